This is an optimization exercise on Yosys and OpenROAD, whose aim is small area, a short achievable clock period and few clock cycles, not a production implementation.
At most, simulation tests tie the RTL to the original design; equivalence was not proved.
The runs stand in the order in which they began. Some may have run side by side, so a run need not build on the results above it, and the first need not be the original design.
Not every run is shown, and edits may drop behaviour that the tests do not exercise.
For runs 12 to 15, 17 to 19, 27 and 30, only the layout was checked, not whether the RTL still works.
In runs 20 to 33, 36 and 37 the design's own scripts or RTL, not TritonCTS, make the clock network.
The flow treats the clock pin as an ideal source. Dropping or thinning the clock tree relies on that and would not hold on a real chip.
Power is estimated from default activity; no workload was simulated.

### run.sh
#!/bin/bash
# synth_recipe.tcl (not shown) runs the flow's synth.tcl, then flattens the netlist and writes it again
# the make line also repeats each setting of config.mk as NAME=value (left out here)
make -C /OpenROAD-flow-scripts/flow DESIGN_CONFIG=/design/flow/config.mk WORK_HOME=/design/flow/orfs CLKGATE_MAP_FILE= SYNTH_SCRIPT=/design/flow/synth_recipe.tcl finish
### config.mk
export PLATFORM = sky130hd
export DESIGN_NAME = crypto_accelerator_top
export DESIGN_NICKNAME = crypto_accelerator_top
export VERILOG_FILES = /design/flow/design.v
export SDC_FILE = /design/flow/constraint.sdc
export NUM_CORES = 4
export LEC_CHECK = 0
export CAP_MARGIN = 20
export CORE_MARGIN = 2
export CORE_UTILIZATION = 35
export SLEW_MARGIN = 20
### constraint.sdc
create_clock -name core_clock -period 6.0 [get_ports {clk}]
set_input_delay 1.2000 -clock core_clock [delete_from_list [all_inputs] [get_ports {clk}]]
set_output_delay 1.2000 -clock core_clock [all_outputs]
set_load 0.01 [all_outputs]
### design.v
module performance_counter #(
    parameter COUNTER_WIDTH = 16
) (
    input  logic                        clk,
    input  logic                        rst_n,
    input  logic                        block_completed,
    output logic [COUNTER_WIDTH-1:0]    blocks_processed,
    output logic [COUNTER_WIDTH-1:0]    cycles_elapsed
);
    always_ff @(posedge clk or negedge rst_n) begin
        if (!rst_n)
            blocks_processed <= '0;
        else if (block_completed)
            blocks_processed <= blocks_processed + 1'b1;
    end
    always_ff @(posedge clk or negedge rst_n) begin
        if (!rst_n)
            cycles_elapsed <= '0;
        else
            cycles_elapsed <= cycles_elapsed + 1'b1;
    end
endmodule
module encrypt_engine #(
    parameter BLOCK_WIDTH = 32
) (
    input  logic [BLOCK_WIDTH-1:0]  data_in,
    output logic [BLOCK_WIDTH-1:0]  data_out
);
    localparam logic [8*32-1:0] KEYS = {
        32'h55555555, 32'hAAAAAAAA, 32'h76543210, 32'hFEDCBA98,
        32'h9ABCDEF0, 32'h12345678, 32'hCAFEBABE, 32'hDEADBEEF
    };
    always_comb begin
        data_out = data_in;
        for (int r = 0; r < 8; r++) begin
            data_out = data_out ^ KEYS[r*32 +: 32];
            data_out = {data_out[BLOCK_WIDTH-2:0], data_out[BLOCK_WIDTH-1]};
        end
    end
endmodule
module crypto_accelerator_top #(
    parameter BLOCK_WIDTH = 32,
    parameter COUNTER_WIDTH = 16
) (
    input  logic                        clk,
    input  logic                        rst_n,
    input  logic [BLOCK_WIDTH-1:0]      data_in,
    input  logic                        data_in_valid,
    output logic                        data_in_ready,
    output logic [BLOCK_WIDTH-1:0]      data_out,
    output logic                        data_out_valid,
    input  logic                        data_out_ready,
    output logic [COUNTER_WIDTH-1:0]    blocks_processed,
    output logic [COUNTER_WIDTH-1:0]    cycles_elapsed
);
    logic [BLOCK_WIDTH-1:0] encrypted;
    encrypt_engine #(.BLOCK_WIDTH(BLOCK_WIDTH)) u_encrypt_engine (
        .data_in  (data_in),
        .data_out (encrypted)
    );
    assign data_in_ready = !data_out_valid || data_out_ready;
    always_ff @(posedge clk or negedge rst_n) begin
        if (!rst_n)
            data_out_valid <= 1'b0;
        else if (data_in_ready)
            data_out_valid <= data_in_valid;
    end
    always_ff @(posedge clk) begin
        if (data_in_ready)
            data_out <= encrypted;
    end
    performance_counter #(.COUNTER_WIDTH(COUNTER_WIDTH)) u_performance_counter (
        .clk              (clk),
        .rst_n            (rst_n),
        .block_completed  (data_out_valid & data_out_ready),
        .blocks_processed (blocks_processed),
        .cycles_elapsed   (cycles_elapsed)
    );
endmodule
==> results of run 1 <==
-- layout by cell type, fill, tap and decap left out, drive strengths merged, types with 2 or more instances in the layout --
master           n
dfrtp           33
clkdlybuf4s50  101
nand2           10
edfxtp          32
ha               2
inv             17
nor2             9
nand4           10
buf              2
xor2             8
nor3             4
clkbuf          12
clkinv           2
xnor2           21
and4             2
nand2b           3
nand3            9
-- cell usage after synthesis --
library cell	instances	share of area [%]
inv_1	17	2.6
nand2_1	10	1.5
nor3_2	3	1.2
xnor2_1	21	7.6
nand3_1	9	1.9
nand4_4	1	0.88
nand4_2	1	0.52
nor2_1	8	1.2
nor3_1	1	0.21
and4_1	2	0.72
dfrtp_1	33	34
and2_4	1	0.36
edfxtp_1	32	40
mux2_1	1	0.46
nand4_1	8	2.1
nor2_2	1	0.26
nand2b_1	3	0.77
ha_1	2	1.0
xor2_1	8	2.9
-- cell type report --
class	instances	area, um2	share of cell area (%)
repair buffers	103	1030	27.3
inverters	17	63.8	1.70
clock buffers	12	155	4.13
flip-flops and latches	65	1790	47.6
well taps	80	100	2.66
multi-input cells	80	573	15.3
clock inverters	4	51.3	1.37
-- worst max-delay path, delay by kind of cell --
| kind | cells | cell delay, ns |
|---|---|---|
| buffers and inverters | 3 | 1.50 |
| and+or+nand+nor | 1 | 0.11 |
-- worst paths after layout --
kind,cells after the start,endpoint,slack [ns],from
worst max-delay path,4,data_in_ready,1.97,data_out_ready
worst min-delay path,1,u_performance_counter.cycles_elapsed[15],0.47,u_performance_counter.cycles_elapsed[15]
max in group asynchronous,2,u_performance_counter.cycles_elapsed[10],4.43,rst_n
min in group asynchronous,2,u_performance_counter.blocks_processed[5],1.27,rst_n
worst min register to register,1,u_performance_counter.cycles_elapsed[15],0.47,u_performance_counter.cycles_elapsed[15]
worst max register to register,5,u_performance_counter.cycles_elapsed[12],4.54,u_performance_counter.cycles_elapsed[0]
-- per-layer routing --
layer  GRT usage, %  vias to the layer above  part of all wire [%]
li1               -                      778                     -
met1           20.5                      762                    50
met2           17.9                       79                    39
met3           4.36                        7                    10
met4           6.29                        0                   1.3
met5              0                        -                     0
-- metrics by stage --
step / power [mW] / setup slack [ns]
2_1_floorplan: 0.602 / 2.70
3_3_place_gp: 0.706 / 2.00
3_5_place_dp: 0.709 / 1.95
4_1_cts: 1.09 / 1.95
5_1_grt: 1.13 / 1.86
6_report: 1.08 / 1.97
-- cells by family (layout without fill, tap and decap cells) --
kind of cell               after synthesis  after routing  synth area share [%]
DFF                                     65             65                  73.7
buffers and inverters                   17            136                  2.63
adders and majority gates                2              2                  1.03
xor gates and xnor gates                29             29                  10.5
muxes                                    1              1                 0.465
and+or+nand+nor                         48             48                  11.7
-- where the power goes --
group          switching [mW]  internal, mW  leakage [nW]
clock                   0.164         0.215         0.103
sequential             0.0347         0.506         0.750
combinational          0.0583        0.0978         0.693
-- state kept, by name, indices dropped and copies added, names as in the netlist --
signal,cells
data_out_valid,1
u_performance_counter.cycles_elapsed,16
data_out,32
u_performance_counter.blocks_processed,16
==> notes.md, run 1 <==
status=no timing/DRC/antenna violations; Net Count, Synth=200; TNS Setup=0 ns; cell chain of the critical path=clkdlybuf4s50_1, nand2b_1, buf_4, clkdlybuf4s50_1; leakage=1.54 nW; Area Overhead vs Synth=55.0%; Clock transition at path regs=about 0.070 ns; antenna violations before repair=0; setup bufs post-CTS=0; Setup crit end kind=primary output; Via density=4.50; critical path required time=4.80 ns; worst relative slew slack=72.0%; DRT iter0 DRCs=68; GR Overflow Total=0; Initial Util=35.9%; DP Wirelength=~3600 um; final core occ=~56%; HP Class=reg -> reg; synthesized cell area=0.00242 mm2; first-pass GRT wire length=7840 um; final hold violations=0; final setup violation count=0; clk root buf=clkbuf_8; FMAX=0.248 GHz; via count=1626; Syn Area/Cell=15.0 um2; synthesized flop and latch total=65; Non-Filler Instances=361; worst skew pair latency=0.33 ns; Crit path arrival time=2.83 ns; largest net degree at the start of global routing=35; Synth Warn #=3; Cells after DPL=approximately 350; cells after synthesis=between 150 and 200; Clock Path Buffers=2; max_cap viols=0; DIE AREA=0.00761 mm2; kind of critical path=in -> out; WL/cell=roughly 14 um; routed wire length=5130 um; Post-Layout Inst Area=between 0.003 and 0.004 mm2; All-Layer GR Usage=13.7%; die width=87.2 um; Fill cells=570; CTS Buf Count=9; DRC=0; n_diodes=0; pwr/cell area=286 mW/mm2; proportion of layout cells with a drive suffix above 1=8.54%; Final #Nets=314; unique cell type count in the Yosys netlist=19; drt first pass iters=5; Die Height=~87 um; io pins=102; Critical-path top delay cell=clkdlybuf4s50_1; core area=0.00676 mm2; Post-DRT Antenna Nets=0; TritonCTS clock tree=built; port bufs=101; Slew Viols, Final=0; Slew @ Worst Pin=approximately 0.42 ns; # H-tree levels=3; Final Cycle Share=approximately two thirds; Placer Congestion=0.705; peak supply drop=0.131 mV; CTS Hold Bufs=0; RSZ-0062 raised after global routing=no; placement row count=30; final hold slack=0.472 ns; startpoint types=input pin; crit-path most repeated cell=clkdlybuf4s50_1; post-synthesis sequential area ratio=about 74%; vias in the first global route=~1600; Critical Path Fanout Max=34; final critical-path required period=4.03 ns; Post-DP Area=0.00355 mm2; worst clock skew=around 0.0069 ns; CTS resizes=0; CTS Sinks=65; max incr delay on CP=0.62 ns
Testbench counts, summed over its fixed seeds: cycles 11,070.
==> run 2: changes to the inputs <==
--- a/design.v
+++ b/design.v
@@ -56,2 +56,5 @@
     logic [BLOCK_WIDTH-1:0] encrypted;
+    logic [BLOCK_WIDTH-1:0] skid_data;
+    logic                   skid_valid;
+    logic                   out_load;
     encrypt_engine #(.BLOCK_WIDTH(BLOCK_WIDTH)) u_encrypt_engine (
@@ -60,12 +63,22 @@
     );
-    assign data_in_ready = !data_out_valid || data_out_ready;
+    assign data_in_ready = !skid_valid;
+    assign out_load = !data_out_valid || data_out_ready;
     always_ff @(posedge clk or negedge rst_n) begin
-        if (!rst_n)
+        if (!rst_n) begin
             data_out_valid <= 1'b0;
-        else if (data_in_ready)
-            data_out_valid <= data_in_valid;
+            skid_valid     <= 1'b0;
+        end else if (out_load) begin
+            data_out_valid <= skid_valid || data_in_valid;
+            skid_valid     <= 1'b0;
+        end else if (!skid_valid) begin
+            skid_valid     <= data_in_valid;
+        end
     end
     always_ff @(posedge clk) begin
-        if (data_in_ready)
-            data_out <= encrypted;
+        if (out_load)
+            data_out <= skid_valid ? skid_data : encrypted;
+    end
+    always_ff @(posedge clk) begin
+        if (!skid_valid)
+            skid_data <= encrypted;
     end
==> run 2 against run 1 <==
Against the previous run:
- synthesized cell count rose by 48%
- hold slack barely moved
- clock power rose by 26%
- critical path depth fell by 1
- count of clock-buffer cells in the layout fell by 1
- first-iteration DRC count fell by 50%
==> notes.md, run 2 <==
Hold Path Sink=skid_data[7]; final setup violation count=0 (unchanged); most frequent cells in the layout=101 x clkdlybuf4s50_1, 34 x dfrtp_1, 32 x edfxtp_1, 32 x dfxtp_1, 23 x nand2_1; CTS Hold Bufs=0 (unchanged); Post-Layout Inst Area=0.00480 mm2 (+28%); via count=2109 (+30%); synthesized flop and latch total=98 (+51%); Clk pwr share=31.1% (-4.1 points); TritonCTS clock tree=built; Post-DP Area=0.00457 mm2 (+29%); Crit path arrival time=1.66 ns (-1.17 ns); final hold slack=0.472 ns (+0.000416 ns); Cells after DPL=466 (+35%); unique cell type count in the Yosys netlist=24 (+5); # H-tree levels=3 (unchanged); Top Registers=data_out (32), skid_data (32); most instantiated cells after synthesis=34 x dfrtp_1, 32 x dfxtp_1, 32 x edfxtp_1, 23 x nand2_1, 20 x xnor2_1; peak supply drop=0.165 mV (+26%); antenna violations before repair=0 (unchanged); FF-to-FF End=u_performance_counter.blocks_processed[15]; cell taking the most area after synthesis=edfxtp_1; WL/cell=12.8 um (-10%); Gate power share=15.9% (+1.4 points); final hold violations=0 (unchanged); kind of critical path=reg -> out; placement row count=35 (+17%); Pint=1.17 mW (+43%); Reg2Reg Setup Slack=4.42 ns (-0.12 ns); commonest non-fill, non-tap cell in the layout=clkdlybuf4s50_1; cell chain of the critical path=buf_4, inv_1, clkdlybuf4s50_1; DRC=0 (unchanged); most frequent cell after synthesis=dfrtp_1; synthesized cell area=0.00340 mm2 (+40%); Final #Nets=386 (+23%); Critical path buffers and inverters=3 (unchanged); DRT iter0 DRCs=34 (-50%); Final Cycle Share=47.7% (-19 points); first-pass GRT wire length=9850 um (+26%); die width=103 um (+18%); Synth area leaders=edfxtp_1 28%, dfrtp_1 25%, dfxtp_1 19%; clk root buf=clkbuf_8; RSZ-0062 raised after global routing=no; Setup crit end kind=primary output; DIE AREA=0.0105 mm2 (+38%); io pins=102 (unchanged); HP Class=reg -> reg; Critical Path Fanout Max=48 (+41%); top_reg_cell synth=dfrtp_1; Slew Viols, Final=0 (unchanged); Synth Warn #=3 (unchanged); All-Layer GR Usage=12.3% (-1.4 points); core area=0.00933 mm2 (+38%); CTS resizes=0 (unchanged); Post-synth EDFFs=32 (unchanged); Post-DRT Antenna Nets=0 (unchanged); TNS Setup=0 ns (unchanged); CTS Sinks=98 (+51%); Critical-path top delay cell=clkdlybuf4s50_1; min-delay src=skid_data[7]; critical path required time=4.80 ns (about the same); Net Sw Power=0.360 mW (+40%); Reg2Reg Depth=4 (-1); cell family with most CP delay=buffers and inverters; Non-Filler Instances=482 (+34%); status=no timing/DRC/antenna violations; Area Overhead vs Synth=41.2%; proportion of layout cells with a drive suffix above 1=12.2% (+3.6 points); port bufs=101 (unchanged); DP Wirelength=4310 um (+21%); Die Height=103 um (+18%); Fill cells=848 (+49%); final critical-path required period=2.86 ns (-1.16 ns); n_diodes=0 (unchanged); Placer Congestion=0.745 (+5.7%); Via density=4.38 (-2.9%); ys async rst share=34.7% (-16 points); post-synthesis sequential area ratio=72.1% (-1.7 points); Multi-input gate area=895 um2 (+56%); setup bufs post-CTS=0 (unchanged); FF/Latch Area=0.00245 mm2 (+37%); max_cap viols=0 (unchanged); drt first pass iters=4 (-1); Clock Path Buffers=2 (unchanged); R2R Path Start=data_out_valid; hold depth=2 (+1); Slew @ Worst Pin=0.502 ns (+0.0810 ns); pwr/cell area=319 mW/mm2 (+11%); Syn Area/Cell=14.2 um2 (-4.8%); FMAX=0.349 GHz (+41%); Yosys top cell area share=28.2% (-11 points); max incr delay on CP=0.49 ns (-0.13 ns); worst relative slew slack=66.6% (-5.4 points); Net Count, Synth=277 (+39%); worst clock skew=0.0106 ns (+0.00366 ns); vias in the first global route=1963 (+27%); CTS Buf Count=9 (unchanged); worst skew pair latency=0.35 ns (+0.02 ns); Clock transition at path regs=0.09 ns (+0.02 ns); routed wire length=6160 um (+20%); sw frac=23.5% (-0.41 points); leakage=1.90 nW (+23%); largest net degree at the start of global routing=49 (+40%); cells after synthesis=239 (+48%); final core occ=51.5% (-4.1 points); Flop pwr share=53.0% (+2.7 points); startpoint types=flop; Initial Util=36.5% (+0.62 points); GR Overflow Total=0 (unchanged)
run 2: changes by cell type after synthesis, sizes merged, moves of 5 or more:
cell	before	now
nand2	10	23
dfxtp	0	32
inv	17	7
clkbuf	0	5
o21ai	0	14
mux2	1	19
run 2: tightest hold or removal path, delay by kind of cell, from the launching register on:
kind | cells | cell delay [ns]
DFF | 1 | 0.31
and+or+nand+nor | 1 | 0.04
AOI/OAI and AO/OA | 1 | 0.08
run 2: per-layer routing:
layer / global-route usage [%] / vias up / share of wire, %
met3: 3.59 / 11 / 5.1
li1: - / 1045 / -
met5: 0 / - / 0
met4: 5.23 / 0 / 1.6
met2: 19.8 / 55 / 50
met1: 15.7 / 998 / 43
run 2: cell families (layout without fill, tap and decap cells):
kind of cell | after synthesis | in the layout | share of synthesized area, %
compound gates | 14 | 14 | 2.06
fa+ha+maj | 2 | 2 | 0.735
mux | 19 | 19 | 6.29
simple gates | 64 | 64 | 9.74
buf+inv | 13 | 127 | 1.65
xor+xnor | 29 | 29 | 7.46
flops | 98 | 98 | 72.1
run 2: area by class of cell:
type | instances | share of cell area (%)
Sequential cell | 98 | 51.0
Timing Repair Buffer | 104 | 21.5
Multi-Input combinational cell | 128 | 18.6
Tap cell | 129 | 3.36
Clock buffer | 11 | 3.15
Clock inverter | 5 | 1.77
Inverter | 7 | 0.547
run 2: worst max-delay path by stage:
stage,start,endpoint,slack (ns),depth (start not counted)
2_1_floorplan,data_out_ready,data_out[0],3.66,1
3_3_place_gp,data_out_ready,u_performance_counter.blocks_processed[15],3.17,5
3_5_place_dp,data_out_ready,u_performance_counter.blocks_processed[15],3.13,5
4_1_cts,skid_valid,data_in_ready,3.09,3
5_1_grt,skid_valid,data_in_ready,2.99,3
6_report,skid_valid,data_in_ready,3.14,3
run 2: power by group through the flow:
stage	Sequential [mW]	Combinational [mW]	Clock, mW
final	0.813	0.243	0.477
after global routing	0.821	0.267	0.529
after CTS	0.813	0.249	0.496
after detailed placement	0.828	0.248	0
after global placement	0.827	0.243	0
after floorplan	0.846	0.0775	0
run 2: metrics by stage:
stage | setup slack, ns | power (mW)
after floorplan | 3.66 | 0.923
after global placement | 3.17 | 1.07
after detailed placement | 3.13 | 1.08
after CTS | 3.09 | 1.56
after global routing | 2.99 | 1.62
final | 3.14 | 1.53
Testbench counts for the RTL of run 2, summed over its fixed seeds: cycles 11,071.
==> run 3: changes to the inputs <==
--- a/design.v
+++ b/design.v
@@ -56,5 +56,2 @@
     logic [BLOCK_WIDTH-1:0] encrypted;
-    logic [BLOCK_WIDTH-1:0] skid_data;
-    logic                   skid_valid;
-    logic                   out_load;
     encrypt_engine #(.BLOCK_WIDTH(BLOCK_WIDTH)) u_encrypt_engine (
@@ -63,22 +60,12 @@
     );
-    assign data_in_ready = !skid_valid;
-    assign out_load = !data_out_valid || data_out_ready;
+    assign data_in_ready = !data_out_valid || data_out_ready;
     always_ff @(posedge clk or negedge rst_n) begin
-        if (!rst_n) begin
+        if (!rst_n)
             data_out_valid <= 1'b0;
-            skid_valid     <= 1'b0;
-        end else if (out_load) begin
-            data_out_valid <= skid_valid || data_in_valid;
-            skid_valid     <= 1'b0;
-        end else if (!skid_valid) begin
-            skid_valid     <= data_in_valid;
-        end
+        else if (data_in_ready)
+            data_out_valid <= data_in_valid;
     end
     always_ff @(posedge clk) begin
-        if (out_load)
-            data_out <= skid_valid ? skid_data : encrypted;
-    end
-    always_ff @(posedge clk) begin
-        if (!skid_valid)
-            skid_data <= encrypted;
+        if (data_in_ready)
+            data_out <= encrypted;
     end
--- a/config.mk
+++ b/config.mk
@@ -10,2 +10,3 @@
 export CORE_UTILIZATION = 35
+export SETUP_SLACK_MARGIN = 4
 export SLEW_MARGIN = 20
==> run 3 against run 2 <==
Against the previous run:
- synthesized cell count down 32%
- critical endpoint unchanged
- clock skew down 0.00086 ns
- highest routed layer unchanged
- sequential power down 36%
- synthesized area down 29%
- count of clock-buffer cells in the layout down 1
==> notes.md, run 3 <==
CTS Sinks=65 (-34%); number of flip-flops under the largest register name=32; most instantiated cells after synthesis=33 x dfrtp_1, 32 x edfxtp_1, 21 x xnor2_1, 17 x inv_1, 10 x nand2_1; n_diodes=0 (unchanged); io pins=102 (unchanged); DRT iter0 DRCs=52 (+53%); Top Registers=data_out (32), u_performance_counter.blocks_processed (16), u_performance_counter.cycles_elapsed (16); max_cap viols=0 (unchanged); setup ws final=3.23 ns (+0.0949 ns); HP Class=reg -> reg; unique cell type count in the Yosys netlist=19 (-21%); DRC=0 (unchanged); Initial Util=35.9% (-0.62 points); Reg with most FFs=data_out; RSZ-0062 raised after global routing=yes; port bufs=101 (unchanged); Post-DRT Antenna Nets=0 (unchanged); kind of critical path=in -> out; die width=87.2 um (-15%); TritonCTS clock tree=built; mux contribution to synthesized area=0.465% (-5.8 points); Cells after DPL=344 (-26%); most frequent cell after synthesis=dfrtp_1; Syn Area/Cell=15.0 um2 (+5.1%); Post-Layout Inst Area=0.00381 mm2 (-21%); cells after synthesis=162 (-32%); Final #Nets=356 (-7.8%); GR Overflow Total=0 (unchanged); pwr/cell area=282 mW/mm2 (-12%); Slew @ Worst Pin=0.428 ns (-0.0736 ns); FMAX=0.361 GHz (+3.4%); most frequent cells in the layout=56 x buf_2, 42 x buf_4, 34 x clkdlybuf4s50_1; antenna violations before repair=0 (unchanged); via count=1793 (-15%); ys async rst share=50.8% (+16 points); Final Cycle Share=46.2% (-1.6 points); first-pass GRT wire length=8780 um (-11%); cell taking the most area after synthesis=edfxtp_1; synthesized flop and latch total=65 (-34%); leakage=1.81 nW (-4.9%); # H-tree levels=3 (unchanged); worst clock skew=0.00972 ns (-0.000861 ns); vias in the first global route=1706 (-13%); final hold violations=0 (unchanged); max incr delay on CP=0.15 ns (-0.34 ns); DIE AREA=0.00761 mm2 (-28%); critical path required time=4.80 ns (about the same); Yosys top cell area share=39.6% (+11 points); Synth Area in Compound Gates=0% (-2.1 points); final setup violation count=0 (unchanged); WL/cell=14.5 um (+14%); Net Count, Synth=200 (-28%); peak supply drop=0.194 mV (+18%); largest family of logic cells by synthesized area=simple AND/OR/NAND/NOR gates; startpoint types=input pin; xor/xnor share of the synthesized area=10.5% (+3.0 points); post-synthesis sequential area ratio=73.7% (+1.7 points); final critical-path required period=2.77 ns (-0.0949 ns); commonest non-fill, non-tap cell in the layout=buf_2; cell chain of the critical path=buf_8, nand2b_4, buf_6; worst skew pair latency=0.33 ns (-0.02 ns); Critical Path Fanout Max=2 (-96%); All-Layer GR Usage=15.7% (+3.3 points); Area Overhead vs Synth=57.2%; synthesized cell area=0.00242 mm2 (-29%); Synth area leaders=edfxtp_1 40%, dfrtp_1 34%, xnor2_1 7.6%; largest net degree at the start of global routing=34 (-31%); pre-CTS WS=2.04 ns (-1.10 ns); Slew Viols, Final=0 (unchanged); top_reg_cell synth=dfrtp_1; Setup crit end kind=primary output; DP Wirelength=3730 um (-13%); placement row count=30 (-14%); CTS Buf Count=9 (unchanged); Die Height=87.2 um (-15%); Post-DP Area=0.00355 mm2 (-22%); Non-Filler Instances=403 (-16%); worst relative slew slack=71.5% (+4.9 points); Post-Synth Simple-Gate Area=11.7% (+1.9 points); Critical-path top delay cell=nand2b_4; final hold slack=0.544 ns (+0.0715 ns); drt first pass iters=4 (unchanged); Synth Warn #=3 (unchanged); TNS Setup=0 ns (unchanged); routed wire length=5860 um (-4.9%); Clock Path Buffers=2 (unchanged); status=no timing/DRC/antenna violations; Post-synth EDFFs=32 (unchanged); Clock transition at path regs=0.07 ns (-0.02 ns); clk root buf=clkbuf_8; Placer Congestion=0.738 (-0.95%); Via density=4.45 (+1.7%); Post-Synth Adder-Cell Area=1.03% (+0.30 points); Crit path arrival time=1.57 ns (-0.09 ns); proportion of layout cells with a drive suffix above 1=43.3% (+31 points); core area=0.00676 mm2 (-28%)
run 3: cell types whose count changed in the layout (fill, tap and decap cells not counted), moves of 6 or more:
cell             before  now
buf_2                 0   56
buf_4                 3   42
buf_6                 0   11
clkdlybuf4s50_1     101   34
dfrtp_1              34   27
dfrtp_2               0    6
dfxtp_1              32    0
inv_1                 7   17
mux2_2               19    0
nand2_1              23   10
o21ai_0              14    0
run 3: final cells by class:
type	instances	area, um2
Clock inverter	6	60.1
Sequential cell	65	1790
Timing Repair Buffer	144	1070
Fill cell	629	2950
Multi-Input combinational cell	81	589
Inverter	17	63.8
Tap cell	80	100
Clock buffer	10	128
run 3: layer usage:
metal	global-route usage (%)	routed length (um)	vias up	share of wire [%]
met5	0	0	-	0
met4	4.62	63	0	1.1
met3	6.16	577	7	9.9
met2	22.1	2440	92	42
met1	22.4	2780	829	47
li1	-	-	865	-
run 3: metrics by stage:
| step | total power, mW | utilization, % |
|---|---|---|
| final | 1.08 | 56.4 |
| after CTS | 1.08 | 55.4 |
| after global placement | 0.706 | 52.5 |
| after global routing | 1.13 | 56.4 |
| after detailed placement | 0.711 | 52.5 |
| after floorplan | 0.602 | - |
run 3: repair_timing:
action | CTS | global route
endpoints found under the hold margin | 0 | 0
setup buffers | 34 | 8
gates resized for setup | 288 | 1
cloned | 1 | 0
hold buffers | 0 | 0
setup endpoints to repair | 110 | 66
run 3: cells by family (layout without fill, tap and decap cells):
| kind of cell | count (synthesis) | in the layout |
|---|---|---|
| simple gates | 48 | 49 |
| fa+ha+maj | 2 | 2 |
| mux | 1 | 1 |
| buf+inv | 17 | 177 |
| xor+xnor | 29 | 29 |
| flops | 65 | 65 |
run 3: where the power goes:
part	internal, mW	total [mW]	switching, mW
Combinational	0.107	0.196	0.0891
Sequential	0.508	0.524	0.0162
Clock	0.190	0.355	0.166
run 3: worst max-delay path, delay by kind of cell:
| family | cells | cell delay (ns) |
|---|---|---|
| buf+inv | 2 | 0.21 |
| simple gates | 1 | 0.15 |
run 3: final timing paths:
check	startpoint	endpoint	slack, ns	cells past startpoint
max	data_out_ready	data_in_ready	3.23	3
min	u_performance_counter.cycles_elapsed[15]	u_performance_counter.cycles_elapsed[15]	0.54	2
max reg2reg	u_performance_counter.cycles_elapsed[1]	u_performance_counter.cycles_elapsed[12]	4.43	7
min reg2reg	u_performance_counter.cycles_elapsed[15]	u_performance_counter.cycles_elapsed[15]	0.54	2
max in group asynchronous	rst_n	u_performance_counter.cycles_elapsed[9]	4.39	2
min in group asynchronous	rst_n	u_performance_counter.blocks_processed[5]	1.26	2
Testbench counts for the RTL of run 3, summed over its fixed seeds: cycles 11,070.
==> run 4: changes to the inputs <==
--- a/design.v
+++ b/design.v
@@ -56,2 +56,5 @@
     logic [BLOCK_WIDTH-1:0] encrypted;
+    logic [BLOCK_WIDTH-1:0] skid_data;
+    logic                   skid_valid;
+    logic                   out_load;
     encrypt_engine #(.BLOCK_WIDTH(BLOCK_WIDTH)) u_encrypt_engine (
@@ -60,12 +63,22 @@
     );
-    assign data_in_ready = !data_out_valid || data_out_ready;
+    assign data_in_ready = !skid_valid;
+    assign out_load = !data_out_valid || data_out_ready;
     always_ff @(posedge clk or negedge rst_n) begin
-        if (!rst_n)
+        if (!rst_n) begin
             data_out_valid <= 1'b0;
-        else if (data_in_ready)
-            data_out_valid <= data_in_valid;
+            skid_valid     <= 1'b0;
+        end else if (out_load) begin
+            data_out_valid <= skid_valid || data_in_valid;
+            skid_valid     <= 1'b0;
+        end else if (!skid_valid) begin
+            skid_valid     <= data_in_valid;
+        end
     end
     always_ff @(posedge clk) begin
-        if (data_in_ready)
-            data_out <= encrypted;
+        if (out_load)
+            data_out <= skid_valid ? skid_data : encrypted;
+    end
+    always_ff @(posedge clk) begin
+        if (!skid_valid)
+            skid_data <= encrypted;
     end
==> run 4 against run 3 <==
Against the previous run:
- still clean on timing, DRC and antenna
- register-to-register slack got worse by 0.17 ns
- synthesized cell count increased by 48%
- power increased by 42%
- synthesized area increased by 40%
- utilization is 3.1 points lower
- wire length rose by 23%
- global-route usage shrank 1.8 points
- combinational power is 52% higher
- cell count up 32%
- largest power group unchanged
==> notes.md, run 4 <==
Syn Area/Cell=14.2 um2 (-4.8%); Post-DRT Antenna Nets=0 (unchanged); port bufs=101 (unchanged); DP Wirelength=4480 um (+20%); HP Class=reg -> reg; synthesized cell area=0.00340 mm2 (+40%); most instantiated cells after synthesis=34 x dfrtp_1, 32 x dfxtp_1, 32 x edfxtp_1, 23 x nand2_1, 20 x xnor2_1; Post-synth EDFFs=32 (unchanged); Setup crit end kind=primary output; GR Overflow Total=0 (unchanged); ys async rst share=34.7% (-16 points); xor/xnor share of the synthesized area=7.46% (-3.0 points); Synth Area in Compound Gates=2.06% (+2.1 points); Synth Warn #=3 (unchanged); Slew @ Worst Pin=0.499 ns (+0.0710 ns); kind of critical path=reg -> out; max incr delay on CP=0.50 ns (+0.35 ns); Area Overhead vs Synth=46.2%; most frequent cells in the layout=50 x buf_2, 47 x buf_4, 34 x clkdlybuf4s50_1; die width=103 um (+18%); largest family of logic cells by synthesized area=simple AND/OR/NAND/NOR gates; n_diodes=0 (unchanged); worst clock skew=0.00954 ns (-0.000185 ns); worst relative slew slack=66.7% (-4.7 points); CTS Buf Count=9 (unchanged); proportion of layout cells with a drive suffix above 1=42.4% (-0.95 points); unique cell type count in the Yosys netlist=24 (+5); Crit path arrival time=0.99 ns (-0.58 ns); Clock Path Buffers=2 (unchanged); io pins=102 (unchanged); routed wire length=7200 um (+23%); cells after synthesis=239 (+48%); Critical-path top delay cell=dfrtp_4; vias in the first global route=2364 (+39%); worst skew pair latency=0.35 ns (+0.02 ns); RSZ-0062 raised after global routing=yes; CTS Hold Bufs=0 (unchanged); Placer Congestion=0.773 (+4.7%); final setup violation count=0 (unchanged); FMAX=0.456 GHz (+26%); Net Count, Synth=277 (+39%); Die Height=103 um (+18%); Final #Nets=434 (+22%); pwr/cell area=307 mW/mm2 (+8.7%); status=no timing/DRC/antenna violations; Multi-input gate area=933 um2 (+58%); final core occ=53.3% (-3.1 points); commonest non-fill, non-tap cell in the layout=buf_2; Critical path buffers and inverters=2 (unchanged); Final Power=1.53 mW (+42%); WL/cell=13.6 um (-6.5%); CTS Sinks=98 (+51%); Post-Synth Adder-Cell Area=0.735% (-0.30 points); placement row count=35 (+17%); clk root buf=clkbuf_8; All-Layer GR Usage=13.9% (-1.8 points); mux contribution to synthesized area=6.29% (+5.8 points); TritonCTS clock tree=built; synthesized flop and latch total=98 (+51%); Critical Path Fanout Max=2 (unchanged); # H-tree levels=3 (unchanged); Clock transition at path regs=0.09 ns (+0.02 ns); Synth area leaders=edfxtp_1 28%, dfrtp_1 25%, dfxtp_1 19%; antenna violations before repair=0 (unchanged); Non-Filler Instances=530 (+32%); drt first pass iters=4 (unchanged); Final Cycle Share=36.5% (-9.6 points); core area=0.00933 mm2 (+38%); cell chain of the critical path=inv_2, buf_6; DRT iter0 DRCs=43 (-17%); DIE AREA=0.0105 mm2 (+38%); Top Registers=data_out (32), skid_data (32); largest net degree at the start of global routing=35 (+2.9%); peak supply drop=0.186 mV (-4.2%); via count=2319 (+29%); cell taking the most area after synthesis=edfxtp_1; max_cap viols=0 (unchanged); Slew Viols, Final=0 (unchanged); TNS Setup=0 ns (unchanged); FF/Latch Area=0.00246 mm2 (+37%); top_reg_cell synth=dfrtp_1; Via density=4.38 (-1.7%); leakage=2.21 nW (+22%); post-synthesis sequential area ratio=72.1% (-1.7 points); first-pass GRT wire length=11100 um (+27%); Fill cells=868 (+38%); Yosys top cell area share=28.2% (-11 points); critical path required time=4.80 ns (about the same); Post-Synth Simple-Gate Area=9.74% (-1.9 points); Post-Layout Inst Area=0.00497 mm2 (+31%); final hold violations=0 (unchanged); Cells after DPL=464 (+35%); startpoint types=flop; cell family with most CP delay=flip-flops; most frequent cell after synthesis=dfrtp_1; Post-DP Area=0.00457 mm2 (+29%); Initial Util=36.5% (+0.62 points); final critical-path required period=2.19 ns (-0.578 ns); DRC=0 (unchanged)
-- run 4: changes by cell type after synthesis, sizes merged, moves of 4 or more --
cell	before	now
nand3	9	13
inv	17	7
and3	0	4
mux2	1	19
nand4	10	6
clkbuf	0	5
dfxtp	0	32
nand2	10	23
o21ai	0	14
-- run 4: worst paths after layout --
check	start	end	slack [ns]	cells past startpoint
max	skid_valid	data_in_ready	3.81	2
min	skid_data[25]	skid_data[25]	0.47	2
max reg2reg	data_out_valid	u_performance_counter.blocks_processed[13]	4.26	7
min reg2reg	skid_data[25]	skid_data[25]	0.47	2
max in group asynchronous	rst_n	skid_valid	4.40	2
min in group asynchronous	rst_n	u_performance_counter.blocks_processed[12]	1.26	2
-- run 4: kinds of logic after synthesis --
logic type      after synthesis
xor+xnor                     29
compound gates               14
mux                          19
simple gates                 64
fa+ha+maj                     2
buf+inv                      13
flops                        98
-- run 4: per-layer routing --
layer,part of all wire [%],track usage [%]
met1,42,16.3
met5,0,0
met2,49,22.9
met3,9.4,6.85
met4,0.26,3.38
-- run 4: per-stage QoR --
stage	setup slack (ns)	hold WS, ns
2_1_floorplan	3.72	0.431
3_3_place_gp	3.16	0.443
4_1_cts	3.77	0.480
6_report	3.81	0.472
5_1_grt	3.75	0.495
3_5_place_dp	3.13	0.457
-- run 4: area by class of cell --
| type | instances | share of cell area, % |
|---|---|---|
| clock buffer | 10 | 2.77 |
| clock inverter | 6 | 1.31 |
| inverter | 7 | 0.528 |
| multi-input combinational | 128 | 18.8 |
| sequential | 98 | 49.5 |
| tap | 129 | 3.24 |
| timing repair buffer | 152 | 23.9 |
-- run 4: timing repair --
item / CTS / global route
setup endpoints to repair: 109 / 74
buffers inserted: 41 / 9
pin swaps: 5 / 4
gates resized for setup: 290 / 12
-- run 4: power breakdown --
group	leakage (nW)	internal (mW)	total, mW	switching [mW]
logic	1.09	0.163	0.298	0.135
registers	1.02	0.771	0.805	0.0334
clock network	0.103	0.205	0.424	0.219
total	2.21	1.14	1.53	0.388
-- run 4: tightest hold or removal path: cells and delay by family (launching register included) --
family | cells | cell delay [ns]
compound gates | 1 | 0.08
simple gates | 1 | 0.04
flops | 1 | 0.32
Testbench counts for the RTL of run 4, summed over its fixed seeds: cycles 11,071.
==> run 5: changes to the inputs <==
--- a/design.v
+++ b/design.v
@@ -56,5 +56,2 @@
     logic [BLOCK_WIDTH-1:0] encrypted;
-    logic [BLOCK_WIDTH-1:0] skid_data;
-    logic                   skid_valid;
-    logic                   out_load;
     encrypt_engine #(.BLOCK_WIDTH(BLOCK_WIDTH)) u_encrypt_engine (
@@ -63,22 +60,12 @@
     );
-    assign data_in_ready = !skid_valid;
-    assign out_load = !data_out_valid || data_out_ready;
+    assign data_in_ready = !data_out_valid || data_out_ready;
     always_ff @(posedge clk or negedge rst_n) begin
-        if (!rst_n) begin
+        if (!rst_n)
             data_out_valid <= 1'b0;
-            skid_valid     <= 1'b0;
-        end else if (out_load) begin
-            data_out_valid <= skid_valid || data_in_valid;
-            skid_valid     <= 1'b0;
-        end else if (!skid_valid) begin
-            skid_valid     <= data_in_valid;
-        end
+        else if (data_in_ready)
+            data_out_valid <= data_in_valid;
     end
     always_ff @(posedge clk) begin
-        if (out_load)
-            data_out <= skid_valid ? skid_data : encrypted;
-    end
-    always_ff @(posedge clk) begin
-        if (!skid_valid)
-            skid_data <= encrypted;
+        if (data_in_ready)
+            data_out <= encrypted;
     end
==> flow/run.sh (new file) <==
#!/bin/bash
# Own layout flow: the standard ORFS flow, with every input and output port
# buffered by a plain sky130_fd_sc_hd__buf_1 (which timing repair then sizes as
# needed) instead of the delay buffer buffer_ports picks by default.
# The make output goes to flow_make.log in the work folder; each ORFS step also
# keeps its own log under orfs/logs/.
set -euo pipefail
export BUFFER_PORTS_ARGS="-buffer_cell sky130_fd_sc_hd__buf_1"
bash standard.sh > flow_make.log 2>&1
==> standard.sh (new file) <==
#!/bin/bash
# synth_recipe.tcl (not shown) runs the flow's synth.tcl, then flattens the netlist and writes it again
# the make line also repeats each setting of config.mk as NAME=value (left out here)
make -C /OpenROAD-flow-scripts/flow DESIGN_CONFIG=/design/flow/config.mk WORK_HOME=/design/flow/orfs CLKGATE_MAP_FILE= SYNTH_SCRIPT=/design/flow/synth_recipe.tcl "${@:-finish}"
removed: run.sh
==> run 5 against run 4 <==
Against the previous run:
- still clean on timing, DRC and antenna
- fmax shrank 21%
- sequential power fell by 35%
- register-to-register slack better by 0.19 ns
- clock skew fell by 0.0056 ns
- via count down 24%
- non-clock buffer count is 7 lower
- utilization down 0.61 points
==> notes.md, run 5 <==
status=no timing/DRC/antenna violations; Final Power=1.05 mW (-31%); unique cell type count in the Yosys netlist=19 (-21%); worst relative slew slack=43.7% (-23 points); TNS Setup=0 ns (unchanged); Synth area leaders=edfxtp_1 40%, dfrtp_1 34%, xnor2_1 7.6%; cell taking the most area after synthesis=edfxtp_1; Clock Path Buffers=2 (unchanged); vias in the first global route=1643 (-30%); synthesized flop and latch total=65 (-34%); CTS Sinks=65 (-34%); most frequent cell after synthesis=dfrtp_1; most instantiated cells after synthesis=33 x dfrtp_1, 32 x edfxtp_1, 21 x xnor2_1, 17 x inv_1, 10 x nand2_1; via count=1772 (-24%); final setup violation count=0 (unchanged); CTS Hold Bufs=0 (unchanged); GR Overflow Total=0 (unchanged); Reg with most FFs=data_out; Non-Filler Instances=403 (-24%); Top Registers=data_out (32), u_performance_counter.blocks_processed (16), u_performance_counter.cycles_elapsed (16); Post-synth EDFFs=32 (unchanged); setup ws final=3.23 ns (-0.579 ns); commonest non-fill, non-tap cell in the layout=buf_4; Via density=4.40 (+0.49%); first-pass GRT wire length=8070 um (-28%); pre-CTS WS=2.85 ns (-0.278 ns); Slew Viols, Final=0 (unchanged); n_diodes=0 (unchanged); proportion of layout cells with a drive suffix above 1=41.8% (-0.60 points); die width=87.2 um (-15%); DIE AREA=0.00761 mm2 (-28%); Final Cycle Share=46.2% (+9.6 points); Crit path arrival time=1.57 ns (+0.58 ns); Post-DRT Antenna Nets=0 (unchanged); Syn Area/Cell=15.0 um2 (+5.1%); final hold violations=0 (unchanged); WL/cell=13.5 um (-0.62%); post-synthesis sequential area ratio=73.7% (+1.7 points); RSZ-0062 raised after global routing=yes; FMAX=0.361 GHz (-21%); Placer Congestion=0.711 (-8.0%); CTS Buf Count=9 (unchanged); synthesized cell area=0.00242 mm2 (-29%); clk root buf=clkbuf_8; Slew @ Worst Pin=0.845 ns (+0.346 ns); final core occ=52.7% (-0.61 points); All-Layer GR Usage=14.2% (+0.35 points); top_reg_cell synth=dfrtp_1; routed wire length=5440 um (-24%); placement row count=30 (-14%); DRT iter0 DRCs=29 (-33%); DP Wirelength=3360 um (-25%); number of flip-flops under the largest register name=32; most frequent cells in the layout=44 x buf_4, 43 x clkbuf_2, 41 x buf_1; Post-DP Area=0.00291 mm2 (-36%); max_cap viols=0 (unchanged); Setup crit end kind=primary output; kind of critical path=in -> out; critical path required time=4.80 ns (about the same); drt first pass iters=4 (unchanged); worst clock skew=0.00398 ns (-0.00556 ns); Area Overhead vs Synth=47.0%; Post-Layout Inst Area=0.00356 mm2 (-28%); Yosys top cell area share=39.6% (+11 points); Synth Warn #=3 (unchanged); Die Height=87.2 um (-15%); antenna violations before repair=0 (unchanged); DRC=0 (unchanged); Net Count, Synth=200 (-28%); core area=0.00676 mm2 (-28%); peak supply drop=0.144 mV (-22%); largest net degree at the start of global routing=34 (-2.9%); port bufs=101 (unchanged); Critical Path Fanout Max=2 (unchanged); # H-tree levels=3 (unchanged); Reg2Reg Setup Slack=4.45 ns (+0.19 ns); worst skew pair latency=0.32 ns (-0.03 ns); Cells after DPL=343 (-26%); Initial Util=35.9% (-0.62 points); startpoint types=input pin; pwr/cell area=295 mW/mm2 (-3.8%); ys async rst share=50.8% (+16 points); TritonCTS clock tree=built; Clock transition at path regs=0.07 ns (-0.02 ns); io pins=102 (unchanged); leakage=1.69 nW (-23%); HP Class=reg -> reg; final hold slack=0.494 ns (+0.0220 ns); Final #Nets=357 (-18%); cells after synthesis=162 (-32%); final critical-path required period=2.77 ns (+0.579 ns)
==> run 5: metal layers <==
| metal | part of all wire [%] | GRT usage [%] |
|---|---|---|
| met1 | 46 | 18.9 |
| met2 | 45 | 21.4 |
| met5 | 0 | 0 |
| met3 | 9.0 | 5.50 |
| met4 | 0.40 | 5.03 |
==> run 5: final timing paths <==
kind,startpoint,to,depth (start not counted)
setup / recovery,data_out_ready,data_in_ready,3
min in group asynchronous,rst_n,u_performance_counter.blocks_processed[6],1
setup reg to reg,u_performance_counter.cycles_elapsed[1],u_performance_counter.cycles_elapsed[12],7
hold / removal,u_performance_counter.blocks_processed[13],u_performance_counter.blocks_processed[13],1
hold reg to reg,u_performance_counter.blocks_processed[13],u_performance_counter.blocks_processed[13],1
max in group asynchronous,rst_n,u_performance_counter.cycles_elapsed[9],1
==> run 5: cell type report <==
class	instances	area, um2
fillers	618	3190
flip-flops and latches	65	1790
repair buffers	145	826
multi-input cells	81	594
clock buffers	9	124
well taps	80	100
inverters	17	63.8
clock inverters	6	60.1
==> run 5: critical path, stage by stage <==
cell and delay, ns:
buf_8 0.09, nand2b_4 0.15, buf_6 0.12
==> run 5: logic make-up after synthesis <==
logic type / count (synthesis) / synth area share [%]
adders and majority gates: 2 / 1.03
xor gates and xnor gates: 29 / 10.5
and+or+nand+nor: 48 / 11.7
muxes: 1 / 0.465
buffers and inverters: 17 / 2.63
DFF: 65 / 73.7
==> run 5: what timing repair did <==
action                     in CTS  in global routing
gates cloned                    1                  0
buffers inserted               32                 12
resized for setup              27                 49
setup endpoints to repair      66                 67
==> run 5: power by group <==
group	switching (mW)	internal, mW	total (mW)
logic	0.0918	0.0884	0.180
registers	0.0159	0.508	0.524
clock network	0.161	0.187	0.348
Testbench counts for the RTL of run 5, summed over its fixed seeds: cycles 11,070.
==> run 6: changes to the inputs <==
--- a/design.v
+++ b/design.v
@@ -56,2 +56,5 @@
     logic [BLOCK_WIDTH-1:0] encrypted;
+    logic [BLOCK_WIDTH-1:0] skid_data;
+    logic                   skid_valid;
+    logic                   out_load;
     encrypt_engine #(.BLOCK_WIDTH(BLOCK_WIDTH)) u_encrypt_engine (
@@ -60,12 +63,22 @@
     );
-    assign data_in_ready = !data_out_valid || data_out_ready;
+    assign data_in_ready = !skid_valid;
+    assign out_load = !data_out_valid || data_out_ready;
     always_ff @(posedge clk or negedge rst_n) begin
-        if (!rst_n)
+        if (!rst_n) begin
             data_out_valid <= 1'b0;
-        else if (data_in_ready)
-            data_out_valid <= data_in_valid;
+            skid_valid     <= 1'b0;
+        end else if (out_load) begin
+            data_out_valid <= skid_valid || data_in_valid;
+            skid_valid     <= 1'b0;
+        end else if (!skid_valid) begin
+            skid_valid     <= data_in_valid;
+        end
     end
     always_ff @(posedge clk) begin
-        if (data_in_ready)
-            data_out <= encrypted;
+        if (out_load)
+            data_out <= skid_valid ? skid_data : encrypted;
+    end
+    always_ff @(posedge clk) begin
+        if (!skid_valid)
+            skid_data <= encrypted;
     end
==> run 6 against run 5 <==
Against the previous run:
- still clean on timing, DRC and antenna
- flip-flop and latch count grew 33
- clock skew grew 0.0040 ns
- register-to-register slack got worse by 0.11 ns
- critical path depth fell by 2
- power up 39%
- count of clock-buffer cells in the layout rose by 1
- fmax grew 30%
- worst setup slack improved by 0.64 ns
- cell count is 30% higher
- highest routed layer unchanged
==> notes.md, run 6 <==
CTS Buf Count=9 (unchanged); Clock transition at path regs=0.09 ns (+0.02 ns); proportion of layout cells with a drive suffix above 1=39.6% (-2.2 points); Clock Path Buffers=2 (unchanged); startpoint types=flop; Placer Congestion=0.747 (+5.0%); Post-Layout Inst Area=0.00460 mm2 (+29%); Post-DP Area=0.00394 mm2 (+35%); clk root buf=clkbuf_8; Post-DRT Antenna Nets=0 (unchanged); Yosys top cell area share=28.2% (-11 points); cell family with most CP delay=flip-flops; critical path required time=4.80 ns (about the same); drt first pass iters=5 (+1); DP Wirelength=4270 um (+27%); max incr delay on CP=0.45 ns (+0.30 ns); max_cap viols=0 (unchanged); DRT iter0 DRCs=34 (+17%); Post-synth EDFFs=32 (unchanged); cells after synthesis=239 (+48%); Flop pwr share=54.9% (+5.1 points); DRC=0 (unchanged); crit path from=data_out_valid; peak supply drop=0.146 mV (+1.6%); Slew @ Worst Pin=0.824 ns (-0.0212 ns); synthesized flop and latch total=98 (+51%); All-Layer GR Usage=12.9% (-1.3 points); M3 GR Usage=6.85% (+1.3 points); cell taking the most area after synthesis=edfxtp_1; Initial Util=36.5% (+0.62 points); Area Overhead vs Synth=35.2%; routed wire length=6690 um (+23%); Syn Area/Cell=14.2 um2 (-4.8%); Critical Path Fanout Max=5 (+3); Final Cycle Share=35.4% (-11 points); pwr/cell area=318 mW/mm2 (+7.6%); GR Layer Usage met2=20.4% (-0.96 points); final hold violations=0 (unchanged); most frequent cells in the layout=46 x clkbuf_2, 44 x buf_4, 39 x buf_1; synthesized cell area=0.00340 mm2 (+40%); CTS Sinks=98 (+51%); TNS Setup=0 ns (unchanged); CP Capture Point=data_out_valid; ys async rst share=34.7% (-16 points); HP Class=reg -> reg; Synth Warn #=3 (unchanged); status=no timing/DRC/antenna violations; WL/cell=12.8 um (-5.2%); port bufs=101 (unchanged); DIE AREA=0.0105 mm2 (+38%); FF-to-FF End=u_performance_counter.blocks_processed[15]; Net Sw Power=0.393 mW (+47%); worst clock skew=0.00798 ns (+0.00400 ns); GR Overflow Total=0 (unchanged); core area=0.00933 mm2 (+38%); via count=2310 (+30%); first-pass GRT wire length=10400 um (+28%); most frequent cell after synthesis=dfrtp_1; most instantiated cells after synthesis=34 x dfrtp_1, 32 x dfxtp_1, 32 x edfxtp_1, 23 x nand2_1, 20 x xnor2_1; CP Depth=1 (-2); largest net degree at the start of global routing=48 (+41%); Final #Nets=427 (+20%); Setup crit end kind=primary output; RSZ-0062 raised after global routing=yes; kind of critical path=reg -> out; R2R Path Start=u_performance_counter.blocks_processed[4]; Gate power share=18.0% (+0.9 points); antenna violations before repair=0 (unchanged); Synth area leaders=edfxtp_1 28%, dfrtp_1 25%, dfxtp_1 19%; Critical path buffers and inverters=1 (-1); worst relative slew slack=45.1% (+1.4 points); leakage=2.03 nW (+20%); TritonCTS clock tree=built; # H-tree levels=3 (unchanged); busiest layer in global routing=met2; sw frac=26.9% (+1.4 points); met1 GRT Util=15.2% (-3.6 points); worst skew pair latency=0.35 ns (+0.03 ns); Die Height=103 um (+18%); Via density=4.42 (+0.45%); Reg2Reg Depth=6 (-1); final critical-path required period=2.13 ns (-0.643 ns); io pins=102 (unchanged); Clk pwr share=27.1% (-5.9 points); Pint=1.07 mW (+36%); cell chain of the critical path=buf_1; top_reg_cell synth=dfrtp_1; placement row count=35 (+17%); Slew Viols, Final=0 (unchanged); Top Registers=data_out (32), skid_data (32); final setup violation count=0 (unchanged); unique cell type count in the Yosys netlist=24 (+5); vias in the first global route=2268 (+38%); Crit path arrival time=0.93 ns (-0.64 ns); Critical-path top delay cell=dfrtp_2; post-synthesis sequential area ratio=72.1% (-1.7 points); FMAX=0.470 GHz (+30%); n_diodes=0 (unchanged); Reg2Reg Setup Slack=4.34 ns (-0.11 ns); commonest non-fill, non-tap cell in the layout=clkbuf_2; Net Count, Synth=277 (+39%); die width=103 um (+18%)
run 6: cell count changes in the layout (fill, tap and decap cells not counted), sizes merged, moves of 2 or more:
cell / previous run / this run
nor2: 9 / 11
nand4: 10 / 6
clkbuf: 52 / 56
nand2b: 4 / 0
nand2: 10 / 23
nand3: 9 / 13
dfxtp: 0 / 32
and3: 0 / 4
buf: 102 / 99
o21ai: 0 / 14
inv: 17 / 9
mux2: 1 / 19
run 6: what timing repair did:
item,4_1_cts,5_1_grt
hold buffers,0,0
gates resized for setup,21,61
cloned,0,0
endpoints found under the setup margin,72,72
setup buffers,30,13
pin swaps,0,3
run 6: power groups by stage:
stage               logic [mW]  clock network (mW)  registers [mW]
CTS                      0.236               0.415           0.801
global placement         0.169                   0           0.830
finish                   0.264               0.396           0.802
global route             0.291               0.444           0.810
detailed placement       0.173                   0           0.832
floorplan               0.0797                   0           0.848
run 6: layer usage:
layer | vias up | routed length (um)
met5 | - | 0
met4 | 0 | 25
met3 | 2 | 600
met2 | 71 | 3210
met1 | 1112 | 2860
li1 | 1125 | -
run 6: cells by family (layout without fill, tap and decap cells):
| family | count (synthesis) | after routing | synth area share [%] |
|---|---|---|---|
| AOI/OAI and AO/OA | 14 | 14 | 2.06 |
| xor gates and xnor gates | 29 | 29 | 7.46 |
| adders and majority gates | 2 | 2 | 0.735 |
| buffers and inverters | 13 | 168 | 1.65 |
| DFF | 98 | 98 | 72.1 |
| muxes | 19 | 19 | 6.29 |
| and+or+nand+nor | 64 | 64 | 9.74 |
run 6: how the worst min path moves through the flow:
stage               slack [ns]  cells after the start          start            end
detailed placement        0.46                      2  skid_data[15]  skid_data[15]
floorplan                 0.43                      2  skid_data[11]  skid_data[11]
global placement          0.44                      2   skid_data[8]   skid_data[8]
global route              0.50                      2   skid_data[5]   skid_data[5]
CTS                       0.48                      2  skid_data[15]  skid_data[15]
finish                    0.47                      2  skid_data[16]  skid_data[16]
run 6: stage by stage:
step | util, % | power [mW] | cells | setup WS, ns | hold slack, ns
after floorplan | - | 0.927 | 239 | 3.72 | 0.431
after global placement | 42.2 | 0.999 | 464 | 3.52 | 0.442
after detailed placement | 42.2 | 1.01 | 464 | 3.51 | 0.455
after CTS | 47.0 | 1.45 | 510 | 3.83 | 0.478
after global routing | 49.3 | 1.55 | 523 | 3.81 | 0.499
final | 49.3 | 1.46 | 523 | 3.87 | 0.471
run 6: area by class of cell:
class	instances	area, um2
fill	872	4730
clock buffer	10	138
sequential	98	2460
inverter	7	26.3
multi-input combinational	128	917
timing repair buffer	145	850
clock inverter	6	50.0
tap	129	161
Testbench counts for the RTL of run 6, summed over its fixed seeds: cycles 11,071.
==> run 7: changes to the inputs <==
--- a/design.v
+++ b/design.v
@@ -57,3 +57,5 @@
     logic [BLOCK_WIDTH-1:0] skid_data;
-    logic                   skid_valid;
+    logic                   skid_valid;    
+    logic                   in_ready;      
+    logic                   out_empty;     
     logic                   out_load;
@@ -63,4 +65,4 @@
     );
-    assign data_in_ready = !skid_valid;
-    assign out_load = !data_out_valid || data_out_ready;
+    assign data_in_ready = in_ready;
+    assign out_load = out_empty || data_out_ready;
     always_ff @(posedge clk or negedge rst_n) begin
@@ -68,8 +70,13 @@
             data_out_valid <= 1'b0;
+            out_empty      <= 1'b1;
             skid_valid     <= 1'b0;
+            in_ready       <= 1'b1;
         end else if (out_load) begin
             data_out_valid <= skid_valid || data_in_valid;
+            out_empty      <= !(skid_valid || data_in_valid);
             skid_valid     <= 1'b0;
+            in_ready       <= 1'b1;
         end else if (!skid_valid) begin
             skid_valid     <= data_in_valid;
+            in_ready       <= !data_in_valid;
         end
@@ -87,3 +94,3 @@
         .rst_n            (rst_n),
-        .block_completed  (data_out_valid & data_out_ready),
+        .block_completed  (!out_empty && data_out_ready),
         .blocks_processed (blocks_processed),
==> run 7 against run 6 <==
Against the previous run:
- still clean on timing, DRC and antenna
- register-to-register slack about the same
- sequential share of layout area up 0.75 points
- power down 1.9%
- clock power up 1%
- hold slack better by 0.0058 ns
- wire length down 2.5%
- sequential power up 1%
- utilization down 1.5 points
- global-route usage down 0.80 points
- clock skew up 0.0049 ns
- first-iteration DRC count up 85%
- count of clock-buffer cells in the layout up 2
==> notes.md, run 7 <==
Area Overhead vs Synth=34.1%; worst clock skew=0.0129 ns (+0.00488 ns); cell family with most CP delay=flip-flops; Initial Util=35.6% (-0.84 points); proportion of layout cells with a drive suffix above 1=39.1% (-0.51 points); drt first pass iters=4 (-1); TNS Setup=0 ns (unchanged); post-synthesis sequential area ratio=72.6% (+0.50 points); cells after synthesis=236 (-1.3%); Post-DP Area=0.00399 mm2 (+1.3%); final core occ=47.8% (-1.5 points); Net Count, Synth=274 (-1.1%); setup ws final=3.81 ns (-0.0588 ns); Post-Layout Inst Area=0.00463 mm2 (+0.63%); Slew @ Worst Pin=0.890 ns (+0.0664 ns); Final Power=1.43 mW (-1.9%); worst relative slew slack=40.7% (-4.4 points); TritonCTS clock tree=built; Setup crit end kind=primary output; die width=103 um (+0.68%); ys async rst share=36.0% (+1.3 points); peak supply drop=0.154 mV (+5.4%); first-pass GRT wire length=9840 um (-5.0%); Critical Path Fanout Max=2 (-3); kind of critical path=reg -> out; Critical-path top delay cell=dfstp_2; CTS Buf Count=9 (unchanged); Cells after DPL=465 (+0.22%); largest net degree at the start of global routing=49 (+2.1%); synthesized flop and latch total=100 (+2.0%); Syn Area/Cell=14.6 um2 (+2.7%); Crit path arrival time=0.99 ns (+0.06 ns); Synth area leaders=edfxtp_1 28%, dfrtp_1 25%, dfxtp_1 19%; DRT iter0 DRCs=63 (+85%); Post-DRT Antenna Nets=0 (unchanged); FMAX=0.458 GHz (-2.7%); cell chain of the critical path=buf_6; DP Wirelength=4070 um (-4.5%); Synth Warn #=3 (unchanged); status=no timing/DRC/antenna violations; Die Height=103 um (+0.68%); Placer Congestion=0.718 (-3.8%); unique cell type count in the Yosys netlist=27 (+13%); All-Layer GR Usage=12.1% (-0.80 points); Slew Viols, Final=0 (unchanged); core area=0.00968 mm2 (+3.8%); DIE AREA=0.0107 mm2 (+1.4%); # H-tree levels=3 (unchanged); leakage=2.14 nW (+5.4%); final setup violation count=0 (unchanged); Clock Path Buffers=2 (unchanged); DRC=0 (unchanged); Non-Filler Instances=527 (+0.76%); Clock transition at path regs=0.09 ns (about the same); pwr/cell area=310 mW/mm2 (-2.5%); cell taking the most area after synthesis=edfxtp_1; clk root buf=clkbuf_8; n_diodes=0 (unchanged); GR Overflow Total=0 (unchanged); WL/cell=12.4 um (-3.3%); CTS Sinks=100 (+2.0%); HP Class=reg -> reg; most frequent cell after synthesis=dfrtp_1; placement row count=36 (+2.9%); Yosys top cell area share=27.8% (-0.40 points); vias in the first global route=2109 (-7.0%); synthesized cell area=0.00345 mm2 (+1.4%); Final #Nets=427 (unchanged); Top Registers=data_out (32), skid_data (32); Critical path buffers and inverters=1 (unchanged); RSZ-0062 raised after global routing=yes; most instantiated cells after synthesis=34 x dfrtp_1, 32 x dfxtp_1, 32 x edfxtp_1, 22 x nand2_1, 19 x mux2_2; final hold slack=0.477 ns (+0.00582 ns); top_reg_cell synth=dfrtp_1; io pins=102 (unchanged); commonest non-fill, non-tap cell in the layout=clkbuf_2; max incr delay on CP=0.55 ns (+0.10 ns); most frequent cells in the layout=54 x clkbuf_2, 46 x buf_4, 38 x buf_1; routed wire length=6530 um (-2.5%); port bufs=101 (unchanged); antenna violations before repair=0 (unchanged); Final Cycle Share=36.4% (+0.98 points); Post-synth EDFFs=32 (unchanged); final critical-path required period=2.19 ns (+0.0588 ns); final hold violations=0 (unchanged); pre-CTS WS=3.66 ns (+0.152 ns); via count=2257 (-2.3%); startpoint types=flop; max_cap viols=0 (unchanged); critical path required time=4.80 ns (about the same); Via density=4.28 (-3.0%); worst skew pair latency=0.35 ns (about the same)
-- run 7: cell count changes in the layout (fill, tap and decap cells not counted), moves of 4 or more --
cell,previous run,this run
inv_1,6,2
buf_6,10,5
xor2_1,9,14
clkbuf_2,46,54
xnor2_1,20,15
and3_1,3,12
nand4_1,5,0
-- run 7: final timing paths --
check	slack [ns]	endpoint	start	cells past startpoint
max	3.81	data_in_ready	in_ready	1
min	0.48	skid_data[30]	skid_data[30]	2
max reg2reg	4.35	data_out[1]	skid_valid	1
min reg2reg	0.48	skid_data[30]	skid_data[30]	2
max in group asynchronous	4.44	skid_valid	rst_n	1
min in group asynchronous	0.95	u_performance_counter.blocks_processed[15]	rst_n	1
-- run 7: report_power, final --
part | switching, mW | internal (mW)
clock | 0.222 | 0.179
combinational | 0.112 | 0.110
sequential | 0.0341 | 0.778
total | 0.368 | 1.07
-- run 7: repair_timing --
action,CTS,global route
endpoints found under the hold margin,0,0
setup buffers,31,15
setup endpoints to repair,66,68
pin swaps,0,1
hold buffers,0,0
gates resized for setup,11,62
-- run 7: area by class of cell --
type | count | area, um2
clock buffers | 12 | 156
fillers | 902 | 5050
repair buffers | 147 | 835
clock inverters | 4 | 28.8
well taps | 133 | 166
multi-input cells | 129 | 927
flip-flops and latches | 100 | 2510
inverters | 2 | 7.51
-- run 7: kinds of logic after synthesis --
family / synth area share, %
buffers and inverters: 0.834
DFF: 72.6
adders and majority gates: 0.725
and+or+nand+nor: 10.3
muxes: 6.20
AOI/OAI and AO/OA: 2.03
xor gates and xnor gates: 7.36
-- run 7: routing by layer --
layer,global-route usage (%),vias to the layer above,wire [um]
met3,3.49,8,373
met4,5.77,0,97
met2,19.0,65,3170
met5,0,-,0
met1,15.4,1062,2880
li1,-,1122,-
Testbench counts for the RTL of run 7, summed over its fixed seeds: cycles 11,071.
==> run 8: changes to the inputs <==
--- a/config.mk
+++ b/config.mk
@@ -9,3 +9,3 @@
 export CORE_MARGIN = 2
-export CORE_UTILIZATION = 35
+export CORE_UTILIZATION = 60
 export SETUP_SLACK_MARGIN = 4
==> run 8 against run 7 <==
Against the previous run:
- still clean
- die area down 40%
- fmax is 0.46% lower
- first-iteration DRC count is 86% higher
- register-to-register slack better by 0.04 ns
- synthesized cell count unchanged
- count of clock-buffer cells in the layout down 1
- combinational power up 2%
- clock skew is 0.0027 ns lower
- worst setup slack lost 0.010 ns
- sequential share of layout area is 1.1 points higher
- critical path depth did not move
- synthesized area did not move
- critical endpoint unchanged
- largest cell class unchanged
- largest power group unchanged
==> notes.md, run 8 <==
placement row count=27 (-25%); core area=0.00554 mm2 (-43%); Via density=4.95 (+16%); via count=2293 (+1.6%); TritonCTS clock tree=built; unique cell type count in the Yosys netlist=27 (unchanged); Synth area leaders=edfxtp_1 28%, dfrtp_1 25%, dfxtp_1 19%; worst skew pair latency=0.35 ns (about the same); crit path from=in_ready; DRC=0 (unchanged); Area Overhead vs Synth=31.5%; All-Layer GR Usage=21.2% (+9.1 points); final hold violations=0 (unchanged); final setup violation count=0 (unchanged); worst relative slew slack=41.5% (+0.81 points); final critical-path required period=2.20 ns (+0.0102 ns); Fill cells=342 (-62%); Syn Area/Cell=14.6 um2 (unchanged); final core occ=81.9% (+34 points); vias in the first global route=2146 (+1.8%); kind of critical path=reg -> out; Yosys top cell area share=27.8% (unchanged); Final Cycle Share=36.6% (+0.17 points); Initial Util=62.3% (+27 points); top_reg_cell synth=dfrtp_1; routed wire length=6810 um (+4.3%); GR Overflow Total=0 (unchanged); DP Wirelength=4030 um (-1.0%); Net Count, Synth=274 (unchanged); HP Class=reg -> reg; Critical Path Fanout Max=2 (unchanged); pwr/cell area=320 mW/mm2 (+3.3%); worst clock skew=0.0101 ns (-0.00273 ns); largest net degree at the start of global routing=49 (unchanged); port bufs=101 (unchanged); pre-CTS WS=3.66 ns (+0.00405 ns); TNS Setup=0 ns (unchanged); # H-tree levels=3 (unchanged); cell chain of the critical path=buf_6; Clock Path Buffers=2 (unchanged); Critical path buffers and inverters=1 (unchanged); max incr delay on CP=0.55 ns (about the same); Reg2Reg Setup Slack=4.39 ns (+0.04 ns); Clock transition at path regs=0.08 ns (about the same); DRT iter0 DRCs=117 (+86%); leakage=2.10 nW (-1.5%); FF-to-FF End=u_performance_counter.cycles_elapsed[8]; critical path required time=4.80 ns (about the same); ys async rst share=36.0% (unchanged); Critical-path top delay cell=dfstp_2; CTS Buf Count=9 (unchanged); max_cap viols=0 (unchanged); post-synthesis sequential area ratio=72.6% (unchanged); commonest non-fill, non-tap cell in the layout=buf_1; Crit path arrival time=1.00 ns (about the same); Post-DP Area=0.00392 mm2 (-1.8%); first-pass GRT wire length=10100 um (+2.4%); Placer Congestion=0.714 (-0.58%); CP Capture Point=data_in_ready; DIE AREA=0.00638 mm2 (-40%); antenna violations before repair=0 (unchanged); WL/cell=14.7 um (+19%); CTS Hold Bufs=0 (unchanged); Setup crit end kind=primary output; R2R Path Start=u_performance_counter.cycles_elapsed[3]; FMAX=0.456 GHz (-0.46%); Reg2Reg Depth=6 (+5); peak supply drop=0.212 mV (+37%); drt first pass iters=4 (unchanged); final hold slack=0.471 ns (-0.00612 ns); setup ws final=3.80 ns (-0.0102 ns); Post-DRT Antenna Nets=0 (unchanged); cells after synthesis=236 (unchanged); most frequent cells in the layout=46 x buf_1, 44 x buf_4, 37 x clkbuf_2; synthesized cell area=0.00345 mm2 (unchanged); Slew Viols, Final=0 (unchanged); n_diodes=0 (unchanged); cell taking the most area after synthesis=edfxtp_1; Final #Nets=424 (-0.70%); Post-Layout Inst Area=0.00454 mm2 (-2.0%); most frequent cell after synthesis=dfrtp_1; Final Power=1.45 mW (+1.2%); status=no timing/DRC/antenna violations; Post-synth EDFFs=32 (unchanged); proportion of layout cells with a drive suffix above 1=36.6% (-2.5 points); synthesized flop and latch total=100 (unchanged); clk root buf=clkbuf_8; startpoint types=flop; Cells after DPL=405 (-13%); Top Registers=data_out (32), skid_data (32); CTS Sinks=100 (unchanged); die width=79.9 um (-23%); Die Height=79.9 um (-23%); most instantiated cells after synthesis=34 x dfrtp_1, 32 x dfxtp_1, 32 x edfxtp_1, 22 x nand2_1, 19 x mux2_2; Non-Filler Instances=463 (-12%); Synth Warn #=3 (unchanged); io pins=102 (unchanged); cell family with most CP delay=flip-flops; Slew @ Worst Pin=0.878 ns (-0.0121 ns); CP Depth=1 (unchanged); RSZ-0062 raised after global routing=yes
run 8: logic make-up (layout without fill, tap and decap cells):
family | count (synthesis) | in the layout | synth area share [%]
compound gates | 14 | 14 | 2.03
simple gates | 65 | 65 | 10.3
flops | 100 | 100 | 72.6
xor+xnor | 29 | 29 | 7.36
mux | 19 | 19 | 6.20
fa+ha+maj | 2 | 2 | 0.725
buf+inv | 7 | 162 | 0.834
run 8: report_power, final:
group | switching (mW) | internal [mW] | total, mW
sequential | 0.0264 | 0.779 | 0.805
combinational | 0.120 | 0.105 | 0.225
clock | 0.216 | 0.206 | 0.422
run 8: how the worst min path moves through the flow:
stage / slack [ns] / cells after the start / endpoint / start
final: 0.47 / 2 / skid_data[24] / skid_data[24]
after global routing: 0.50 / 1 / skid_data[20] / skid_data[20]
after CTS: 0.48 / 2 / skid_data[24] / skid_data[24]
after detailed placement: 0.45 / 2 / skid_data[28] / skid_data[28]
after global placement: 0.44 / 2 / skid_data[14] / skid_data[14]
after floorplan: 0.43 / 2 / skid_data[11] / skid_data[11]
run 8: area by class of cell:
cell class / count / area (um2) / share of cell area, %
Sequential cell: 100 / 2510 / 55.3
Inverter: 2 / 7.51 / 0.165
Clock inverter: 5 / 60.1 / 1.32
Multi-Input combinational cell: 129 / 927 / 20.4
Timing Repair Buffer: 144 / 805 / 17.7
Clock buffer: 11 / 141 / 3.11
Tap cell: 72 / 90.1 / 1.98
run 8: per-layer routing:
layer | up-vias | wire length (um) | track usage (%) | share of wire, %
met5 | - | 0 | 0 | 0
met3 | 11 | 448 | 6.90 | 6.6
met2 | 75 | 3390 | 34.9 | 50
li1 | 1116 | - | - | -
met1 | 1091 | 2840 | 26.7 | 42
met4 | 0 | 126 | 7.12 | 1.9
run 8: repair_timing:
action	4_1_cts	5_1_grt
pin swaps	0	4
setup buffers	31	11
endpoints found under the setup margin	66	71
gates resized for setup	20	46
==> run 9: changes to the inputs <==
--- a/config.mk
+++ b/config.mk
@@ -9,4 +9,3 @@
 export CORE_MARGIN = 2
-export CORE_UTILIZATION = 60
-export SETUP_SLACK_MARGIN = 4
+export CORE_UTILIZATION = 35
 export SLEW_MARGIN = 20
==> run 9 against run 8 <==
Against the previous run:
- die area grew 67%
- hold slack gained 0.00077 ns
- count of clock-buffer cells in the layout is the same
- synthesized area is the same
- worst setup slack lost 0.053 ns
- global-route usage shrank 9.8 points
- via count shrank 8.6%
- wire length shrank 11%
- synthesized cell count is the same
- sequential share of layout area grew 4.8 points
- critical path type unchanged
- largest power group unchanged
==> notes.md, run 9 <==
status=no timing/DRC/antenna violations; final critical-path required period=2.25 ns (+0.0525 ns); Critical-path top delay cell=dfstp_2; Critical path buffers and inverters=1 (unchanged); worst skew pair latency=0.35 ns (about the same); DIE AREA=0.0107 mm2 (+67%); most instantiated cells after synthesis=34 x dfrtp_1, 32 x dfxtp_1, 32 x edfxtp_1, 22 x nand2_1, 19 x mux2_2; Synth area leaders=edfxtp_1 28%, dfrtp_1 25%, dfxtp_1 19%; Net Count, Synth=274 (unchanged); GR Overflow Total=0 (unchanged); Placer Congestion=0.784 (+9.8%); pwr/cell area=332 mW/mm2 (+3.7%); most frequent cells in the layout=100 x buf_1, 33 x dfrtp_1, 32 x edfxtp_1, 32 x dfxtp_1, 22 x nand2_1; leakage=1.69 nW (-20%); Slew @ Worst Pin=0.875 ns (-0.00271 ns); CTS Hold Bufs=0 (unchanged); unique cell type count in the Yosys netlist=27 (unchanged); vias in the first global route=1925 (-10%); Reg2Reg Setup Slack=4.34 ns (-0.05 ns); HP Class=reg -> reg; cell taking the most area after synthesis=edfxtp_1; port bufs=101 (unchanged); Top Registers=data_out (32), skid_data (32); die width=103 um (+29%); CTS Sinks=100 (unchanged); io pins=102 (unchanged); startpoint types=flop; Yosys top cell area share=27.8% (unchanged); via count=2096 (-8.6%); max incr delay on CP=0.54 ns (about the same); Slew Viols, Final=0 (unchanged); RSZ-0062 raised after global routing=no; Initial Util=35.6% (-27 points); Syn Area/Cell=14.6 um2 (unchanged); proportion of layout cells with a drive suffix above 1=12.1% (-25 points); Post-DRT Antenna Nets=0 (unchanged); Final Cycle Share=37.5% (+0.88 points); peak supply drop=0.142 mV (-33%); synthesized flop and latch total=100 (unchanged); cell family with most CP delay=flip-flops; pre-CTS WS=3.48 ns (-0.187 ns); DP Wirelength=4180 um (+3.7%); # H-tree levels=3 (unchanged); CTS resizes=0 (-100%); Die Height=103 um (+29%); DRC=0 (unchanged); n_diodes=0 (unchanged); WL/cell=12.6 um (-14%); Final Power=1.38 mW (-4.7%); Post-synth EDFFs=32 (unchanged); Area Overhead vs Synth=20.8%; placement row count=36 (+33%); commonest non-fill, non-tap cell in the layout=buf_1; TritonCTS clock tree=built; FMAX=0.445 GHz (-2.3%); top_reg_cell synth=dfrtp_1; final hold violations=0 (unchanged); core area=0.00968 mm2 (+75%); TNS Setup=0 ns (unchanged); drt first pass iters=4 (unchanged); first-pass GRT wire length=9170 um (-9.0%); post-synthesis sequential area ratio=72.6% (unchanged); ys async rst share=36.0% (unchanged); kind of critical path=reg -> out; Via density=4.36 (-12%); DRT iter0 DRCs=59 (-50%); All-Layer GR Usage=11.4% (-9.8 points); Final #Nets=381 (-10%); setup ws final=3.75 ns (-0.0525 ns); Critical Path Fanout Max=2 (unchanged); final setup violation count=0 (unchanged); cells after synthesis=236 (unchanged); CTS Buf Count=9 (unchanged); max_cap viols=0 (unchanged); antenna violations before repair=0 (unchanged); largest net degree at the start of global routing=49 (unchanged); Clock Path Buffers=2 (unchanged); routed wire length=6080 um (-11%); clk root buf=clkbuf_8; worst relative slew slack=41.6% (+0.18 points); Clock transition at path regs=0.09 ns (about the same); most frequent cell after synthesis=dfrtp_1; setup bufs post-CTS=0 (-100%); cell chain of the critical path=buf_1; Crit path arrival time=1.05 ns (+0.05 ns); worst clock skew=0.0106 ns (+0.000494 ns); Setup crit end kind=primary output; Synth Warn #=3 (unchanged); synthesized cell area=0.00345 mm2 (unchanged); critical path required time=4.80 ns (about the same)
run 9: cell types whose count changed in the layout (fill, tap and decap cells not counted), sizes merged:
| cell | before | now |
|---|---|---|
| buf | 107 | 100 |
| clkbuf | 48 | 12 |
run 9: worst paths after layout:
check | startpoint | end | cells after the start
hold / removal | skid_data[14] | skid_data[14] | 2
min in group asynchronous | rst_n | u_performance_counter.blocks_processed[15] | 1
setup / recovery | in_ready | data_in_ready | 1
hold reg to reg | skid_data[14] | skid_data[14] | 2
setup reg to reg | out_empty | data_out_valid | 3
max in group asynchronous | rst_n | skid_valid | 1
run 9: cell families (layout without fill, tap and decap cells):
group	after synthesis	in the layout	share of synthesized area, %
DFF	100	100	72.6
and+or+nand+nor	65	65	10.3
xor gates and xnor gates	29	29	7.36
muxes	19	19	6.20
AOI/OAI and AO/OA	14	14	2.03
buffers and inverters	7	119	0.834
adders and majority gates	2	2	0.725
run 9: power breakdown:
part,leakage (nW),switching (mW),internal (mW),total [mW]
registers,1.06,0.0519,0.777,0.829
clock network,0.0939,0.221,0.195,0.415
logic,0.543,0.0811,0.0589,0.140
run 9: per-layer routing:
metal	part of all wire [%]	track usage (%)	wire length, um	vias to the layer above
li1	-	-	-	1023
met1	46	14.5	2770	999
met4	0.81	5.16	49	0
met3	6.9	4.91	420	4
met2	47	16.9	2830	70
met5	0	0	0	-
run 9: cell type report:
type,instances,area [um2]
flip-flops and latches,100,2510
repair buffers,101,380
inverters,2,7.51
clock buffers,11,131
well taps,133,166
fillers,939,5510
multi-input cells,129,918
clock inverters,5,60.1
run 9: metrics by stage:
step           area [um2]  hold slack (ns)  util (%)  instances
6_report             4170            0.472      43.1        481
5_1_grt              4170            0.492      43.1        481
4_1_cts              4170            0.474      43.1        481
3_5_place_dp         3980            0.457      41.1        465
3_3_place_gp         3980            0.441      41.1        465
2_1_floorplan        3450            0.431         -        236
==> run 10: changes to the inputs <==
==> flow/run.sh (replaced) <==
#!/bin/bash
# Own layout flow: the standard ORFS flow (standard.sh) with
#  - every input and output port buffered by a plain sky130_fd_sc_hd__buf_1
#    (timing repair sizes it as needed) instead of the delay buffer
#    buffer_ports picks by default;
set -euo pipefail
export BUFFER_PORTS_ARGS="-buffer_cell sky130_fd_sc_hd__buf_1"
export SETUP_MOVE_SEQUENCE="sizeup,swap"
export SKIP_GATE_CLONING=1
bash standard.sh > flow_make.log 2>&1
--- a/config.mk
+++ b/config.mk
@@ -10,2 +10,3 @@
 export CORE_UTILIZATION = 35
+export SETUP_SLACK_MARGIN = 4
 export SLEW_MARGIN = 20
==> run 10 against run 9 <==
Against the previous run:
- hold slack gained 0.0034 ns
- still clean on timing, DRC and antenna
- flip-flop and latch count did not move
- largest power group unchanged
- largest cell class unchanged
- critical path type unchanged
- non-clock buffer count did not move
- die area did not move
- critical endpoint unchanged
- clock skew is 0.00082 ns higher
==> notes.md, run 10 <==
HP Class=reg -> reg; peak supply drop=0.132 mV (-6.9%); max_cap viols=0 (unchanged); Initial Util=35.6% (unchanged); Critical path buffers and inverters=1 (unchanged); drt first pass iters=4 (unchanged); cell taking the most area after synthesis=edfxtp_1; via count=2057 (-1.9%); ys async rst share=36.0% (unchanged); worst clock skew=0.0114 ns (+0.000819 ns); cell chain of the critical path=buf_6; GR Overflow Total=0 (unchanged); largest net degree at the start of global routing=49 (unchanged); RSZ-0062 raised after global routing=yes; most instantiated cells after synthesis=34 x dfrtp_1, 32 x dfxtp_1, 32 x edfxtp_1, 22 x nand2_1, 19 x mux2_2; cells after synthesis=236 (unchanged); Synth area leaders=edfxtp_1 28%, dfrtp_1 25%, dfxtp_1 19%; Net Count, Synth=274 (unchanged); CTS Hold Bufs=0 (unchanged); Via density=4.28 (-1.9%); Crit path arrival time=0.99 ns (-0.06 ns); WL/cell=12.3 um (-2.5%); Clk pwr share=28.6% (-1.4 points); Reg2Reg Depth=1 (-2); most frequent cell after synthesis=dfrtp_1; synthesized cell area=0.00345 mm2 (unchanged); most frequent cells in the layout=43 x clkbuf_2, 36 x buf_1, 32 x edfxtp_1, 32 x dfxtp_1, 27 x dfrtp_1; final critical-path required period=2.19 ns (-0.0563 ns); die width=103 um (unchanged); proportion of layout cells with a drive suffix above 1=32.5% (+20 points); core area=0.00968 mm2 (unchanged); setup bufs post-CTS=0 (unchanged); TNS Setup=0 ns (unchanged); antenna violations before repair=0 (unchanged); Syn Area/Cell=14.6 um2 (unchanged); Gate power share=11.8% (+1.7 points); CTS Sinks=100 (unchanged); crit path from=in_ready; final hold violations=0 (unchanged); status=no timing/DRC/antenna violations; sw frac=25.5% (-0.037 points); io pins=102 (unchanged); worst skew pair latency=0.35 ns (about the same); Die Height=103 um (unchanged); Flop pwr share=59.5% (-0.4 points); worst relative slew slack=42.3% (+0.68 points); routed wire length=5930 um (-2.5%); setup ws final=3.81 ns (+0.0563 ns); vias in the first global route=1965 (+2.1%); commonest non-fill, non-tap cell in the layout=clkbuf_2; Final #Nets=381 (unchanged); Post-DRT Antenna Nets=0 (unchanged); GR Layer Usage met2=17.2% (+0.30 points); CP Depth=1 (unchanged); pre-CTS WS=3.66 ns (+0.183 ns); critical path required time=4.80 ns (about the same); FMAX=0.456 GHz (+2.6%); first-pass GRT wire length=9340 um (+1.9%); Fill cells=914 (-2.7%); CTS Buf Count=9 (unchanged); unique cell type count in the Yosys netlist=27 (unchanged); startpoint types=flop; final core occ=44.6% (+1.5 points); hold depth=2 (unchanged); final setup violation count=0 (unchanged); Slew Viols, Final=0 (unchanged); Yosys top cell area share=27.8% (unchanged); Clock transition at path regs=0.09 ns (about the same); pwr/cell area=324 mW/mm2 (-2.3%); Placer Congestion=0.718 (-8.4%); Synth Warn #=3 (unchanged); port bufs=101 (unchanged); Pint=1.04 mW (+1.2%); Area Overhead vs Synth=25.0%; clk root buf=clkbuf_8; leakage=1.91 nW (+13%); cell family with most CP delay=flip-flops; Slew @ Worst Pin=0.865 ns (-0.0103 ns); Final Cycle Share=36.5% (-0.94 points); DRT iter0 DRCs=51 (-14%); busiest layer in global routing=met2; M3 GR Usage=3.49% (-1.4 points); final hold slack=0.475 ns (+0.00336 ns); R2R Path Start=skid_valid; placement row count=36 (unchanged); Final Power=1.40 mW (+1.2%); post-synthesis sequential area ratio=72.6% (unchanged); DP Wirelength=4070 um (-2.5%); min-delay src=skid_data[30]; TritonCTS clock tree=built; kind of critical path=reg -> out; DIE AREA=0.0107 mm2 (unchanged); DRC=0 (unchanged); top_reg_cell synth=dfrtp_1; Critical-path top delay cell=dfstp_2; Critical Path Fanout Max=2 (unchanged); n_diodes=0 (unchanged); Net Sw Power=0.357 mW (+1.0%); synthesized flop and latch total=100 (unchanged); Clock Path Buffers=2 (unchanged); Top Registers=data_out (32), skid_data (32); met1 GRT Util=15.1% (+0.53 points); Setup crit end kind=primary output; All-Layer GR Usage=11.5% (+0.051 points); # H-tree levels=3 (unchanged); Post-synth EDFFs=32 (unchanged); max incr delay on CP=0.55 ns (about the same)
-- run 10: cell types whose count changed in the layout (fill, tap and decap cells not counted), moves of 6 or more --
cell | before | now
clkbuf_2 | 1 | 43
buf_2 | 0 | 13
buf_6 | 0 | 9
dfrtp_2 | 1 | 7
buf_1 | 100 | 36
dfrtp_1 | 33 | 27
-- run 10: kinds of logic (layout without fill, tap and decap cells) --
logic type | count (synthesis) | count (layout) | synth area share (%)
flip-flops | 100 | 100 | 72.6
buffers and inverters | 7 | 119 | 0.834
adder cells (fa/ha/maj) | 2 | 2 | 0.725
XOR/XNOR | 29 | 29 | 7.36
AND/OR/NAND/NOR | 65 | 65 | 10.3
multiplexers | 19 | 19 | 6.20
AO/OA/AOI/OAI | 14 | 14 | 2.03
-- run 10: area by class of cell --
cell class                      instances  area, um2  area share [%]
Clock inverter                          4       28.8           0.667
Multi-Input combinational cell        129        927            21.5
Tap cell                              133        166            3.86
Sequential cell                       100       2510            58.2
Inverter                                2       7.51           0.174
Clock buffer                           12        156            3.62
Timing Repair Buffer                  101        517            12.0
-- run 10: final timing paths --
path                                                              endpoint  slack [ns]
worst max-delay path                                         data_in_ready        3.81
worst min-delay path                                         skid_data[30]        0.48
max in group asynchronous        u_performance_counter.blocks_processed[4]        4.45
min in group asynchronous       u_performance_counter.blocks_processed[15]        0.95
worst min register to register                               skid_data[30]        0.48
worst max register to register                                 data_out[1]        4.38
-- run 10: power groups by stage --
stage	Combinational (mW)	Sequential (mW)	Clock, mW
3_5_place_dp	0.144	0.844	0
4_1_cts	0.153	0.832	0.419
6_report	0.166	0.834	0.401
3_3_place_gp	0.140	0.843	0
2_1_floorplan	0.0691	0.853	0
5_1_grt	0.189	0.846	0.448
-- run 10: per-layer routing --
metal  vias up  wire [um]
met5         -          0
met1       958       2720
met2        62       2780
li1       1029          -
met4         0        100
met3         8        329
-- run 10: repair_timing --
item,CTS,global route
resized for setup,26,55
endpoints found under the setup margin,66,68
pin swaps,0,1
-- run 10: through the flow --
stage,std cells,area [um2]
after floorplan,236,3460
after global placement,465,3990
after detailed placement,465,3990
after CTS,481,4220
after global routing,481,4320
final,481,4320
==> run 11: changes to the inputs <==
--- a/config.mk
+++ b/config.mk
@@ -10,2 +10,4 @@
 export CORE_UTILIZATION = 35
+export CTS_CLUSTER_DIAMETER = 100
+export CTS_CLUSTER_SIZE = 50
 export SETUP_SLACK_MARGIN = 4
==> run 11 against run 10 <==
Against the previous run:
- critical path type unchanged
- combinational power about the same
- non-clock buffer count stayed put
- via count unchanged
- fmax stayed put
- largest cell class unchanged
- count of clock-buffer cells in the layout unchanged
- hold slack unchanged
- utilization is the same
- synthesized cell count unchanged
- synthesized area is the same
- cell area stayed put
- largest power group unchanged
- critical path depth did not move
==> notes.md, run 11 <==
FMAX=0.456 GHz (unchanged); CTS Buf Count=9 (unchanged); routed wire length=5930 um (unchanged); Crit path arrival time=0.99 ns (about the same); worst skew pair latency=0.35 ns (about the same); CP Depth=1 (unchanged); All-Layer GR Usage=11.5% (unchanged); Synth area leaders=edfxtp_1 28%, dfrtp_1 25%, dfxtp_1 19%; Setup crit end kind=primary output; final hold violations=0 (unchanged); Gate power share=11.8% (about the same); # H-tree levels=3 (unchanged); setup bufs post-CTS=0 (unchanged); CTS Sinks=100 (unchanged); Slew Viols, Final=0 (unchanged); Flop pwr share=59.5% (about the same); most frequent cell after synthesis=dfrtp_1; critical path required time=4.80 ns (about the same); post-synthesis sequential area ratio=72.6% (unchanged); Reg2Reg Depth=1 (unchanged); Critical-path top delay cell=dfstp_2; placement row count=36 (unchanged); Clk pwr share=28.6% (about the same); worst relative slew slack=42.3% (unchanged); worst clock skew=0.0114 ns (unchanged); Clock transition at path regs=0.09 ns (about the same); DRC=0 (unchanged); DRT iter0 DRCs=51 (unchanged); Area Overhead vs Synth=25.0% (unchanged); Pint=1.04 mW (unchanged); leakage=1.91 nW (unchanged); unique cell type count in the Yosys netlist=27 (unchanged); Die Height=103 um (unchanged); peak supply drop=0.132 mV (unchanged); Placer Congestion=0.718 (unchanged); Final Power=1.40 mW (unchanged); HP Class=reg -> reg; cell family with most CP delay=flip-flops; top_reg_cell synth=dfrtp_1; Synth Warn #=3 (unchanged); startpoint types=flop; Reg2Reg Setup Slack=4.38 ns (about the same); first-pass GRT wire length=9340 um (unchanged); Clock Path Buffers=2 (unchanged); largest net degree at the start of global routing=49 (unchanged); RSZ-0062 raised after global routing=yes; vias in the first global route=1965 (unchanged); max_cap viols=0 (unchanged); synthesized flop and latch total=100 (unchanged); Yosys top cell area share=27.8% (unchanged); GR Overflow Total=0 (unchanged); antenna violations before repair=0 (unchanged); max incr delay on CP=0.55 ns (about the same); synthesized cell area=0.00345 mm2 (unchanged); clk root buf=clkbuf_8; Final Cycle Share=36.5% (unchanged); port bufs=101 (unchanged); TNS Setup=0 ns (unchanged); TritonCTS clock tree=built; Cells after DPL=465 (unchanged); drt first pass iters=4 (unchanged); most instantiated cells after synthesis=34 x dfrtp_1, 32 x dfxtp_1, 32 x edfxtp_1, 22 x nand2_1, 19 x mux2_2; Non-Filler Instances=481 (unchanged); commonest non-fill, non-tap cell in the layout=clkbuf_2; Initial Util=35.6% (unchanged); CTS Hold Bufs=0 (unchanged); kind of critical path=reg -> out; Syn Area/Cell=14.6 um2 (unchanged); Critical Path Fanout Max=2 (unchanged); die width=103 um (unchanged); sw frac=25.5% (unchanged); cells after synthesis=236 (unchanged); DP Wirelength=4070 um (unchanged); Post-DRT Antenna Nets=0 (unchanged); Net Count, Synth=274 (unchanged); n_diodes=0 (unchanged); most frequent cells in the layout=43 x clkbuf_2, 36 x buf_1, 32 x edfxtp_1, 32 x dfxtp_1, 27 x dfrtp_1; Multi-input gate area=927 um2 (unchanged); status=no timing/DRC/antenna violations; io pins=102 (unchanged); Fill cells=914 (unchanged); final setup violation count=0 (unchanged); core area=0.00968 mm2 (unchanged); Post-synth EDFFs=32 (unchanged); ys async rst share=36.0% (unchanged); final core occ=44.6% (unchanged); hold depth=2 (unchanged); Net Sw Power=0.357 mW (unchanged); DIE AREA=0.0107 mm2 (unchanged); Final #Nets=381 (unchanged); Critical path buffers and inverters=1 (unchanged); final critical-path required period=2.19 ns (unchanged); cell taking the most area after synthesis=edfxtp_1; FF/Latch Area=0.00251 mm2 (unchanged); Top Registers=data_out (32), skid_data (32); via count=2057 (unchanged); pwr/cell area=324 mW/mm2 (unchanged); WL/cell=12.3 um (unchanged); proportion of layout cells with a drive suffix above 1=32.5% (unchanged); Slew @ Worst Pin=0.865 ns (unchanged); final hold slack=0.475 ns (unchanged); cell chain of the critical path=buf_6; Via density=4.28 (unchanged)
-- run 11: what timing repair did --
action                                  CTS  global route
resized for setup                        26            55
pin swaps                                 0             1
endpoints found under the setup margin   66            68
-- run 11: power by group through the flow --
stage               sequential (mW)  clock, mW  combinational, mW
global route                  0.846      0.448              0.189
finish                        0.834      0.401              0.166
CTS                           0.832      0.419              0.153
floorplan                     0.853          0             0.0691
global placement              0.843          0              0.140
detailed placement            0.844          0              0.144
-- run 11: metal layers --
metal,up-vias,wire [um],GRT usage (%)
met5,-,0,0
met4,0,100,5.77
met3,8,329,3.49
met2,62,2780,17.2
met1,958,2720,15.1
li1,1029,-,-
-- run 11: per-stage QoR --
stage	worst slack, ns	cell area (um2)
global placement	3.72	3990
CTS	3.78	4220
finish	3.81	4320
global route	3.76	4320
floorplan	3.99	3460
detailed placement	3.66	3990
-- run 11: cell families after synthesis --
family	after synthesis	synth area share [%]
and+or+nand+nor	65	10.3
adders and majority gates	2	0.725
AOI/OAI and AO/OA	14	2.03
xor gates and xnor gates	29	7.36
muxes	19	6.20
buffers and inverters	7	0.834
DFF	100	72.6
-- run 11: area by class of cell --
cell class	count	area share [%]
clock inverters	4	0.667
flip-flops and latches	100	58.2
repair buffers	101	12.0
inverters	2	0.174
multi-input cells	129	21.5
clock buffers	12	3.62
well taps	133	3.86
-- run 11: final timing paths --
path | from | end
max | in_ready | data_in_ready
max reg2reg | skid_valid | data_out[1]
min | skid_data[30] | skid_data[30]
min in group asynchronous | rst_n | u_performance_counter.blocks_processed[15]
max in group asynchronous | rst_n | u_performance_counter.blocks_processed[4]
min reg2reg | skid_data[30] | skid_data[30]
==> run 12: changes to the inputs <==
--- a/design.v
+++ b/design.v
@@ -67,3 +67,3 @@
     assign out_load = out_empty || data_out_ready;
-    always_ff @(posedge clk or negedge rst_n) begin
+    always_ff @(posedge clk) begin
         if (!rst_n) begin
--- a/config.mk
+++ b/config.mk
@@ -10,4 +10,2 @@
 export CORE_UTILIZATION = 35
-export CTS_CLUSTER_DIAMETER = 100
-export CTS_CLUSTER_SIZE = 50
 export SETUP_SLACK_MARGIN = 4
==> run 12 against run 11 <==
Against the previous run:
- flip-flop and latch count did not move
- synthesized cell count rose by 3.0%
- die area rose by 0.52%
- register-to-register slack got worse by 0.08 ns
- global-route usage rose by 0.95 points
- cell count rose by 1.5%
- clock power rose by 8.5%
- critical endpoint is now data_out[18]
- cell area rose by 1.7%
- synthesized area rose by 0.54%
- power fell by 3.7%
- critical path depth rose by 2
- clock skew fell by 0.0016 ns
==> notes.md, run 12 <==
post-synthesis sequential area ratio=71.5% (-1.0 points); Slew Viols, Final=0 (unchanged); Syn Area/Cell=14.3 um2 (-2.4%); clk root buf=clkbuf_8; largest net degree at the start of global routing=50 (+2.0%); Final #Nets=388 (+1.8%); max_cap viols=0 (unchanged); DIE AREA=0.0107 mm2 (+0.52%); status=no timing/DRC/antenna violations; drt first pass iters=4 (unchanged); DP Wirelength=4240 um (+4.1%); DRC=0 (unchanged); Post-DRT Antenna Nets=0 (unchanged); final hold violations=0 (unchanged); Via density=4.39 (+2.6%); Slew @ Worst Pin=0.947 ns (+0.0819 ns); via count=2142 (+4.1%); synthesized cell area=0.00347 mm2 (+0.54%); Synth Warn #=3 (unchanged); startpoint types=input pin; Critical Path Fanout Max=33 (+31); core area=0.00968 mm2 (unchanged); leakage=1.86 nW (-2.6%); Synth area leaders=edfxtp_1 28%, dfrtp_1 23%, dfxtp_1 21%; cell chain of the critical path=buf_8, nor2_4, clkinvlp_4; CTS Sinks=100 (unchanged); io pins=102 (unchanged); hold depth=2 (unchanged); TNS Setup=0 ns (unchanged); unique cell type count in the Yosys netlist=32 (+19%); # H-tree levels=3 (unchanged); peak supply drop=0.136 mV (+3.4%); cells after synthesis=243 (+3.0%); TritonCTS clock tree=built; port bufs=101 (unchanged); CTS Buf Count=9 (unchanged); n_diodes=0 (unchanged); first-pass GRT wire length=10500 um (+12%); synthesized flop and latch total=100 (unchanged); Top Registers=data_out (32), skid_data (32); FMAX=0.442 GHz (-3.2%); Area Overhead vs Synth=26.5%; setup bufs post-CTS=0 (unchanged); RSZ-0062 raised after global routing=yes; Clock transition at path regs=0.08 ns (about the same); Critical-path top delay cell=clkinvlp_4; Reg2Reg Depth=2 (+1); antenna violations before repair=0 (unchanged); DRT iter0 DRCs=69 (+35%); ys async rst share=32.0% (-4.0 points); Crit path arrival time=2.11 ns (+1.12 ns); GR Overflow Total=0 (unchanged); worst skew pair latency=0.35 ns (about the same); final setup violation count=0 (unchanged); proportion of layout cells with a drive suffix above 1=32.1% (-0.36 points); max incr delay on CP=0.66 ns (+0.11 ns); most instantiated cells after synthesis=36 x dfxtp_1, 32 x dfrtp_1, 32 x edfxtp_1, 26 x nand2_1; Clock Path Buffers=2 (unchanged); Final Cycle Share=37.7% (+1.2 points); Fill cells=924 (+1.1%); Setup crit end kind=flop; top_reg_cell synth=dfxtp_1; worst clock skew=0.00985 ns (-0.00159 ns); Placer Congestion=0.738 (+2.8%); vias in the first global route=2076 (+5.6%); CP Depth=3 (+2); CTS Hold Bufs=0 (unchanged); Yosys top cell area share=27.7% (-0.15 points); final critical-path required period=2.26 ns (+0.0716 ns); cell taking the most area after synthesis=edfxtp_1; WL/cell=13.0 um (+5.5%); commonest non-fill, non-tap cell in the layout=buf_1; worst relative slew slack=36.9% (-5.5 points); cell family with most CP delay=buffers and inverters; Final Power=1.35 mW (-3.7%); pwr/cell area=307 mW/mm2 (-5.4%); Post-synth EDFFs=32 (unchanged); Net Count, Synth=281 (+2.6%); Die Height=104 um (+0.26%); routed wire length=6350 um (+7.1%); most frequent cell after synthesis=dfxtp_1; Critical path buffers and inverters=2 (+1); Initial Util=35.8% (+0.19 points); die width=104 um (+0.26%); kind of critical path=in -> reg; most frequent cells in the layout=38 x buf_1, 33 x dfxtp_1, 32 x edfxtp_1, 32 x clkbuf_2, 26 x nand2_1; final core occ=45.3% (+0.78 points); critical path required time=5.84 ns (+1.04 ns); All-Layer GR Usage=12.4% (+0.95 points); placement row count=36 (unchanged); HP Class=reg -> reg
## run 12: cell types whose count changed in the layout (fill, tap and decap cells not counted), moves of 3 or more
| cell | before | now |
|---|---|---|
| clkbuf_2 | 43 | 32 |
| and3_1 | 12 | 2 |
| xnor2_1 | 15 | 19 |
| nand2_1 | 22 | 26 |
| nand4_1 | 0 | 3 |
| dfxtp_2 | 0 | 3 |
| buf_2 | 13 | 17 |
| buf_6 | 9 | 13 |
| xor2_1 | 14 | 10 |
## run 12: path summary, 6_finish.rpt
check	from	to	slack, ns
setup reg to reg	out_empty	data_out[18]	4.30
max in group asynchronous	rst_n	u_performance_counter.blocks_processed[0]	4.57
setup / recovery	data_out_ready	data_out[18]	3.74
hold / removal	skid_data[14]	skid_data[14]	0.47
hold reg to reg	skid_data[14]	skid_data[14]	0.47
min in group asynchronous	rst_n	u_performance_counter.cycles_elapsed[15]	0.90
## run 12: logic make-up after synthesis
family / synth area share [%]
muxes: 6.45
adders and majority gates: 0.721
DFF: 71.5
xor gates and xnor gates: 7.32
AOI/OAI and AO/OA: 2.52
and+or+nand+nor: 10.5
buffers and inverters: 0.937
## run 12: layer usage
layer  track usage, %  vias up  wire (um)
met5                0        -          0
met4             4.63        0         93
met3             5.10        9        414
met2             19.3       56       3030
met1             15.6     1023       2810
li1                 -     1054          -
## run 12: cell type report
class	count	area [um2]	share of cell area [%]
Sequential cell	100	2490	56.8
Multi-Input combinational cell	135	963	21.9
Timing Repair Buffer	101	549	12.5
Tap cell	133	166	3.79
Clock buffer	13	160	3.65
Clock inverter	3	42.5	0.969
Inverter	3	15.0	0.342
## run 12: timing repair
item | 4_1_cts | 5_1_grt
gates resized for setup | 40 | 52
cloned | 0 | 0
pin swaps | 1 | 1
setup endpoints to repair | 99 | 100
## run 12: stage by stage
stage	instance area [um2]	hold WS [ns]	cells	setup slack, ns
2_1_floorplan	3480	0.431	243	3.83
3_3_place_gp	4010	0.442	472	3.36
3_5_place_dp	4010	0.456	472	3.29
4_1_cts	4290	0.477	488	3.70
5_1_grt	4390	0.497	488	3.64
6_report	4390	0.469	488	3.74
## run 12: power by group
part           internal (mW)  total [mW]  switching (mW)
Combinational         0.0674       0.127          0.0601
Sequential             0.753       0.786          0.0326
Clock                  0.220       0.435           0.215
Total                   1.04        1.35           0.308
## run 12: worst reg2reg max path: stages, from the launching register on
cell and delay [ns]:
dfxtp_1 0.36, nor2_4 0.17, clkinvlp_4 0.66
==> run 13: changes to the inputs <==
--- a/design.v
+++ b/design.v
@@ -9,3 +9,3 @@
 );
-    always_ff @(posedge clk or negedge rst_n) begin
+    always_ff @(posedge clk) begin
         if (!rst_n)
@@ -15,3 +15,3 @@
     end
-    always_ff @(posedge clk or negedge rst_n) begin
+    always_ff @(posedge clk) begin
         if (!rst_n)
==> run 13 against run 12 <==
Against the previous run:
- still clean
- first-iteration DRC count increased by 51%
- die area up 0.24%
- cell area grew 5.2%
- combinational power fell by 41%
- synthesized cell count up 19%
- fmax rose by 1.8%
- wire length up 7.7%
- via count rose by 13%
- largest cell class unchanged
- highest routed layer unchanged
==> notes.md, run 13 <==
final setup violation count=0 (unchanged); cell taking the most area after synthesis=dfxtp_1; Fill cells=924 (unchanged); n_diodes=0 (unchanged); Crit path arrival time=2.50 ns (+0.39 ns); worst clock skew=0.00764 ns (-0.00221 ns); DP Wirelength=4540 um (+6.9%); cells after synthesis=290 (+19%); DRC=0 (unchanged); # H-tree levels=3 (unchanged); Initial Util=35.8% (-0.076 points); Slew @ Worst Pin=0.927 ns (-0.0201 ns); Critical Path Fanout Max=31 (-6.1%); worst relative slew slack=38.2% (+1.3 points); commonest non-fill, non-tap cell in the layout=buf_1; CTS Buf Count=9 (unchanged); FMAX=0.450 GHz (+1.8%); max_cap viols=0 (unchanged); Syn Area/Cell=12.0 um2 (-16%); worst skew pair latency=0.35 ns (about the same); Multi-input gate area=0.00112 mm2 (+16%); Yosys top cell area share=39.1% (+11 points); synthesized cell area=0.00348 mm2 (+0.25%); final critical-path required period=2.22 ns (-0.0407 ns); post-synthesis sequential area ratio=66.7% (-4.8 points); most frequent cell after synthesis=dfxtp_1; proportion of layout cells with a drive suffix above 1=35.4% (+3.2 points); Area Overhead vs Synth=32.8%; Synth Warn #=3 (unchanged); port bufs=101 (unchanged); top_reg_cell synth=dfxtp_1; Slew Viols, Final=0 (unchanged); startpoint types=input pin; Final Cycle Share=37.0% (-0.68 points); antenna violations before repair=0 (unchanged); synthesized flop and latch total=100 (unchanged); kind of critical path=in -> reg; All-Layer GR Usage=13.0% (+0.63 points); final hold violations=0 (unchanged); Net Count, Synth=328 (+17%); drt first pass iters=4 (unchanged); HP Class=reg -> reg; unique cell type count in the Yosys netlist=36 (+13%); Post-DRT Antenna Nets=0 (unchanged); Die Height=104 um (+0.12%); DRT iter0 DRCs=104 (+51%); Post-synth EDFFs=32 (unchanged); peak supply drop=0.131 mV (-4.0%); Clock transition at path regs=0.10 ns (+0.02 ns); Clock Path Buffers=2 (unchanged); Final #Nets=429 (+11%); Synth area leaders=dfxtp_1 39%, edfxtp_1 28%, mux2_2 5.8%; TNS Setup=0 ns (unchanged); clk root buf=clkbuf_8; GR Overflow Total=0 (unchanged); Via density=4.59 (+4.5%); pwr/cell area=265 mW/mm2 (-14%); Top Registers=data_out (32), skid_data (32); WL/cell=12.9 um (-0.64%); placement row count=36 (unchanged); core area=0.00973 mm2 (+0.47%); ys async rst share=0% (-32 points); FF/Latch Area=0.00242 mm2 (-2.9%); leakage=1.66 nW (-11%); RSZ-0062 raised after global routing=yes; first-pass GRT wire length=11400 um (+8.8%); Placer Congestion=0.750 (+1.5%); TritonCTS clock tree=built; vias in the first global route=2322 (+12%); status=no timing/DRC/antenna violations; Setup crit end kind=flop; via count=2427 (+13%); CTS Sinks=100 (unchanged); critical path required time=6.28 ns (+0.44 ns); most frequent cells in the layout=41 x buf_1, 34 x buf_6, 33 x dfxtp_1; io pins=102 (unchanged); final core occ=47.5% (+2.2 points); die width=104 um (+0.12%); most instantiated cells after synthesis=68 x dfxtp_1, 32 x edfxtp_1, 28 x nor2_1, 27 x nand2_1, 19 x o21ai_0; DIE AREA=0.0108 mm2 (+0.24%); routed wire length=6840 um (+7.7%); largest net degree at the start of global routing=50 (unchanged); setup bufs post-CTS=0 (unchanged)
==> run 13: cell count changes after synthesis, moves of 7 or more <==
cell	previous run	this run
nor2_1	9	28
xnor2_1	19	9
dfxtp_1	36	68
dfrtp_1	32	0
a21oi_1	0	7
==> run 13: final cells by class <==
type,count,area share [%]
clock buffer,10,2.98
clock inverter,6,1.22
inverter,6,0.650
multi-input combinational,173,24.1
sequential,100,52.4
tap,133,3.60
timing repair buffer,101,15.0
==> run 13: cell families after synthesis <==
logic type      count (synthesis)  synth area share [%]
fa+ha+maj                       2                 0.719
mux                            20                  6.40
compound gates                 34                  5.54
flops                         100                  66.7
xor+xnor                       18                  4.53
simple gates                   99                  14.2
buf+inv                        17                  1.87
==> run 13: power breakdown <==
group,switching [mW],leakage (nW),internal [mW],total (mW)
Sequential,0.0142,0.916,0.727,0.741
Combinational,0.0400,0.646,0.0346,0.0746
Clock,0.240,0.0965,0.170,0.411
==> run 13: worst max-delay path, stage by stage <==
cell	delay (ns)
buf_12	0.10
clkinvlp_4	0.45
or4_1	0.66
o21ai_1	0.09
==> run 13: what timing repair did <==
item | 4_1_cts | 5_1_grt
hold buffers | 0 | 0
pin swaps | 6 | 2
endpoints found under the hold margin | 0 | 0
endpoints found under the setup margin | 130 | 107
gates resized for setup | 132 | 35
==> run 13: stage by stage <==
stage / area, um2 / hold slack [ns] / total power, mW / setup WS (ns) / instances
6_report: 4620 / 0.455 / 1.23 / 3.78 / 529
5_1_grt: 4620 / 0.471 / 1.28 / 3.69 / 529
4_1_cts: 4560 / 0.457 / 1.24 / 3.77 / 529
3_5_place_dp: 4000 / 0.458 / 0.831 / 3.11 / 513
3_3_place_gp: 4000 / 0.444 / 0.829 / 3.14 / 513
2_1_floorplan: 3500 / 0.431 / 0.800 / 3.74 / 290
==> run 13: per-layer routing <==
layer	GRT usage [%]	vias to the layer above	routed length (um)
li1	-	1227	-
met1	16.5	1118	3170
met2	21.1	72	3120
met3	4.03	10	443
met4	4.63	0	101
met5	0	-	0
==> run 13: worst paths after layout <==
| check | from | end | slack (ns) | cells after the start |
|---|---|---|---|---|
| worst max-delay path | rst_n | u_performance_counter.blocks_processed[9] | 3.78 | 4 |
| worst min-delay path | u_performance_counter.cycles_elapsed[0] | u_performance_counter.cycles_elapsed[0] | 0.45 | 1 |
| worst max register to register | u_performance_counter.cycles_elapsed[2] | u_performance_counter.cycles_elapsed[15] | 4.32 | 4 |
| worst min register to register | u_performance_counter.cycles_elapsed[0] | u_performance_counter.cycles_elapsed[0] | 0.45 | 1 |
==> run 14: changes to the inputs <==
--- a/design.v
+++ b/design.v
@@ -9,3 +9,3 @@
 );
-    always_ff @(posedge clk) begin
+    always_ff @(posedge clk or negedge rst_n) begin
         if (!rst_n)
@@ -15,3 +15,3 @@
     end
-    always_ff @(posedge clk) begin
+    always_ff @(posedge clk or negedge rst_n) begin
         if (!rst_n)
==> flow/run.sh (replaced) <==
#!/bin/bash
# Own layout flow: the standard ORFS flow, with every input and output port
# buffered by a plain sky130_fd_sc_hd__buf_1 (which timing repair then sizes as
# needed) instead of the delay buffer buffer_ports picks by default.
# The make output goes to flow_make.log in the work folder; each ORFS step also
# keeps its own log under orfs/logs/.
set -euo pipefail
export BUFFER_PORTS_ARGS="-buffer_cell sky130_fd_sc_hd__buf_1"
bash standard.sh > flow_make.log 2>&1
--- a/config.mk
+++ b/config.mk
@@ -10,3 +10,4 @@
 export CORE_UTILIZATION = 35
-export SETUP_SLACK_MARGIN = 4
+export SETUP_SLACK_MARGIN = 4.2
 export SLEW_MARGIN = 20
+export TNS_END_PERCENT = 0
==> run 14 against run 13 <==
Against the previous run:
- still clean on timing, DRC and antenna
- fmax up 5.2%
- worst setup slack better by 0.11 ns
- sequential share of layout area up 3.6 points
- critical path type is now reg -> out
- highest routed layer unchanged
==> notes.md, run 14 <==
Syn Area/Cell=14.3 um2 (+19%); Yosys top cell area share=27.7% (-11 points); CP Capture Point=cycles_elapsed[12]; RSZ-0062 raised after global routing=yes; R2R Path Start=skid_valid; Initial Util=35.8% (+0.076 points); Flop pwr share=58.1% (-2.3 points); CTS Hold Bufs=0 (unchanged); max_cap viols=0 (unchanged); die width=104 um (-0.12%); DRC=0 (unchanged); Post-DRT Antenna Nets=0 (unchanged); TNS Setup=0 ns (unchanged); placement row count=36 (unchanged); CP Depth=1 (-3); peak supply drop=0.136 mV (+3.9%); Gate power share=10.1% (+4.0 points); final hold slack=0.475 ns (+0.0205 ns); Clock Path Buffers=2 (unchanged); Top Registers=data_out (32), skid_data (32); All-Layer GR Usage=13.2% (+0.14 points); antenna violations before repair=0 (unchanged); synthesized cell area=0.00347 mm2 (-0.25%); GR Overflow Total=0 (unchanged); Post-DP Area=0.00401 mm2 (+0.34%); Critical-path top delay cell=dfrtp_1; DRT iter0 DRCs=102 (-1.9%); Placer Congestion=0.740 (-1.3%); HP Class=reg -> reg; Slew Viols, Final=0 (unchanged); Reg2Reg Depth=1 (-3); Die Height=104 um (-0.12%); WL/cell=13.2 um (+1.9%); worst clock skew=0.0122 ns (+0.00455 ns); TritonCTS clock tree=built; FMAX=0.474 GHz (+5.2%); n_diodes=0 (unchanged); vias in the first global route=2205 (-5.0%); DIE AREA=0.0107 mm2 (-0.24%); Reg2Reg Setup Slack=4.34 ns (+0.02 ns); cell chain of the critical path=buf_2; final hold violations=0 (unchanged); final setup violation count=0 (unchanged); Critical Path Fanout Max=3 (-90%); sw frac=24.1% (+0.076 points); commonest non-fill, non-tap cell in the layout=buf_1; # H-tree levels=3 (unchanged); crit path from=u_performance_counter.cycles_elapsed[12]; Net Count, Synth=281 (-14%); FF-to-FF End=data_out[21]; cell taking the most area after synthesis=edfxtp_1; Pint=1.01 mW (+8.2%); Clk pwr share=31.8% (-1.7 points); Post-Layout Inst Area=0.00444 mm2 (-4.0%); Setup crit end kind=primary output; proportion of layout cells with a drive suffix above 1=21.6% (-14 points); most frequent cells in the layout=94 x buf_1, 35 x dfxtp_1, 32 x edfxtp_1; largest net degree at the start of global routing=50 (unchanged); core area=0.00968 mm2 (-0.46%); Crit path arrival time=0.91 ns (-1.59 ns); Final Cycle Share=35.2% (-1.8 points); critical path required time=4.80 ns (-1.48 ns); kind of critical path=reg -> out; DP Wirelength=4400 um (-2.9%); hold depth=2 (+1); port bufs=101 (unchanged); startpoint types=flop; final core occ=45.8% (-1.7 points); Synth Warn #=3 (unchanged); Via density=4.35 (-5.1%); status=no timing/DRC/antenna violations; worst relative slew slack=36.8% (-1.5 points); top_reg_cell synth=dfxtp_1; Net Sw Power=0.320 mW (+8.7%); Final #Nets=418 (-2.6%); CTS Buf Count=9 (unchanged); CTS Sinks=100 (unchanged); most frequent cell after synthesis=dfxtp_1; via count=2255 (-7.1%); Post-synth EDFFs=32 (unchanged); worst skew pair latency=0.36 ns (about the same); unique cell type count in the Yosys netlist=32 (-11%); setup ws final=3.89 ns (+0.111 ns); clk root buf=clkbuf_8; leakage=1.81 nW (+9.1%); synthesized flop and latch total=100 (unchanged); max incr delay on CP=0.41 ns (-0.25 ns); io pins=102 (unchanged); Clock transition at path regs=0.09 ns (about the same); pre-CTS WS=3.35 ns (+0.239 ns); cell family with most CP delay=flip-flops; final critical-path required period=2.11 ns (-0.111 ns); first-pass GRT wire length=11100 um (-2.7%); routed wire length=6820 um (-0.20%); drt first pass iters=4 (unchanged); most instantiated cells after synthesis=36 x dfxtp_1, 32 x dfrtp_1, 32 x edfxtp_1, 26 x nand2_1; Critical path buffers and inverters=1 (-1); Slew @ Worst Pin=0.949 ns (+0.0218 ns); cells after synthesis=243 (-16%); Synth area leaders=edfxtp_1 28%, dfrtp_1 23%, dfxtp_1 21%; ys async rst share=32.0% (+32 points); pwr/cell area=299 mW/mm2 (+13%); post-synthesis sequential area ratio=71.5% (+4.8 points); Area Overhead vs Synth=27.9%
-- run 14: stage by stage --
stage | instances | power, mW
after floorplan | 243 | 0.846
after global placement | 472 | 0.896
after detailed placement | 472 | 0.900
after CTS | 512 | 1.35
after global routing | 518 | 1.40
final | 518 | 1.33
-- run 14: cell type report --
type | count | area (um2)
fillers | 930 | 5250
clock inverters | 5 | 61.3
inverters | 3 | 15.0
repair buffers | 130 | 606
clock buffers | 11 | 131
repair inverters | 1 | 7.51
well taps | 133 | 166
flip-flops and latches | 100 | 2490
multi-input cells | 135 | 963
-- run 14: how the worst min path moves through the flow --
stage / from / end / slack, ns
after detailed placement: skid_data[30] / skid_data[30] / 0.45
after global placement: skid_data[28] / skid_data[28] / 0.44
after global routing: skid_data[13] / skid_data[13] / 0.50
after CTS: skid_data[30] / skid_data[30] / 0.48
final: skid_data[5] / skid_data[5] / 0.48
after floorplan: skid_data[11] / skid_data[11] / 0.43
-- run 14: per-layer routing --
layer / global-route usage, % / wire length [um] / up-vias
met2: 20.8 / 3300 / 56
met5: 0 / 0 / -
met3: 4.03 / 388 / 10
li1: - / - / 1116
met4: 6.76 / 140 / 0
met1: 16.4 / 2990 / 1073
-- run 14: what timing repair did --
action	in CTS	in global routing
gates cloned	1	0
setup buffers	23	6
setup endpoints to repair	107	112
gates resized for setup	9	1
-- run 14: kinds of logic after synthesis --
family                     synth area share (%)
DFF                                        71.5
adders and majority gates                 0.721
xor gates and xnor gates                   7.32
AOI/OAI and AO/OA                          2.52
buffers and inverters                     0.937
muxes                                      6.45
and+or+nand+nor                            10.5
-- run 14: power by group through the flow --
stage | registers (mW) | logic, mW | clock network [mW]
2_1_floorplan | 0.807 | 0.0390 | 0
3_3_place_gp | 0.794 | 0.102 | 0
3_5_place_dp | 0.797 | 0.104 | 0
4_1_cts | 0.773 | 0.131 | 0.442
5_1_grt | 0.777 | 0.151 | 0.470
6_report | 0.772 | 0.135 | 0.423
==> run 15: changes to the inputs <==
--- a/config.mk
+++ b/config.mk
@@ -10,3 +10,3 @@
 export CORE_UTILIZATION = 35
-export SETUP_SLACK_MARGIN = 4.2
+export SETUP_SLACK_MARGIN = 4
 export SLEW_MARGIN = 20
==> run 15 against run 14 <==
Against the previous run:
- count of clock-buffer cells in the layout is the same
- cell area grew 1.0%
- wire length rose by 2.5%
- via count grew 2.1%
- combinational power shrank 4%
- first-iteration DRC count is 8.8% higher
- non-clock buffer count grew 5
- largest cell class unchanged
==> notes.md, run 15 <==
status=no timing/DRC/antenna violations; CP Depth=1 (unchanged); most frequent cell after synthesis=dfxtp_1; crit path from=u_performance_counter.cycles_elapsed[6]; Post-synth EDFFs=32 (unchanged); antenna violations before repair=0 (unchanged); R2R Path Start=skid_valid; TNS Setup=0 ns (unchanged); placement row count=36 (unchanged); drt first pass iters=4 (unchanged); Reg2Reg Setup Slack=4.34 ns (about the same); critical path required time=4.80 ns (about the same); Synth area leaders=edfxtp_1 28%, dfrtp_1 23%, dfxtp_1 21%; commonest non-fill, non-tap cell in the layout=buf_1; Via density=4.40 (+1.1%); Clock transition at path regs=0.09 ns (about the same); leakage=1.83 nW (+1.3%); cell family with most CP delay=flip-flops; Non-Filler Instances=523 (+0.97%); unique cell type count in the Yosys netlist=32 (unchanged); Setup crit end kind=primary output; routed wire length=6990 um (+2.5%); peak supply drop=0.139 mV (+1.9%); Die Height=104 um (unchanged); top_reg_cell synth=dfxtp_1; RSZ-0062 raised after global routing=yes; Initial Util=35.8% (unchanged); final setup violation count=0 (unchanged); cell taking the most area after synthesis=edfxtp_1; largest net degree at the start of global routing=50 (unchanged); most frequent cells in the layout=92 x buf_1, 35 x dfxtp_1, 34 x buf_4; vias in the first global route=2074 (-5.9%); Clock Path Buffers=2 (unchanged); Reg2Reg Depth=1 (unchanged); clk root buf=clkbuf_8; Cells after DPL=472 (unchanged); core area=0.00968 mm2 (unchanged); port bufs=101 (unchanged); Post-DRT Antenna Nets=0 (unchanged); CTS Buf Count=9 (unchanged); Net Count, Synth=281 (unchanged); Slew Viols, Final=0 (unchanged); worst clock skew=0.0164 ns (+0.00420 ns); Slew @ Worst Pin=0.948 ns (-0.000837 ns); CP Capture Point=cycles_elapsed[6]; Yosys top cell area share=27.7% (unchanged); TritonCTS clock tree=built; synthesized cell area=0.00347 mm2 (unchanged); via count=2302 (+2.1%); max_cap viols=0 (unchanged); Placer Congestion=0.740 (unchanged); WL/cell=13.4 um (+1.5%); pwr/cell area=296 mW/mm2 (-1.3%); Critical Path Fanout Max=5 (+2); Syn Area/Cell=14.3 um2 (unchanged); CTS Hold Bufs=0 (unchanged); ys async rst share=32.0% (unchanged); synthesized flop and latch total=100 (unchanged); Final Cycle Share=35.9% (+0.74 points); Fill cells=933 (+0.32%); Synth Warn #=3 (unchanged); max incr delay on CP=0.44 ns (+0.03 ns); FF-to-FF End=data_out[19]; final critical-path required period=2.16 ns (+0.0447 ns); kind of critical path=reg -> out; final hold violations=0 (unchanged); n_diodes=0 (unchanged); Critical-path top delay cell=dfrtp_1; DRC=0 (unchanged); cells after synthesis=243 (unchanged); CTS Sinks=100 (unchanged); FMAX=0.464 GHz (-2.1%); HP Class=reg -> reg; Area Overhead vs Synth=29.2%; io pins=102 (unchanged); proportion of layout cells with a drive suffix above 1=24.1% (+2.5 points); All-Layer GR Usage=12.5% (-0.64 points); die width=104 um (unchanged); DIE AREA=0.0107 mm2 (unchanged); DRT iter0 DRCs=111 (+8.8%); cell chain of the critical path=clkbuf_2; first-pass GRT wire length=10500 um (-4.7%); Final #Nets=423 (+1.2%); startpoint types=flop; worst relative slew slack=36.8% (+0.056 points); # H-tree levels=3 (unchanged); worst skew pair latency=0.36 ns (about the same); DP Wirelength=4400 um (unchanged); GR Overflow Total=0 (unchanged); Top Registers=data_out (32), skid_data (32); Critical path buffers and inverters=1 (unchanged); post-synthesis sequential area ratio=71.5% (unchanged); most instantiated cells after synthesis=36 x dfxtp_1, 32 x dfrtp_1, 32 x edfxtp_1, 26 x nand2_1; Crit path arrival time=0.96 ns (+0.05 ns)
==> run 15: how the worst min path moves through the flow <==
stage | end | depth (start not counted) | from | slack [ns]
3_5_place_dp | skid_data[30] | 2 | skid_data[30] | 0.45
5_1_grt | skid_data[13] | 1 | skid_data[13] | 0.50
3_3_place_gp | skid_data[28] | 2 | skid_data[28] | 0.44
4_1_cts | skid_data[30] | 2 | skid_data[30] | 0.48
2_1_floorplan | skid_data[11] | 2 | skid_data[11] | 0.43
6_report | skid_data[5] | 2 | skid_data[5] | 0.48
==> run 15: tightest hold or removal path: cells and delay by family (launching register included) <==
kind	cells	cell delay [ns]
AO/OA/AOI/OAI	1	0.08
AND/OR/NAND/NOR	1	0.04
flip-flops	1	0.32
==> run 15: what timing repair did <==
action	4_1_cts	5_1_grt
hold endpoints to repair	0	0
resized for setup	0	16
setup endpoints to repair	99	100
gates cloned	0	1
setup buffers	0	34
==> run 15: cells by family (layout without fill, tap and decap cells) <==
logic type	count (synthesis)	count (layout)	synth area share [%]
xor gates and xnor gates	29	29	7.32
AOI/OAI and AO/OA	16	16	2.52
and+or+nand+nor	68	68	10.5
DFF	100	100	71.5
muxes	20	20	6.45
adders and majority gates	2	2	0.721
buffers and inverters	8	155	0.937
==> run 15: per-layer routing <==
layer	wire, um	part of all wire (%)	up-vias	track usage, %
met2	3370	48	59	19.1
met1	3080	44	1108	16.0
li1	-	-	1126	-
met4	130	1.9	0	6.37
met5	0	0	-	0
met3	409	5.9	9	4.09
==> run 15: stage by stage <==
step	util (%)	total power [mW]	cell area, um2	hold slack (ns)	worst slack (ns)
final	46.3	1.33	4480	0.476	3.84
after floorplan	-	0.846	3480	0.431	3.83
after CTS	43.4	1.33	4200	0.478	3.75
after global routing	46.3	1.40	4480	0.499	3.82
after detailed placement	41.4	0.900	4010	0.455	3.35
after global placement	41.4	0.896	4010	0.444	3.37
==> run 15: report_power, final <==
group	internal, mW	leakage [nW]	total (mW)	switching [mW]
registers	0.752	1.05	0.773	0.0207
clock network	0.196	0.0979	0.423	0.227
logic	0.0575	0.686	0.129	0.0718
total	1.01	1.83	1.33	0.320
==> run 15: final cells by class <==
type                            instances  area (um2)  area share, %
Timing Repair Buffer                  135         646           14.4
Tap cell                              133         166           3.71
Sequential cell                       100        2490           55.6
Multi-Input combinational cell        135         963           21.5
Timing Repair inverter                  1        7.51          0.167
Clock inverter                          5        61.3           1.37
Clock buffer                           11         131           2.93
Inverter                                3        15.0          0.335
==> run 16: changes to the inputs <==
--- a/design.v
+++ b/design.v
@@ -67,3 +67,3 @@
     assign out_load = out_empty || data_out_ready;
-    always_ff @(posedge clk) begin
+    always_ff @(posedge clk or negedge rst_n) begin
         if (!rst_n) begin
--- a/config.mk
+++ b/config.mk
@@ -10,3 +10,3 @@
 export CORE_UTILIZATION = 35
-export SETUP_SLACK_MARGIN = 4
+export SETUP_SLACK_MARGIN = 3.95
 export SLEW_MARGIN = 20
==> run 16 against run 15 <==
Against the previous run:
- critical endpoint is now data_in_ready
- hold slack improved by 0.00077 ns
- via count fell by 8.3%
- wire length fell by 12%
- highest routed layer unchanged
- count of clock-buffer cells in the layout fell by 1
- sequential power rose by 6.7%
==> notes.md, run 16 <==
final critical-path required period=2.20 ns (+0.0426 ns); routed wire length=6180 um (-12%); HP Class=reg -> reg; FF/Latch Area=0.00251 mm2 (+0.60%); Yosys top cell area share=27.8% (+0.15 points); most frequent cells in the layout=99 x buf_1, 32 x edfxtp_1, 32 x dfrtp_1, 32 x dfxtp_1, 22 x nand2_1; final hold violations=0 (unchanged); Net Count, Synth=274 (-2.5%); largest net degree at the start of global routing=37 (-26%); Clock transition at path regs=0.10 ns (about the same); proportion of layout cells with a drive suffix above 1=13.2% (-11 points); CTS Hold Bufs=0 (unchanged); Post-DP Area=0.00399 mm2 (-0.53%); Fill cells=940 (+0.75%); Via density=4.38 (-0.45%); via count=2112 (-8.3%); GR Overflow Total=0 (unchanged); Clk pwr share=29.2% (-2.7 points); leakage=1.70 nW (-7.1%); Reg2Reg Depth=2 (+1); Flop pwr share=60.2% (+1.9 points); GR Layer Usage met2=19.1% (-0.030 points); Slew Viols, Final=0 (unchanged); TritonCTS clock tree=built; Initial Util=35.6% (-0.19 points); Critical Path Fanout Max=2 (-3); Slew @ Worst Pin=0.890 ns (-0.0583 ns); final hold slack=0.476 ns (+0.000768 ns); Critical path buffers and inverters=1 (unchanged); Crit path arrival time=1.00 ns (+0.04 ns); most instantiated cells after synthesis=34 x dfrtp_1, 32 x dfxtp_1, 32 x edfxtp_1, 22 x nand2_1, 19 x mux2_2; top_reg_cell synth=dfrtp_1; cell taking the most area after synthesis=edfxtp_1; CTS Buf Count=9 (unchanged); Final #Nets=382 (-9.7%); Pint=0.998 mW (-0.72%); DIE AREA=0.0107 mm2 (-0.52%); DP Wirelength=4310 um (-2.0%); most frequent cell after synthesis=dfrtp_1; critical path required time=4.80 ns (about the same); Die Height=103 um (-0.26%); status=no timing/DRC/antenna violations; vias in the first global route=2056 (-0.87%); DRC=0 (unchanged); Post-synth EDFFs=32 (unchanged); Synth area leaders=edfxtp_1 28%, dfrtp_1 25%, dfxtp_1 19%; FMAX=0.455 GHz (-1.9%); Net Sw Power=0.373 mW (+17%); WL/cell=12.8 um (-4.1%); placement row count=36 (unchanged); cell chain of the critical path=buf_6; pre-CTS WS=3.65 ns (+0.295 ns); ys async rst share=36.0% (+4.0 points); Post-DRT Antenna Nets=0 (unchanged); cell family with most CP delay=flip-flops; RSZ-0062 raised after global routing=yes; synthesized flop and latch total=100 (unchanged); cells after synthesis=236 (-2.9%); Cells after DPL=466 (-1.3%); setup ws final=3.80 ns (-0.0426 ns); kind of critical path=reg -> out; commonest non-fill, non-tap cell in the layout=buf_1; TNS Setup=0 ns (unchanged); antenna violations before repair=0 (unchanged); port bufs=101 (unchanged); n_diodes=0 (unchanged); max_cap viols=0 (unchanged); drt first pass iters=3 (-1); clk root buf=clkbuf_8; io pins=102 (unchanged); CP Depth=1 (unchanged); core area=0.00968 mm2 (unchanged); first-pass GRT wire length=9740 um (-7.6%); All-Layer GR Usage=12.0% (-0.49 points); Final Cycle Share=36.6% (+0.71 points); met1 GRT Util=15.1% (-0.93 points); hold depth=1 (-1); worst relative slew slack=40.7% (+3.9 points); synthesized cell area=0.00345 mm2 (-0.54%); Clock Path Buffers=2 (unchanged); Top Registers=data_out (32), skid_data (32); Critical-path top delay cell=dfstp_2; CTS Sinks=100 (unchanged); Syn Area/Cell=14.6 um2 (+2.4%); startpoint types=flop; Area Overhead vs Synth=21.2%; Post-Layout Inst Area=0.00419 mm2 (-6.6%); Placer Congestion=0.728 (-1.6%); DRT iter0 DRCs=77 (-31%); # H-tree levels=3 (unchanged); pwr/cell area=328 mW/mm2 (+11%); setup bufs post-CTS=0 (unchanged); sw frac=27.2% (+3.1 points); peak supply drop=0.107 mV (-23%); busiest layer in global routing=met2; final core occ=43.2% (-3.1 points); Setup crit end kind=primary output; final setup violation count=0 (unchanged); unique cell type count in the Yosys netlist=27 (-16%); max incr delay on CP=0.55 ns (+0.11 ns); worst skew pair latency=0.35 ns (about the same); Synth Warn #=3 (unchanged); Final Power=1.37 mW (+3.4%); worst clock skew=0.0121 ns (-0.00431 ns); M3 GR Usage=3.16% (-0.93 points); Gate power share=10.7% (+0.9 points); Multi-input gate area=921 um2 (-4.4%); Non-Filler Instances=482 (-7.8%); post-synthesis sequential area ratio=72.6% (+1.0 points); die width=103 um (-0.26%)
run 16: cell types whose count changed after synthesis, moves of 3 or more:
cell,previous run,this run
nand4_1,3,0
dfxtp_1,36,32
nand2_1,26,22
and3_1,2,12
xnor2_1,19,15
xor2_1,10,14
run 16: layout make-up:
type,count,area share (%)
clock inverter,6,1.43
multi-input combinational,129,22.0
clock buffer,10,3.05
inverter,2,0.179
sequential,100,59.9
timing repair buffer,102,9.45
tap,133,3.98
run 16: final timing paths:
path / slack [ns] / start / endpoint
min: 0.48 / u_performance_counter.blocks_processed[15] / u_performance_counter.blocks_processed[15]
min reg2reg: 0.48 / u_performance_counter.blocks_processed[15] / u_performance_counter.blocks_processed[15]
min in group asynchronous: 0.95 / rst_n / u_performance_counter.cycles_elapsed[11]
max: 3.80 / in_ready / data_in_ready
max in group asynchronous: 4.43 / rst_n / u_performance_counter.blocks_processed[3]
max reg2reg: 4.18 / skid_valid / data_out[22]
run 16: power by group through the flow:
stage / sequential (mW) / clock, mW / combinational, mW
after floorplan: 0.853 / 0 / 0.0687
after global placement: 0.837 / 0 / 0.146
after detailed placement: 0.840 / 0 / 0.150
after CTS: 0.827 / 0.420 / 0.151
after global routing: 0.836 / 0.448 / 0.169
final: 0.825 / 0.400 / 0.146
run 16: what timing repair did:
item | in CTS | in global routing
resized for setup | 4 | 0
cloned | 0 | 0
hold endpoints to repair | 0 | 0
setup endpoints to repair | 66 | 67
run 16: layer usage:
| layer | wire length [um] | part of all wire (%) |
|---|---|---|
| met5 | 0 | 0 |
| met1 | 2690 | 44 |
| met2 | 3010 | 49 |
| met4 | 154 | 2.5 |
| met3 | 321 | 5.2 |
run 16: cells by family after synthesis:
family	after synthesis	share of synthesized area, %
xor gates and xnor gates	29	7.36
muxes	19	6.20
and+or+nand+nor	65	10.3
DFF	100	72.6
buffers and inverters	7	0.834
AOI/OAI and AO/OA	14	2.03
adders and majority gates	2	0.725
Testbench counts for the RTL of run 16, summed over its fixed seeds: cycles 11,071.
==> run 17: changes to the inputs <==
--- a/design.v
+++ b/design.v
@@ -67,3 +67,3 @@
     assign out_load = out_empty || data_out_ready;
-    always_ff @(posedge clk or negedge rst_n) begin
+    always_ff @(posedge clk) begin
         if (!rst_n) begin
--- a/config.mk
+++ b/config.mk
@@ -10,4 +10,2 @@
 export CORE_UTILIZATION = 35
-export SETUP_SLACK_MARGIN = 3.95
 export SLEW_MARGIN = 20
-export TNS_END_PERCENT = 0
==> run 17 against run 16 <==
Against the previous run:
- synthesized area is 0.54% higher
- flip-flop and latch count did not move
- largest cell class unchanged
- utilization increased by 0.18 points
- cell area up 0.42%
- critical endpoint is now blocks_processed[2]
- highest routed layer unchanged
==> notes.md, run 17 <==
CTS Buf Count=9 (unchanged); TritonCTS clock tree=built; synthesized flop and latch total=100 (unchanged); pwr/cell area=312 mW/mm2 (-4.7%); Syn Area/Cell=14.3 um2 (-2.4%); first-pass GRT wire length=10700 um (+9.5%); most frequent cells in the layout=100 x buf_1, 35 x dfxtp_1, 32 x edfxtp_1, 32 x dfrtp_1, 26 x nand2_1; Initial Util=35.8% (+0.19 points); Synth area leaders=edfxtp_1 28%, dfrtp_1 23%, dfxtp_1 21%; max incr delay on CP=0.46 ns (-0.09 ns); R2R Path Start=skid_valid; Final Cycle Share=36.8% (+0.18 points); Setup crit end kind=primary output; Post-synth EDFFs=32 (unchanged); top_reg_cell synth=dfxtp_1; final hold violations=0 (unchanged); cells after synthesis=243 (+3.0%); DRC=0 (unchanged); max_cap viols=0 (unchanged); vias in the first global route=2170 (+5.5%); Crit path arrival time=1.01 ns (about the same); crit path from=u_performance_counter.blocks_processed[2]; TNS Setup=0 ns (unchanged); Final #Nets=389 (+1.8%); routed wire length=6400 um (+3.6%); Area Overhead vs Synth=21.1%; synthesized cell area=0.00347 mm2 (+0.54%); All-Layer GR Usage=12.8% (+0.72 points); Flop pwr share=59.5% (-0.7 points); io pins=102 (unchanged); clk root buf=clkbuf_8; worst skew pair latency=0.36 ns (about the same); Placer Congestion=0.725 (-0.32%); worst clock skew=0.0112 ns (-0.000916 ns); Critical Path Fanout Max=5 (+3); core area=0.00968 mm2 (unchanged); die width=104 um (+0.26%); GR Overflow Total=0 (unchanged); final core occ=43.4% (+0.18 points); proportion of layout cells with a drive suffix above 1=12.1% (-1.1 points); min-delay src=skid_data[5]; cell taking the most area after synthesis=edfxtp_1; Yosys top cell area share=27.7% (-0.15 points); worst relative slew slack=39.0% (-1.7 points); antenna violations before repair=0 (unchanged); Net Sw Power=0.322 mW (-14%); Reg2Reg Depth=1 (-1); Net Count, Synth=281 (+2.6%); Via density=4.40 (+0.34%); Fill cells=949 (+0.96%); via count=2150 (+1.8%); final setup violation count=0 (unchanged); leakage=1.64 nW (-3.5%); n_diodes=0 (unchanged); RSZ-0062 raised after global routing=no; status=no timing/DRC/antenna violations; Slew Viols, Final=0 (unchanged); CTS Hold Bufs=0 (unchanged); CTS Sinks=100 (unchanged); Die Height=104 um (+0.26%); Clk pwr share=32.7% (+3.5 points); sw frac=24.5% (-2.7 points); FMAX=0.453 GHz (-0.50%); most instantiated cells after synthesis=36 x dfxtp_1, 32 x dfrtp_1, 32 x edfxtp_1, 26 x nand2_1; placement row count=36 (unchanged); port bufs=101 (unchanged); peak supply drop=0.177 mV (+66%); HP Class=reg -> reg; Top Registers=data_out (32), skid_data (32); Hold Path Sink=skid_data[5]; Critical path buffers and inverters=1 (unchanged); setup bufs post-CTS=0 (unchanged); cell family with most CP delay=flip-flops; DRT iter0 DRCs=66 (-14%); CTS resizes=0 (-4); # H-tree levels=3 (unchanged); commonest non-fill, non-tap cell in the layout=buf_1; startpoint types=flop; kind of critical path=reg -> out; DIE AREA=0.0107 mm2 (+0.52%); most frequent cell after synthesis=dfxtp_1; critical path required time=4.80 ns (about the same); hold depth=2 (+1); Critical-path top delay cell=dfrtp_1; Slew @ Worst Pin=0.915 ns (+0.0257 ns); ys async rst share=32.0% (-4.0 points); drt first pass iters=4 (+1); largest net degree at the start of global routing=50 (+35%); cell chain of the critical path=buf_1; Reg2Reg Setup Slack=4.36 ns (+0.18 ns); Synth Warn #=3 (unchanged); Pint=0.990 mW (-0.80%); final critical-path required period=2.21 ns (+0.0110 ns); Clock Path Buffers=2 (unchanged); DP Wirelength=4570 um (+5.9%); Gate power share=7.7% (-3.0 points); WL/cell=13.1 um (+2.1%); unique cell type count in the Yosys netlist=32 (+19%); Clock transition at path regs=0.10 ns (about the same); Post-DRT Antenna Nets=0 (unchanged); post-synthesis sequential area ratio=71.5% (-1.0 points); FF-to-FF End=data_out[22]
==> run 17: kinds of logic (layout without fill, tap and decap cells) <==
kind of cell,count (synthesis),in the layout,synth area share [%]
multiplexers,20,20,6.45
buffers and inverters,8,121,0.937
flip-flops,100,100,71.5
AND/OR/NAND/NOR,68,68,10.5
adder cells (fa/ha/maj),2,2,0.721
XOR/XNOR,29,29,7.32
AO/OA/AOI/OAI,16,16,2.52
==> run 17: metrics by stage <==
stage	hold WS, ns	cells	total power, mW	setup WS (ns)	area (um2)
floorplan	0.431	243	0.845	3.70	3470
global placement	0.441	473	0.898	3.46	4010
detailed placement	0.457	473	0.902	3.42	4010
CTS	0.482	489	1.34	3.76	4200
global route	0.493	489	1.38	3.68	4200
finish	0.475	489	1.31	3.79	4200
==> run 17: area by class of cell <==
type	instances	area (um2)	share of cell area [%]
Sequential cell	100	2480	59.1
Tap cell	133	166	3.96
Multi-Input combinational cell	135	956	22.7
Clock buffer	10	128	3.04
Inverter	3	11.3	0.268
Timing Repair Buffer	102	388	9.23
Clock inverter	6	70.1	1.67
==> run 17: worst max path at each step <==
| stage | slack, ns | cells past startpoint | to |
|---|---|---|---|
| 6_report | 3.79 | 1 | blocks_processed[2] |
| 5_1_grt | 3.68 | 4 | data_out[12] |
| 4_1_cts | 3.76 | 1 | blocks_processed[2] |
| 3_5_place_dp | 3.42 | 4 | data_out[27] |
| 3_3_place_gp | 3.46 | 4 | data_out[29] |
| 2_1_floorplan | 3.70 | 2 | data_out[0] |
==> run 17: power groups by stage <==
| stage | sequential (mW) | clock (mW) | combinational (mW) |
|---|---|---|---|
| 4_1_cts | 0.782 | 0.451 | 0.106 |
| 5_1_grt | 0.788 | 0.475 | 0.116 |
| 2_1_floorplan | 0.807 | 0 | 0.0385 |
| 3_5_place_dp | 0.797 | 0 | 0.106 |
| 3_3_place_gp | 0.795 | 0 | 0.102 |
| 6_report | 0.781 | 0.429 | 0.102 |
==> run 17: metal layers <==
metal  wire length, um  GRT usage (%)
met1              2770           15.4
met2              2970           19.4
met3               573           6.29
met4                87           5.50
met5                 0              0
==> run 18: changes to the inputs <==
--- a/design.v
+++ b/design.v
@@ -9,3 +9,3 @@
 );
-    always_ff @(posedge clk or negedge rst_n) begin
+    always_ff @(posedge clk) begin
         if (!rst_n)
@@ -15,3 +15,3 @@
     end
-    always_ff @(posedge clk or negedge rst_n) begin
+    always_ff @(posedge clk) begin
         if (!rst_n)
==> run 18 against run 17 <==
Against the previous run:
- still clean on timing, DRC and antenna
- clock power is 8.2% lower
- count of clock-buffer cells in the layout decreased by 1
- critical path depth grew 3
- sequential share of layout area decreased by 3.4 points
- combinational power is 37% lower
- first-iteration DRC count rose by 44%
- non-clock buffer count stayed put
- critical path type is now in -> reg
==> notes.md, run 18 <==
max_cap viols=0 (unchanged); CTS Hold Bufs=0 (unchanged); Placer Congestion=0.709 (-2.2%); R2R Path Start=u_performance_counter.blocks_processed[2]; mux contribution to synthesized area=6.40% (-0.052 points); DRC=0 (unchanged); Synth Warn #=3 (unchanged); CTS Buf Count=9 (unchanged); largest family of logic cells by synthesized area=simple AND/OR/NAND/NOR gates; cell chain of the critical path=buf_1, inv_1, or4_1, o21ai_0; Top Registers=data_out (32), skid_data (32); Slew Viols, Final=0 (unchanged); Critical Path Fanout Max=31 (+26); leakage=1.39 nW (-15%); vias in the first global route=2339 (+7.8%); drt first pass iters=4 (unchanged); placement row count=36 (unchanged); TNS Setup=0 ns (unchanged); CTS resizes=0 (unchanged); worst relative slew slack=36.6% (-2.4 points); Synth area leaders=dfxtp_1 39%, edfxtp_1 28%, mux2_2 5.8%; Crit path arrival time=2.75 ns (+1.74 ns); DIE AREA=0.0108 mm2 (+0.24%); critical path required time=6.29 ns (+1.49 ns); clk root buf=clkbuf_8; pwr/cell area=289 mW/mm2 (-7.3%); HP Class=reg -> reg; io pins=102 (unchanged); kind of critical path=in -> reg; routed wire length=6910 um (+8.0%); antenna violations before repair=0 (unchanged); Post-synth EDFFs=32 (unchanged); proportion of layout cells with a drive suffix above 1=9.85% (-2.2 points); worst clock skew=0.0101 ns (-0.00102 ns); peak supply drop=0.0906 mV (-49%); Cells after DPL=514 (+8.7%); ys async rst share=0% (-32 points); most instantiated cells after synthesis=68 x dfxtp_1, 32 x edfxtp_1, 28 x nor2_1, 27 x nand2_1, 19 x o21ai_0; unique cell type count in the Yosys netlist=36 (+13%); CTS Sinks=100 (unchanged); Net Count, Synth=328 (+17%); DRT iter0 DRCs=95 (+44%); GR Overflow Total=0 (unchanged); max incr delay on CP=0.64 ns (+0.18 ns); final hold violations=0 (unchanged); Critical-path top delay cell=or4_1; Fill cells=974 (+2.6%); core area=0.00973 mm2 (+0.47%); Final Cycle Share=41.1% (+4.2 points); Syn Area/Cell=12.0 um2 (-16%); Post-Synth Adder-Cell Area=0.719% (-0.0018 points); status=no timing/DRC/antenna violations; cell taking the most area after synthesis=dfxtp_1; n_diodes=0 (unchanged); Initial Util=35.8% (-0.076 points); Area Overhead vs Synth=19.9%; xor/xnor share of the synthesized area=4.53% (-2.8 points); Die Height=104 um (+0.12%); FMAX=0.406 GHz (-10%); Via density=4.68 (+6.5%); die width=104 um (+0.12%); min-delay src=skid_data[14]; final critical-path required period=2.46 ns (+0.254 ns); first-pass GRT wire length=11400 um (+7.0%); final hold slack=0.474 ns (-0.000699 ns); WL/cell=13.1 um (-0.20%); Final #Nets=430 (+11%); port bufs=101 (unchanged); Synth Area in Compound Gates=5.54% (+3.0 points); RSZ-0062 raised after global routing=no; # H-tree levels=3 (unchanged); Clock transition at path regs=0.09 ns (about the same); most frequent cells in the layout=101 x buf_1, 67 x dfxtp_1, 32 x edfxtp_1; final setup violation count=0 (unchanged); Slew @ Worst Pin=0.949 ns (+0.0342 ns); commonest non-fill, non-tap cell in the layout=buf_1; synthesized cell area=0.00348 mm2 (+0.25%); All-Layer GR Usage=13.2% (+0.47 points); Post-DRT Antenna Nets=0 (unchanged); synthesized flop and latch total=100 (unchanged); Post-Synth Simple-Gate Area=14.2% (+3.7 points); setup bufs post-CTS=0 (unchanged); DP Wirelength=4780 um (+4.6%); worst skew pair latency=0.36 ns (about the same); top_reg_cell synth=dfxtp_1; Setup crit end kind=flop; Non-Filler Instances=529 (+8.2%); TritonCTS clock tree=built; most frequent cell after synthesis=dfxtp_1; post-synthesis sequential area ratio=66.7% (-4.8 points); crit path from=rst_n; startpoint types=input pin; Clock Path Buffers=2 (unchanged); Final Power=1.21 mW (-8.0%); cells after synthesis=290 (+19%); via count=2477 (+15%); Yosys top cell area share=39.1% (+11 points); final core occ=42.9% (-0.51 points); largest net degree at the start of global routing=50 (unchanged)
run 18: routing by layer:
metal  vias up  GRT usage, %  share of wire, %
li1       1223             -                 -
met2        93          21.0                46
met1      1153          16.7                46
met3         8          5.22               6.6
met4         0          4.05               1.1
met5         -             0                 0
run 18: area by class of cell:
class                           count  area, um2  share of cell area, %
Clock buffer                        9        124                   2.97
Timing Repair Buffer              102        387                   9.27
Tap cell                          133        166                   3.99
Inverter                            6       22.5                  0.540
Clock inverter                      6       57.6                   1.38
Multi-Input combinational cell    173       1090                   26.2
Sequential cell                   100       2320                   55.7
run 18: cell families (layout without fill, tap and decap cells):
kind of cell	count (synthesis)	count (layout)
compound gates	34	34
xor+xnor	18	18
fa+ha+maj	2	2
buf+inv	17	123
flops	100	100
mux	20	20
simple gates	99	99
run 18: worst max-delay path, delay by kind of cell:
family | cells | cell delay (ns)
AO/OA/AOI/OAI | 1 | 0.08
buffers and inverters | 2 | 0.82
AND/OR/NAND/NOR | 1 | 0.64
run 18: per-stage QoR:
step	area, um2	worst slack (ns)
3_5_place_dp	3990	3.16
5_1_grt	4170	3.38
3_3_place_gp	3990	3.20
6_report	4170	3.54
4_1_cts	4170	3.53
2_1_floorplan	3480	3.59
run 18: worst paths after layout:
kind | slack (ns) | end | cells past startpoint
min | 0.47 | skid_data[14] | 2
min reg2reg | 0.47 | skid_data[14] | 2
max reg2reg | 4.16 | u_performance_counter.blocks_processed[15] | 4
max | 3.54 | u_performance_counter.blocks_processed[9] | 4
run 18: power breakdown:
group / switching, mW / leakage [nW] / internal, mW
Clock: 0.236 / 0.0937 / 0.158
Sequential: 0.0135 / 0.894 / 0.736
Combinational: 0.0396 / 0.403 / 0.0251
==> run 19: changes to the inputs <==
--- a/config.mk
+++ b/config.mk
@@ -10,2 +10,4 @@
 export CORE_UTILIZATION = 35
+export SETUP_SLACK_MARGIN = 4.2
 export SLEW_MARGIN = 20
+export TNS_END_PERCENT = 0
==> run 19 against run 18 <==
Against the previous run:
- flip-flop and latch count unchanged
- sequential share of layout area fell by 1.0 points
- register-to-register slack improved by 0.19 ns
- still clean on timing, DRC and antenna
- global-route usage increased by 0.41 points
- largest power group unchanged
- largest cell class unchanged
==> notes.md, run 19 <==
port bufs=101 (unchanged); FMAX=0.477 GHz (+17%); # H-tree levels=3 (unchanged); Net Count, Synth=328 (unchanged); hold depth=1 (-1); Syn Area/Cell=12.0 um2 (unchanged); Critical path buffers and inverters=1 (-1); most frequent cells in the layout=72 x buf_1, 43 x dfxtp_1, 32 x edfxtp_1; Final Power=1.24 mW (+2.5%); final critical-path required period=2.10 ns (-0.366 ns); leakage=1.55 nW (+12%); DIE AREA=0.0108 mm2 (unchanged); Synth Warn #=3 (unchanged); cell taking the most area after synthesis=dfxtp_1; top_reg_cell synth=dfxtp_1; drt first pass iters=4 (unchanged); FF-to-FF End=data_out[23]; via count=2482 (+0.20%); antenna violations before repair=0 (unchanged); placement row count=36 (unchanged); worst clock skew=0.0107 ns (+0.000520 ns); Initial Util=35.8% (unchanged); Hold Path Sink=u_performance_counter.cycles_elapsed[0]; cell chain of the critical path=buf_1; kind of critical path=reg -> out; most instantiated cells after synthesis=68 x dfxtp_1, 32 x edfxtp_1, 28 x nor2_1, 27 x nand2_1, 19 x o21ai_0; critical path required time=4.80 ns (-1.49 ns); TNS Setup=0 ns (unchanged); Post-synth EDFFs=32 (unchanged); n_diodes=0 (unchanged); Post-DP Area=0.00399 mm2 (about the same); synthesized flop and latch total=100 (unchanged); pwr/cell area=286 mW/mm2 (-1.2%); Via density=4.61 (-1.5%); Reg2Reg Setup Slack=4.35 ns (+0.19 ns); DRT iter0 DRCs=59 (-38%); peak supply drop=0.0899 mV (-0.68%); first-pass GRT wire length=11600 um (+2.1%); final setup violation count=0 (unchanged); die width=104 um (unchanged); TritonCTS clock tree=built; Clock transition at path regs=0.10 ns (about the same); Non-Filler Instances=538 (+1.7%); cells after synthesis=290 (unchanged); proportion of layout cells with a drive suffix above 1=25.4% (+16 points); All-Layer GR Usage=13.6% (+0.41 points); R2R Path Start=skid_valid; CTS Sinks=100 (unchanged); unique cell type count in the Yosys netlist=36 (unchanged); Crit path arrival time=0.90 ns (-1.85 ns); RSZ-0062 raised after global routing=yes; Final #Nets=438 (+1.9%); ys async rst share=0% (unchanged); Die Height=104 um (unchanged); core area=0.00973 mm2 (unchanged); Critical Path Fanout Max=3 (-90%); CTS Buf Count=9 (unchanged); routed wire length=7210 um (+4.3%); final hold slack=0.460 ns (-0.0142 ns); setup ws final=3.90 ns (+0.366 ns); max_cap viols=0 (unchanged); startpoint types=flop; Reg2Reg Depth=1 (-3); DRC=0 (unchanged); clk root buf=clkbuf_8; cell family with most CP delay=flip-flops; GR Overflow Total=0 (unchanged); pre-CTS WS=3.12 ns (-0.0328 ns); WL/cell=13.4 um (+2.6%); commonest non-fill, non-tap cell in the layout=buf_1; largest net degree at the start of global routing=50 (unchanged); max incr delay on CP=0.37 ns (-0.27 ns); io pins=102 (unchanged); Slew @ Worst Pin=0.932 ns (-0.0180 ns); Setup crit end kind=primary output; Area Overhead vs Synth=24.5%; CTS Hold Bufs=0 (unchanged); Critical-path top delay cell=dfxtp_1; vias in the first global route=2371 (+1.4%); min-delay src=u_performance_counter.cycles_elapsed[0]; Synth area leaders=dfxtp_1 39%, edfxtp_1 28%, mux2_2 5.8%; Fill cells=966 (-0.82%); HP Class=reg -> reg; final core occ=44.5% (+1.6 points); status=no timing/DRC/antenna violations; Yosys top cell area share=39.1% (unchanged); Clock Path Buffers=2 (unchanged); most frequent cell after synthesis=dfxtp_1; Top Registers=data_out (32), skid_data (32); synthesized cell area=0.00348 mm2 (unchanged); Slew Viols, Final=0 (unchanged); worst skew pair latency=0.36 ns (about the same); Post-Layout Inst Area=0.00433 mm2 (+3.8%); Final Cycle Share=35.0% (-6.1 points); Cells after DPL=513 (-0.19%); worst relative slew slack=37.9% (+1.3 points); DP Wirelength=4540 um (-5.1%); final hold violations=0 (unchanged); post-synthesis sequential area ratio=66.7% (unchanged); Post-DRT Antenna Nets=0 (unchanged); Placer Congestion=0.706 (-0.37%)
==> run 19: cells by family after synthesis <==
kind of cell / synth area share (%)
DFF: 66.7
AOI/OAI and AO/OA: 5.54
and+or+nand+nor: 14.2
xor gates and xnor gates: 4.53
muxes: 6.40
buffers and inverters: 1.87
adders and majority gates: 0.719
==> run 19: metal layers <==
layer | wire (um) | global-route usage [%] | vias up
met1 | 3530 | 18.2 | 1149
met3 | 356 | 2.96 | 12
met5 | 0 | 0 | -
li1 | - | - | 1241
met4 | 159 | 6.85 | 0
met2 | 3160 | 21.1 | 80
==> run 19: area by class of cell <==
class	instances	area (um2)	area share, %
timing repair inverter	2	15.0	0.347
multi-input combinational	173	1100	25.3
tap	133	166	3.84
clock inverter	6	61.3	1.41
clock buffer	10	128	2.95
sequential	100	2370	54.7
inverter	6	30.0	0.693
timing repair buffer	108	468	10.8
==> run 19: power breakdown <==
| group | internal [mW] | total [mW] | switching (mW) |
|---|---|---|---|
| clock | 0.193 | 0.421 | 0.227 |
| sequential | 0.733 | 0.747 | 0.0140 |
| combinational | 0.0283 | 0.0704 | 0.0421 |
==> run 19: how the worst max path moves through the flow <==
| stage | end | from | cells past startpoint |
|---|---|---|---|
| after CTS | data_out[13] | data_out[13] | 1 |
| after floorplan | u_performance_counter.blocks_processed[14] | data_out_ready | 5 |
| after global placement | u_performance_counter.blocks_processed[9] | rst_n | 4 |
| after detailed placement | u_performance_counter.blocks_processed[9] | rst_n | 4 |
| after global routing | data_out[8] | data_out[8] | 1 |
| final | blocks_processed[15] | u_performance_counter.blocks_processed[15] | 1 |
==> run 19: what timing repair did <==
item                                    CTS  global route
gates cloned                              2             0
gates resized for setup                  62             1
buffers inserted                          4             3
endpoints found under the setup margin  130           112
pin swaps                                 2             0
hold endpoints to repair                  0             0
==> run 20: changes to the inputs <==
--- a/design.v
+++ b/design.v
@@ -9,7 +9,7 @@
 );
+    logic [COUNTER_WIDTH-1:0] blocks_next;
+    assign blocks_next = rst_n ? blocks_processed + 1'b1 : '0;
     always_ff @(posedge clk) begin
-        if (!rst_n)
-            blocks_processed <= '0;
-        else if (block_completed)
-            blocks_processed <= blocks_processed + 1'b1;
+        if (block_completed || !rst_n)
+            blocks_processed <= blocks_next;
     end
==> flow/run.sh (replaced) <==
#!/bin/bash
# Own layout flow: the standard ORFS flow (standard.sh) with
#  - every input and output port buffered by a plain sky130_fd_sc_hd__buf_1
#    (timing repair sizes it as needed) instead of the delay buffer
#    buffer_ports picks by default;
#  - ORFS's cts step replaced by flow/cts.tcl: a balanced one-level clock
#    tree (the clock port drives 4 clkbuf_16, each driving a cluster of
#    flip-flops), then setup repair aiming at REPAIR_MARGIN ns of slack;
#  - the same setup margin for the repair after global routing.
# Each step's output goes to its own log in the work folder (flow_place.log,
# flow_cts.log, flow_finish.log); ORFS's steps also keep their logs under
# orfs/logs/.
set -euo pipefail
REPAIR_MARGIN=${REPAIR_MARGIN:-4.3}
export BUFFER_PORTS_ARGS="-buffer_cell sky130_fd_sc_hd__buf_1"
bash standard.sh place > flow_place.log 2>&1
RESULTS_DIR=orfs/results/$FLOW_PLATFORM/crypto_accelerator_top/base \
PLATFORM_DIR=$FLOW_HOME/platforms/$FLOW_PLATFORM \
CTS_CLOCK_PORT=clk CTS_NBUF=4 CTS_BUF_CELL=sky130_fd_sc_hd__clkbuf_16 \
CTS_REPAIR_MARGIN=$REPAIR_MARGIN \
  openroad -no_init -exit flow/cts.tcl > flow_cts.log 2>&1
export SETUP_SLACK_MARGIN=$REPAIR_MARGIN
bash standard.sh > flow_finish.log 2>&1
==> flow/cts.tcl (new file) <==
# Clock tree step, in place of ORFS's cts step: a one-level tree in which the
# clock port drives CTS_NBUF buffers (CTS_BUF_CELL), each driving the
# flip-flops of one cluster (k-means on the flip-flop positions). The tree is
# balanced: every flip-flop is one buffer from the port. Then setup repair
# aiming at CTS_REPAIR_MARGIN ns of slack, hold repair, and legalization.
# Reads 3_place.odb/.sdc and writes 4_1_cts.odb and 4_cts.sdc in RESULTS_DIR.
set P $::env(PLATFORM_DIR)
set R $::env(RESULTS_DIR)
read_liberty $P/lib/sky130_fd_sc_hd__tt_025C_1v80.lib
read_db $R/3_place.odb
read_sdc $R/3_place.sdc
source $P/setRC.tcl
set_dont_use [list sky130_fd_sc_hd__probe_p_8 sky130_fd_sc_hd__probec_p_8 sky130_fd_sc_hd__lpflow_*]

set block [ord::get_db_block]
set clknet [[$block findBTerm $::env(CTS_CLOCK_PORT)] getNet]
set sinks {}
foreach it [$clknet getITerms] {
  set inst [$it getInst]
  lappend sinks [list $it {*}[$inst getLocation]]
}
set n [llength $sinks]
set k $::env(CTS_NBUF)
puts "clock sinks: $n, clusters: $k"
# k-means, seeded with sinks sorted by angle around the centroid
set cx 0; set cy 0
foreach s $sinks { set cx [expr {$cx + [lindex $s 1]}]; set cy [expr {$cy + [lindex $s 2]}] }
set cx [expr {$cx / double($n)}]; set cy [expr {$cy / double($n)}]
set sorted [lsort -real -index 3 [lmap s $sinks { list {*}$s [expr {atan2([lindex $s 2]-$cy, [lindex $s 1]-$cx)}] }]]
set cent {}
for {set c 0} {$c < $k} {incr c} {
  set s [lindex $sorted [expr {int(($c + 0.5) * $n / $k)}]]
  lappend cent [list [lindex $s 1] [lindex $s 2]]
}
for {set iter 0} {$iter < 50} {incr iter} {
  set sumx [lrepeat $k 0.0]; set sumy [lrepeat $k 0.0]; set cnt [lrepeat $k 0]
  set assign {}
  foreach s $sorted {
    set best 0; set bd 1e30
    for {set c 0} {$c < $k} {incr c} {
      set d [expr {abs([lindex $s 1]-[lindex $cent $c 0]) + abs([lindex $s 2]-[lindex $cent $c 1])}]
      if {$d < $bd} { set bd $d; set best $c }
    }
    lappend assign $best
    lset sumx $best [expr {[lindex $sumx $best] + [lindex $s 1]}]
    lset sumy $best [expr {[lindex $sumy $best] + [lindex $s 2]}]
    lset cnt $best [expr {[lindex $cnt $best] + 1}]
  }
  for {set c 0} {$c < $k} {incr c} {
    if {[lindex $cnt $c] > 0} {
      lset cent $c [list [expr {[lindex $sumx $c] / [lindex $cnt $c]}] [expr {[lindex $sumy $c] / [lindex $cnt $c]}]]
    }
  }
}
puts "cluster sizes: $cnt"
set master [[ord::get_db] findMaster $::env(CTS_BUF_CELL)]
set bufs {}
for {set c 0} {$c < $k} {incr c} {
  set inst [odb::dbInst_create $block $master "clkbuf_leaf_$c"]
  set net [odb::dbNet_create $block "clknet_leaf_$c"]
  $net setSigType CLOCK
  [$inst findITerm A] connect $clknet
  [$inst findITerm X] connect $net
  $inst setLocation [expr {int([lindex $cent $c 0])}] [expr {int([lindex $cent $c 1])}]
  $inst setPlacementStatus PLACED
  lappend bufs $net
}
foreach s $sorted a $assign {
  set it [lindex $s 0]
  $it disconnect
  $it connect [lindex $bufs $a]
}
$clknet setSigType CLOCK
detailed_placement
set_propagated_clock [all_clocks]
estimate_parasitics -placement
report_clock_latency
report_worst_slack -max -digits 3
repair_timing -setup -setup_margin $::env(CTS_REPAIR_MARGIN) -repair_tns 100 -match_cell_footprint -verbose
repair_timing -hold -hold_margin 0 -match_cell_footprint -verbose
detailed_placement
check_placement -verbose
estimate_parasitics -placement
report_clock_latency
report_worst_slack -max -digits 3
report_checks -group_path_count 5 -format end
write_db $R/4_1_cts.odb
write_sdc -no_timestamp $R/4_cts.sdc
--- a/config.mk
+++ b/config.mk
@@ -9,5 +9,3 @@
 export CORE_MARGIN = 2
-export CORE_UTILIZATION = 35
-export SETUP_SLACK_MARGIN = 4.2
+export CORE_UTILIZATION = 55
 export SLEW_MARGIN = 20
-export TNS_END_PERCENT = 0
==> run 20 against run 19 <==
Against the previous run:
- hold slack better by 0.021 ns
- wire length increased by 20%
- register-to-register slack got worse by 0.24 ns
- sequential power up 4.7%
- via count is 8.3% higher
- clock skew is 0.020 ns higher
- utilization grew 38 points
- critical path type unchanged
- critical endpoint is now blocks_processed[12]
==> notes.md, run 20 <==
status=no timing/DRC/antenna violations; routed wire length=8670 um (+20%); Final Cycle Share=32.3% (-2.7 points); vias in the first global route=2561 (+8.0%); core area=0.00639 mm2 (-34%); n_diodes=0 (unchanged); DRC=0 (unchanged); RSZ-0062 raised after global routing=yes; top_reg_cell synth=dfxtp_1; synthesized cell area=0.00367 mm2 (+5.4%); max incr delay on CP=0.42 ns (+0.05 ns); worst clock skew=0.0311 ns (+0.0204 ns); FMAX=0.516 GHz (+8.4%); All-Layer GR Usage=20.2% (+6.5 points); Initial Util=57.4% (+22 points); Post-synth EDFFs=48 (+50%); drt first pass iters=4 (unchanged); cell taking the most area after synthesis=edfxtp_1; synthesized flop and latch total=100 (unchanged); Clock transition at path regs=0.11 ns (about the same); Placer Congestion=0.735 (+4.0%); Synth Warn #=3 (unchanged); unique cell type count in the Yosys netlist=32 (-11%); Slew Viols, Final=0 (unchanged); cells after synthesis=282 (-2.8%); Critical path buffers and inverters=1 (unchanged); final setup violation count=0 (unchanged); kind of critical path=reg -> out; final hold slack=0.481 ns (+0.0205 ns); Post-DP Area=0.00413 mm2 (+3.4%); placement row count=29 (-19%); cell family with most CP delay=flip-flops; most instantiated cells after synthesis=52 x dfxtp_1, 48 x edfxtp_1, 26 x and2_1, 22 x nand2_1, 18 x mux2_2; leakage=2.20 nW (+42%); Critical-path top delay cell=edfxtp_1; Setup crit end kind=primary output; first-pass GRT wire length=12100 um (+3.8%); Syn Area/Cell=13.0 um2 (+8.3%); antenna violations before repair=0 (unchanged); critical path required time=4.80 ns (about the same); GR Overflow Total=0 (unchanged); final hold violations=0 (unchanged); Final Power=1.23 mW (-0.40%); cell chain of the critical path=clkbuf_2; proportion of layout cells with a drive suffix above 1=44.7% (+19 points); pwr/cell area=234 mW/mm2 (-18%); Die Height=85.6 um (-17%); DRT iter0 DRCs=102 (+73%); most frequent cells in the layout=48 x edfxtp_1, 42 x buf_4, 41 x buf_1; max_cap viols=0 (unchanged); port bufs=101 (unchanged); io pins=102 (unchanged); Via density=5.19 (+12%); Top Registers=data_out (32), skid_data (32); post-synthesis sequential area ratio=67.7% (+0.97 points); via count=2687 (+8.3%); Final #Nets=481 (+9.8%); worst skew pair latency=0.17 ns (-0.19 ns); Critical Path Fanout Max=2 (-1); Crit path arrival time=0.74 ns (-0.16 ns); most frequent cell after synthesis=dfxtp_1; DP Wirelength=4400 um (-2.9%); Yosys top cell area share=39.3% (+0.19 points); Post-Layout Inst Area=0.00526 mm2 (+21%); WL/cell=16.7 um (+25%); ys async rst share=0% (unchanged); commonest non-fill, non-tap cell in the layout=edfxtp_1; Post-DRT Antenna Nets=0 (unchanged); die width=85.6 um (-17%); peak supply drop=0.252 mV (+180%); Slew @ Worst Pin=0.551 ns (-0.380 ns); Synth area leaders=edfxtp_1 39%, dfxtp_1 28%, mux2_2 5.5%; HP Class=reg -> reg; startpoint types=flop; TNS Setup=0 ns (unchanged); Net Count, Synth=320 (-2.4%); DIE AREA=0.00733 mm2 (-32%); Area Overhead vs Synth=43.5%; final critical-path required period=1.94 ns (-0.162 ns); worst relative slew slack=63.2% (+25 points); largest net degree at the start of global routing=50 (unchanged)
-- run 20: changes by cell type after synthesis, sizes merged, moves of 3 or more --
cell | previous run | this run
and2 | 2 | 26
xnor2 | 9 | 12
nand2 | 27 | 22
edfxtp | 32 | 48
a21oi | 7 | 0
o31ai | 4 | 1
xor2 | 9 | 12
or3 | 5 | 2
nor2 | 28 | 8
or4 | 4 | 0
dfxtp | 68 | 52
-- run 20: power by group --
group	switching [mW]	internal [mW]
registers	0.0191	0.763
clock network	0.157	0.122
logic	0.0802	0.0918
total	0.257	0.977
-- run 20: routing by layer --
layer  vias to the layer above  share of wire (%)  GRT usage, %
li1                       1310                  -             -
met1                      1302                 40          25.3
met2                        65                 54          37.9
met3                        10                5.7          4.04
met4                         0                1.0          1.30
met5                         -                  0             0
-- run 20: through the flow --
step                      std cells  setup slack, ns  utilization, %
after floorplan                 282             3.19               -
after detailed placement        453             3.48            64.6
final                           518             4.06            82.4
after global routing            518             4.03            82.4
after global placement          453             3.49            64.6
-- run 20: layout make-up --
class | count | area, um2
well taps | 77 | 96.3
flip-flops and latches | 100 | 2520
plain buffers | 4 | 100
multi-input cells | 165 | 1240
fillers | 357 | 1120
repair buffers | 165 | 1270
inverters | 7 | 33.8
-- run 20: logic make-up (layout without fill, tap and decap cells) --
kind of cell | Yosys count | count (layout) | synth area share [%]
and+or+nand+nor | 97 | 97 | 14.5
AOI/OAI and AO/OA | 21 | 21 | 3.21
xor gates and xnor gates | 24 | 24 | 5.73
DFF | 100 | 100 | 67.7
buffers and inverters | 17 | 176 | 1.77
muxes | 21 | 21 | 6.35
adders and majority gates | 2 | 2 | 0.682
-- run 20: worst paths after layout --
kind                                                                 start                                    endpoint  slack [ns]  cells after the start
worst max-delay path            u_performance_counter.blocks_processed[12]                        blocks_processed[12]        4.06                      1
worst min-delay path                                          skid_data[6]                                skid_data[6]        0.48                      1
worst max register to register   u_performance_counter.blocks_processed[1]  u_performance_counter.blocks_processed[14]        4.11                      5
worst min register to register                                skid_data[6]                                skid_data[6]        0.48                      1
Testbench counts for the RTL of run 20, summed over its fixed seeds: cycles 11,071.
==> run 21: changes to the inputs <==
--- a/config.mk
+++ b/config.mk
@@ -9,3 +9,3 @@
 export CORE_MARGIN = 2
-export CORE_UTILIZATION = 55
+export CORE_UTILIZATION = 35
 export SLEW_MARGIN = 20
==> run 21 against run 20 <==
Against the previous run:
- still clean on timing, DRC and antenna
- global-route usage decreased by 7.3 points
- power increased by 0.16%
- cell count increased by 10%
- flip-flop and latch count unchanged
- critical path type unchanged
- critical endpoint is now blocks_processed[0]
- largest power group unchanged
==> notes.md, run 21 <==
DRT iter0 DRCs=52 (-49%); Fill cells=902 (+150%); Critical-path top delay cell=edfxtp_1; Final Cycle Share=32.6% (+0.31 points); commonest non-fill, non-tap cell in the layout=edfxtp_1; Setup crit end kind=primary output; crit path from=u_performance_counter.blocks_processed[0]; io pins=102 (unchanged); most frequent cell after synthesis=dfxtp_1; pwr/cell area=234 mW/mm2 (-0.10%); Yosys top cell area share=39.3% (unchanged); cell family with most CP delay=flip-flops; DIE AREA=0.0113 mm2 (+54%); Reg2Reg Setup Slack=4.14 ns (+0.03 ns); unique cell type count in the Yosys netlist=32 (unchanged); ys async rst share=0% (unchanged); RSZ-0062 raised after global routing=yes; FMAX=0.512 GHz (-0.96%); Final Power=1.24 mW (+0.16%); first-pass GRT wire length=12100 um (-0.22%); status=no timing/DRC/antenna violations; Critical path buffers and inverters=1 (unchanged); Critical Path Fanout Max=4 (+2); HP Class=reg -> reg; most instantiated cells after synthesis=52 x dfxtp_1, 48 x edfxtp_1, 26 x and2_1, 22 x nand2_1, 18 x mux2_2; R2R Path Start=u_performance_counter.blocks_processed[9]; Post-synth EDFFs=48 (unchanged); kind of critical path=reg -> out; cell taking the most area after synthesis=edfxtp_1; WL/cell=13.4 um (-20%); Post-DRT Antenna Nets=0 (unchanged); Initial Util=35.8% (-22 points); GR Overflow Total=0 (unchanged); leakage=2.15 nW (-2.2%); Placer Congestion=0.726 (-1.2%); placement row count=37 (+28%); final setup violation count=0 (unchanged); Clock transition at path regs=0.09 ns (-0.02 ns); peak supply drop=0.148 mV (-41%); vias in the first global route=2427 (-5.2%); TNS Setup=0 ns (unchanged); largest net degree at the start of global routing=50 (unchanged); worst relative slew slack=63.7% (+0.46 points); Slew Viols, Final=0 (unchanged); Crit path arrival time=0.76 ns (+0.02 ns); Multi-input gate area=0.00123 mm2 (-0.81%); Top Registers=data_out (32), skid_data (32); Syn Area/Cell=13.0 um2 (unchanged); top_reg_cell synth=dfxtp_1; cells after synthesis=282 (unchanged); proportion of layout cells with a drive suffix above 1=42.3% (-2.4 points); setup ws final=4.04 ns (-0.0188 ns); min-delay src=skid_data[27]; die width=106 um (+24%); max incr delay on CP=0.44 ns (+0.02 ns); synthesized flop and latch total=100 (unchanged); final critical-path required period=1.96 ns (+0.0188 ns); Non-Filler Instances=571 (+10%); port bufs=101 (unchanged); All-Layer GR Usage=12.9% (-7.3 points); DP Wirelength=4590 um (+4.2%); pre-CTS WS=3.47 ns (-0.0105 ns); via count=2576 (-4.1%); Net Count, Synth=320 (unchanged); antenna violations before repair=0 (unchanged); synthesized cell area=0.00367 mm2 (unchanged); max_cap viols=0 (unchanged); core area=0.0102 mm2 (+60%); Synth Warn #=3 (unchanged); startpoint types=flop; routed wire length=7640 um (-12%); DRC=0 (unchanged); worst skew pair latency=0.16 ns (about the same); final core occ=51.6% (-31 points); critical path required time=4.80 ns (about the same); Cells after DPL=512 (+13%); cell chain of the critical path=buf_1; Synth area leaders=edfxtp_1 39%, dfxtp_1 28%, mux2_2 5.5%; Via density=4.51 (-13%); post-synthesis sequential area ratio=67.7% (unchanged); worst clock skew=0.0137 ns (-0.0174 ns); FF/Latch Area=0.00252 mm2 (about the same); final hold violations=0 (unchanged); n_diodes=0 (unchanged); Die Height=106 um (+24%); Area Overhead vs Synth=43.9%; Slew @ Worst Pin=0.545 ns (-0.00685 ns); Final #Nets=475 (-1.2%); drt first pass iters=4 (unchanged); most frequent cells in the layout=48 x edfxtp_1, 43 x buf_1, 42 x buf_4
run 21: metrics by stage:
step,hold WS [ns],area [um2]
final,0.476,5280
after global routing,0.491,5280
after detailed placement,0.454,4200
after global placement,0.441,4200
after floorplan,0.431,3670
run 21: kinds of logic after synthesis:
| group | synth area share (%) |
|---|---|
| adder cells (fa/ha/maj) | 0.682 |
| AND/OR/NAND/NOR | 14.5 |
| XOR/XNOR | 5.73 |
| AO/OA/AOI/OAI | 3.21 |
| buffers and inverters | 1.77 |
| flip-flops | 67.7 |
| multiplexers | 6.35 |
run 21: final timing paths:
kind,end,depth (start not counted)
max,blocks_processed[0],1
max reg2reg,u_performance_counter.blocks_processed[14],6
min,skid_data[27],1
min reg2reg,skid_data[27],1
run 21: power by group:
group / switching (mW) / internal (mW)
clock: 0.165 / 0.123
sequential: 0.0189 / 0.762
combinational: 0.0768 / 0.0903
total: 0.261 / 0.975
run 21: final cells by class:
class                   count  share of cell area, %
flip-flops and latches    100                   47.8
multi-input cells         165                   23.3
repair buffers            159                   23.1
well taps                 136                   3.23
plain buffers               4                   1.90
inverters                   7                  0.593
run 21: metal layers:
metal,routed length [um],vias up,GRT usage [%]
met5,0,-,0
met4,125,0,2.07
met3,433,9,2.39
met2,3620,61,21.2
met1,3460,1210,18.2
li1,-,1296,-
==> run 22: changes to the inputs <==
--- a/flow/run.sh
+++ b/flow/run.sh
@@ -13,3 +13,3 @@
 set -euo pipefail
-REPAIR_MARGIN=${REPAIR_MARGIN:-4.3}
+REPAIR_MARGIN=${REPAIR_MARGIN:-4.0}
 export BUFFER_PORTS_ARGS="-buffer_cell sky130_fd_sc_hd__buf_1"
==> run 22 against run 21 <==
Against the previous run:
- hold slack got worse by 0.0019 ns
- fmax is 0.19% lower
- via count fell by 8.2%
- worst setup slack worse by 0.0038 ns
- cell count shrank 7.2%
- clock skew rose by 0.0021 ns
- first-iteration DRC count rose by 35%
- cell area shrank 16%
- synthesized area stayed put
==> notes.md, run 22 <==
All-Layer GR Usage=11.2% (-1.8 points); Post-Synth Simple-Gate Area=14.5% (unchanged); Syn Area/Cell=13.0 um2 (unchanged); die width=106 um (unchanged); worst relative slew slack=37.7% (-26 points); drt first pass iters=4 (unchanged); DP Wirelength=4590 um (unchanged); most frequent cells in the layout=101 x buf_1, 48 x edfxtp_1, 47 x dfxtp_1; kind of critical path=reg -> out; Pint=0.935 mW (-4.1%); startpoint types=flop; busiest layer in global routing=met2; Post-synth EDFFs=48 (unchanged); Synth Warn #=3 (unchanged); Post-DRT Antenna Nets=0 (unchanged); post-synthesis sequential area ratio=67.7% (unchanged); Final #Nets=434 (-8.6%); Final Cycle Share=32.6% (+0.063 points); Clk pwr share=24.3% (+1.0 points); status=no timing/DRC/antenna violations; Critical Path Fanout Max=4 (unchanged); final critical-path required period=1.96 ns (+0.00379 ns); cells after synthesis=282 (unchanged); final hold slack=0.475 ns (-0.00190 ns); xor/xnor share of the synthesized area=5.73% (unchanged); pwr/cell area=267 mW/mm2 (+14%); met1 GRT Util=16.3% (-1.9 points); Top Registers=data_out (32), skid_data (32); Slew Viols, Final=0 (unchanged); Flop pwr share=66.4% (+3.2 points); core area=0.0102 mm2 (unchanged); setup ws final=4.04 ns (-0.00379 ns); largest family of logic cells by synthesized area=simple AND/OR/NAND/NOR gates; Via density=4.46 (-1.1%); DRC=0 (unchanged); Critical-path top delay cell=edfxtp_1; GR Overflow Total=0 (unchanged); min-delay src=u_performance_counter.cycles_elapsed[0]; final setup violation count=0 (unchanged); WL/cell=12.6 um (-5.7%); cell family with most CP delay=flip-flops; cell taking the most area after synthesis=edfxtp_1; leakage=1.62 nW (-25%); synthesized flop and latch total=100 (unchanged); Critical path buffers and inverters=1 (unchanged); proportion of layout cells with a drive suffix above 1=12.7% (-30 points); worst skew pair latency=0.17 ns (about the same); antenna violations before repair=0 (unchanged); Post-DP Area=0.00420 mm2 (unchanged); vias in the first global route=2138 (-12%); most instantiated cells after synthesis=52 x dfxtp_1, 48 x edfxtp_1, 26 x and2_1, 22 x nand2_1, 18 x mux2_2; Net Count, Synth=320 (unchanged); pre-CTS WS=3.47 ns (unchanged); FMAX=0.511 GHz (-0.19%); GR Layer Usage met2=17.4% (-3.7 points); Clock transition at path regs=0.09 ns (about the same); Reg2Reg Setup Slack=4.12 ns (-0.02 ns); Area Overhead vs Synth=20.9%; DIE AREA=0.0113 mm2 (unchanged); io pins=102 (unchanged); Yosys top cell area share=39.3% (unchanged); DRT iter0 DRCs=70 (+35%); first-pass GRT wire length=10600 um (-12%); Synth Area in Compound Gates=3.21% (unchanged); via count=2365 (-8.2%); max incr delay on CP=0.45 ns (about the same); Reg2Reg Depth=5 (-1); Synth area leaders=edfxtp_1 39%, dfxtp_1 28%, mux2_2 5.5%; mux contribution to synthesized area=6.35% (unchanged); Crit path arrival time=0.76 ns (about the same); final hold violations=0 (unchanged); FF-to-FF End=u_performance_counter.blocks_processed[14]; critical path required time=4.80 ns (about the same); TNS Setup=0 ns (unchanged); Die Height=106 um (unchanged); largest net degree at the start of global routing=50 (unchanged); most frequent cell after synthesis=dfxtp_1; Gate power share=9.3% (-4.2 points); R2R Path Start=u_performance_counter.blocks_processed[0]; Placer Congestion=0.726 (unchanged); Initial Util=35.8% (unchanged); cell chain of the critical path=buf_1; HP Class=reg -> reg; placement row count=37 (unchanged); routed wire length=6690 um (-12%); M3 GR Usage=2.51% (+0.12 points); Post-Layout Inst Area=0.00443 mm2 (-16%); Hold Path Sink=u_performance_counter.cycles_elapsed[0]; commonest non-fill, non-tap cell in the layout=buf_1; hold depth=1 (unchanged); Slew @ Worst Pin=0.934 ns (+0.389 ns); synthesized cell area=0.00367 mm2 (unchanged); max_cap viols=0 (unchanged); n_diodes=0 (unchanged); Setup crit end kind=primary output; Post-Synth Adder-Cell Area=0.683% (unchanged); worst clock skew=0.0158 ns (+0.00211 ns); port bufs=101 (unchanged); sw frac=20.9% (-0.21 points); top_reg_cell synth=dfxtp_1; peak supply drop=0.148 mV (about the same); RSZ-0062 raised after global routing=no; ys async rst share=0% (unchanged); Net Sw Power=0.247 mW (-5.3%); unique cell type count in the Yosys netlist=32 (unchanged)
run 22: kinds of logic (layout without fill, tap and decap cells):
| logic type | count (synthesis) | count (layout) |
|---|---|---|
| DFF | 100 | 100 |
| and+or+nand+nor | 97 | 97 |
| xor gates and xnor gates | 24 | 24 |
| AOI/OAI and AO/OA | 21 | 21 |
| muxes | 21 | 21 |
| buffers and inverters | 17 | 129 |
| adders and majority gates | 2 | 2 |
run 22: metrics by stage:
step | power [mW] | util, % | std cells
2_1_floorplan | 0.855 | - | 282
3_3_place_gp | 0.897 | 41.1 | 512
3_5_place_dp | 0.900 | 41.1 | 512
5_1_grt | 1.23 | 43.3 | 530
6_report | 1.18 | 43.3 | 530
run 22: per-layer routing:
layer	vias to the layer above	wire, um
li1	1215	-
met1	1088	3180
met2	56	2950
met3	6	451
met4	0	105
met5	-	0
run 22: cell type report:
| cell class | instances | area (um2) |
|---|---|---|
| multi-input combinational | 165 | 1120 |
| fill | 987 | 5800 |
| sequential | 100 | 2490 |
| timing repair buffer | 118 | 522 |
| buffer | 4 | 100 |
| inverter | 7 | 28.8 |
| tap | 136 | 170 |
run 22: power groups by stage:
| stage | Combinational (mW) | Clock, mW | Sequential [mW] |
|---|---|---|---|
| global placement | 0.0918 | 0 | 0.806 |
| global route | 0.123 | 0.316 | 0.791 |
| floorplan | 0.0393 | 0 | 0.816 |
| detailed placement | 0.0931 | 0 | 0.807 |
| finish | 0.110 | 0.287 | 0.785 |
run 22: how the worst max path moves through the flow:
stage / cells past startpoint / startpoint / slack, ns / endpoint
after global placement: 4 / data_out_ready / 3.50 / data_out[16]
final: 1 / u_performance_counter.blocks_processed[0] / 4.04 / blocks_processed[0]
after floorplan: 2 / data_out_ready / 3.19 / u_performance_counter.blocks_processed[0]
after detailed placement: 4 / data_out_ready / 3.47 / data_out[15]
after global routing: 4 / rst_n / 4.00 / u_performance_counter.blocks_processed[5]
==> run 23: changes to the inputs <==
--- a/flow/run.sh
+++ b/flow/run.sh
@@ -18,3 +18,3 @@
 PLATFORM_DIR=$FLOW_HOME/platforms/$FLOW_PLATFORM \
-CTS_CLOCK_PORT=clk CTS_NBUF=4 CTS_BUF_CELL=sky130_fd_sc_hd__clkbuf_16 \
+CTS_CLOCK_PORT=clk CTS_NBUF=3 CTS_BUF_CELL=sky130_fd_sc_hd__clkbuf_16 \
 CTS_REPAIR_MARGIN=$REPAIR_MARGIN \
==> run 23 against run 22 <==
Against the previous run:
- fmax is 2.0% lower
- highest routed layer unchanged
- still clean on timing, DRC and antenna
- die area stayed put
- global-route usage hardly changed
- synthesized area stayed put
- critical path type unchanged
- utilization is 0.13 points higher
- largest power group unchanged
- via count is 0.51% higher
- clock power is about 10% lower
- cell area is 0.31% higher
- sequential power hardly changed
- clock skew is 0.0035 ns lower
- wire length is 0.55% lower
- hold slack better by 0.0053 ns
==> notes.md, run 23 <==
status=no timing/DRC/antenna violations; drt first pass iters=4 (unchanged); Net Count, Synth=320 (unchanged); Clock transition at path regs=0.12 ns (+0.03 ns); most instantiated cells after synthesis=52 x dfxtp_1, 48 x edfxtp_1, 26 x and2_1, 22 x nand2_1, 18 x mux2_2; GR Overflow Total=0 (unchanged); Setup crit end kind=primary output; antenna violations before repair=0 (unchanged); Post-DRT Antenna Nets=0 (unchanged); Critical-path top delay cell=edfxtp_1; FMAX=0.500 GHz (-2.0%); worst clock skew=0.0123 ns (-0.00352 ns); n_diodes=0 (unchanged); HP Class=reg -> reg; Placer Congestion=0.726 (unchanged); routed wire length=6650 um (-0.55%); DRT iter0 DRCs=96 (+37%); Slew @ Worst Pin=0.920 ns (-0.0136 ns); unique cell type count in the Yosys netlist=32 (unchanged); Via density=4.46 (about the same); Synth Area in Compound Gates=3.21% (unchanged); final core occ=43.5% (+0.13 points); leakage=1.64 nW (+0.91%); most frequent cells in the layout=99 x buf_1, 48 x edfxtp_1, 44 x dfxtp_1; sw frac=21.3% (+0.42 points); final hold violations=0 (unchanged); DP Wirelength=4590 um (unchanged); Post-Synth Adder-Cell Area=0.683% (unchanged); synthesized flop and latch total=100 (unchanged); Slew Viols, Final=0 (unchanged); Gate power share=9.9% (+0.6 points); proportion of layout cells with a drive suffix above 1=15.1% (+2.4 points); Reg2Reg Depth=6 (+1); synthesized cell area=0.00367 mm2 (unchanged); cell taking the most area after synthesis=edfxtp_1; cell chain of the critical path=buf_1; die width=106 um (unchanged); worst relative slew slack=38.6% (+0.90 points); commonest non-fill, non-tap cell in the layout=buf_1; final hold slack=0.480 ns (+0.00534 ns); final critical-path required period=2.00 ns (+0.0406 ns); Synth Warn #=3 (unchanged); worst skew pair latency=0.18 ns (about the same); Cells after DPL=512 (unchanged); Critical Path Fanout Max=4 (unchanged); All-Layer GR Usage=11.2% (-0.013 points); TNS Setup=0 ns (unchanged); xor/xnor share of the synthesized area=5.73% (unchanged); Post-synth EDFFs=48 (unchanged); Critical path buffers and inverters=1 (unchanged); first-pass GRT wire length=10700 um (+0.58%); cells after synthesis=282 (unchanged); Die Height=106 um (unchanged); top_reg_cell synth=dfxtp_1; Flop pwr share=67.9% (+1.5 points); Yosys top cell area share=39.3% (unchanged); Crit path arrival time=0.80 ns (+0.04 ns); critical path required time=4.80 ns (about the same); mux contribution to synthesized area=6.35% (unchanged); pwr/cell area=260 mW/mm2 (-2.6%); cell family with most CP delay=flip-flops; max incr delay on CP=0.47 ns (+0.02 ns); Net Sw Power=0.246 mW (-0.32%); Syn Area/Cell=13.0 um2 (unchanged); WL/cell=12.5 um (-1.1%); io pins=102 (unchanged); Top Registers=data_out (32), skid_data (32); port bufs=101 (unchanged); Initial Util=35.8% (unchanged); Pint=0.909 mW (-2.8%); DRC=0 (unchanged); peak supply drop=0.146 mV (-1.6%); Clk pwr share=22.2% (-2.1 points); hold depth=1 (unchanged); startpoint types=flop; kind of critical path=reg -> out; Final Cycle Share=33.3% (+0.68 points); largest family of logic cells by synthesized area=simple AND/OR/NAND/NOR gates; placement row count=37 (unchanged); RSZ-0062 raised after global routing=yes; Post-Synth Simple-Gate Area=14.5% (unchanged); Final #Nets=437 (+0.69%); CP Depth=1 (unchanged); Non-Filler Instances=533 (+0.57%); vias in the first global route=2183 (+2.1%); via count=2377 (+0.51%); post-synthesis sequential area ratio=67.7% (unchanged); Area Overhead vs Synth=21.3%; most frequent cell after synthesis=dfxtp_1; largest net degree at the start of global routing=50 (unchanged); final setup violation count=0 (unchanged); ys async rst share=0% (unchanged); Synth area leaders=edfxtp_1 39%, dfxtp_1 28%, mux2_2 5.5%; DIE AREA=0.0113 mm2 (unchanged); max_cap viols=0 (unchanged); core area=0.0102 mm2 (unchanged)
[run 23: cell counts after synthesis]
No cell type changed its count.
[run 23: final timing paths]
path | from | end | slack (ns)
max | u_performance_counter.blocks_processed[1] | blocks_processed[1] | 4.00
max reg2reg | u_performance_counter.blocks_processed[1] | u_performance_counter.blocks_processed[14] | 4.06
min reg2reg | u_performance_counter.cycles_elapsed[0] | u_performance_counter.cycles_elapsed[0] | 0.48
min | u_performance_counter.cycles_elapsed[0] | u_performance_counter.cycles_elapsed[0] | 0.48
[run 23: final cells by class]
class / instances / area [um2]
Inverter: 7 / 28.8
Timing Repair Buffer: 122 / 551
Fill cell: 983 / 5780
Tap cell: 136 / 170
Buffer: 3 / 75.1
Sequential cell: 100 / 2490
Multi-Input combinational cell: 165 / 1130
[run 23: metal layers]
layer	wire, um	part of all wire (%)	GRT usage [%]
met1	3120	47	16.3
met2	3020	45	17.7
met3	467	7.0	2.64
met4	42	0.63	0.752
met5	0	0	0
[run 23: logic make-up (layout without fill, tap and decap cells)]
group,Yosys count,count (layout)
AOI/OAI and AO/OA,21,21
xor gates and xnor gates,24,24
adders and majority gates,2,2
buffers and inverters,17,132
DFF,100,100
muxes,21,21
and+or+nand+nor,97,97
[run 23: per-stage QoR]
stage | worst slack [ns] | area, um2 | total power, mW
2_1_floorplan | 3.19 | 3670 | 0.855
3_3_place_gp | 3.50 | 4200 | 0.897
3_5_place_dp | 3.47 | 4200 | 0.900
5_1_grt | 3.98 | 4450 | 1.20
6_report | 4.00 | 4450 | 1.15
[run 23: worst register-to-register path, delay by kind of cell (launching register included)]
family        cells  cell delay (ns)
xor+xnor          1             0.13
fa+ha+maj         1             0.19
buf+inv           1             0.14
flops             1             0.44
simple gates      3             0.83
[run 23: power groups by stage]
stage               logic (mW)  registers (mW)  clock network, mW
floorplan               0.0393           0.816                  0
global placement        0.0918           0.806                  0
detailed placement      0.0931           0.807                  0
global route             0.128           0.790              0.285
finish                   0.114           0.784              0.257
==> run 24: changes to the inputs <==
--- a/flow/run.sh
+++ b/flow/run.sh
@@ -18,3 +18,3 @@
 PLATFORM_DIR=$FLOW_HOME/platforms/$FLOW_PLATFORM \
-CTS_CLOCK_PORT=clk CTS_NBUF=3 CTS_BUF_CELL=sky130_fd_sc_hd__clkbuf_16 \
+CTS_CLOCK_PORT=clk CTS_NBUF=4 CTS_BUF_CELL=sky130_fd_sc_hd__clkbuf_16 \
 CTS_REPAIR_MARGIN=$REPAIR_MARGIN \
--- a/config.mk
+++ b/config.mk
@@ -9,3 +9,3 @@
 export CORE_MARGIN = 2
-export CORE_UTILIZATION = 35
+export CORE_UTILIZATION = 55
 export SLEW_MARGIN = 20
==> run 24 against run 23 <==
Against the previous run:
- first-iteration DRC count decreased by 10%
- sequential power about the same
- still clean on timing, DRC and antenna
- die area decreased by 35%
- utilization increased by 25 points
- combinational power decreased by 4%
- global-route usage increased by 5.9 points
- cell area decreased by 1.7%
==> notes.md, run 24 <==
first-pass GRT wire length=10400 um (-2.6%); Initial Util=57.4% (+22 points); Crit path arrival time=0.78 ns (-0.02 ns); Final #Nets=435 (-0.46%); critical path required time=4.80 ns (about the same); io pins=102 (unchanged); Placer Congestion=0.735 (+1.2%); Critical-path top delay cell=edfxtp_1; core area=0.00639 mm2 (-38%); port bufs=101 (unchanged); final core occ=68.4% (+25 points); All-Layer GR Usage=17.1% (+5.9 points); Syn Area/Cell=13.0 um2 (unchanged); routed wire length=6350 um (-4.5%); setup ws final=4.02 ns (+0.0227 ns); most instantiated cells after synthesis=52 x dfxtp_1, 48 x edfxtp_1, 26 x and2_1, 22 x nand2_1, 18 x mux2_2; Die Height=85.6 um (-19%); pwr/cell area=268 mW/mm2 (+3.4%); Synth area leaders=edfxtp_1 39%, dfxtp_1 28%, mux2_2 5.5%; Top Registers=data_out (32), skid_data (32); most frequent cells in the layout=101 x buf_1, 48 x edfxtp_1, 48 x dfxtp_1; max incr delay on CP=0.47 ns (about the same); Top Layer Used=met4; GR Overflow Total=0 (unchanged); HP Class=reg -> reg; status=no timing/DRC/antenna violations; cell family with most CP delay=flip-flops; Setup crit end kind=primary output; leakage=1.63 nW (-0.63%); Area Overhead vs Synth=19.2%; cells after synthesis=282 (unchanged); DIE AREA=0.00733 mm2 (-35%); Net Count, Synth=320 (unchanged); final hold violations=0 (unchanged); pre-CTS WS=3.48 ns (+0.0105 ns); DRT iter0 DRCs=86 (-10%); DP Wirelength=4400 um (-4.0%); largest net degree at the start of global routing=50 (unchanged); FF-to-FF End=u_performance_counter.blocks_processed[14]; n_diodes=0 (unchanged); CP Depth=1 (unchanged); commonest non-fill, non-tap cell in the layout=buf_1; post-synthesis sequential area ratio=67.7% (unchanged); R2R Path Start=u_performance_counter.blocks_processed[0]; met3 wire len=477 um (+2.1%); kind of critical path=reg -> out; unique cell type count in the Yosys netlist=32 (unchanged); startpoint types=flop; top_reg_cell synth=dfxtp_1; min-delay src=data_out_valid; TNS Setup=0 ns (unchanged); cell chain of the critical path=buf_1; Reg2Reg Setup Slack=4.11 ns (+0.05 ns); Via density=5.04 (+13%); peak supply drop=0.262 mV (+80%); worst skew pair latency=0.17 ns (about the same); Slew Viols, Final=0 (unchanged); Post-synth EDFFs=48 (unchanged); Reg2Reg Depth=5 (-1); hold depth=2 (+1); drt first pass iters=4 (unchanged); antenna violations before repair=0 (unchanged); FMAX=0.506 GHz (+1.2%); die width=85.6 um (-19%); Synth Warn #=3 (unchanged); final hold slack=0.472 ns (-0.00756 ns); cell taking the most area after synthesis=edfxtp_1; synthesized flop and latch total=100 (unchanged); Non-Filler Instances=472 (-11%); DRT met1 WL=2780 um (-11%); worst clock skew=0.0296 ns (+0.0173 ns); Cells after DPL=453 (-12%); Hold Path Sink=data_out_valid; Post-DRT Antenna Nets=0 (unchanged); final critical-path required period=1.98 ns (-0.0227 ns); Critical Path Fanout Max=5 (+1); Slew @ Worst Pin=0.909 ns (-0.0116 ns); via count=2378 (+0.042%); most frequent cell after synthesis=dfxtp_1; WL/cell=13.5 um (+7.8%); Clock transition at path regs=0.09 ns (-0.03 ns); final setup violation count=0 (unchanged); proportion of layout cells with a drive suffix above 1=12.7% (-2.5 points); Critical path buffers and inverters=1 (unchanged); WL met2=3050 um (+1.1%); RSZ-0062 raised after global routing=no; placement row count=29 (-22%); DRC=0 (unchanged); synthesized cell area=0.00367 mm2 (unchanged); Final Cycle Share=32.9% (-0.38 points); vias in the first global route=2253 (+3.2%); max_cap viols=0 (unchanged); worst relative slew slack=39.4% (+0.77 points); ys async rst share=0% (unchanged); Yosys top cell area share=39.3% (unchanged)
[run 24: cell type report]
type                    instances  area (um2)
flip-flops and latches        100        2490
fillers                       517        2020
multi-input cells             165        1130
repair buffers                119         529
plain buffers                   4         100
well taps                      77        96.3
inverters                       7        26.3
[run 24: worst max-delay path by stage]
stage,from,endpoint,slack [ns]
after global placement,data_out_ready,data_out[30],3.49
after floorplan,data_out_ready,u_performance_counter.blocks_processed[0],3.19
final,u_performance_counter.blocks_processed[7],blocks_processed[7],4.02
after global routing,u_performance_counter.blocks_processed[11],blocks_processed[11],4.00
after detailed placement,data_out_ready,data_out[30],3.48
[run 24: routing by layer]
| layer | up-vias | GRT usage, % |
|---|---|---|
| li1 | 1207 | - |
| met1 | 1107 | 22.8 |
| met2 | 60 | 29.8 |
| met3 | 4 | 4.23 |
| met4 | 0 | 1.01 |
| met5 | - | 0 |
[run 24: kinds of logic (layout without fill, tap and decap cells)]
logic type | count (synthesis) | after routing | synth area share (%)
xor+xnor | 24 | 24 | 5.73
fa+ha+maj | 2 | 2 | 0.682
flops | 100 | 100 | 67.7
simple gates | 97 | 97 | 14.5
mux | 21 | 21 | 6.35
compound gates | 21 | 21 | 3.21
buf+inv | 17 | 130 | 1.77
[run 24: power by group]
group / leakage [nW] / switching [mW] / internal [mW] / total, mW
sequential: 0.933 / 0.0220 / 0.764 / 0.786
clock: 0.0493 / 0.156 / 0.122 / 0.278
combinational: 0.643 / 0.0601 / 0.0490 / 0.109
total: 1.63 / 0.238 / 0.935 / 1.17
[run 24: through the flow]
| stage | instance area (um2) | power, mW |
|---|---|---|
| after floorplan | 3670 | 0.855 |
| after global placement | 4130 | 0.895 |
| after detailed placement | 4130 | 0.899 |
| after global routing | 4370 | 1.22 |
| final | 4370 | 1.17 |
==> run 25: changes to the inputs <==
--- a/flow/run.sh
+++ b/flow/run.sh
@@ -13,3 +13,3 @@
 set -euo pipefail
-REPAIR_MARGIN=${REPAIR_MARGIN:-4.0}
+REPAIR_MARGIN=${REPAIR_MARGIN:-4.1}
 export BUFFER_PORTS_ARGS="-buffer_cell sky130_fd_sc_hd__buf_1"
--- a/config.mk
+++ b/config.mk
@@ -9,3 +9,3 @@
 export CORE_MARGIN = 2
-export CORE_UTILIZATION = 55
+export CORE_UTILIZATION = 35
 export SLEW_MARGIN = 20
==> run 25 against run 24 <==
Against the previous run:
- utilization down 21 points
- combinational power up 32%
- global-route usage down 5.4 points
- via count up 4.4%
- synthesized cell count unchanged
- flip-flop and latch count unchanged
- cell area up 11%
- still clean
- die area up 54%
- critical endpoint is now blocks_processed[1]
- cell count up 17%
==> notes.md, run 25 <==
DP Wirelength=4590 um (+4.2%); ys async rst share=0% (unchanged); max incr delay on CP=0.45 ns (-0.02 ns); DIE AREA=0.0113 mm2 (+54%); DRT iter0 DRCs=63 (-27%); critical path required time=4.80 ns (about the same); status=no timing/DRC/antenna violations; worst clock skew=0.0121 ns (-0.0175 ns); commonest non-fill, non-tap cell in the layout=buf_1; via count=2483 (+4.4%); Non-Filler Instances=553 (+17%); Post-DRT Antenna Nets=0 (unchanged); synthesized flop and latch total=100 (unchanged); Reg2Reg Depth=5 (unchanged); hold depth=1 (-1); largest net degree at the start of global routing=50 (unchanged); leakage=1.97 nW (+21%); proportion of layout cells with a drive suffix above 1=32.4% (+20 points); HP Class=reg -> reg; Placer Congestion=0.726 (-1.2%); n_diodes=0 (unchanged); cells after synthesis=282 (unchanged); Final Power=1.21 mW (+3.3%); worst relative slew slack=38.5% (-0.92 points); antenna violations before repair=0 (unchanged); Crit path arrival time=0.76 ns (-0.02 ns); All-Layer GR Usage=11.7% (-5.4 points); Area Overhead vs Synth=32.3%; busiest layer in global routing=met2; Post-DP Area=0.00420 mm2 (+1.8%); Critical path buffers and inverters=1 (unchanged); DRC=0 (unchanged); synthesized cell area=0.00367 mm2 (unchanged); Via density=4.49 (-11%); top_reg_cell synth=dfxtp_1; M3 GR Usage=2.39% (-1.8 points); Slew @ Worst Pin=0.922 ns (+0.0138 ns); Cells after DPL=512 (+13%); GR Layer Usage met2=18.5% (-11 points); peak supply drop=0.148 mV (-43%); RSZ-0062 raised after global routing=yes; Setup crit end kind=primary output; most frequent cell after synthesis=dfxtp_1; Clock transition at path regs=0.09 ns (about the same); Net Count, Synth=320 (unchanged); Final #Nets=457 (+5.1%); Yosys top cell area share=39.3% (unchanged); routed wire length=7100 um (+12%); Syn Area/Cell=13.0 um2 (unchanged); post-synthesis sequential area ratio=67.7% (unchanged); Final Cycle Share=32.7% (-0.22 points); max_cap viols=0 (unchanged); placement row count=37 (+28%); Synth area leaders=edfxtp_1 39%, dfxtp_1 28%, mux2_2 5.5%; pwr/cell area=250 mW/mm2 (-6.9%); vias in the first global route=2245 (-0.36%); worst skew pair latency=0.16 ns (about the same); final setup violation count=0 (unchanged); cell taking the most area after synthesis=edfxtp_1; FMAX=0.509 GHz (+0.68%); cell chain of the critical path=buf_1; cell family with most CP delay=flip-flops; Initial Util=35.8% (-22 points); first-pass GRT wire length=11100 um (+6.3%); met1 GRT Util=16.8% (-6.0 points); Top Registers=data_out (32), skid_data (32); Slew Viols, Final=0 (unchanged); io pins=102 (unchanged); Post-Layout Inst Area=0.00485 mm2 (+11%); Critical-path top delay cell=edfxtp_1; Critical Path Fanout Max=4 (-1); most frequent cells in the layout=52 x buf_1, 48 x edfxtp_1, 36 x clkbuf_2; GR Overflow Total=0 (unchanged); most instantiated cells after synthesis=52 x dfxtp_1, 48 x edfxtp_1, 26 x and2_1, 22 x nand2_1, 18 x mux2_2; port bufs=101 (unchanged); drt first pass iters=4 (unchanged); TNS Setup=0 ns (unchanged); core area=0.0102 mm2 (+60%); final critical-path required period=1.96 ns (-0.0133 ns); final hold violations=0 (unchanged); WL/cell=12.8 um (-4.6%); Synth Warn #=3 (unchanged); unique cell type count in the Yosys netlist=32 (unchanged); startpoint types=flop; kind of critical path=reg -> out; Post-synth EDFFs=48 (unchanged); final hold slack=0.476 ns (+0.00410 ns); Die Height=106 um (+24%); die width=106 um (+24%); CP Depth=1 (unchanged)
## run 25: cell count changes in the layout (fill, tap and decap cells not counted), sizes merged
cell and change:
inv -1, clkinv +1, clkbuf +39, buf -17
## run 25: worst paths after layout
path / startpoint / to / slack [ns]
hold / removal: skid_data[27] / skid_data[27] / 0.48
setup reg to reg: u_performance_counter.blocks_processed[1] / u_performance_counter.blocks_processed[14] / 4.12
setup / recovery: u_performance_counter.blocks_processed[1] / blocks_processed[1] / 4.04
hold reg to reg: skid_data[27] / skid_data[27] / 0.48
## run 25: cells by family (layout without fill, tap and decap cells)
logic type / count (synthesis) / in the layout / synth area share, %
xor+xnor: 24 / 24 / 5.73
buf+inv: 17 / 152 / 1.77
mux: 21 / 21 / 6.35
flops: 100 / 100 / 67.7
fa+ha+maj: 2 / 2 / 0.682
simple gates: 97 / 97 / 14.5
compound gates: 21 / 21 / 3.21
## run 25: per-stage QoR
stage	util (%)	worst slack, ns
2_1_floorplan	-	3.19
3_3_place_gp	41.1	3.50
3_5_place_dp	41.1	3.47
5_1_grt	47.4	4.01
6_report	47.4	4.04
## run 25: layer usage
layer / share of wire, % / up-vias
li1: - / 1261
met1: 46 / 1159
met2: 46 / 56
met3: 6.0 / 7
met4: 1.5 / 0
met5: 0 / -
## run 25: area by class of cell
| type | count | area [um2] |
|---|---|---|
| sequential | 100 | 2520 |
| inverter | 7 | 31.3 |
| buffer | 4 | 100 |
| tap | 136 | 170 |
| fill | 951 | 5380 |
| multi-input combinational | 165 | 1130 |
| timing repair buffer | 141 | 900 |
## run 25: power breakdown
part	total, mW	switching, mW	internal (mW)	leakage (nW)
sequential	0.781	0.0190	0.762	0.941
clock	0.286	0.164	0.123	0.0493
combinational	0.144	0.0696	0.0745	0.976
total	1.21	0.252	0.959	1.97
==> run 26: changes to the inputs <==
--- a/flow/run.sh
+++ b/flow/run.sh
@@ -13,3 +13,3 @@
 set -euo pipefail
-REPAIR_MARGIN=${REPAIR_MARGIN:-4.1}
+REPAIR_MARGIN=${REPAIR_MARGIN:-4.0}
 export BUFFER_PORTS_ARGS="-buffer_cell sky130_fd_sc_hd__buf_1"
--- a/config.mk
+++ b/config.mk
@@ -7,2 +7,3 @@
 export LEC_CHECK = 0
+export ABC_AREA = 1
 export CAP_MARGIN = 20
==> run 26 against run 25 <==
Against the previous run:
- critical path type unchanged
- sequential power increased by 0.6%
- clock skew increased by 0.0073 ns
- critical endpoint is now blocks_processed[4]
- still clean on timing, DRC and antenna
- worst setup slack got worse by 0.021 ns
==> notes.md, run 26 <==
Clk pwr share=24.1% (+0.5 points); pwr/cell area=260 mW/mm2 (+4.3%); worst skew pair latency=0.17 ns (about the same); drt first pass iters=4 (unchanged); synthesized cell area=0.00378 mm2 (+3.2%); Net Sw Power=0.254 mW (+0.73%); cells after synthesis=406 (+44%); WL/cell=12.1 um (-5.7%); Critical-path top delay cell=edfxtp_1; Crit path arrival time=0.78 ns (+0.02 ns); cell chain of the critical path=buf_1; Syn Area/Cell=9.32 um2 (-28%); pre-CTS WS=3.77 ns (+0.296 ns); final hold slack=0.459 ns (-0.0172 ns); Slew @ Worst Pin=0.532 ns (-0.391 ns); post-synthesis sequential area ratio=65.6% (-2.1 points); Post-synth EDFFs=48 (unchanged); proportion of layout cells with a drive suffix above 1=6.38% (-26 points); Pint=0.929 mW (-3.2%); Setup crit end kind=primary output; Yosys top cell area share=38.1% (-1.2 points); final core occ=43.6% (-3.8 points); via count=2923 (+18%); DIE AREA=0.0117 mm2 (+3.1%); max incr delay on CP=0.47 ns (+0.02 ns); critical path required time=4.80 ns (about the same); Critical Path Fanout Max=4 (unchanged); Area Overhead vs Synth=20.1%; ys async rst share=0% (unchanged); core area=0.0104 mm2 (+1.8%); FMAX=0.504 GHz (-1.1%); startpoint types=flop; Net Count, Synth=444 (+39%); Critical path buffers and inverters=1 (unchanged); Clock transition at path regs=0.09 ns (about the same); routed wire length=7900 um (+11%); vias in the first global route=2737 (+22%); DP Wirelength=5550 um (+21%); Initial Util=36.3% (+0.48 points); die width=108 um (+1.5%); Final #Nets=557 (+22%); TNS Setup=0 ns (unchanged); Placer Congestion=0.861 (+19%); leakage=1.79 nW (-9.0%); most frequent cell after synthesis=nand2_1; Top Registers=data_out (32), skid_data (32); top_reg_cell synth=dfxtp_1; Cells after DPL=638 (+25%); max_cap viols=0 (unchanged); Final Cycle Share=33.1% (+0.35 points); cell taking the most area after synthesis=edfxtp_1; final setup violation count=0 (unchanged); status=no timing/DRC/antenna violations; placement row count=37 (unchanged); unique cell type count in the Yosys netlist=26 (-19%); Post-DRT Antenna Nets=0 (unchanged); All-Layer GR Usage=13.3% (+1.6 points); peak supply drop=0.268 mV (+81%); io pins=102 (unchanged); Via density=4.48 (-0.31%); HP Class=reg -> reg; final hold violations=0 (unchanged); Non-Filler Instances=653 (+18%); Gate power share=9.5% (-2.4 points); DRT iter0 DRCs=146 (+130%); kind of critical path=reg -> out; n_diodes=0 (unchanged); commonest non-fill, non-tap cell in the layout=nand2_1; worst clock skew=0.0194 ns (+0.00732 ns); setup ws final=4.02 ns (-0.0209 ns); Synth Warn #=3 (unchanged); first-pass GRT wire length=12900 um (+16%); cell family with most CP delay=flip-flops; Die Height=108 um (+1.5%); Synth area leaders=edfxtp_1 38%, dfxtp_1 28%, nand2_1 14%; sw frac=21.5% (+0.66 points); DRC=0 (unchanged); GR Overflow Total=0 (unchanged); most instantiated cells after synthesis=137 x nand2_1, 57 x nor2_1, 52 x dfxtp_1, 48 x edfxtp_1, 34 x inv_1; RSZ-0062 raised after global routing=yes; synthesized flop and latch total=100 (unchanged); final critical-path required period=1.98 ns (+0.0209 ns); worst relative slew slack=64.3% (+26 points); antenna violations before repair=0 (unchanged); port bufs=101 (unchanged); most frequent cells in the layout=137 x nand2_1, 101 x buf_1, 57 x nor2_1; Flop pwr share=66.5% (+2.0 points); largest net degree at the start of global routing=49 (-2.0%); Fill cells=1070 (+13%); Slew Viols, Final=0 (unchanged)
run 26: kinds of logic after synthesis:
group	after synthesis	synth area share (%)
adders and majority gates	2	0.661
AOI/OAI and AO/OA	40	5.56
xor gates and xnor gates	3	0.695
and+or+nand+nor	216	22.8
DFF	100	65.6
buffers and inverters	45	4.63
run 26: power by group through the flow:
| stage | registers, mW | logic, mW | clock network (mW) |
|---|---|---|---|
| detailed placement | 0.804 | 0.101 | 0 |
| global route | 0.792 | 0.128 | 0.317 |
| finish | 0.786 | 0.112 | 0.285 |
| floorplan | 0.815 | 0.0417 | 0 |
| global placement | 0.802 | 0.0991 | 0 |
run 26: per-stage QoR:
stage / total power [mW] / instance area (um2)
after global placement: 0.901 / 4320
after global routing: 1.24 / 4540
after floorplan: 0.857 / 3780
final: 1.18 / 4540
after detailed placement: 0.905 / 4320
run 26: metal layers:
layer  wire length (um)  GRT usage, %  up-vias
met5                  0             0        -
met4                 71          1.10        0
met3                701          3.74        4
met2               3610          22.9       74
met1               3520          17.5     1322
li1                   -             -     1523
run 26: path summary, 6_finish.rpt:
kind / cells after the start / start / slack (ns) / end
hold / removal: 2 / skid_data[19] / 0.46 / skid_data[19]
setup reg to reg: 9 / u_performance_counter.blocks_processed[0] / 4.44 / u_performance_counter.blocks_processed[14]
setup / recovery: 1 / u_performance_counter.blocks_processed[4] / 4.02 / blocks_processed[4]
hold reg to reg: 2 / skid_data[19] / 0.46 / skid_data[19]
run 26: final cells by class:
type | instances | area (um2) | area share (%)
Timing Repair Buffer | 116 | 519 | 11.4
Inverter | 36 | 139 | 3.06
Multi-Input combinational cell | 261 | 1120 | 24.8
Tap cell | 136 | 170 | 3.75
Buffer | 4 | 100 | 2.20
Sequential cell | 100 | 2490 | 54.8
run 26: worst reg2reg max path, stage by stage (launching register included):
cell	delay, ns
edfxtp_1	0.38
buf_4	0.15
ha_1	0.17
nand2_2	0.08
nor2_4	0.13
nand2_1	0.11
nor2_1	0.15
nand2_1	0.07
nand2_1	0.05
nor2_1	0.03
==> run 27: changes to the inputs <==
--- a/design.v
+++ b/design.v
@@ -15,3 +15,3 @@
     end
-    always_ff @(posedge clk) begin
+    always_ff @(posedge clk or negedge rst_n) begin
         if (!rst_n)
--- a/config.mk
+++ b/config.mk
@@ -7,3 +7,2 @@
 export LEC_CHECK = 0
-export ABC_AREA = 1
 export CAP_MARGIN = 20
==> run 27 against run 26 <==
Against the previous run:
- still clean
- wire length is 12% lower
- flip-flop and latch count stayed put
- global-route usage is 1.4 points lower
- combinational power is 4% lower
- register-to-register slack worse by 0.30 ns
- clock power is 1% lower
- synthesized cell count is 35% lower
- critical path depth stayed put
- hold slack better by 0.013 ns
- sequential power is 0.5% lower
- fmax is 0.14% higher
- die area is 4.1% lower
==> notes.md, run 27 <==
status=no timing/DRC/antenna violations; core area=0.0102 mm2 (-2.2%); max incr delay on CP=0.46 ns (about the same); routed wire length=6920 um (-12%); startpoint types=flop; Post-DRT Antenna Nets=0 (unchanged); cell chain of the critical path=clkbuf_2; ys async rst share=16.0% (+16 points); synthesized flop and latch total=100 (unchanged); WL/cell=13.4 um (+10%); cell taking the most area after synthesis=edfxtp_1; Fill cells=992 (-7.3%); Reg2Reg Setup Slack=4.14 ns (-0.30 ns); Slew @ Worst Pin=0.932 ns (+0.401 ns); CP Capture Point=blocks_processed[7]; most instantiated cells after synthesis=48 x edfxtp_1, 36 x dfxtp_1, 24 x nand2_1, 18 x mux2_2; post-synthesis sequential area ratio=70.7% (+5.1 points); Final Cycle Share=33.0% (-0.047 points); Setup crit end kind=primary output; Crit path arrival time=0.78 ns (about the same); crit path from=u_performance_counter.blocks_processed[7]; Net Count, Synth=301 (-32%); Yosys top cell area share=39.8% (+1.7 points); All-Layer GR Usage=11.9% (-1.4 points); proportion of layout cells with a drive suffix above 1=14.1% (+7.8 points); worst skew pair latency=0.16 ns (about the same); Top Registers=data_out (32), skid_data (32); Final #Nets=422 (-24%); cell family with most CP delay=flip-flops; critical path required time=4.80 ns (about the same); worst clock skew=0.0156 ns (-0.00382 ns); leakage=1.71 nW (-4.3%); final setup violation count=0 (unchanged); commonest non-fill, non-tap cell in the layout=buf_1; Critical Path Fanout Max=4 (unchanged); DRC=0 (unchanged); Via density=4.47 (-0.20%); Initial Util=35.6% (-0.75 points); HP Class=reg -> reg; pwr/cell area=264 mW/mm2 (+1.3%); Critical-path top delay cell=edfxtp_1; Area Overhead vs Synth=22.6%; largest net degree at the start of global routing=50 (+2.0%); n_diodes=0 (unchanged); GR Overflow Total=0 (unchanged); synthesized cell area=0.00362 mm2 (-4.2%); max_cap viols=0 (unchanged); most frequent cells in the layout=100 x buf_1, 48 x edfxtp_1, 35 x dfxtp_1; Syn Area/Cell=13.8 um2 (+48%); FMAX=0.505 GHz (+0.14%); DP Wirelength=4680 um (-16%); TNS Setup=0 ns (unchanged); FF-to-FF End=u_performance_counter.blocks_processed[14]; io pins=102 (unchanged); Clock transition at path regs=0.10 ns (about the same); unique cell type count in the Yosys netlist=30 (+15%); Post-synth EDFFs=48 (unchanged); first-pass GRT wire length=11200 um (-13%); Slew Viols, Final=0 (unchanged); vias in the first global route=2289 (-16%); die width=106 um (-2.1%); port bufs=101 (unchanged); most frequent cell after synthesis=edfxtp_1; peak supply drop=0.220 mV (-18%); Synth area leaders=edfxtp_1 40%, dfxtp_1 20%, dfrtp_1 11%; Reg2Reg Depth=6 (-3); Die Height=106 um (-2.1%); worst relative slew slack=37.8% (-26 points); CP Depth=1 (unchanged); RSZ-0062 raised after global routing=yes; via count=2314 (-21%); final hold violations=0 (unchanged); Synth Warn #=3 (unchanged); final critical-path required period=1.98 ns (-0.00282 ns); cells after synthesis=263 (-35%); top_reg_cell synth=edfxtp_1; DRT iter0 DRCs=130 (-11%); antenna violations before repair=0 (unchanged); Critical path buffers and inverters=1 (unchanged); Final Power=1.17 mW (-0.98%); Placer Congestion=0.734 (-15%); drt first pass iters=4 (unchanged); placement row count=37 (unchanged); kind of critical path=reg -> out; R2R Path Start=u_performance_counter.blocks_processed[0]; DIE AREA=0.0112 mm2 (-4.1%)
## run 27: cell types whose count changed in the layout (fill, tap and decap cells not counted), sizes merged, moves of 16 or more
cell | before | now
dfrtp | 0 | 16
dfxtp | 52 | 36
nand2 | 139 | 24
nor2 | 61 | 12
mux2 | 0 | 18
inv | 34 | 8
## run 27: power breakdown
part | total, mW | internal (mW) | switching, mW
Combinational | 0.108 | 0.0467 | 0.0613
Sequential | 0.782 | 0.764 | 0.0186
Clock | 0.281 | 0.122 | 0.159
Total | 1.17 | 0.933 | 0.239
## run 27: per-stage QoR
step                worst slack (ns)  cells  util, %  hold slack (ns)  cell area (um2)
floorplan                       3.19    263        -            0.431             3620
global placement                3.57    495     40.8            0.440             4160
detailed placement              3.52    495     40.8            0.453             4160
global route                    4.00    518     43.6            0.493             4440
finish                          4.02    518     43.6            0.473             4440
## run 27: worst min path at each step
stage                        startpoint       endpoint  cells past startpoint  slack (ns)
after global routing      skid_data[12]  skid_data[12]                      1        0.49
final                     skid_data[11]  skid_data[11]                      2        0.47
after detailed placement  skid_data[11]  skid_data[11]                      2        0.45
after global placement    skid_data[11]  skid_data[11]                      2        0.44
after floorplan           skid_data[11]  skid_data[11]                      2        0.43
## run 27: final cells by class
| class | instances | area [um2] | share of cell area [%] |
|---|---|---|---|
| flip-flops and latches | 100 | 2570 | 57.8 |
| multi-input cells | 147 | 1010 | 22.7 |
| repair buffers | 123 | 566 | 12.7 |
| well taps | 136 | 170 | 3.83 |
| plain buffers | 4 | 100 | 2.25 |
| inverters | 8 | 30.0 | 0.676 |
## run 27: logic make-up (layout without fill, tap and decap cells)
logic type	after synthesis	in the layout	synth area share, %
simple gates	80	80	11.4
fa+ha+maj	2	2	0.691
flops	100	100	70.7
buf+inv	16	135	1.87
mux	20	20	6.15
compound gates	19	19	2.90
xor+xnor	26	26	6.29
## run 27: metal layers
layer  wire length, um  GRT usage (%)  up-vias
li1                  -              -     1146
met1              3030           15.9     1108
met2              3480           21.4       54
met3               327           1.61        6
met4                85           1.41        0
met5                 0              0        -
==> run 28: changes to the inputs <==
--- a/design.v
+++ b/design.v
@@ -15,3 +15,3 @@
     end
-    always_ff @(posedge clk or negedge rst_n) begin
+    always_ff @(posedge clk) begin
         if (!rst_n)
--- a/flow/run.sh
+++ b/flow/run.sh
@@ -13,3 +13,3 @@
 set -euo pipefail
-REPAIR_MARGIN=${REPAIR_MARGIN:-4.0}
+REPAIR_MARGIN=${REPAIR_MARGIN:-3.9}
 export BUFFER_PORTS_ARGS="-buffer_cell sky130_fd_sc_hd__buf_1"
==> run 28 against run 27 <==
Against the previous run:
- still clean
- sequential power grew 1%
- cell count fell by 0.39%
- worst setup slack worse by 0.051 ns
- synthesized cell count grew 7.2%
- flip-flop and latch count stayed put
==> notes.md, run 28 <==
status=no timing/DRC/antenna violations; DIE AREA=0.0113 mm2 (+1.2%); placement row count=37 (unchanged); kind of critical path=reg -> out; most frequent cell after synthesis=dfxtp_1; io pins=102 (unchanged); cells after synthesis=282 (+7.2%); final setup violation count=0 (unchanged); Fill cells=992 (unchanged); Final #Nets=420 (-0.47%); RSZ-0062 raised after global routing=no; core area=0.0102 mm2 (+0.45%); port bufs=101 (unchanged); Synth area leaders=edfxtp_1 39%, dfxtp_1 28%, mux2_2 5.5%; TNS Setup=0 ns (unchanged); FMAX=0.492 GHz (-2.5%); Critical path buffers and inverters=1 (unchanged); Slew Viols, Final=0 (unchanged); synthesized cell area=0.00367 mm2 (+1.2%); n_diodes=0 (unchanged); Top Registers=data_out (32), skid_data (32); Yosys top cell area share=39.3% (-0.48 points); routed wire length=6590 um (-4.7%); Post-DRT Antenna Nets=0 (unchanged); commonest non-fill, non-tap cell in the layout=buf_1; Post-Layout Inst Area=0.00432 mm2 (-2.8%); critical path required time=4.80 ns (about the same); post-synthesis sequential area ratio=67.7% (-3.0 points); largest net degree at the start of global routing=50 (unchanged); Final Cycle Share=33.9% (+0.85 points); unique cell type count in the Yosys netlist=32 (+6.7%); Setup crit end kind=primary output; max_cap viols=0 (unchanged); Initial Util=35.8% (+0.27 points); Die Height=106 um (+0.58%); final critical-path required period=2.03 ns (+0.0512 ns); die width=106 um (+0.58%); Post-synth EDFFs=48 (unchanged); Syn Area/Cell=13.0 um2 (-5.6%); vias in the first global route=2090 (-8.7%); cell chain of the critical path=buf_1; DRT iter0 DRCs=67 (-48%); Post-DP Area=0.00420 mm2 (+1.0%); cell family with most CP delay=flip-flops; WL/cell=12.8 um (-4.4%); leakage=1.55 nW (-9.7%); via count=2317 (+0.13%); synthesized flop and latch total=100 (unchanged); drt first pass iters=4 (unchanged); most frequent cells in the layout=101 x buf_1, 50 x dfxtp_1, 48 x edfxtp_1; first-pass GRT wire length=10500 um (-6.6%); Crit path arrival time=0.83 ns (+0.05 ns); worst clock skew=0.0158 ns (+0.000239 ns); worst relative slew slack=37.8% (-0.088 points); Slew @ Worst Pin=0.934 ns (+0.00132 ns); Area Overhead vs Synth=17.7%; worst skew pair latency=0.17 ns (about the same); top_reg_cell synth=dfxtp_1; All-Layer GR Usage=11.0% (-0.94 points); proportion of layout cells with a drive suffix above 1=8.68% (-5.5 points); HP Class=reg -> reg; Synth Warn #=3 (unchanged); DRC=0 (unchanged); Clock transition at path regs=0.10 ns (about the same); max incr delay on CP=0.51 ns (+0.05 ns); most instantiated cells after synthesis=52 x dfxtp_1, 48 x edfxtp_1, 26 x and2_1, 22 x nand2_1, 18 x mux2_2; peak supply drop=0.148 mV (-33%); Critical-path top delay cell=edfxtp_1; cell taking the most area after synthesis=edfxtp_1; Via density=4.49 (+0.52%); startpoint types=flop; Placer Congestion=0.726 (-1.2%); final hold violations=0 (unchanged); DP Wirelength=4590 um (-2.0%); Critical Path Fanout Max=7 (+3); antenna violations before repair=0 (unchanged); Net Count, Synth=320 (+6.3%); pwr/cell area=271 mW/mm2 (+2.7%); GR Overflow Total=0 (unchanged); ys async rst share=0% (-16 points)
==> run 28: cell types whose count changed after synthesis, moves of 2 or more <==
cell      previous run  this run
nand3_1              9        14
nand4_1              7         5
dfxtp_1             36        52
dfrtp_1             16         0
xor2_1              16        12
nand2_1             24        22
xnor2_1             10        12
nor2_1              12         8
clkbuf_1             5         7
and2_1              13        26
==> run 28: worst reg2reg max path: stages, from the launching register on <==
cell and delay, ns:
edfxtp_1 0.44, ha_1 0.24, and4_4 0.26, or4b_1 0.46, xnor2_1 0.13, and2_1 0.15
==> run 28: layer usage <==
metal  global-route usage [%]  up-vias  wire length, um
li1                         -     1183                -
met1                     16.2     1072             3150
met2                     16.9       56             2880
met3                     2.51        6              450
met4                     1.50        0              105
met5                        0        -                0
==> run 28: area by class of cell <==
type | instances | area [um2] | area share (%)
Buffer | 4 | 100 | 2.32
Inverter | 7 | 26.3 | 0.609
Timing Repair Buffer | 104 | 413 | 9.57
Tap cell | 136 | 170 | 3.94
Multi-Input combinational cell | 165 | 1120 | 26.0
Sequential cell | 100 | 2480 | 57.6
==> run 28: per-stage QoR <==
step                      util [%]  instances  total power, mW  setup slack (ns)  hold WS [ns]
after floorplan                  -        282            0.855              3.19         0.431
after global placement        41.1        512            0.897              3.50         0.441
after detailed placement      41.1        512            0.900              3.47         0.454
after global routing          42.2        516             1.22              3.91         0.491
final                         42.2        516             1.17              3.97         0.477
==> run 28: worst paths after layout <==
| check | startpoint | end | slack (ns) | depth (start not counted) |
|---|---|---|---|---|
| worst max-delay path | u_performance_counter.blocks_processed[5] | blocks_processed[5] | 3.97 | 1 |
| worst min-delay path | skid_data[30] | skid_data[30] | 0.48 | 2 |
| worst max register to register | u_performance_counter.blocks_processed[0] | u_performance_counter.blocks_processed[14] | 4.09 | 5 |
| worst min register to register | skid_data[30] | skid_data[30] | 0.48 | 2 |
==> run 28: cells by family after synthesis <==
| group | Yosys count | synth area share [%] |
|---|---|---|
| multiplexers | 21 | 6.35 |
| adder cells (fa/ha/maj) | 2 | 0.682 |
| flip-flops | 100 | 67.7 |
| AND/OR/NAND/NOR | 97 | 14.5 |
| AO/OA/AOI/OAI | 21 | 3.21 |
| buffers and inverters | 17 | 1.77 |
| XOR/XNOR | 24 | 5.73 |
==> run 28: report_power, final <==
group / switching [mW] / internal [mW]
logic: 0.0535 / 0.0388
registers: 0.0267 / 0.764
clock network: 0.164 / 0.123
total: 0.244 / 0.926
Testbench counts for the RTL of run 28, summed over its fixed seeds: cycles 11,071.
==> run 29: changes to the inputs <==
--- a/flow/run.sh
+++ b/flow/run.sh
@@ -13,3 +13,3 @@
 set -euo pipefail
-REPAIR_MARGIN=${REPAIR_MARGIN:-3.9}
+REPAIR_MARGIN=${REPAIR_MARGIN:-3.8}
 export BUFFER_PORTS_ARGS="-buffer_cell sky130_fd_sc_hd__buf_1"
==> run 29 against run 28 <==
Against the previous run:
- sequential power about the same
- still clean on timing, DRC and antenna
- power about the same
- synthesized cell count unchanged
- critical path depth up 3
- sequential share of layout area up 0.12 points
- largest cell class unchanged
- critical endpoint is now data_out[19]
- wire length down 0.41%
- combinational power down 0.9%
==> notes.md, run 29 <==
unique cell type count in the Yosys netlist=32 (unchanged); DRT iter0 DRCs=67 (unchanged); proportion of layout cells with a drive suffix above 1=8.16% (-0.53 points); worst relative slew slack=38.7% (+0.94 points); HP Class=reg -> reg; io pins=102 (unchanged); drt first pass iters=4 (unchanged); Post-DRT Antenna Nets=0 (unchanged); worst clock skew=0.0156 ns (-0.000211 ns); leakage=1.54 nW (-0.19%); most instantiated cells after synthesis=52 x dfxtp_1, 48 x edfxtp_1, 26 x and2_1, 22 x nand2_1, 18 x mux2_2; GR Overflow Total=0 (unchanged); FMAX=0.488 GHz (-0.74%); Top Registers=data_out (32), skid_data (32); Final #Nets=420 (unchanged); All-Layer GR Usage=11.0% (+0.026 points); vias in the first global route=2093 (+0.14%); Crit path arrival time=1.90 ns (+1.07 ns); n_diodes=0 (unchanged); most frequent cell after synthesis=dfxtp_1; most frequent cells in the layout=101 x buf_1, 51 x dfxtp_1, 48 x edfxtp_1; Fill cells=995 (+0.30%); Yosys top cell area share=39.3% (unchanged); DRC=0 (unchanged); WL/cell=12.7 um (-0.41%); max_cap viols=0 (unchanged); Final Cycle Share=34.1% (+0.25 points); Initial Util=35.8% (unchanged); Critical Path Fanout Max=23 (+16); Area Overhead vs Synth=17.4%; status=no timing/DRC/antenna violations; largest net degree at the start of global routing=50 (unchanged); ys async rst share=0% (unchanged); Placer Congestion=0.726 (unchanged); RSZ-0062 raised after global routing=no; critical path required time=5.85 ns (+1.05 ns); kind of critical path=in -> reg; Clock transition at path regs=0.10 ns (about the same); Die Height=106 um (unchanged); top_reg_cell synth=dfxtp_1; post-synthesis sequential area ratio=67.7% (unchanged); TNS Setup=0 ns (unchanged); final critical-path required period=2.05 ns (+0.0151 ns); placement row count=37 (unchanged); routed wire length=6560 um (-0.41%); core area=0.0102 mm2 (unchanged); Final Power=1.17 mW (about the same); Syn Area/Cell=13.0 um2 (unchanged); Post-synth EDFFs=48 (unchanged); startpoint types=input pin; Via density=4.47 (-0.43%); synthesized cell area=0.00367 mm2 (unchanged); Net Count, Synth=320 (unchanged); final hold violations=0 (unchanged); cells after synthesis=282 (unchanged); DIE AREA=0.0113 mm2 (unchanged); first-pass GRT wire length=10500 um (about the same); port bufs=101 (unchanged); Slew Viols, Final=0 (unchanged); cell taking the most area after synthesis=edfxtp_1; synthesized flop and latch total=100 (unchanged); antenna violations before repair=0 (unchanged); Setup crit end kind=flop; pwr/cell area=272 mW/mm2 (+0.21%); Slew @ Worst Pin=0.919 ns (-0.0141 ns); final setup violation count=0 (unchanged); via count=2307 (-0.43%); DP Wirelength=4590 um (unchanged); die width=106 um (unchanged); commonest non-fill, non-tap cell in the layout=buf_1; peak supply drop=0.148 mV (about the same); Synth Warn #=3 (unchanged); worst skew pair latency=0.17 ns (about the same); Synth area leaders=edfxtp_1 39%, dfxtp_1 28%, mux2_2 5.5%
==> run 29: cell counts after synthesis <==
Identical to the previous run, type by type.
==> run 29: cell type report <==
type | instances | area (um2) | share of cell area (%)
multi-input cells | 165 | 1120 | 26.0
repair buffers | 104 | 405 | 9.42
inverters | 7 | 26.3 | 0.610
well taps | 136 | 170 | 3.95
flip-flops and latches | 100 | 2480 | 57.7
plain buffers | 4 | 100 | 2.33
==> run 29: path summary, 6_finish.rpt <==
| path | start | end | slack, ns | depth (start not counted) |
|---|---|---|---|---|
| setup / recovery | data_out_ready | data_out[19] | 3.95 | 4 |
| hold / removal | skid_data[30] | skid_data[30] | 0.48 | 2 |
| setup reg to reg | u_performance_counter.blocks_processed[0] | u_performance_counter.blocks_processed[14] | 4.09 | 5 |
| hold reg to reg | skid_data[30] | skid_data[30] | 0.48 | 2 |
==> run 29: critical path, cell delays in order <==
cell	delay, ns
buf_1	0.10
nor2_1	0.09
inv_2	0.22
buf_6	0.28
==> run 29: per-layer routing <==
layer	track usage, %	share of wire (%)
met1	16.3	48
met4	1.50	1.6
met2	16.9	44
met5	0	0
met3	2.51	6.9
==> run 29: report_power, final <==
group          total (mW)  internal (mW)  leakage (nW)  switching (mW)
Combinational      0.0915         0.0383         0.564          0.0532
Clock               0.287          0.123        0.0493           0.164
Sequential          0.791          0.764         0.932          0.0265
==> run 29: logic make-up after synthesis <==
logic type	synth area share, %
xor gates and xnor gates	5.73
muxes	6.35
adders and majority gates	0.682
DFF	67.7
AOI/OAI and AO/OA	3.21
and+or+nand+nor	14.5
buffers and inverters	1.77
==> run 29: stage by stage <==
step | std cells | utilization (%) | hold slack (ns) | area (um2) | setup WS, ns
global route | 516 | 42.1 | 0.491 | 4300 | 3.86
floorplan | 282 | - | 0.431 | 3670 | 3.19
global placement | 512 | 41.1 | 0.441 | 4200 | 3.50
finish | 516 | 42.1 | 0.477 | 4300 | 3.95
detailed placement | 512 | 41.1 | 0.454 | 4200 | 3.47
==> run 30: changes to the inputs <==
--- a/design.v
+++ b/design.v
@@ -9,7 +9,7 @@
 );
-    logic [COUNTER_WIDTH-1:0] blocks_next;
-    assign blocks_next = rst_n ? blocks_processed + 1'b1 : '0;
     always_ff @(posedge clk) begin
-        if (block_completed || !rst_n)
-            blocks_processed <= blocks_next;
+        if (!rst_n)
+            blocks_processed <= '0;
+        else if (block_completed)
+            blocks_processed <= blocks_processed + 1'b1;
     end
--- a/flow/run.sh
+++ b/flow/run.sh
@@ -13,3 +13,3 @@
 set -euo pipefail
-REPAIR_MARGIN=${REPAIR_MARGIN:-3.8}
+REPAIR_MARGIN=${REPAIR_MARGIN:-4.0}
 export BUFFER_PORTS_ARGS="-buffer_cell sky130_fd_sc_hd__buf_1"
==> run 30 against run 29 <==
Against the previous run:
- still clean
- first-iteration DRC count grew 13%
- cell count grew 1.7%
- fmax shrank 6.6%
- cell area shrank 2.4%
- clock skew grew 0.011 ns
- combinational power shrank 24%
- flip-flop and latch count is the same
- sequential power shrank 5.3%
- critical path type unchanged
- highest routed layer unchanged
==> notes.md, run 30 <==
Slew @ Worst Pin=0.943 ns (+0.0231 ns); Critical Path Fanout Max=5 (-78%); GR Overflow Total=0 (unchanged); Net Count, Synth=328 (+2.5%); most frequent cell after synthesis=dfxtp_1; cell taking the most area after synthesis=dfxtp_1; Placer Congestion=0.709 (-2.3%); Synth area leaders=dfxtp_1 39%, edfxtp_1 28%, mux2_2 5.8%; DP Wirelength=4780 um (+4.2%); DIE AREA=0.0108 mm2 (-4.9%); startpoint types=input pin; Fill cells=975 (-2.0%); critical path required time=6.08 ns (+0.23 ns); Clock transition at path regs=0.10 ns (about the same); peak supply drop=0.125 mV (-15%); Synth Warn #=3 (unchanged); Post-DP Area=0.00399 mm2 (-5.0%); top_reg_cell synth=dfxtp_1; Post-synth EDFFs=32 (-33%); worst skew pair latency=0.17 ns (about the same); status=no timing/DRC/antenna violations; ys async rst share=0% (unchanged); pwr/cell area=262 mW/mm2 (-3.7%); n_diodes=0 (unchanged); commonest non-fill, non-tap cell in the layout=buf_1; routed wire length=6980 um (+6.4%); leakage=1.38 nW (-10%); Top Registers=data_out (32), skid_data (32); drt first pass iters=4 (unchanged); largest net degree at the start of global routing=50 (unchanged); HP Class=reg -> reg; vias in the first global route=2345 (+12%); Via density=4.70 (+5.0%); first-pass GRT wire length=11500 um (+9.7%); Initial Util=35.8% (-0.068 points); kind of critical path=in -> reg; Post-Layout Inst Area=0.00420 mm2 (-2.4%); FMAX=0.456 GHz (-6.6%); Die Height=104 um (-2.5%); placement row count=36 (-2.7%); Area Overhead vs Synth=20.7%; final hold violations=0 (unchanged); synthesized flop and latch total=100 (unchanged); unique cell type count in the Yosys netlist=36 (+13%); final critical-path required period=2.19 ns (+0.144 ns); cells after synthesis=290 (+2.8%); Slew Viols, Final=0 (unchanged); max_cap viols=0 (unchanged); worst clock skew=0.0268 ns (+0.0112 ns); Crit path arrival time=2.27 ns (+0.37 ns); Setup crit end kind=flop; core area=0.00973 mm2 (-4.9%); RSZ-0062 raised after global routing=yes; final hold slack=0.479 ns (+0.00168 ns); proportion of layout cells with a drive suffix above 1=13.3% (+5.1 points); Final Cycle Share=36.5% (+2.4 points); Yosys top cell area share=39.1% (-0.19 points); Syn Area/Cell=12.0 um2 (-7.7%); Post-DRT Antenna Nets=0 (unchanged); via count=2465 (+6.8%); Multi-input gate area=0.00112 mm2 (+0.34%); worst relative slew slack=37.2% (-1.5 points); DRT iter0 DRCs=76 (+13%); synthesized cell area=0.00348 mm2 (-5.1%); die width=104 um (-2.5%); final setup violation count=0 (unchanged); most frequent cells in the layout=99 x buf_1, 60 x dfxtp_1, 32 x edfxtp_1; DRC=0 (unchanged); port bufs=101 (unchanged); WL/cell=13.3 um (+4.6%); FF/Latch Area=0.00233 mm2 (-6.1%); All-Layer GR Usage=12.3% (+1.3 points); io pins=102 (unchanged); TNS Setup=0 ns (unchanged); antenna violations before repair=0 (unchanged); most instantiated cells after synthesis=68 x dfxtp_1, 32 x edfxtp_1, 28 x nor2_1, 27 x nand2_1, 19 x o21ai_0; post-synthesis sequential area ratio=66.7% (-0.97 points); Final #Nets=432 (+2.9%)
==> run 30: changes by cell type after synthesis, moves of 4 or more <==
cell | before | now
and2_1 | 26 | 1
nor2_1 | 8 | 28
or4_1 | 0 | 4
edfxtp_1 | 48 | 32
nand2_1 | 22 | 27
a21oi_1 | 0 | 7
dfxtp_1 | 52 | 68
==> run 30: final timing paths <==
| check | from | to | slack (ns) | cells after the start |
|---|---|---|---|---|
| setup / recovery | data_out_ready | u_performance_counter.blocks_processed[13] | 3.81 | 6 |
| hold / removal | skid_data[14] | skid_data[14] | 0.48 | 2 |
| setup reg to reg | u_performance_counter.cycles_elapsed[4] | u_performance_counter.cycles_elapsed[15] | 4.32 | 4 |
| hold reg to reg | skid_data[14] | skid_data[14] | 0.48 | 2 |
==> run 30: final cells by class <==
cell class	instances	share of cell area, %
buffer	4	2.38
timing repair buffer	108	10.6
sequential	100	55.5
timing repair inverter	1	0.179
tap	133	3.96
inverter	6	0.625
multi-input combinational	173	26.7
==> run 30: report_power, final <==
| part | internal (mW) | switching (mW) |
|---|---|---|
| Clock | 0.122 | 0.159 |
| Combinational | 0.0280 | 0.0411 |
| Sequential | 0.735 | 0.0135 |
==> run 30: cell families (layout without fill, tap and decap cells) <==
logic type               after synthesis  count (layout)  share of synthesized area [%]
flip-flops                           100             100                           66.7
AND/OR/NAND/NOR                       99              99                           14.2
multiplexers                          20              20                           6.40
adder cells (fa/ha/maj)                2               2                          0.719
AO/OA/AOI/OAI                         34              34                           5.54
XOR/XNOR                              18              18                           4.53
buffers and inverters                 17             119                           1.87
==> run 30: critical path, stage by stage <==
cell,delay [ns]
buf_6,0.07
and3b_2,0.19
nand4_1,0.16
buf_4,0.20
or3_4,0.33
a21oi_2,0.12
==> run 30: routing by layer <==
metal | vias up | track usage (%) | share of wire (%)
met5 | - | 0 | 0
met4 | 0 | 1.25 | 1.2
met3 | 6 | 1.38 | 4.9
met2 | 69 | 21.8 | 47
met1 | 1172 | 17.0 | 47
li1 | 1218 | - | -
==> run 30: through the flow <==
stage | worst slack, ns | total power [mW] | utilization, % | std cells
final | 3.81 | 1.10 | 43.2 | 525
after global placement | 3.20 | 0.828 | 41.0 | 514
after floorplan | 3.59 | 0.799 | - | 290
after detailed placement | 3.16 | 0.831 | 41.0 | 514
after global routing | 3.77 | 1.15 | 43.2 | 525
==> run 31: changes to the inputs <==
--- a/design.v
+++ b/design.v
@@ -9,7 +9,7 @@
 );
+    logic [COUNTER_WIDTH-1:0] blocks_next;
+    assign blocks_next = rst_n ? blocks_processed + 1'b1 : '0;
     always_ff @(posedge clk) begin
-        if (!rst_n)
-            blocks_processed <= '0;
-        else if (block_completed)
-            blocks_processed <= blocks_processed + 1'b1;
+        if (block_completed || !rst_n)
+            blocks_processed <= blocks_next;
     end
--- a/config.mk
+++ b/config.mk
@@ -10,2 +10,3 @@
 export CORE_UTILIZATION = 35
+export PLACE_DENSITY = 0.45
 export SLEW_MARGIN = 20
==> run 31 against run 30 <==
Against the previous run:
- worst setup slack better by 0.22 ns
- first-iteration DRC count up 2.6%
- wire length down 1.6%
- clock skew down 0.012 ns
- fmax up 11%
- critical endpoint is now blocks_processed[1]
==> notes.md, run 31 <==
status=no timing/DRC/antenna violations; Final #Nets=430 (-0.46%); GR Overflow Total=0 (unchanged); port bufs=101 (unchanged); cell chain of the critical path=buf_1; Post-Synth Simple-Gate Area=14.5% (+0.34 points); via count=2331 (-5.4%); peak supply drop=0.219 mV (+74%); most frequent cell after synthesis=dfxtp_1; cells after synthesis=282 (-2.8%); worst clock skew=0.0144 ns (-0.0124 ns); Critical path buffers and inverters=1 (-1); proportion of layout cells with a drive suffix above 1=12.1% (-1.2 points); pwr/cell area=268 mW/mm2 (+2.3%); Slew @ Worst Pin=0.931 ns (-0.0117 ns); post-synthesis sequential area ratio=67.7% (+0.97 points); Crit path arrival time=0.77 ns (-1.50 ns); Synth Warn #=3 (unchanged); cell taking the most area after synthesis=edfxtp_1; DRC=0 (unchanged); Top Registers=data_out (32), skid_data (32); TNS Setup=0 ns (unchanged); Setup crit end kind=primary output; critical path required time=4.80 ns (-1.28 ns); Initial Util=35.8% (+0.068 points); RSZ-0062 raised after global routing=yes; core area=0.0102 mm2 (+5.2%); Via density=4.43 (-5.6%); final setup violation count=0 (unchanged); Post-DP Area=0.00420 mm2 (+5.2%); placement row count=37 (+2.8%); Die Height=106 um (+2.5%); Post-DRT Antenna Nets=0 (unchanged); All-Layer GR Usage=11.8% (-0.52 points); cell family with most CP delay=flip-flops; largest net degree at the start of global routing=50 (unchanged); FMAX=0.507 GHz (+11%); final hold slack=0.470 ns (-0.00927 ns); Non-Filler Instances=526 (+0.19%); first-pass GRT wire length=11100 um (-3.5%); Area Overhead vs Synth=20.0%; synthesized cell area=0.00367 mm2 (+5.4%); Synth area leaders=edfxtp_1 39%, dfxtp_1 28%, mux2_2 5.5%; Post-Synth Adder-Cell Area=0.683% (-0.037 points); Synth Area in Compound Gates=3.21% (-2.3 points); Syn Area/Cell=13.0 um2 (+8.3%); max_cap viols=0 (unchanged); drt first pass iters=4 (unchanged); routed wire length=6870 um (-1.6%); most instantiated cells after synthesis=52 x dfxtp_1, 48 x edfxtp_1, 26 x and2_1, 22 x nand2_1, 18 x mux2_2; kind of critical path=reg -> out; antenna violations before repair=0 (unchanged); unique cell type count in the Yosys netlist=32 (-11%); DP Wirelength=4690 um (-1.8%); Slew Viols, Final=0 (unchanged); leakage=1.60 nW (+16%); Cells after DPL=512 (-0.39%); mux contribution to synthesized area=6.35% (-0.052 points); Net Count, Synth=320 (-2.4%); vias in the first global route=2322 (-0.98%); most frequent cells in the layout=100 x buf_1, 48 x edfxtp_1, 47 x dfxtp_1; worst relative slew slack=37.9% (+0.78 points); n_diodes=0 (unchanged); final hold violations=0 (unchanged); Clock transition at path regs=0.10 ns (about the same); startpoint types=flop; pre-CTS WS=3.77 ns (+0.614 ns); io pins=102 (unchanged); setup ws final=4.03 ns (+0.219 ns); synthesized flop and latch total=100 (unchanged); final core occ=43.0% (-0.20 points); die width=106 um (+2.5%); commonest non-fill, non-tap cell in the layout=buf_1; ys async rst share=0% (unchanged); DIE AREA=0.0113 mm2 (+5.2%); WL/cell=13.1 um (-1.8%); Post-Layout Inst Area=0.00440 mm2 (+4.7%); Final Power=1.18 mW (+7.1%); Final Cycle Share=32.9% (-3.6 points); Post-synth EDFFs=48 (+50%); xor/xnor share of the synthesized area=5.73% (+1.2 points); top_reg_cell synth=dfxtp_1; final critical-path required period=1.97 ns (-0.219 ns); largest family of logic cells by synthesized area=simple AND/OR/NAND/NOR gates; worst skew pair latency=0.16 ns (about the same); max incr delay on CP=0.45 ns (+0.12 ns); Placer Congestion=0.703 (-0.80%); Critical-path top delay cell=edfxtp_1; Yosys top cell area share=39.3% (+0.19 points); HP Class=reg -> reg; Critical Path Fanout Max=4 (-1); DRT iter0 DRCs=78 (+2.6%)
==> run 31: cells by family after synthesis <==
kind of cell | after synthesis
AOI/OAI and AO/OA | 21
and+or+nand+nor | 97
adders and majority gates | 2
DFF | 100
muxes | 21
xor gates and xnor gates | 24
buffers and inverters | 17
==> run 31: metal layers <==
layer	vias to the layer above	part of all wire (%)	track usage (%)
met5	-	0	0
met3	7	9.2	4.17
met1	1062	44	15.3
met4	0	1.4	1.41
met2	60	46	19.6
li1	1202	-	-
==> run 31: path summary, 6_finish.rpt <==
| kind | slack (ns) | end | cells past startpoint | startpoint |
|---|---|---|---|---|
| worst max-delay path | 4.03 | blocks_processed[1] | 1 | u_performance_counter.blocks_processed[1] |
| worst min-delay path | 0.47 | skid_data[8] | 2 | skid_data[8] |
| worst max register to register | 4.11 | u_performance_counter.blocks_processed[14] | 5 | u_performance_counter.blocks_processed[1] |
| worst min register to register | 0.47 | skid_data[8] | 2 | skid_data[8] |
==> run 31: cell type report <==
type | count | area [um2]
multi-input combinational | 165 | 1120
inverter | 7 | 26.3
fill | 1038 | 5830
sequential | 100 | 2490
timing repair buffer | 114 | 489
tap | 136 | 170
buffer | 4 | 100
==> run 31: power by group <==
group	leakage (nW)	switching, mW	internal, mW
Clock	0.0493	0.163	0.122
Combinational	0.617	0.0616	0.0461
Sequential	0.933	0.0203	0.764
Total	1.60	0.244	0.933
Testbench counts for the RTL of run 31, summed over its fixed seeds: cycles 11,071.
==> run 32: changes to the inputs <==
--- a/config.mk
+++ b/config.mk
@@ -10,3 +10,3 @@
 export CORE_UTILIZATION = 35
-export PLACE_DENSITY = 0.45
+export PLACE_DENSITY = 0.75
 export SLEW_MARGIN = 20
==> run 32 against run 31 <==
Against the previous run:
- sequential share of layout area fell by 0.34 points
- hold slack improved by 0.0079 ns
- largest cell class unchanged
- worst setup slack got worse by 0.0065 ns
- wire length rose by 1.2%
- clock skew fell by 0.0052 ns
- power barely moved
- flip-flop and latch count did not move
- global-route usage fell by 0.21 points
- sequential power barely moved
- clock power fell by 1%
- fmax fell by 0.33%
==> notes.md, run 32 <==
FF-to-FF End=u_performance_counter.blocks_processed[14]; RSZ-0062 raised after global routing=yes; synthesized flop and latch total=100 (unchanged); Yosys top cell area share=39.3% (unchanged); Fill cells=1005 (-3.2%); io pins=102 (unchanged); WL/cell=13.1 um (+0.39%); crit path from=u_performance_counter.blocks_processed[0]; Gate power share=9.3% (about the same); GR Overflow Total=0 (unchanged); Critical Path Fanout Max=4 (unchanged); worst clock skew=0.00920 ns (-0.00523 ns); Reg2Reg Depth=5 (unchanged); Synth area leaders=edfxtp_1 39%, dfxtp_1 28%, mux2_2 5.5%; Pint=0.935 mW (+0.27%); Die Height=106 um (unchanged); DP Wirelength=4800 um (+2.2%); Net Count, Synth=320 (unchanged); unique cell type count in the Yosys netlist=32 (unchanged); routed wire length=6950 um (+1.2%); critical path required time=4.80 ns (about the same); TNS Setup=0 ns (unchanged); DRC=0 (unchanged); Flop pwr share=66.8% (+0.2 points); final hold violations=0 (unchanged); first-pass GRT wire length=11200 um (+0.50%); HP Class=reg -> reg; Post-synth EDFFs=48 (unchanged); Slew Viols, Final=0 (unchanged); top_reg_cell synth=dfxtp_1; port bufs=101 (unchanged); worst relative slew slack=36.9% (-1.0 points); die width=106 um (unchanged); FF/Latch Area=0.00249 mm2 (about the same); leakage=1.62 nW (+1.3%); Placer Congestion=0.770 (+9.5%); largest net degree at the start of global routing=50 (unchanged); final setup violation count=0 (unchanged); commonest non-fill, non-tap cell in the layout=buf_1; most frequent cell after synthesis=dfxtp_1; Via density=4.62 (+4.3%); CP Depth=1 (unchanged); DIE AREA=0.0113 mm2 (unchanged); most instantiated cells after synthesis=52 x dfxtp_1, 48 x edfxtp_1, 26 x and2_1, 22 x nand2_1, 18 x mux2_2; Post-DRT Antenna Nets=0 (unchanged); post-synthesis sequential area ratio=67.7% (unchanged); cell chain of the critical path=buf_1; Critical path buffers and inverters=1 (unchanged); via count=2449 (+5.1%); peak supply drop=0.159 mV (-27%); Post-Layout Inst Area=0.00443 mm2 (+0.65%); Crit path arrival time=0.78 ns (about the same); proportion of layout cells with a drive suffix above 1=13.2% (+1.1 points); sw frac=20.6% (-0.21 points); Final #Nets=434 (+0.93%); Net Sw Power=0.242 mW (-1.0%); status=no timing/DRC/antenna violations; Slew @ Worst Pin=0.946 ns (+0.0153 ns); placement row count=37 (unchanged); pwr/cell area=266 mW/mm2 (-0.64%); Area Overhead vs Synth=20.8%; worst skew pair latency=0.16 ns (about the same); max incr delay on CP=0.46 ns (about the same); Reg2Reg Setup Slack=4.10 ns (about the same); ys async rst share=0% (unchanged); vias in the first global route=2443 (+5.2%); synthesized cell area=0.00367 mm2 (unchanged); most frequent cells in the layout=100 x buf_1, 48 x edfxtp_1, 46 x dfxtp_1; Top Registers=data_out (32), skid_data (32); CP Capture Point=blocks_processed[0]; core area=0.0102 mm2 (unchanged); Critical-path top delay cell=edfxtp_1; R2R Path Start=u_performance_counter.blocks_processed[0]; Synth Warn #=3 (unchanged); drt first pass iters=4 (unchanged); Syn Area/Cell=13.0 um2 (unchanged); n_diodes=0 (unchanged); antenna violations before repair=0 (unchanged); max_cap viols=0 (unchanged); Final Cycle Share=33.0% (+0.11 points); Initial Util=35.8% (unchanged); final critical-path required period=1.98 ns (+0.00646 ns); cell family with most CP delay=flip-flops; FMAX=0.505 GHz (-0.33%); cell taking the most area after synthesis=edfxtp_1; startpoint types=flop; Clock transition at path regs=0.10 ns (about the same); Clk pwr share=23.9% (-0.3 points); final hold slack=0.478 ns (+0.00788 ns); DRT iter0 DRCs=71 (-9.0%); Multi-input gate area=0.00112 mm2 (unchanged); kind of critical path=reg -> out; Setup crit end kind=primary output; cells after synthesis=282 (unchanged); Post-DP Area=0.00419 mm2 (-0.18%); All-Layer GR Usage=11.6% (-0.21 points)
-- run 32: cell counts after synthesis --
Identical to the previous run, type by type.
-- run 32: metrics by stage --
| stage | power (mW) | cells | utilization (%) | setup WS (ns) |
|---|---|---|---|---|
| after floorplan | 0.855 | 282 | - | 3.19 |
| after global placement | 0.894 | 511 | 41.0 | 3.27 |
| after detailed placement | 0.901 | 511 | 41.0 | 3.22 |
| after global routing | 1.24 | 530 | 43.3 | 3.98 |
| final | 1.18 | 530 | 43.3 | 4.02 |
-- run 32: cells by family (layout without fill, tap and decap cells) --
group | count (synthesis) | in the layout | share of synthesized area, %
buffers and inverters | 17 | 129 | 1.77
AOI/OAI and AO/OA | 21 | 21 | 3.21
DFF | 100 | 100 | 67.7
adders and majority gates | 2 | 2 | 0.682
muxes | 21 | 21 | 6.35
and+or+nand+nor | 97 | 97 | 14.5
xor gates and xnor gates | 24 | 24 | 5.73
-- run 32: how the worst min path moves through the flow --
stage                        startpoint            end  depth (start not counted)
final                     skid_data[15]  skid_data[15]                          2
after global routing      skid_data[21]  skid_data[21]                          1
after detailed placement  skid_data[15]  skid_data[15]                          2
after global placement    skid_data[24]  skid_data[24]                          2
after floorplan           skid_data[11]  skid_data[11]                          2
-- run 32: metal layers --
metal | GRT usage, % | share of wire, % | vias up
li1 | - | - | 1204
met1 | 14.6 | 42 | 1175
met2 | 21.5 | 51 | 63
met3 | 1.41 | 5.1 | 7
met4 | 1.97 | 1.9 | 0
met5 | 0 | 0 | -
-- run 32: layout make-up --
cell class,count,share of cell area (%)
Sequential cell,100,56.2
Multi-Input combinational cell,165,25.4
Timing Repair Buffer,118,11.7
Tap cell,136,3.84
Buffer,4,2.26
Inverter,7,0.594
-- run 32: power by group through the flow --
| stage | logic (mW) | clock network [mW] | registers [mW] |
|---|---|---|---|
| floorplan | 0.0393 | 0 | 0.816 |
| global placement | 0.0895 | 0 | 0.805 |
| detailed placement | 0.0933 | 0 | 0.808 |
| global route | 0.122 | 0.322 | 0.792 |
| finish | 0.110 | 0.281 | 0.786 |
==> run 33: changes to the inputs <==
--- a/design.v
+++ b/design.v
@@ -9,7 +9,11 @@
 );
-    logic [COUNTER_WIDTH-1:0] blocks_next;
-    assign blocks_next = rst_n ? blocks_processed + 1'b1 : '0;
+    logic [COUNTER_WIDTH-1:0] toggle;    
+    always_comb begin
+        toggle[0] = 1'b1;
+        for (int i = 1; i < COUNTER_WIDTH; i++)
+            toggle[i] = toggle[i-1] & blocks_processed[i-1];
+    end
     always_ff @(posedge clk) begin
-        if (block_completed || !rst_n)
-            blocks_processed <= blocks_next;
+        blocks_processed <= {COUNTER_WIDTH{rst_n}}
+                          & (blocks_processed ^ ({COUNTER_WIDTH{block_completed}} & toggle));
     end
--- a/config.mk
+++ b/config.mk
@@ -10,3 +10,2 @@
 export CORE_UTILIZATION = 35
-export PLACE_DENSITY = 0.75
 export SLEW_MARGIN = 20
==> run 33 against run 32 <==
Against the previous run:
- clock power is essentially flat
- combinational power shrank 38%
- still clean on timing, DRC and antenna
- cell area shrank 3.5%
- register-to-register slack gained 0.02 ns
- via count shrank 3.0%
- cell count shrank 1.9%
- worst setup slack lost 0.27 ns
- critical endpoint is now u_performance_counter.blocks_processed[10]
- first-iteration DRC count grew 54%
- largest cell class unchanged
==> notes.md, run 33 <==
Area Overhead vs Synth=24.2%; die width=103 um (-3.0%); worst relative slew slack=39.8% (+2.9 points); vias in the first global route=2062 (-16%); final hold violations=0 (unchanged); cell chain of the critical path=buf_8, nand4b_4, or4_4, or3_4, a21oi_2; ys async rst share=0% (unchanged); drt first pass iters=4 (unchanged); cell family with most CP delay=simple AND/OR/NAND/NOR gates; Synth Warn #=3 (unchanged); placement row count=36 (-2.7%); DP Wirelength=4550 um (-5.2%); Die Height=103 um (-3.0%); n_diodes=0 (unchanged); kind of critical path=in -> reg; Critical path buffers and inverters=1 (unchanged); top_reg_cell synth=dfxtp_1; core area=0.00964 mm2 (-5.8%); RSZ-0062 raised after global routing=yes; proportion of layout cells with a drive suffix above 1=15.8% (+2.6 points); port bufs=101 (unchanged); Post-DRT Antenna Nets=0 (unchanged); Syn Area/Cell=12.2 um2 (-6.2%); max incr delay on CP=0.45 ns (about the same); Post-synth EDFFs=32 (-33%); synthesized cell area=0.00344 mm2 (-6.2%); DRT iter0 DRCs=109 (+54%); most frequent cells in the layout=99 x buf_1, 57 x dfxtp_1, 32 x nand2_1, 32 x edfxtp_1, 23 x nor2_1; final critical-path required period=2.25 ns (+0.271 ns); Top Registers=data_out (32), skid_data (32); first-pass GRT wire length=10300 um (-8.0%); HP Class=reg -> reg; antenna violations before repair=0 (unchanged); commonest non-fill, non-tap cell in the layout=buf_1; DIE AREA=0.0106 mm2 (-6.0%); Critical Path Fanout Max=4 (unchanged); startpoint types=input pin; All-Layer GR Usage=11.9% (+0.26 points); Post-Layout Inst Area=0.00427 mm2 (-3.5%); io pins=102 (unchanged); Initial Util=35.7% (-0.15 points); Final Cycle Share=37.5% (+4.5 points); synthesized flop and latch total=100 (unchanged); FMAX=0.444 GHz (-12%); Placer Congestion=0.776 (+0.75%); peak supply drop=0.182 mV (+14%); WL/cell=13.2 um (+0.88%); critical path required time=6.09 ns (+1.29 ns); pwr/cell area=258 mW/mm2 (-3.1%); Crit path arrival time=2.34 ns (+1.56 ns); Synth area leaders=dfxtp_1 40%, edfxtp_1 28%, mux2_2 5.9%; routed wire length=6880 um (-1.0%); Slew Viols, Final=0 (unchanged); largest net degree at the start of global routing=49 (-2.0%); cell taking the most area after synthesis=dfxtp_1; Clock transition at path regs=0.09 ns (about the same); DRC=0 (unchanged); worst clock skew=0.0157 ns (+0.00654 ns); Critical-path top delay cell=or4_4; Via density=4.57 (-1.1%); TNS Setup=0 ns (unchanged); Post-DP Area=0.00395 mm2 (-5.7%); via count=2376 (-3.0%); worst skew pair latency=0.16 ns (about the same); final setup violation count=0 (unchanged); Setup crit end kind=flop; Net Count, Synth=320 (unchanged); Final #Nets=427 (-1.6%); Slew @ Worst Pin=0.902 ns (-0.0437 ns); status=no timing/DRC/antenna violations; most frequent cell after synthesis=dfxtp_1; Yosys top cell area share=39.6% (+0.26 points); unique cell type count in the Yosys netlist=34 (+6.3%); GR Overflow Total=0 (unchanged); max_cap viols=0 (unchanged); cells after synthesis=282 (unchanged); post-synthesis sequential area ratio=67.5% (-0.20 points); leakage=1.50 nW (-7.7%); most instantiated cells after synthesis=68 x dfxtp_1, 32 x edfxtp_1, 32 x nand2_1, 24 x nor2_1
==> run 33: cell types whose count changed after synthesis, sizes merged, moves of 4 or more <==
cell,before,now
and2,26,2
dfxtp,52,68
edfxtp,48,32
nor2,8,24
nand2,22,32
a21oi,0,7
nand3,14,7
xor2,12,7
inv,7,3
==> run 33: kinds of logic after synthesis <==
group,synth area share (%)
XOR/XNOR,4.84
flip-flops,67.5
AND/OR/NAND/NOR,14.6
adder cells (fa/ha/maj),0.727
multiplexers,6.47
AO/OA/AOI/OAI,4.55
buffers and inverters,1.31
==> run 33: final timing paths <==
kind / start / endpoint / slack, ns / cells past startpoint
max: data_out_ready / u_performance_counter.blocks_processed[10] / 3.75 / 5
min: in_ready / in_ready / 0.45 / 2
max reg2reg: u_performance_counter.blocks_processed[3] / u_performance_counter.blocks_processed[10] / 4.12 / 4
min reg2reg: in_ready / in_ready / 0.45 / 2
==> run 33: per-stage QoR <==
step	hold slack, ns	cells	utilization, %	total power, mW	worst slack, ns
after global placement	0.436	507	41.0	0.828	3.35
after detailed placement	0.442	507	41.0	0.830	3.27
after floorplan	0.431	282	-	0.798	3.61
after global routing	0.495	520	44.3	1.15	3.73
final	0.448	520	44.3	1.10	3.75
==> run 33: worst register-to-register path, delay by kind of cell, from the launching register on <==
family	cells	cell delay (ns)
AO/OA/AOI/OAI	1	0.12
AND/OR/NAND/NOR	3	1.26
flip-flops	1	0.44
==> run 33: final cells by class <==
class,instances,area (um2)
Sequential cell,100,2340
Buffer,4,100
Inverter,3,13.8
Timing Repair Buffer,109,479
Tap cell,133,166
Multi-Input combinational cell,171,1170
Fill cell,956,5370
==> run 33: layer usage <==
layer	wire, um	global-route usage [%]	vias up
li1	-	-	1197
met1	3030	16.8	1125
met2	3320	19.3	51
met3	471	2.92	3
met4	53	1.01	0
met5	0	0	-
==> run 33: report_power, final <==
group	total (mW)	leakage, nW	internal (mW)	switching (mW)
clock network	0.282	0.0493	0.122	0.160
registers	0.749	0.899	0.735	0.0140
logic	0.0687	0.548	0.0284	0.0403
total	1.10	1.50	0.886	0.214
Testbench counts for the RTL of run 33, summed over its fixed seeds: cycles 11,071.
==> run 34: changes to the inputs <==
--- a/flow/run.sh
+++ b/flow/run.sh
@@ -2,2 +2,5 @@
 # Own layout flow: the standard ORFS flow (standard.sh) with
+#  - flow/fix_counter.tcl run at the end of floorplan (ORFS's POST_FLOORPLAN
+#    hook): it rebuilds the block counter's next-state logic so the late
+#    handshake signal passes through few gates (same function, same registers);
 #  - every input and output port buffered by a plain sky130_fd_sc_hd__buf_1
@@ -15,2 +18,3 @@
 export BUFFER_PORTS_ARGS="-buffer_cell sky130_fd_sc_hd__buf_1"
+export POST_FLOORPLAN_TCL=$PWD/flow/fix_counter.tcl
 bash standard.sh place > flow_place.log 2>&1
==> flow/fix_counter.tcl (new file) <==
# Rebuild the next-state logic of the block counter (u_performance_counter's
# blocks_processed registers) so that the late handshake signal passes through
# few gates. Synthesis merges the handshake into the counter's carry chain;
# this builds, per bit i,
#   d[i] = rst_n & (q[i] ^ (hs & t[i])),  t[i] = &q[i-1:0],  hs = !out_empty & data_out_ready
# with t from a prefix-AND tree of the register outputs, then deletes the old
# logic that no longer drives anything. The function is unchanged (the
# RTL computes the same d), and the registers are untouched.
proc fc_lib {name} { return [[ord::get_db] findMaster sky130_fd_sc_hd__$name] }
set fc_block [ord::get_db_block]
set fc_n 0
proc fc_net {} {
  global fc_block fc_n
  incr fc_n
  set net [odb::dbNet_create $fc_block "fc_net_$fc_n"]
  return $net
}
proc fc_gate {cell ins} {
  # ins: list of {pin net}; returns the output net
  global fc_block fc_n
  incr fc_n
  set inst [odb::dbInst_create $fc_block [fc_lib $cell] "fc_g_$fc_n"]
  foreach {pin net} $ins { [$inst findITerm $pin] connect $net }
  set out [fc_net]
  foreach mt [[$inst getMaster] getMTerms] {
    if {[$mt getIoType] == "OUTPUT"} { [$inst findITerm [$mt getName]] connect $out }
  }
  return $out
}
proc fc_and {nets} {
  switch [llength $nets] {
    1 { return [lindex $nets 0] }
    2 { return [fc_gate and2_1 [list A [lindex $nets 0] B [lindex $nets 1]]] }
    3 { return [fc_gate and3_1 [list A [lindex $nets 0] B [lindex $nets 1] C [lindex $nets 2]]] }
    4 { return [fc_gate and4_1 [list A [lindex $nets 0] B [lindex $nets 1] C [lindex $nets 2] D [lindex $nets 3]]] }
  }
  error "fc_and: [llength $nets] inputs"
}
proc fc_find_reg {pattern} {
  global fc_block
  foreach inst [$fc_block getInsts] {
    if {[regexp $pattern [$inst getName]]} { return $inst }
  }
  error "no register matching $pattern"
}
proc fc_qnet {inst} { return [[$inst findITerm Q] getNet] }

set W 16
set q {}; set regs {}
for {set i 0} {$i < $W} {incr i} {
  set r [fc_find_reg [format {^u_performance_counter\.blocks_processed\\?\[%d\\?\]\$} $i]]
  lappend regs $r
  lappend q [fc_qnet $r]
}
set rst [[$fc_block findBTerm rst_n] getNet]
set rdy [[$fc_block findBTerm data_out_ready] getNet]
set empty [fc_qnet [fc_find_reg {^out_empty\$}]]

set hs [fc_gate and2b_1 [list A_N $empty B $rdy]]
# prefix ANDs: t(i) = &q[i-1:0]
set nib {}
for {set k 0} {$k < 3} {incr k} { lappend nib [fc_and [lrange $q [expr {4*$k}] [expr {4*$k+3}]]] }
set pre(0) {}
set pre(1) [list [lindex $nib 0]]
set pre(2) [list [fc_and [lrange $nib 0 1]]]
set pre(3) [list [fc_and [list [lindex $pre(2) 0] [lindex $nib 2]]]]
for {set i 1} {$i < $W} {incr i} {
  set full [expr {$i / 4}]
  set rest [lrange $q [expr {4*$full}] [expr {$i - 1}]]
  set t($i) [fc_and [concat $pre($full) $rest]]
}
set old {}
for {set i 0} {$i < $W} {incr i} {
  set r [lindex $regs $i]
  if {$i == 0} {
    set x [fc_gate inv_1 [list A $hs]]
  } else {
    set x [fc_gate nand2_1 [list A $hs B $t($i)]]
  }
  set y [fc_gate xnor2_1 [list A [lindex $q $i] B $x]]
  set d [fc_gate and2_1 [list A $rst B $y]]
  set dit [$r findITerm D]
  lappend old [$dit getNet]
  $dit disconnect
  $dit connect $d
}
# delete logic left without loads
set changed 1
set removed 0
while {$changed} {
  set changed 0
  foreach inst [$fc_block getInsts] {
    if {[[$inst getMaster] isSequential]} continue
    set outs 0; set loads 0; set isout 0
    foreach it [$inst getITerms] {
      if {[$it isOutputSignal]} {
        incr outs
        set net [$it getNet]
        if {$net == "NULL" || $net == ""} continue
        foreach it2 [$net getITerms] { if {[$it2 isInputSignal]} { incr loads } }
        if {[llength [$net getBTerms]] > 0} { set isout 1 }
      }
    }
    if {$outs > 0 && $loads == 0 && !$isout} {
      set nets {}
      foreach it [$inst getITerms] { if {[$it isOutputSignal]} { lappend nets [$it getNet] } }
      odb::dbInst_destroy $inst
      foreach net $nets { if {$net != "NULL" && $net != ""} { if {[llength [$net getITerms]] == 0 && [llength [$net getBTerms]] == 0} { odb::dbNet_destroy $net } } }
      incr removed; set changed 1
    }
  }
}
foreach net [$fc_block getNets] {
  if {[llength [$net getITerms]] == 0 && [llength [$net getBTerms]] == 0 && ![$net isSpecial]} { odb::dbNet_destroy $net }
}
puts "fix_counter: rebuilt $W bits with $fc_n new objects, removed $removed old cells"
==> run 34 against run 33 <==
Against the previous run:
- the run now fails in floorplan
- synthesized cell count did not move
- synthesized area did not move
==> notes.md, run 34 <==
top_reg_cell synth=dfxtp_1; post-synthesis sequential area ratio=67.5% (unchanged); synthesized flop and latch total=100 (unchanged); status=aborted with a tool error; Synth area leaders=dfxtp_1 40%, edfxtp_1 28%, mux2_2 5.9%; cells after synthesis=282 (unchanged); Syn Area/Cell=12.2 um2 (unchanged); most frequent cell after synthesis=dfxtp_1; Synth Warn #=3 (unchanged); Initial Util=35.7% (unchanged); Post-synth EDFFs=32 (unchanged); Stop stage=floorplan; most instantiated cells after synthesis=68 x dfxtp_1, 32 x edfxtp_1, 32 x nand2_1, 24 x nor2_1; Yosys top cell area share=39.6% (unchanged); die width=103 um (unchanged); cell taking the most area after synthesis=dfxtp_1; synthesized cell area=0.00344 mm2 (unchanged); placement row count=36 (unchanged); Die Height=103 um (unchanged); unique cell type count in the Yosys netlist=34 (unchanged); Net Count, Synth=320 (unchanged); ys async rst share=0% (unchanged); first error=Error: floorplan.tcl, 161 can't read "fc_block": no such variable
run 34: cell counts after synthesis:
Identical to the previous run, type by type.
run 34: cells by family after synthesis:
group	after synthesis	share of synthesized area, %
AND/OR/NAND/NOR	100	14.6
flip-flops	100	67.5
AO/OA/AOI/OAI	29	4.55
multiplexers	20	6.47
XOR/XNOR	19	4.84
buffers and inverters	12	1.31
adder cells (fa/ha/maj)	2	0.727
==> run 35: changes to the inputs <==
--- a/flow/fix_counter.tcl
+++ b/flow/fix_counter.tcl
@@ -9,4 +9,5 @@
 proc fc_lib {name} { return [[ord::get_db] findMaster sky130_fd_sc_hd__$name] }
-set fc_block [ord::get_db_block]
-set fc_n 0
+set ::fc_block [ord::get_db_block]
+set fc_block $::fc_block
+set ::fc_n 0
 proc fc_net {} {
==> run 35 against run 34 <==
Against the previous run:
- the run again fails in floorplan
- synthesized cell count is the same
- synthesized area is the same
==> notes.md, run 35 <==
most instantiated cells after synthesis=68 x dfxtp_1, 32 x edfxtp_1, 32 x nand2_1, 24 x nor2_1; Synth area leaders=dfxtp_1 40%, edfxtp_1 28%, mux2_2 5.9%; status=aborted with a tool error; first error=Error: floorplan.tcl, 161 can't read "fc_n": no such variable; top_reg_cell synth=dfxtp_1; placement row count=36 (unchanged); cells after synthesis=282 (unchanged); Initial Util=35.7% (unchanged); synthesized flop and latch total=100 (unchanged); Stop stage=floorplan; most frequent cell after synthesis=dfxtp_1; cell taking the most area after synthesis=dfxtp_1; ys async rst share=0% (unchanged); unique cell type count in the Yosys netlist=34 (unchanged); Synth Warn #=3 (unchanged); Post-synth EDFFs=32 (unchanged); Syn Area/Cell=12.2 um2 (unchanged); synthesized cell area=0.00344 mm2 (unchanged); post-synthesis sequential area ratio=67.5% (unchanged); Net Count, Synth=320 (unchanged); die width=103 um (unchanged); Die Height=103 um (unchanged); Yosys top cell area share=39.6% (unchanged)
==> run 35: cell counts after synthesis <==
No cell type changed its count.
==> run 35: cell families after synthesis <==
family                     Yosys count  synth area share [%]
DFF                                100                  67.5
buffers and inverters               12                  1.31
adders and majority gates            2                 0.727
and+or+nand+nor                    100                  14.6
muxes                               20                  6.47
AOI/OAI and AO/OA                   29                  4.55
xor gates and xnor gates            19                  4.84
==> run 36: changes to the inputs <==
--- a/flow/fix_counter.tcl
+++ b/flow/fix_counter.tcl
@@ -116,2 +116,2 @@
 }
-puts "fix_counter: rebuilt $W bits with $fc_n new objects, removed $removed old cells"
+puts "fix_counter: rebuilt $W bits with $::fc_n new objects, removed $removed old cells"
==> run 36 against run 35 <==
Against the previous run:
- the run now finishes clean
- synthesized area unchanged
- synthesized cell count unchanged
==> notes.md, run 36 <==
cells after synthesis=282 (unchanged); die width=103 um (unchanged); Critical Path Fanout Max=35; kind of critical path=in -> reg; CP Capture Point=in_ready; critical path required time=6.05 ns; Gate power share=under 10%; Post-synth EDFFs=32 (unchanged); Slew @ Worst Pin=0.888 ns; Net Count, Synth=320 (unchanged); synthesized cell area=0.00344 mm2 (unchanged); most frequent cells in the layout=100 x buf_1, 60 x dfxtp_1, 37 x nand2_1; Net Sw Power=around 0.21 mW; Post-DRT Antenna Nets=0; Clock transition at path regs=0.09 ns; final hold violations=0; Slew Viols, Final=0; proportion of layout cells with a drive suffix above 1=8.92%; Synth Warn #=3 (unchanged); Via density=4.48; top_reg_cell synth=dfxtp_1; n_diodes=0; Pint=0.884 mW; Top Registers=data_out (32), skid_data (32); Non-Filler Instances=514; final setup violation count=0; TNS Setup=0 ns; Flop pwr share=68.2%; placement row count=36 (unchanged); DIE AREA=0.0106 mm2; crit path from=data_out_ready; setup ws final=4.03 ns; startpoint types=input pin; via count=2303; Die Height=103 um (unchanged); All-Layer GR Usage=11.0%; Cells after DPL=510; Reg2Reg Depth=7; HP Class=reg -> reg; antenna violations before repair=0; pwr/cell area=267 mW/mm2; worst relative slew slack=40.8%; status=no timing/DRC/antenna violations; core area=approximately 0.0096 mm2; Setup crit end kind=flop; commonest non-fill, non-tap cell in the layout=buf_1; most frequent cell after synthesis=dfxtp_1; R2R Path Start=u_performance_counter.blocks_processed[2]; Crit path arrival time=~2.0 ns; Final #Nets=420; sw frac=19.5%; most instantiated cells after synthesis=68 x dfxtp_1, 32 x edfxtp_1, 32 x nand2_1, 24 x nor2_1; Syn Area/Cell=12.2 um2 (unchanged); FF-to-FF End=u_performance_counter.blocks_processed[15]; io pins=102; pre-CTS WS=3.46 ns; RSZ-0062 raised after global routing=yes; Critical-path top delay cell=or2_4; Post-Layout Inst Area=slightly above 0.004 mm2; Initial Util=35.7% (unchanged); vias in the first global route=~2000; Placer Congestion=0.714; Final Power=~1.1 mW; max_cap viols=0; max incr delay on CP=about 0.40 ns; cell taking the most area after synthesis=dfxtp_1; routed wire length=6280 um; drt first pass iters=4; Reg2Reg Setup Slack=4.31 ns; worst skew pair latency=0.17 ns; ys async rst share=0% (unchanged); DRC=0; worst clock skew=0.0289 ns; Clk pwr share=26.0%; unique cell type count in the Yosys netlist=34 (unchanged); Area Overhead vs Synth=19.5%; post-synthesis sequential area ratio=67.5% (unchanged); port bufs=101; cell chain of the critical path=buf_1, or2_4, nor3_1, nand2_1; DP Wirelength=around 4300 um; DRT iter0 DRCs=35; peak supply drop=0.145 mV; Final Cycle Share=between 30 and 40%; first-pass GRT wire length=9670 um; hold depth=1; GR Overflow Total=0; WL/cell=approximately 12 um; final critical-path required period=1.97 ns; largest net degree at the start of global routing=approximately 50; synthesized flop and latch total=100 (unchanged); Post-DP Area=0.00399 mm2; Yosys top cell area share=39.6% (unchanged); Synth area leaders=dfxtp_1 40%, edfxtp_1 28%, mux2_2 5.9%; leakage=1.41 nW; FMAX=0.507 GHz
run 36: cell counts after synthesis:
No cell type changed its count.
run 36: stage by stage:
step                hold WS, ns  util, %
global placement          0.439     41.4
detailed placement        0.451     41.4
finish                    0.452     42.6
global route              0.479     42.6
floorplan                 0.431        -
run 36: worst min path at each step:
stage	start	to	slack, ns
floorplan	skid_data[11]	skid_data[11]	0.43
global placement	in_ready	in_ready	0.44
detailed placement	in_ready	in_ready	0.45
global route	u_performance_counter.cycles_elapsed[0]	u_performance_counter.cycles_elapsed[0]	0.48
finish	u_performance_counter.cycles_elapsed[0]	u_performance_counter.cycles_elapsed[0]	0.45
run 36: routing by layer:
metal | vias to the layer above | wire, um | share of wire [%] | global-route usage (%)
met4 | 0 | 104 | 1.7 | 1.72
met1 | 1058 | 3070 | 49 | 16.3
met2 | 72 | 2700 | 43 | 17.7
met5 | - | 0 | 0 | 0
met3 | 5 | 411 | 6.5 | 1.36
li1 | 1168 | - | - | -
run 36: layout make-up:
cell class | count | area, um2
fill | 958 | 5530
sequential | 100 | 2330
multi-input combinational | 173 | 1120
timing repair buffer | 101 | 383
tap | 133 | 166
buffer | 4 | 100
inverter | 3 | 11.3
run 36: critical path, delay by kind of cell:
family / cells / cell delay [ns]
AND/OR/NAND/NOR: 3 / 0.73
buffers and inverters: 1 / 0.08
run 36: power groups by stage:
stage / combinational (mW) / clock [mW] / sequential (mW)
floorplan: 0.0251 / 0 / 0.773
finish: 0.0638 / 0.285 / 0.749
global route: 0.0733 / 0.317 / 0.753
global placement: 0.0626 / 0 / 0.764
detailed placement: 0.0644 / 0 / 0.765
run 36: logic make-up (layout without fill, tap and decap cells):
kind of cell,Yosys count,count (layout),share of synthesized area [%]
flip-flops,100,100,67.5
AND/OR/NAND/NOR,100,106,14.6
AO/OA/AOI/OAI,29,22,4.55
multiplexers,20,18,6.47
XOR/XNOR,19,26,4.84
buffers and inverters,12,108,1.31
adder cells (fa/ha/maj),2,1,0.727
==> run 37: changes to the inputs <==
--- a/flow/run.sh
+++ b/flow/run.sh
@@ -16,3 +16,3 @@
 set -euo pipefail
-REPAIR_MARGIN=${REPAIR_MARGIN:-4.0}
+REPAIR_MARGIN=${REPAIR_MARGIN:-4.15}
 export BUFFER_PORTS_ARGS="-buffer_cell sky130_fd_sc_hd__buf_1"
==> run 37 against run 36 <==
Against the previous run:
- power up 1.4%
- clock power about the same
- via count up 8.5%
- combinational power up 27%
- synthesized area unchanged
- cell count up 6.0%
- hold slack better by 0.010 ns
- flip-flop and latch count unchanged
- register-to-register slack about the same
- clock skew about the same
- critical path depth down 3
- sequential share of layout area down 5.3 points
- critical endpoint is now data_out[19]
==> notes.md, run 37 <==
most instantiated cells after synthesis=68 x dfxtp_1, 32 x edfxtp_1, 32 x nand2_1, 24 x nor2_1; pwr/cell area=240 mW/mm2 (-10%); Via density=4.59 (+2.3%); Yosys top cell area share=39.6% (unchanged); Syn Area/Cell=12.2 um2 (unchanged); largest net degree at the start of global routing=49 (unchanged); Net Count, Synth=320 (unchanged); Slew @ Worst Pin=0.900 ns (+0.0124 ns); DRC=0 (unchanged); cell taking the most area after synthesis=dfxtp_1; DRT iter0 DRCs=50 (+43%); All-Layer GR Usage=11.9% (+0.90 points); FF/Latch Area=0.00239 mm2 (+2.5%); Slew Viols, Final=0 (unchanged); most frequent cells in the layout=33 x buf_1, 33 x dfxtp_1, 32 x edfxtp_1, 32 x clkbuf_2, 30 x buf_4; max_cap viols=0 (unchanged); vias in the first global route=2096 (+4.7%); core area=0.00964 mm2 (unchanged); io pins=102 (unchanged); unique cell type count in the Yosys netlist=34 (unchanged); synthesized cell area=0.00344 mm2 (unchanged); Final Cycle Share=32.1% (-0.80 points); kind of critical path=reg -> out; first-pass GRT wire length=10400 um (+7.1%); proportion of layout cells with a drive suffix above 1=41.7% (+33 points); TNS Setup=0 ns (unchanged); top_reg_cell synth=dfxtp_1; startpoint types=flop; routed wire length=7090 um (+13%); leakage=1.89 nW (+34%); peak supply drop=0.146 mV (+0.99%); Final #Nets=451 (+7.4%); Synth area leaders=dfxtp_1 40%, edfxtp_1 28%, mux2_2 5.9%; Top Registers=data_out (32), skid_data (32); cells after synthesis=282 (unchanged); cell chain of the critical path=clkbuf_2; antenna violations before repair=0 (unchanged); HP Class=reg -> reg; n_diodes=0 (unchanged); final hold slack=0.463 ns (+0.0102 ns); Initial Util=35.7% (unchanged); Critical-path top delay cell=edfxtp_1; Multi-input gate area=0.00118 mm2 (+5.3%); Placer Congestion=0.714 (unchanged); drt first pass iters=4 (unchanged); FMAX=0.520 GHz (+2.5%); die width=103 um (unchanged); critical path required time=4.80 ns (-1.25 ns); Cells after DPL=510 (unchanged); most frequent cell after synthesis=dfxtp_1; Synth Warn #=3 (unchanged); cell family with most CP delay=flip-flops; Crit path arrival time=0.72 ns (-1.30 ns); ys async rst share=0% (unchanged); Post-DRT Antenna Nets=0 (unchanged); via count=2499 (+8.5%); worst relative slew slack=40.0% (-0.83 points); Area Overhead vs Synth=35.0%; DIE AREA=0.0106 mm2 (unchanged); Critical path buffers and inverters=1 (unchanged); worst skew pair latency=0.17 ns (about the same); post-synthesis sequential area ratio=67.5% (unchanged); Final Power=1.11 mW (+1.4%); synthesized flop and latch total=100 (unchanged); Post-synth EDFFs=32 (unchanged); Clock transition at path regs=0.11 ns (+0.02 ns); worst clock skew=0.0288 ns (-0.0000721 ns); final hold violations=0 (unchanged); Critical Path Fanout Max=1 (-97%); status=no timing/DRC/antenna violations; max incr delay on CP=0.41 ns (about the same); port bufs=101 (unchanged); GR Overflow Total=0 (unchanged); Setup crit end kind=primary output; final setup violation count=0 (unchanged); placement row count=36 (unchanged); RSZ-0062 raised after global routing=yes; WL/cell=13.0 um (+6.6%); final critical-path required period=1.92 ns (-0.0483 ns); DP Wirelength=4320 um (unchanged); Fill cells=924 (-3.5%); Non-Filler Instances=545 (+6.0%); Die Height=103 um (unchanged)
## run 37: changes by cell type in the layout (fill, tap and decap cells not counted), moves of 2 or more
cell      before  now
nand2_2        0    8
buf_2          0   19
dfxtp_4        0   10
buf_4          0   30
buf_1        100   33
buf_6          0   14
and2_1        23   21
dfxtp_2        8   25
nand2_1       37   28
dfxtp_1       60   33
clkbuf_2       0   32
## run 37: path summary, 6_finish.rpt
path,from,end,slack (ns),cells after the start
worst min-delay path,in_ready,in_ready,0.46,2
worst max-delay path,data_out[19],data_out[19],4.08,1
worst max register to register,u_performance_counter.blocks_processed[0],u_performance_counter.blocks_processed[15],4.31,8
worst min register to register,in_ready,in_ready,0.46,2
## run 37: cells by family (layout without fill, tap and decap cells)
family,count (synthesis),count (layout),synth area share [%]
adders and majority gates,2,1,0.727
DFF,100,100,67.5
AOI/OAI and AO/OA,29,22,4.55
and+or+nand+nor,100,108,14.6
xor gates and xnor gates,19,26,4.84
buffers and inverters,12,137,1.31
muxes,20,18,6.47
## run 37: cell type report
| type | count | area share (%) |
|---|---|---|
| multi-input cells | 175 | 25.3 |
| repair buffers | 130 | 17.2 |
| flip-flops and latches | 100 | 51.5 |
| well taps | 133 | 3.58 |
| inverters | 3 | 0.296 |
| plain buffers | 4 | 2.16 |
## run 37: through the flow
stage / instance area [um2] / util, % / setup WS (ns)
after floorplan: 3440 / - / 3.61
after global placement: 3990 / 41.4 / 3.51
after detailed placement: 3990 / 41.4 / 3.46
after global routing: 4640 / 48.2 / 4.04
final: 4640 / 48.2 / 4.08
## run 37: metal layers
metal,track usage (%),part of all wire (%),up-vias
li1,-,-,1235
met1,17.8,47,1172
met2,19.1,45,87
met3,1.36,6.3,5
met4,1.72,1.5,0
met5,0,0,-
## run 37: where the power goes
part | internal [mW] | switching, mW | total, mW
Combinational | 0.0385 | 0.0427 | 0.0812
Sequential | 0.732 | 0.0133 | 0.745
Clock | 0.123 | 0.164 | 0.287
Total | 0.893 | 0.220 | 1.11

-- separate check: timing with driven ports --
In the flow no input, the clock included, has a driving cell. The finished layouts below were timed again as built, in two steps.
Step 1 (the two cells are an assumption about what drives the block):
set clk [get_ports {clk}]
set_driving_cell -lib_cell sky130_fd_sc_hd__clkbuf_16 $clk
set_driving_cell -lib_cell sky130_fd_sc_hd__buf_2 [delete_from_list [all_inputs] $clk]
Step 2 times the ports against the registers' clock, not the clock port: input delays grow and output delays shrink by t, the midpoint of the rising clock arrivals with the driver on.
Three values: ideal, step 1, step 2; two values: the first two.
run | shift t [ns] | setup WS [ns] | clock arrival spread, ns | pins driven straight from the clock port
run 1 | 0.350 | 1.975 / 1.952 / 1.952 | 0.007 / 0.007 | 1
run 2 | 0.373 | 3.136 / 3.106 / 3.109 | 0.010 / 0.010 | 1
run 3 | 0.355 | 3.231 / 3.192 / 3.192 | 0.011 / 0.010 | 1
run 4 | 0.372 | 3.809 / 3.781 / 3.573 | 0.010 / 0.010 | 1
run 5 | 0.351 | 3.230 / 3.191 / 3.191 | 0.006 / 0.006 | 1
run 6 | 0.373 | 3.874 / 3.844 / 3.590 | 0.009 / 0.010 | 1
run 7 | 0.373 | 3.815 / 3.781 / 3.678 | 0.014 / 0.014 | 1
run 8 | 0.376 | 3.805 / 3.775 / 3.648 | 0.010 / 0.011 | 1
run 9 | 0.381 | 3.752 / 3.718 / 3.479 | 0.011 / 0.011 | 1
run 10 | 0.375 | 3.808 / 3.775 / 3.731 | 0.014 / 0.014 | 1
run 11 | 0.375 | 3.808 / 3.775 / 3.731 | 0.014 / 0.014 | 1
run 12 | 0.375 | 3.737 / 3.713 / 3.338 | 0.015 / 0.016 | 1
run 13 | 0.378 | 3.778 / 3.747 / 3.369 | 0.010 / 0.010 | 1
run 14 | 0.384 | 3.888 / 3.855 / 3.639 | 0.012 / 0.012 | 1
run 15 | 0.384 | 3.844 / 3.810 / 3.629 | 0.017 / 0.016 | 1
run 16 | 0.378 | 3.801 / 3.771 / 3.665 | 0.013 / 0.012 | 1
run 17 | 0.383 | 3.790 / 3.760 / 3.423 | 0.011 / 0.011 | 1
run 18 | 0.384 | 3.536 / 3.544 / 3.161 | 0.012 / 0.011 | 1
run 19 | 0.391 | 3.902 / 3.870 / 3.526 | 0.011 / 0.011 | 1
run 20 | 0.225 | 4.064 / 3.992 / 3.876 | 0.031 / 0.032 | 4
run 21 | 0.235 | 4.045 / 3.967 / 3.875 | 0.017 / 0.017 | 4
run 22 | 0.235 | 4.041 / 3.964 / 3.869 | 0.018 / 0.017 | 4
run 23 | 0.232 | 4.001 / 3.940 / 3.877 | 0.013 / 0.014 | 3
run 24 | 0.223 | 4.023 / 3.953 / 3.909 | 0.030 / 0.030 | 4
run 25 | 0.235 | 4.037 / 3.958 / 3.860 | 0.016 / 0.016 | 4
run 26 | 0.238 | 4.016 / 3.934 / 3.880 | 0.033 / 0.032 | 4
run 27 | 0.232 | 4.019 / 3.941 / 3.897 | 0.017 / 0.017 | 4
run 28 | 0.235 | 3.967 / 3.890 / 3.793 | 0.018 / 0.018 | 4
run 29 | 0.235 | 3.952 / 3.889 / 3.761 | 0.018 / 0.018 | 4
run 30 | 0.231 | 3.808 / 3.845 / 3.614 | 0.027 / 0.028 | 4
run 31 | 0.231 | 4.027 / 3.951 / 3.884 | 0.019 / 0.018 | 4
run 32 | 0.231 | 4.020 / 3.945 / 3.873 | 0.011 / 0.012 | 4
run 33 | 0.232 | 3.749 / 3.770 / 3.538 | 0.017 / 0.017 | 4
run 36 | 0.233 | 4.027 / 3.961 / 3.840 | 0.029 / 0.029 | 4
run 37 | 0.235 | 4.075 / 3.995 / 3.923 | 0.029 / 0.029 | 4
After both steps every run listed still meets setup and hold. For run 13, which loses most, drivers alone change the setup slack by -0.031 ns; drivers and shift together by -0.409 ns.
